This design comes from an exercise in tuning for a short achievable clock period and few clock cycles on the open sky130 flow, not from production work. Where RTL was checked, it was by simulation tests only, not by an equivalence proof against the original. Runs are listed by start time; runs that overlapped did not see each other's results, and the first one shown may already differ from the original design. Not every run is shown, and edits may drop behaviour that the tests do not exercise. Function not checked in run 2: the RTL went through the layout flow alone. Power is estimated from default activity; no workload was simulated.

File: design/flow/config.mk
export PLATFORM = sky130hd
export DESIGN_NAME = CPU
export DESIGN_NICKNAME = CPU
export VERILOG_FILES = /design/flow/design.v
export SDC_FILE = /design/flow/constraint.sdc
export NUM_CORES = 4
export LEC_CHECK = 0
export CAP_MARGIN = 20
export CORE_MARGIN = 2
export CORE_UTILIZATION = 40
export PLACE_DENSITY = 0.6
export SLEW_MARGIN = 20
File: design/flow/constraint.sdc
create_clock -name core_clock -period 5.0 [get_ports {i_clk}]
set_input_delay 1.0000 -clock core_clock [delete_from_list [all_inputs] [get_ports {i_clk}]]
set_output_delay 1.0000 -clock core_clock [all_outputs]
set_load 0.01 [all_outputs]
File: design/flow/design.v
module ALU(
    /*verilator lint_off UNUSED*/
    input i_clk,
    input i_reset_n,
    /*verilator lint_on UNUSED*/
    input [3:0] i_op,
    input [31:0] i_d1,
    input [31:0] i_d2,
    output [31:0] o_result
);
reg [31:0] r_result;
localparam [3:0] OP_PASSTHROUGH = 0;
localparam [3:0] OP_ADD = 1;
localparam [3:0] OP_SUB = 2;
always @(*)
begin
    case (i_op)
        OP_PASSTHROUGH: r_result = i_d1;
        OP_ADD: r_result = i_d1 + i_d2;
        OP_SUB: r_result = i_d1 - i_d2;
        default: r_result = 0;
    endcase
end
assign o_result = r_result;
endmodule
module Decoder(
    /*verilator lint_off UNUSED*/
    input i_clk,
    input i_reset_n,
    /*verilator lint_on UNUSED*/
    input [31:0] i_ir,                   
    output [7:0] o_opcode,               
    output o_re1,                        
    output [3:0] o_rs1,                  
    output o_re2,                        
    output [3:0] o_rs2,                  
    output [3:0] o_ws,                   
    output o_we,                         
    output o_ie,                         
    output [15:0] o_id                   
);
localparam [7:0]  
                 LW = 1,
                 SW = 2,
                 ADD = 3,
                 SUB = 4;
reg [7:0] r_opcode;
reg r_re1;
reg [3:0] r_rs1;
reg r_re2;
reg [3:0] r_rs2;
reg [3:0] r_ws;
reg r_we;
reg r_ie;
reg [15:0] r_id;
always @(*)
begin
    r_re1 = 0;
    r_rs1 = 0;
    r_re2 = 0;
    r_rs2 = 0;
    r_ws = 0;
    r_we = 0;
    r_id = 0;
    r_ie = 0;
    r_opcode = i_ir[31:24];
    case (r_opcode)
        LW: begin
            r_ws = i_ir[23:20];
            r_ie = 1;
            r_id = i_ir[19:4];
            r_re1 = 1;
            r_rs1 = i_ir[3:0];
        end
        SW: begin
            r_ie = 1;
            r_id = i_ir[23:8];
            r_re1 = 1;
            r_rs1 = i_ir[7:4];
            r_re2 = 1;
            r_rs2 = i_ir[3:0];
        end
        ADD, SUB: begin
            r_re1 = 1;
            r_rs1 = i_ir[7:4];
            r_re2 = 1;
            r_rs2 = i_ir[3:0];
            r_ws = i_ir[23:20];
        end
        default: begin
        end
    endcase
    case (r_opcode)
        ADD, SUB, LW: r_we = 1;
        default: begin
        end
    endcase
end
assign o_opcode = r_opcode;
assign o_re1 = r_re1;
assign o_rs1 = r_rs1;
assign o_re2 = r_re2;
assign o_rs2 = r_rs2;
assign o_ws = r_ws;
assign o_we = r_we;
assign o_ie = r_ie;
assign o_id = r_id;
endmodule
module RegisterFile(
    input i_clk,
    input i_reset_n,
    input i_we,                      
    input [3:0] i_ws,                
    input [31:0] i_wd,               
    input [3:0] i_rs1,               
    input [3:0] i_rs2,               
    output [31:0] o_rd1,             
    output [31:0] o_rd2              
);
reg [31:0] r_registers [15:0];
reg [31:0] r_rd1;
reg [31:0] r_rd2;
always @(*)
begin
    r_rd1 = r_registers[i_rs1];
    r_rd2 = r_registers[i_rs2]; 
    if (i_we)
    begin
        if (i_ws == i_rs1)
            r_rd1 = i_wd;
        if (i_ws == i_rs2)
            r_rd2 = i_wd;
    end
end
integer i;
always @(posedge i_clk or negedge i_reset_n)
begin
    if (!i_reset_n)
    begin
        begin
            for (i=0; i<16; i=i+1)
                r_registers[i] <= 0;
        end
    end
    else if (i_we)
    begin
        r_registers[i_ws] <= i_wd;
    end
end
assign o_rd1 = r_rd1;
assign o_rd2 = r_rd2;
endmodule
module StallControl(
    /*verilator lint_off UNUSED*/
    input i_clk,
    input i_reset_n,
    /*verilator lint_on UNUSED*/
    input i_decoder_re1,             
    input [3:0] i_decoder_rs1,       
    input i_decoder_re2,             
    input [3:0] i_decoder_rs2,       
    input [3:0] i_execute_ws,        
    input [7:0] i_execute_opcode,
    output o_stall
);
localparam [7:0]  
                 LW = 1;
reg r_stall;
always @(*)
begin
    r_stall = (
                (i_decoder_rs1 == i_execute_ws)
                && (i_execute_opcode == LW)
                && i_decoder_re1
              ) || 
              (
                (i_decoder_rs2 == i_execute_ws)
                && (i_execute_opcode == LW)
                && i_decoder_re2
              );
end
assign o_stall = r_stall;
endmodule
module DecoderReadRegisterMux(
    input [3:0] i_rs,
    input [31:0] i_rd,
    input [7:0] i_memory_opcode,
    input [3:0] i_memory_ws,
    input [31:0] i_memory_data,
    input [31:0] i_memory_alu_data,
    input [7:0] i_execute_opcode,
    input [3:0] i_execute_ws,
    input [31:0] i_execute_data,
    output [31:0] o_rd
);
localparam [7:0]  
                 LW = 1,
                ADD = 3,
                SUB = 4;
reg [31:0] r_rd;
always @(*)
begin
    r_rd = i_rd;
    if (((i_execute_opcode == ADD) || (i_execute_opcode == SUB)) && (i_rs == i_execute_ws))
        r_rd = i_execute_data;
    else if ((i_memory_opcode == LW) && (i_rs == i_memory_ws))
        r_rd = i_memory_data;
    else if (((i_memory_opcode == ADD) || (i_memory_opcode == SUB)) && (i_rs == i_memory_ws))
        r_rd = i_memory_alu_data;
end
assign o_rd = r_rd;
endmodule
module CPU(
    input i_clk,
    input i_reset_n,
    output [15:0] o_pc,
    input [31:0] i_instruction,
    output [15:0] o_address,
    output o_rw,
    output [31:0] o_data,
    input [31:0] i_data
);
localparam RW_READ = 0;
localparam RW_WRITE = 1;
localparam [7:0]  
                 LW = 1,
                 SW = 2,
                 ADD = 3,
                 SUB = 4;
wire w_stall;
reg [7:0] r_execute_opcode;
reg [3:0] r_execute_ws;
reg r_execute_we;
reg [31:0] r_execute_rd1;
reg [31:0] r_execute_rd2;
reg [31:0] r_execute_write_data;
reg [7:0] r_memory_opcode;
reg [3:0] r_memory_ws;
reg r_memory_we;
reg [31:0] r_memory_alu_y;
reg [31:0] r_memory_write_data;
reg [7:0] r_writeback_opcode;
reg [3:0] r_writeback_ws;
reg r_writeback_we;
reg [31:0] r_writeback_alu_y;
reg [31:0] r_writeback_data;
reg [15:0] r_pc;             
reg [31:0] r_ir;             
always @(posedge i_clk or negedge i_reset_n)
begin
    if (!i_reset_n) begin
        r_pc <= 0;
        r_ir <= 0;
    end
    else if (!w_stall) begin
        r_pc <= r_pc + 4;
        r_ir <= i_instruction;
    end
end
assign o_pc = r_pc;
wire [7:0] w_decoder_opcode;
wire w_decoder_re1;
wire [3:0] w_decoder_rs1;
wire w_decoder_re2;
wire [3:0] w_decoder_rs2;
wire [3:0] w_decoder_ws;
wire w_decoder_we;
wire w_decoder_ie;
wire [15:0] w_decoder_id;
reg w_registerfile_we;              
reg [3:0] w_registerfile_ws;        
reg [31:0] w_registerfile_wd;       
wire [31:0] w_registerfile_rd1;
wire [31:0] w_registerfile_rd2;
Decoder decoder(
    .i_clk(i_clk),
    .i_reset_n(i_reset_n),
    .i_ir(r_ir),
    .o_opcode(w_decoder_opcode),
    .o_re1(w_decoder_re1),
    .o_rs1(w_decoder_rs1),
    .o_re2(w_decoder_re2),
    .o_rs2(w_decoder_rs2),
    .o_ws(w_decoder_ws),
    .o_we(w_decoder_we),
    .o_ie(w_decoder_ie),
    .o_id(w_decoder_id)
);
RegisterFile registerFile(
    .i_clk(i_clk),
    .i_reset_n(i_reset_n),
    .i_we(w_registerfile_we),
    .i_ws(w_registerfile_ws),
    .i_wd(w_registerfile_wd),
    .i_rs1(w_decoder_rs1),
    .i_rs2(w_decoder_rs2),
    .o_rd1(w_registerfile_rd1),
    .o_rd2(w_registerfile_rd2)
);
StallControl stallControl(
    .i_clk(i_clk),
    .i_reset_n(i_reset_n),
    .i_decoder_re1(w_decoder_re1),
    .i_decoder_rs1(w_decoder_rs1),
    .i_decoder_re2(w_decoder_re2),
    .i_decoder_rs2(w_decoder_rs2),
    .i_execute_ws(r_execute_ws),
    .i_execute_opcode(r_execute_opcode),
    .o_stall(w_stall)
);
reg [31:0] r_muxed_decoder_rd1;
reg [31:0] r_muxed_decoder_rd2;
DecoderReadRegisterMux decoderReadRegisterMuxRD1(
    .i_rs(w_decoder_rs1),
    .i_rd(w_registerfile_rd1),
    .i_memory_opcode(r_memory_opcode),
    .i_memory_ws(r_memory_ws),
    .i_memory_data(i_data),
    .i_memory_alu_data(r_memory_alu_y),
    .i_execute_opcode(r_execute_opcode),
    .i_execute_ws(r_execute_ws),
    .i_execute_data(w_alu_y),
    .o_rd(r_muxed_decoder_rd1)
);
DecoderReadRegisterMux decoderReadRegisterMuxRD2(
    .i_rs(w_decoder_rs2),
    .i_rd(w_registerfile_rd2),
    .i_memory_opcode(r_memory_opcode),
    .i_memory_ws(r_memory_ws),
    .i_memory_data(i_data),
    .i_memory_alu_data(r_memory_alu_y),
    .i_execute_opcode(r_execute_opcode),
    .i_execute_ws(r_execute_ws),
    .i_execute_data(w_alu_y),
    .o_rd(r_muxed_decoder_rd2)
);
always @(posedge i_clk or negedge i_reset_n)
begin
    if (!i_reset_n)
    begin
        r_execute_opcode <= 0;
        r_execute_ws <= 0;
        r_execute_we <= 0;
    end
    else if (!w_stall) 
    begin
        r_execute_opcode <= w_decoder_opcode;
        r_execute_ws <= w_decoder_ws;
        r_execute_we <= w_decoder_we;
    end
    else
    begin
        r_execute_opcode <= 0;
        r_execute_ws <= 0;
        r_execute_we <= 0;
    end
end
always @(posedge i_clk)
begin
    if (!w_stall) 
    begin
        r_execute_rd1 <= r_muxed_decoder_rd1;
        if (w_decoder_ie)
            r_execute_rd2 <= { 16'b0, w_decoder_id };
        else
            r_execute_rd2 <= r_muxed_decoder_rd2;
        r_execute_write_data <= r_muxed_decoder_rd2;
    end
    else
    begin
        r_execute_rd1 <= 0;
        r_execute_rd2 <= 0;
        r_execute_write_data <= 0;
    end
end
reg [3:0] r_alu_op;
reg [31:0] r_alu_a;
reg [31:0] r_alu_b;
wire [31:0] w_alu_y;
ALU alu(
    .i_clk(i_clk),
    .i_reset_n(i_reset_n),
    .i_op(r_alu_op),
    .i_d1(r_alu_a),
    .i_d2(r_alu_b),
    .o_result(w_alu_y)
);
localparam [3:0] OP_PASSTHROUGH = 0;
localparam [3:0] OP_ADD = 1;
localparam [3:0] OP_SUB = 2;
always @(*)
begin
    case (r_execute_opcode)
        ADD, LW, SW: r_alu_op = OP_ADD;
        SUB: r_alu_op = OP_SUB;
        default: r_alu_op = OP_PASSTHROUGH;
    endcase
    r_alu_a = r_execute_rd1;
    r_alu_b = r_execute_rd2;
end
always @(posedge i_clk or negedge i_reset_n)
begin
    if (!i_reset_n)
    begin
        r_memory_opcode <= 0;
        r_memory_ws <= 0;
        r_memory_we <= 0;
    end
    else
    begin
        r_memory_opcode <= r_execute_opcode;
        r_memory_ws <= r_execute_ws;
        r_memory_we <= r_execute_we;
    end
end
always @(posedge i_clk)
begin
    r_memory_write_data <= r_execute_write_data;
    r_memory_alu_y <= w_alu_y;
end
reg r_rw;
reg [31:0] r_data;
reg [15:0] r_address;
always @(*)
begin
    case (r_memory_opcode)
        SW: begin
            r_rw = RW_WRITE;
            r_data = r_memory_write_data;
        end
        default: begin
            r_rw = RW_READ;
            r_data = 0;
        end
    endcase
    r_address = r_memory_alu_y[15:0];
end
always @(posedge i_clk or negedge i_reset_n)
begin
    if (!i_reset_n)
    begin
        r_writeback_opcode <= 0;
        r_writeback_ws <= 0;
        r_writeback_we <= 0;
    end
    else
    begin
        r_writeback_opcode <= r_memory_opcode;
        r_writeback_ws <= r_memory_ws;
        r_writeback_we <= r_memory_we;
    end
end
always @(posedge i_clk)
begin
    r_writeback_alu_y <= r_memory_alu_y;
    r_writeback_data <= i_data;
end
always @(*)
begin
    w_registerfile_we = r_writeback_we;
    w_registerfile_ws = r_writeback_ws;
    case (r_writeback_opcode)
        ADD, SUB: w_registerfile_wd = r_writeback_alu_y;
        LW: w_registerfile_wd = r_writeback_data;
        default: w_registerfile_wd = 0;
    endcase
end
assign o_address = r_address;
assign o_data = r_data;
assign o_rw = r_rw;
endmodule
File: design/flow/run.sh
#!/bin/bash
# synth_recipe.tcl (not shown) runs the flow's synth.tcl, then flattens the netlist and writes it again
# the make line also repeats each setting of config.mk as NAME=value (left out here)
make -C /OpenROAD-flow-scripts/flow DESIGN_CONFIG=/design/flow/config.mk WORK_HOME=/design/flow/orfs CLKGATE_MAP_FILE= SYNTH_SCRIPT=/design/flow/synth_recipe.tcl finish
==> impl_metrics.py, run 1 <==
metrics = {
    "synth": {
        "async_flop_share_pct": 72.7,
        "synth_common_cells": "597 x dfrtp_1, 526 x nand2_1, 436 x nor2_1",
        "post_synth_num_cell_types": 110,
        "synth-warning-count": 7,
        "synth_edf_count": 0,
        "ys_seq_elements": 821,
        "syn_area_per_cell_um2": 9.04,
        "syn_area_um2": 40700,
        "synthTopCellsByArea": "dfrtp_1 37%, dfxtp_1 11%, a21oi_1 5.1%",
        "synthCells": 4506,
        "yosys.cell_count.top_type": "dfrtp_1",
        "yosysSeqAreaShare_pct": 47.7,
        "yosysTopAreaCell": "dfrtp_1",
        "ys.flop_type": "dfrtp_1",
        "synth_top_area_share_pct": 36.7,
    },
    "power": {
        "ir_drop_v": 0.000210,
        "powerDensity_nw_per_um2": 323,
        "power.leakage_uw": 0.0197,
        "power_uw": 15600,
    },
    "setup_path": {
        "required_ns": 5.62,
        "cp-endpoint": "r_execute_rd1[25]",
        "cp.arrival_ns": 5.31,
        "slowest_delay_ns": 1.22,
        "critPathCaptureType": "flop",
        "r2r_cells": 10,
        "path_cells": "and4bb_1, or3_2, o41ai_4, buf_4, a31oi_1, and3_1, nand3_1, o21ai_0, o22ai_1, a21o_1",
        "path_max_fanout": 25,
        "ff2ff_setup_slack_ns": 0.31,
        "worstReg2RegEnd": "r_execute_rd1[25]",
        "criticalPathCategory": "reg2reg",
        "rr_startpoint": "r_ir[26]",
        "cp-startpoint": "r_ir[26]",
        "cp-start-kind": "flop",
        "crit_path_top_delay_cell": "o41ai_4",
    },
    "clocking": {
        "htree_levels": 3,
        "cts_resized": 0,
        "cts-root-buf": "clkbuf_16",
        "cts.path.max_buffers": 3,
        "cts_hold_buffers": 0,
        "insertion_delay_ns": 0.70,
        "clk_pin_slew_ns": 0.06,
        "cts_num_sinks": 821,
        "postCtsSetupBuffers": 0,
        "cts_tree": "done",
        "numCtsBuffers": 92,
    },
    "floorplan": {
        "die_h_um": 323,
        "die_w_um": 323,
        "pin_count": 131,
        "die_area_um2": 104000,
        "core_area_um2": 101000,
        "std_cell_rows": 117,
        "start_util_pct": 40.2,
    },
    "timing": {
        "drv_slew": 0,
        "period_share_pct": 93.7,
        "fmaxAchievable_mhz": 213,
        "setup_viol": 0,
        "hold_viol_final": 0,
        "worst_pin_slew_ns": 1.35,
        "fin_crit_ns": 4.69,
        "rsz0062_at_grt": "false",
        "fin_tns_setup_ns": 0,
        "skew_ns": 0.0354,
        "slew_headroom_pct": 10.1,
        "holdWs_ns": 0.326,
    },
    "placement": {
        "io_buffers": 128,
        "post_dp_cell_area_um2": 45000,
        "dp_hpwl_mm": 140,
        "gp_congestion": 1.01,
    },
    "final_layout": {
        "regMostFlops": "registerFile.r_registers",
        "multiInputGateArea_um2": 19900,
        "area_growth_syn_to_layout_pct": 18.5,
        "drive_above_1_share_pct": 13.5,
        "regArea_um2": 19400,
        "nets": 4757,
        "fillCellCount": 9669,
        "final_cell_area_um2": 48300,
        "fin_util_pct": 47.6,
        "largest_reg_flops": 512,
    },
    "route": {
        "drc": 0,
        "post_drt_via_cell_ratio": 6.58,
        "drt_iter0_drc": 6895,
        "routed_wl_mm": 201,
        "antenna_left": 0,
        "dr.pass1.iters": 10,
        "num_vias": 40300,
        "wl_per_cell_um": 32.8,
    },
    "status": {
        "status": "no timing/DRC/antenna violations",
    },
    "global_route": {
        "grt_pass1_wl_mm": 283,
        "grt_pass1_vias": 37900,
        "grt_usage_pct": 37.8,
        "grt_max_degree": 112,
        "grt_overflow": 0,
        "antenna_found_initial": 15,
    },
    "flow_run": {
        "cap_violations": 0,
    },
    "worst_hold_path": {
        "hp-class": "reg2reg",
    },
}
==> through the flow <==
| stage | setup WS (ns) | std cells |
|---|---|---|
| finish | 0.315 | 6117 |
| global route | 0.00927 | 6102 |
| floorplan | 0.461 | 4507 |
| global placement | 0.143 | 5925 |
| detailed placement | 0.0924 | 5926 |
| CTS | 0.0936 | 6099 |
==> critical path, delay by kind of cell (launching register included) <==
kind | cells | cell delay [ns]
compound gates | 5 | 1.86
buf+inv | 1 | 0.31
flops | 1 | 0.78
simple gates | 4 | 1.65
==> cell type report <==
type / count / area share, %
Clock inverter: 54 / 1.17
Multi-Input combinational cell: 3260 / 41.1
Clock buffer: 119 / 5.48
Timing Repair Buffer: 443 / 8.09
Tap cell: 1368 / 3.54
Inverter: 36 / 0.280
Antenna cell: 16 / 0.0829
Sequential cell: 821 / 40.2
==> cell families (layout without fill, tap and decap cells) <==
group / Yosys count / count (layout) / synth area share [%]
buf+inv: 426 / 652 / 4.49
flops: 821 / 821 / 47.7
mux: 85 / 85 / 2.35
fa+ha+maj: 37 / 37 / 1.15
compound gates: 1592 / 1592 / 25.9
simple gates: 1467 / 1467 / 16.8
xor+xnor: 77 / 77 / 1.66
other cells: 1 / 18 / 0.00920
==> routing by layer <==
metal / up-vias / global-route usage (%) / wire length [µm]
met4: 4 / 22.9 / 14600
met3: 828 / 13.8 / 27200
li1: 16900 / - / -
met1: 19400 / 48.3 / 75700
met5: - / 0 / 34
met2: 3149 / 54.6 / 83100
==> power breakdown <==
| part | total (µW) | internal (µW) | leakage [µW] | switching, µW |
|---|---|---|---|---|
| Sequential | 6820 | 6710 | 0.0100 | 107 |
| Clock | 7260 | 4190 | 0.00159 | 3070 |
| Combinational | 1520 | 522 | 0.00811 | 999 |
==> placed cells by master, fill, tap and decap left out, types with 19 or more instances in the layout <==
master / n
a2111oi_0: 22
a211oi_1: 34
a21oi_1: 412
a221oi_1: 59
a222oi_1: 42
a22o_1: 45
a22oi_1: 208
a31oi_1: 30
a32oi_1: 28
and2_1: 58
and3_1: 46
buf_4: 295
clkbuf_16: 96
clkdlybuf4s50_1: 127
clkinv_2: 20
dfrtp_1: 593
dfxtp_1: 224
ha_1: 35
inv_1: 36
mux2_2: 34
mux2i_1: 46
nand2_1: 523
nand2b_1: 20
nand3_1: 97
nand4_1: 56
nor2_1: 413
nor3_1: 53
nor4_1: 25
o211ai_1: 43
o21a_1: 19
o21ai_0: 387
o221ai_1: 21
o22ai_1: 32
o31ai_1: 28
xnor2_1: 62
==> worst min-delay path by stage <==
| stage | startpoint | to | slack, ns | cells after the start |
|---|---|---|---|---|
| 2_1_floorplan | r_execute_write_data[0] | r_memory_write_data[0] | 0.31 | 0 |
| 3_3_place_gp | r_execute_write_data[22] | r_memory_write_data[22] | 0.31 | 0 |
| 3_5_place_dp | r_execute_write_data[1] | r_memory_write_data[1] | 0.31 | 0 |
| 4_1_cts | r_execute_write_data[24] | r_memory_write_data[24] | 0.33 | 0 |
| 5_1_grt | r_execute_write_data[1] | r_memory_write_data[1] | 0.33 | 0 |
| 6_report | r_execute_write_data[24] | r_memory_write_data[24] | 0.33 | 0 |
Testbench counts, summed over its fixed seeds: cycles 34,558.
==> run 2: changes to the inputs <==
==> design/flow/design.v (replaced) <==
module ALU(
    input i_sub,
    input [31:0] i_d1,
    input [31:0] i_d2,
    output [31:0] o_result
);
wire [31:0] w_sum  = i_d1 + i_d2;
wire [31:0] w_diff = i_d1 - i_d2;
assign o_result = i_sub ? w_diff : w_sum;
endmodule
module Decoder(
    input [31:0] i_ir,
    output o_lw,             
    output o_sw,             
    output o_alu,            
    output o_sub,            
    output o_we,             
    output o_e1,             
    output o_e2,             
    output [3:0] o_rd,
    output [3:0] o_rs1,
    output [3:0] o_rs2,
    output [15:0] o_imm
);
wire [7:0] w_op = i_ir[31:24];
assign o_lw  = (w_op == 8'd1);
assign o_sw  = (w_op == 8'd2);
assign o_alu = (w_op == 8'd3) || (w_op == 8'd4);
assign o_sub = (w_op == 8'd4);
assign o_we  = o_lw || o_alu;
assign o_e1  = o_lw || o_sw || o_alu;
assign o_e2  = o_alu;
assign o_rd  = i_ir[23:20];
assign o_rs1 = o_lw ? i_ir[3:0] : i_ir[7:4];
assign o_rs2 = i_ir[3:0];
assign o_imm = o_lw ? i_ir[19:4] : i_ir[23:8];
endmodule
module RegisterFile(
    input i_clk,
    input i_reset_n,
    input i_we,                      
    input [3:0] i_ws,                
    input [31:0] i_wd,               
    input [3:0] i_rs1,               
    input [3:0] i_rs2,               
    output [31:0] o_rd1,             
    output [31:0] o_rd2              
);
reg [31:0] r_registers [15:0];
assign o_rd1 = (i_we && i_ws == i_rs1) ? i_wd : r_registers[i_rs1];
assign o_rd2 = (i_we && i_ws == i_rs2) ? i_wd : r_registers[i_rs2];
integer i;
always @(posedge i_clk or negedge i_reset_n)
begin
    if (!i_reset_n) begin
        for (i = 0; i < 16; i = i + 1)
            r_registers[i] <= 0;
    end
    else if (i_we) begin
        r_registers[i_ws] <= i_wd;
    end
end
endmodule
module StallControl(
    input i_stall,
    input i_d_lw,
    input [3:0] i_d_rd,
    input i_f_e1,
    input [3:0] i_f_rs1,
    input i_f_e2,
    input [3:0] i_f_rs2,
    output o_stall_next
);
assign o_stall_next = !i_stall && i_d_lw &&
                      ((i_f_e1 && (i_f_rs1 == i_d_rd)) ||
                       (i_f_e2 && (i_f_rs2 == i_d_rd)));
endmodule
module DecoderReadRegisterMux(
    input [31:0] i_rd,
    input i_sel1,
    input [31:0] i_d1,
    input i_sel2,
    input [31:0] i_d2,
    output [31:0] o_rd
);
wire w_sel0 = !(i_sel1 || i_sel2);
assign o_rd = ({32{i_sel1}} & i_d1) | ({32{i_sel2}} & i_d2) | ({32{w_sel0}} & i_rd);
endmodule
module CPU(
    input i_clk,
    input i_reset_n,
    output [15:0] o_pc,
    input [31:0] i_instruction,
    output [15:0] o_address,
    output o_rw,
    output [31:0] o_data,
    input [31:0] i_data
);
wire        f_lw, f_sw, f_alu, f_sub, f_we, f_e1, f_e2;
wire [3:0]  f_rd, f_rs1, f_rs2;
wire [15:0] f_imm;
Decoder decoder(
    .i_ir(i_instruction),
    .o_lw(f_lw), .o_sw(f_sw), .o_alu(f_alu), .o_sub(f_sub), .o_we(f_we),
    .o_e1(f_e1), .o_e2(f_e2),
    .o_rd(f_rd), .o_rs1(f_rs1), .o_rs2(f_rs2), .o_imm(f_imm)
);
reg         r_stall;
reg [13:0]  r_pc;
reg         d_lw, d_sw, d_alu, d_sub, d_we;
reg [3:0]   d_rd, d_rs1, d_rs2;
reg [15:0]  d_imm;
reg         e_lw, e_sw, e_sub, e_we;
reg [3:0]   e_rd;
reg [31:0]  e_a, e_b, e_s;
reg         e_a1, e_a2, e_b1, e_b2, e_s1, e_s2, e_sl;
reg         m_lw, m_we;
reg [3:0]   m_rd;
reg [31:0]  m_res;
reg [15:0]  m_addr;
reg         m_rw;
reg [31:0]  m_data;
reg         w_we;
reg [3:0]   w_rd;
reg [31:0]  w_val;
wire w_stall_next;
StallControl stallControl(
    .i_stall(r_stall),
    .i_d_lw(d_lw),
    .i_d_rd(d_rd),
    .i_f_e1(f_e1),
    .i_f_rs1(f_rs1),
    .i_f_e2(f_e2),
    .i_f_rs2(f_rs2),
    .o_stall_next(w_stall_next)
);
always @(posedge i_clk or negedge i_reset_n)
begin
    if (!i_reset_n) begin
        r_stall <= 0;
        r_pc <= 0;
        d_lw <= 0;
        d_sw <= 0;
        d_alu <= 0;
        d_sub <= 0;
        d_we <= 0;
    end
    else begin
        r_stall <= w_stall_next;
        if (!r_stall) begin
            r_pc <= r_pc + 14'd1;
            d_lw <= f_lw;
            d_sw <= f_sw;
            d_alu <= f_alu;
            d_sub <= f_sub;
            d_we <= f_we;
        end
    end
end
always @(posedge i_clk)
begin
    if (!r_stall) begin
        d_rd <= f_rd;
        d_rs1 <= f_rs1;
        d_rs2 <= f_rs2;
        d_imm <= f_imm;
    end
end
assign o_pc = {r_pc, 2'b00};
wire [31:0] w_rf1, w_rf2;
RegisterFile registerFile(
    .i_clk(i_clk),
    .i_reset_n(i_reset_n),
    .i_we(w_we),
    .i_ws(w_rd),
    .i_wd(w_val),
    .i_rs1(d_rs1),
    .i_rs2(d_rs2),
    .o_rd1(w_rf1),
    .o_rd2(w_rf2)
);
wire d_m1 = e_we && (e_rd == d_rs1);
wire d_m2 = e_we && (e_rd == d_rs2);
wire d_n1 = m_we && (m_rd == d_rs1);
wire d_n2 = m_we && (m_rd == d_rs2);
always @(posedge i_clk or negedge i_reset_n)
begin
    if (!i_reset_n) begin
        e_lw <= 0;
        e_sw <= 0;
        e_sub <= 0;
        e_we <= 0;
    end
    else if (r_stall) begin
        e_lw <= 0;
        e_sw <= 0;
        e_sub <= 0;
        e_we <= 0;
    end
    else begin
        e_lw <= d_lw;
        e_sw <= d_sw;
        e_sub <= d_sub;
        e_we <= d_we;
    end
end
always @(posedge i_clk)
begin
    e_rd <= d_rd;
    e_a <= w_rf1;
    e_b <= d_alu ? w_rf2 : {16'b0, d_imm};
    e_s <= w_rf2;
    e_a1 <= d_m1;
    e_a2 <= d_n1 && !d_m1;
    e_b1 <= d_alu && d_m2;
    e_b2 <= d_alu && d_n2 && !d_m2;
    e_s1 <= d_m2 && !e_lw;
    e_sl <= d_m2 && e_lw;
    e_s2 <= d_n2 && !d_m2;
end
wire [31:0] w_a, w_b, w_s, w_y;
DecoderReadRegisterMux muxA(
    .i_rd(e_a), .i_sel1(e_a1), .i_d1(m_res), .i_sel2(e_a2), .i_d2(w_val),
    .o_rd(w_a)
);
DecoderReadRegisterMux muxB(
    .i_rd(e_b), .i_sel1(e_b1), .i_d1(m_res), .i_sel2(e_b2), .i_d2(w_val),
    .o_rd(w_b)
);
DecoderReadRegisterMux muxS(
    .i_rd(e_s), .i_sel1(e_s1), .i_d1(m_res), .i_sel2(e_s2), .i_d2(w_val),
    .o_rd(w_s)
);
ALU alu(
    .i_sub(e_sub),
    .i_d1(w_a),
    .i_d2(w_b),
    .o_result(w_y)
);
always @(posedge i_clk or negedge i_reset_n)
begin
    if (!i_reset_n) begin
        m_lw <= 0;
        m_we <= 0;
        m_rw <= 0;
    end
    else begin
        m_lw <= e_lw;
        m_we <= e_we;
        m_rw <= e_sw;
    end
end
always @(posedge i_clk)
begin
    m_rd <= e_rd;
    m_res <= w_y;
    m_addr <= w_y[15:0];
    m_data <= e_sl ? i_data : w_s;
end
assign o_address = m_addr;
assign o_rw = m_rw;
assign o_data = m_data;
always @(posedge i_clk or negedge i_reset_n)
begin
    if (!i_reset_n)
        w_we <= 0;
    else
        w_we <= m_we;
end
always @(posedge i_clk)
begin
    w_rd <= m_rd;
    w_val <= m_lw ? i_data : m_res;
end
endmodule
--- a/design/flow/config.mk
+++ b/design/flow/config.mk
@@ -5,8 +5,10 @@
 export SDC_FILE = /design/flow/constraint.sdc
 export NUM_CORES = 4
 export LEC_CHECK = 0
+export ABC_CLOCK_PERIOD_IN_PS = 1500
 export CAP_MARGIN = 20
 export CORE_MARGIN = 2
 export CORE_UTILIZATION = 40
 export PLACE_DENSITY = 0.6
+export SETUP_SLACK_MARGIN = 3.2
 export SLEW_MARGIN = 20
==> run 2 against run 1 <==
Net effect:
- wire length decreased by 11%
- via count decreased by 13%
- critical endpoint is now m_res[29]
- highest routed layer unchanged
- clock-buffer cell count decreased by 8
- fmax rose by 6.4%
- utilization increased by 10 points
- hold slack improved by 0.0030 ns
- critical path depth is 13 higher
- sequential power down 2%
- final area up 10%
- combinational power about the same
- clock skew rose by 0.010 ns
- sequential share of layout area fell by 5.0 points
- largest cell class unchanged
==> impl_metrics.py, run 2 <==
metrics = {
    "route": {
        "topRoutingLayerUsed": "met5",
        "drt_iter0_drc": 5408,
        "wl_per_cell_um": 34.5,
        "drc": 0,
        "post_drt_via_cell_ratio": 6.78,
        "wl_met2_mm": 73.0,
        "antenna_left": 0,
        "dr_wl_met3_mm": 27.4,
        "dr.pass1.iters": 8,
        "num_vias": 35200,
        "routed_wl_mm": 179,
        "wl_met1_mm": 62.1,
    },
    "floorplan": {
        "start_util_pct": 40.5,
        "die_h_um": 309,
        "core_area_um2": 91900,
        "die_w_um": 309,
        "pin_count": 131,
        "std_cell_rows": 111,
        "die_area_um2": 95600,
    },
    "flow_run": {
        "cap_violations": 0,
    },
    "timing": {
        "slew_headroom_pct": 22.6,
        "fin_tns_setup_ns": 0,
        "hold_viol_final": 0,
        "rsz0062_at_grt": "true",
        "fmaxAchievable_mhz": 227,
        "worst_pin_slew_ns": 1.16,
        "drv_slew": 0,
        "skew_ns": 0.0453,
        "setup_viol": 0,
        "period_share_pct": 88.1,
        "fin_crit_ns": 4.40,
    },
    "worst_hold_path": {
        "hp-class": "in2async",
    },
    "global_route": {
        "grt_pass1_wl_mm": 240,
        "antenna_found_initial": 7,
        "grt_usage_pct": 34.7,
        "grt_max_degree": 107,
        "grt_overflow": 0,
        "grt_pass1_vias": 33400,
    },
    "final_layout": {
        "drive_above_1_share_pct": 48.9,
        "final_common_cell": "dfrtp_1",
        "mostFrequentLayoutCells": "538 x dfrtp_1, 488 x mux2_2, 322 x a22oi_1, 293 x buf_4, 180 x buf_6",
        "fin_cells": 5198,
        "largest_reg_flops": 512,
        "area_growth_syn_to_layout_pct": 42.5,
        "regMostFlops": "registerFile.r_registers",
        "nets": 3989,
        "fillCellCount": 7058,
    },
    "setup_path": {
        "slowest_delay_ns": 0.40,
        "required_ns": 5.54,
        "worstReg2RegEnd": "m_res[29]",
        "cp-start-kind": "flop",
        "criticalPathCategory": "reg2reg",
        "path_max_fanout": 6,
        "rr_startpoint": "e_b2",
        "crit_path_top_delay_cell": "nor4_4",
        "critPathCaptureType": "flop",
        "cp.arrival_ns": 4.95,
        "critPathMostFrequentCell": "buf_6",
        "critPathTopFamily": "compound AO/OA/AOI/OAI gates",
        "r2r_cells": 23,
        "cp-startpoint": "e_b2",
        "critical_path_buf_inv_count": 7,
        "path_cells": "buf_8, buf_6, buf_6, a22o_4, a21oi_4, ha_4, nand4_1, buf_6, buf_6, nor4_4, a31oi_1, xnor2_1, ha_1, nand2_2, nor3_4, buf_6, nand2_4, a211oi_4, o31ai_2, buf_4, o21ai_4, nand4_1, o311ai_1",
        "ff2ff_setup_slack_ns": 0.60,
    },
    "status": {
        "status": "no timing/DRC/antenna violations",
    },
    "clocking": {
        "cts_num_sinks": 779,
        "clk_pin_slew_ns": 0.06,
        "cts_tree": "done",
        "cts-root-buf": "clkbuf_16",
        "cts.path.max_buffers": 3,
        "insertion_delay_ns": 0.68,
        "htree_levels": 3,
        "numCtsBuffers": 82,
    },
    "synth": {
        "post_synth_num_cell_types": 65,
        "synthCells": 3345,
        "yosysTopAreaCell": "dfrtp_1",
        "synth_common_cells": "583 x mux2_2, 540 x dfrtp_1, 386 x a22oi_1",
        "syn_area_per_cell_um2": 11.1,
        "syn_area_um2": 37300,
        "synth-warning-count": 3,
        "synthTopCellsByArea": "dfrtp_1 36%, mux2_2 18%, dfxtp_1 11%",
        "ys_seq_elements": 779,
        "synth_edf_count": 28,
        "yosysSeqAreaShare_pct": 49.9,
        "async_flop_share_pct": 69.3,
        "synth_top_area_share_pct": 36.3,
        "ys.flop_type": "dfrtp_1",
        "yosys.cell_count.top_type": "mux2_2",
    },
    "power": {
        "powerDensity_nw_per_um2": 281,
        "power.leakage_uw": 0.0239,
        "ir_drop_v": 0.000253,
    },
    "placement": {
        "io_buffers": 128,
        "place_inst": 4514,
        "dp_hpwl_mm": 85.4,
        "gp_congestion": 0.949,
    },
}
-- run 2: cell types whose count changed after synthesis, sizes merged, moves of 57 or more --
cell,delta
mux2,+549
a22oi,+178
dfrtp,-57
a22o,+65
buf,-68
o21ai,-320
a21oi,-253
nand2,-350
nor2,-361
-- run 2: area by class of cell --
cell class / count / area, µm² / share of cell area (%)
Multi-Input combinational cell: 2209 / 20700 / 39.0
Sequential cell: 779 / 18700 / 35.2
Timing Repair Buffer: 762 / 9060 / 17.1
Clock buffer: 111 / 2330 / 4.39
Tap cell: 1243 / 1560 / 2.93
Clock inverter: 40 / 567 / 1.07
Inverter: 47 / 180 / 0.339
Antenna cell: 6 / 15.0 / 0.0283
Timing Repair inverter: 1 / 7.51 / 0.0141
-- run 2: logic make-up after synthesis --
kind of cell | Yosys count | synth area share (%)
buffers and inverters | 365 | 3.90
and+or+nand+nor | 527 | 6.98
DFF | 779 | 49.9
xor gates and xnor gates | 98 | 2.30
adders and majority gates | 41 | 1.40
other | 1 | 0.0101
AOI/OAI and AO/OA | 951 | 17.9
muxes | 583 | 17.6
-- run 2: repair_timing --
action | in CTS | in global routing
pin swaps | 293 | 293
resized for setup | 971 | 357
setup buffers | 367 | 109
setup endpoints to repair | 797 | 643
hold buffers | 0 | 0
cloned | 37 | 14
hold endpoints to repair | 0 | 0
-- run 2: power breakdown --
part	internal (µW)	leakage (µW)	switching [µW]
Clock	3920	0.00141	2790
Combinational	640	0.0129	893
Sequential	6480	0.00956	213
Total	11000	0.0239	3900
-- run 2: metrics by stage --
step	instance area [µm²]	util [%]	hold WS, ns	total power, µW	setup slack (ns)
after global routing	53100	57.7	0.361	15300	0.482
after detailed placement	40600	44.2	0.336	7770	0.386
after global placement	40600	44.2	0.336	7770	0.473
final	53100	57.8	0.329	14900	0.597
after floorplan	38000	-	0.331	7220	1.16
after CTS	50200	54.7	0.349	14700	0.703
-- run 2: worst max-delay path by stage --
stage | cells past startpoint | endpoint
floorplan | 16 | m_res[20]
global placement | 15 | m_res[29]
detailed placement | 14 | m_res[29]
CTS | 17 | m_res[31]
global route | 22 | m_res[31]
finish | 23 | m_res[29]
-- run 2: metal layers --
metal  track usage, %  up-vias
li1                 -    13700
met3             14.6     1079
met2             50.1     3019
met5           0.0506        -
met4             22.8       16
met1             42.4    17400
==> run 3: changes to the inputs <==
==> design/flow/design.v (replaced) <==
module ALU(
    input i_c,
    input [15:0] i_d1,
    input [15:0] i_d2,
    output [15:0] o_result,
    output o_c
);
wire [15:0] w_p = i_d1 | i_d2;
wire [15:0] w_g = i_d1 & i_d2;
wire [15:0] g1, p1, g2, p2, g3, p3, g4, p4;
genvar i;
generate
    for (i = 0; i < 16; i = i + 1) begin : lv
        if (i >= 1) begin : l1
            assign g1[i] = w_g[i] | (w_p[i] & w_g[i-1]);
            assign p1[i] = w_p[i] & w_p[i-1];
        end else begin : l1n
            assign g1[i] = w_g[i];
            assign p1[i] = w_p[i];
        end
        if (i >= 2) begin : l2
            assign g2[i] = g1[i] | (p1[i] & g1[i-2]);
            assign p2[i] = p1[i] & p1[i-2];
        end else begin : l2n
            assign g2[i] = g1[i];
            assign p2[i] = p1[i];
        end
        if (i >= 4) begin : l3
            assign g3[i] = g2[i] | (p2[i] & g2[i-4]);
            assign p3[i] = p2[i] & p2[i-4];
        end else begin : l3n
            assign g3[i] = g2[i];
            assign p3[i] = p2[i];
        end
        if (i >= 8) begin : l4
            assign g4[i] = g3[i] | (p3[i] & g3[i-8]);
            assign p4[i] = p3[i] & p3[i-8];
        end else begin : l4n
            assign g4[i] = g3[i];
            assign p4[i] = p3[i];
        end
    end
endgenerate
wire [15:0] w_c = g4 | (p4 & {16{i_c}});
assign o_result = (i_d1 ^ {w_c[14:0], i_c}) ^ i_d2;
assign o_c = w_c[15];
endmodule
module Decoder(
    input [31:0] i_ir,
    output o_lw,             
    output o_sw,             
    output o_alu,            
    output o_sub,            
    output o_we,             
    output [3:0] o_rd,
    output [3:0] o_rs1,      
    output [3:0] o_rs2,      
    output [15:0] o_rs1_oh,  
    output [15:0] o_rs2_oh,  
    output [15:0] o_imm_lw,  
    output [15:0] o_imm_sw   
);
wire [7:0] w_op = i_ir[31:24];
assign o_lw  = (w_op == 8'd1);
assign o_sw  = (w_op == 8'd2);
assign o_alu = (w_op == 8'd3) || (w_op == 8'd4);
assign o_sub = (w_op == 8'd4);
assign o_we  = o_lw || o_alu;
assign o_rd  = i_ir[23:20];
assign o_rs1 = (w_op[2:0] == 3'b001) ? i_ir[3:0] : i_ir[7:4];
assign o_rs2 = i_ir[3:0];
genvar i;
generate
    for (i = 0; i < 16; i = i + 1) begin : oh
        assign o_rs1_oh[i] = (o_rs1 == i);
        assign o_rs2_oh[i] = (o_rs2 == i);
    end
endgenerate
assign o_imm_lw = i_ir[19:4];
assign o_imm_sw = i_ir[23:8];
endmodule
module RegisterFile(
    input i_clk,
    input i_reset_n,
    input i_we,                      
    input [3:0] i_ws,                
    input [31:0] i_wd,               
    input [15:0] i_rs1,              
    input [15:0] i_rs2,              
    output [31:0] o_rd1,
    output [31:0] o_rd2
);
reg [31:0] r_registers [15:0];
reg [31:0] w_part1 [3:0];
reg [31:0] w_part2 [3:0];
reg [31:0] r_part1 [3:0];
reg [31:0] r_part2 [3:0];
integer g, j;
always @(*)
begin
    for (g = 0; g < 4; g = g + 1) begin
        w_part1[g] = 0;
        w_part2[g] = 0;
        for (j = 0; j < 4; j = j + 1) begin
            w_part1[g] = w_part1[g] | ({32{i_rs1[4*g+j]}} & r_registers[4*g+j]);
            w_part2[g] = w_part2[g] | ({32{i_rs2[4*g+j]}} & r_registers[4*g+j]);
        end
    end
end
always @(posedge i_clk)
begin
    for (g = 0; g < 4; g = g + 1) begin
        r_part1[g] <= w_part1[g];
        r_part2[g] <= w_part2[g];
    end
end
assign o_rd1 = r_part1[0] | r_part1[1] | r_part1[2] | r_part1[3];
assign o_rd2 = r_part2[0] | r_part2[1] | r_part2[2] | r_part2[3];
integer i;
always @(posedge i_clk or negedge i_reset_n)
begin
    if (!i_reset_n) begin
        for (i = 0; i < 16; i = i + 1)
            r_registers[i] <= 0;
    end
    else if (i_we) begin
        r_registers[i_ws] <= i_wd;
    end
end
endmodule
module StallControl(
    input [3:0] i_rs,
    input i_e_we,            
    input i_e_lw,
    input [3:0] i_e_rd,
    input i_x_we,            
    input [3:0] i_x_rd,
    output o_f1,             
    output o_fl,             
    output o_f2              
);
wire w_m1 = i_e_we && (i_e_rd == i_rs);
wire w_m2 = i_x_we && (i_x_rd == i_rs);
assign o_f1 = w_m1 && !i_e_lw;
assign o_fl = w_m1 && i_e_lw;
assign o_f2 = w_m2 && !w_m1;
endmodule
module DecoderReadRegisterMux(
    input i_s0,
    input [15:0] i_d0,
    input i_s1,
    input [15:0] i_d1,
    input i_s2,
    input [15:0] i_d2,
    input i_s3,
    input [15:0] i_d3,
    output [15:0] o_d
);
assign o_d = ({16{i_s0}} & i_d0) | ({16{i_s1}} & i_d1)
           | ({16{i_s2}} & i_d2) | ({16{i_s3}} & i_d3);
endmodule
module CPU(
    input i_clk,
    input i_reset_n,
    output [15:0] o_pc,
    input [31:0] i_instruction,
    output [15:0] o_address,
    output o_rw,
    output [31:0] o_data,
    input [31:0] i_data
);
wire        f_lw, f_sw, f_alu, f_sub, f_we;
wire [3:0]  f_rd, f_rs1, f_rs2;
wire [15:0] f_rs1_oh, f_rs2_oh;
wire [15:0] f_imm_lw, f_imm_sw;
Decoder decoder(
    .i_ir(i_instruction),
    .o_lw(f_lw), .o_sw(f_sw), .o_alu(f_alu), .o_sub(f_sub), .o_we(f_we),
    .o_rd(f_rd), .o_rs1(f_rs1), .o_rs2(f_rs2),
    .o_rs1_oh(f_rs1_oh), .o_rs2_oh(f_rs2_oh), .o_imm_lw(f_imm_lw), .o_imm_sw(f_imm_sw)
);
reg [13:0]  r_pc;
reg         d_lw, d_sw, d_alu, d_sub, d_we;
reg [3:0]   d_rd, d_rs1, d_rs2;
reg         d_w1, d_w2;              
reg         d_v1, d_v2;              
reg [15:0]  d_imm_lw, d_imm_sw;
always @(posedge i_clk or negedge i_reset_n)
begin
    if (!i_reset_n) begin
        r_pc <= 0;
        d_lw <= 0;
        d_sw <= 0;
        d_alu <= 0;
        d_sub <= 0;
        d_we <= 0;
    end
    else begin
        r_pc <= r_pc + 14'd1;
        d_lw <= f_lw;
        d_sw <= f_sw;
        d_alu <= f_alu;
        d_sub <= f_sub;
        d_we <= f_we;
    end
end
always @(posedge i_clk)
begin
    d_rd <= f_rd;
    d_rs1 <= f_rs1;
    d_rs2 <= f_rs2;
    d_imm_lw <= f_imm_lw;
    d_imm_sw <= f_imm_sw;
end
assign o_pc = {r_pc, 2'b00};
reg         e_lw, e_sw, e_sub, e_we;
reg [3:0]   e_rd;
reg [31:0]  e_a, e_b, e_s;           
reg         e_a0, e_a1, e_al, e_a2;
reg         e_s0, e_s1, e_sl, e_s2;
reg         e_b0, e_b1, e_bl, e_b2, e_b1n, e_bln, e_b2n;
reg         x_lw, x_we;
reg [3:0]   x_rd;
reg [15:0]  x_lo;                    
reg [15:0]  x_lo_n;                  
reg         x_c;                     
reg [15:0]  x_a, x_b;                
reg         x_a0, x_a1, x_b0, x_b1, x_b1n;   
reg [15:0]  r_address;
reg         r_rw;
reg [31:0]  r_data;
reg         w_we;
reg [3:0]   w_rd;
reg [31:0]  w_val;
reg [31:0]  w2_val;
reg [31:0]  w_val_n;                 
wire [31:0] w_rfr1, w_rfr2;
wire [31:0] w_rf1 = d_w1 ? w_val : d_v1 ? w2_val : w_rfr1;
wire [31:0] w_rf2 = d_w2 ? w_val : d_v2 ? w2_val : w_rfr2;
wire [31:0] w_result;            
RegisterFile registerFile(
    .i_clk(i_clk),
    .i_reset_n(i_reset_n),
    .i_we(w_we),
    .i_ws(w_rd),
    .i_wd(w_val),
    .i_rs1(f_rs1_oh),
    .i_rs2(f_rs2_oh),
    .o_rd1(w_rfr1),
    .o_rd2(w_rfr2)
);
wire w_a1, w_al, w_a2, w_b1, w_bl, w_b2;
StallControl hazard1(
    .i_rs(d_rs1),
    .i_e_we(e_we), .i_e_lw(e_lw), .i_e_rd(e_rd),
    .i_x_we(x_we), .i_x_rd(x_rd),
    .o_f1(w_a1), .o_fl(w_al), .o_f2(w_a2)
);
StallControl hazard2(
    .i_rs(d_rs2),
    .i_e_we(e_we), .i_e_lw(e_lw), .i_e_rd(e_rd),
    .i_x_we(x_we), .i_x_rd(x_rd),
    .o_f1(w_b1), .o_fl(w_bl), .o_f2(w_b2)
);
wire d_add = d_alu && !d_sub;
always @(posedge i_clk)
begin
    d_w1 <= x_we && (x_rd == f_rs1);
    d_w2 <= x_we && (x_rd == f_rs2);
    d_v1 <= w_we && (w_rd == f_rs1);
    d_v2 <= w_we && (w_rd == f_rs2);
end
always @(posedge i_clk or negedge i_reset_n)
begin
    if (!i_reset_n) begin
        e_lw <= 0;
        e_sw <= 0;
        e_sub <= 0;
        e_we <= 0;
    end
    else begin
        e_lw <= d_lw;
        e_sw <= d_sw;
        e_sub <= d_sub;
        e_we <= d_we;
    end
end
always @(posedge i_clk)
begin
    e_rd <= d_rd;
    e_a <= w_rf1;
    e_b <= d_alu ? (w_rf2 ^ {32{d_sub}}) : {16'b0, d_lw ? d_imm_lw : d_imm_sw};
    e_s <= w_rf2;
    e_a0 <= !(w_a1 || w_al || w_a2);
    e_a1 <= w_a1;
    e_al <= w_al;
    e_a2 <= w_a2;
    e_b0 <= !(d_alu && (w_b1 || w_bl || w_b2));
    e_b1 <= d_add && w_b1;
    e_bl <= d_add && w_bl;
    e_b2 <= d_add && w_b2;
    e_b1n <= d_sub && w_b1;
    e_bln <= d_sub && w_bl;
    e_b2n <= d_sub && w_b2;
    e_s0 <= !(w_b1 || w_bl || w_b2);
    e_s1 <= w_b1;
    e_sl <= w_bl;
    e_s2 <= w_b2;
end
wire [15:0] w_a_lo, w_b_lo, w_bn_lo, w_s_lo;
DecoderReadRegisterMux muxA(
    .i_s0(e_a0), .i_d0(e_a[15:0]),
    .i_s1(e_a1), .i_d1(x_lo),
    .i_s2(e_al), .i_d2(i_data[15:0]),
    .i_s3(e_a2), .i_d3(w_val[15:0]),
    .o_d(w_a_lo)
);
DecoderReadRegisterMux muxB(
    .i_s0(e_b0), .i_d0(e_b[15:0]),
    .i_s1(e_b1), .i_d1(x_lo),
    .i_s2(e_bl), .i_d2(i_data[15:0]),
    .i_s3(e_b2), .i_d3(w_val[15:0]),
    .o_d(w_b_lo)
);
DecoderReadRegisterMux muxBn(
    .i_s0(1'b0), .i_d0(16'b0),
    .i_s1(e_b1n), .i_d1(x_lo_n),
    .i_s2(e_bln), .i_d2(~i_data[15:0]),
    .i_s3(e_b2n), .i_d3(w_val_n[15:0]),
    .o_d(w_bn_lo)
);
DecoderReadRegisterMux muxS(
    .i_s0(e_s0), .i_d0(e_s[15:0]),
    .i_s1(e_s1), .i_d1(x_lo),
    .i_s2(e_sl), .i_d2(i_data[15:0]),
    .i_s3(e_s2), .i_d3(w_val[15:0]),
    .o_d(w_s_lo)
);
wire [15:0] w_y_lo;
wire        w_c_lo;
ALU alu_lo(
    .i_c(e_sub),
    .i_d1(w_a_lo),
    .i_d2(w_b_lo | w_bn_lo),
    .o_result(w_y_lo),
    .o_c(w_c_lo)
);
wire [15:0] w_a_hi = ({16{x_a0}} & x_a) | ({16{x_a1}} & w_val[31:16]);
wire [15:0] w_b_hi = ({16{x_b0}} & x_b) | ({16{x_b1}} & w_val[31:16])
                   | ({16{x_b1n}} & w_val_n[31:16]);
wire [15:0] w_y_hi;
/*verilator lint_off UNUSED*/
wire        w_c_hi;
/*verilator lint_on UNUSED*/
ALU alu_hi(
    .i_c(x_c),
    .i_d1(w_a_hi),
    .i_d2(w_b_hi),
    .o_result(w_y_hi),
    .o_c(w_c_hi)
);
wire [15:0] w_s_hi;
DecoderReadRegisterMux muxShi(
    .i_s0(e_s0), .i_d0(e_s[31:16]),
    .i_s1(e_s1), .i_d1(w_y_hi),
    .i_s2(e_sl), .i_d2(i_data[31:16]),
    .i_s3(e_s2), .i_d3(w_val[31:16]),
    .o_d(w_s_hi)
);
always @(posedge i_clk or negedge i_reset_n)
begin
    if (!i_reset_n) begin
        x_lw <= 0;
        x_we <= 0;
        r_rw <= 0;
    end
    else begin
        x_lw <= e_lw;
        x_we <= e_we;
        r_rw <= e_sw;
    end
end
always @(posedge i_clk)
begin
    x_rd <= e_rd;
    x_lo <= w_y_lo;
    x_lo_n <= ~w_y_lo;
    x_c <= w_c_lo;
    r_address <= w_y_lo;
    x_a <= e_a2 ? w_val[31:16] : e_a[31:16];
    x_b <= (e_b2 ? w_val[31:16] : 16'b0) | (e_b2n ? w_val_n[31:16] : 16'b0)
         | (e_b2 || e_b2n ? 16'b0 : e_b[31:16]);
    x_a0 <= !(e_a1 || e_al);
    x_a1 <= e_a1 || e_al;
    x_b0 <= !(e_b1 || e_bl || e_b1n || e_bln);
    x_b1 <= e_b1 || e_bl;
    x_b1n <= e_b1n || e_bln;
    r_data <= {w_s_hi, w_s_lo};
end
assign o_address = r_address;
assign o_rw = r_rw;
assign o_data = r_data;
assign w_result = x_lw ? i_data : {w_y_hi, x_lo};
always @(posedge i_clk or negedge i_reset_n)
begin
    if (!i_reset_n)
        w_we <= 0;
    else
        w_we <= x_we;
end
always @(posedge i_clk)
begin
    w_rd <= x_rd;
    w2_val <= w_val;
    w_val <= w_result;
    w_val_n <= ~w_result;
end
endmodule
==> design/flow/config.mk (replaced) <==
export PLATFORM = sky130hd
export DESIGN_NAME = CPU
export DESIGN_NICKNAME = CPU
export VERILOG_FILES = /design/flow/design.v
export SDC_FILE = /design/flow/constraint.sdc
export NUM_CORES = 4
export LEC_CHECK = 0
export ABC_AREA = 1
export CAP_MARGIN = 20
export CORE_MARGIN = 2
export CORE_UTILIZATION = 60
export PLACE_DENSITY = 0.75
export SETUP_SLACK_MARGIN = 3.2
export SLEW_MARGIN = 20
==> run 3 against run 2 <==
Net effect:
- sequential cell count increased by 369
- largest power group is now registers
- setup slack improved by 2.0 ns
- wire length increased by 5.7%
- hold slack got worse by 0.0090 ns
==> impl_metrics.py, run 3 <==
metrics = {
    "clocking": {
        "clk_pin_slew_ns": 0.06,
        "insertion_delay_ns": 0.69,
        "cts_tree": "done",
        "htree_levels": 3,
        "cts_num_sinks": 1148,
        "cts-root-buf": "clkbuf_16",
        "numCtsBuffers": 113,
        "cts.path.max_buffers": 3,
    },
    "floorplan": {
        "die_w_um": 281,
        "std_cell_rows": 101,
        "pin_count": 131,
        "die_h_um": 281,
        "core_area_um2": 76100,
        "start_util_pct": 60.6,
        "die_area_um2": 79100,
    },
    "timing": {
        "fmaxAchievable_mhz": 418,
        "fin_crit_ns": 2.39,
        "slew_headroom_pct": 31.6,
        "worst_pin_slew_ns": 1.03,
        "drv_slew": 0,
        "fin_tns_setup_ns": 0,
        "rsz0062_at_grt": "true",
        "setup_viol": 0,
        "skew_ns": 0.0225,
        "period_share_pct": 47.8,
        "hold_viol_final": 0,
    },
    "placement": {
        "dp_hpwl_mm": 96.1,
        "gp_congestion": 0.948,
        "io_buffers": 128,
    },
    "synth": {
        "syn_area_um2": 46100,
        "syn_area_per_cell_um2": 8.11,
        "ys.flop_type": "dfxtp_1",
        "synth-warning-count": 7,
        "synth_edf_count": 0,
        "synth_top_area_share_pct": 29.3,
        "yosysTopAreaCell": "dfrtp_1",
        "post_synth_num_cell_types": 52,
        "async_flop_share_pct": 47.0,
        "yosys.cell_count.top_type": "nand2_1",
        "synth_common_cells": "1940 x nand2_1, 734 x o21ai_0, 609 x dfxtp_1",
        "synthTopCellsByArea": "dfrtp_1 29%, dfxtp_1 26%, nand2_1 16%",
        "synthCells": 5686,
        "yosysSeqAreaShare_pct": 55.7,
        "ys_seq_elements": 1148,
    },
    "route": {
        "routed_wl_mm": 190,
        "drc": 0,
        "dr.pass1.iters": 8,
        "wl_per_cell_um": 26.7,
        "antenna_left": 0,
        "post_drt_via_cell_ratio": 6.57,
        "num_vias": 46600,
        "drt_iter0_drc": 6691,
    },
    "power": {
        "power_uw": 19700,
        "powerDensity_nw_per_um2": 324,
        "power.leakage_uw": 0.0275,
        "ir_drop_v": 0.000370,
    },
    "status": {
        "status": "no timing/DRC/antenna violations",
    },
    "global_route": {
        "grt_overflow": 0,
        "grt_pass1_vias": 42200,
        "grt_usage_pct": 42.9,
        "grt_max_degree": 115,
        "grt_pass1_wl_mm": 253,
        "antenna_found_initial": 8,
    },
    "setup_path": {
        "path_max_fanout": 6,
        "required_ns": 5.55,
        "cp.arrival_ns": 2.94,
        "criticalPathCategory": "in2reg",
        "cp-start-kind": "primary input",
        "cp-startpoint": "i_instruction[25]",
        "critPathCaptureType": "flop",
        "rr_startpoint": "registerFile.r_part2[1][0]",
    },
    "final_layout": {
        "mostFrequentLayoutCells": "1566 x nand2_1, 650 x o21ai_0, 542 x dfxtp_1, 536 x dfrtp_1, 315 x inv_1",
        "nets": 6037,
        "largest_reg_flops": 512,
        "regMostFlops": "registerFile.r_registers",
        "multiInputGateArea_um2": 22500,
        "fillCellCount": 4495,
        "regArea_um2": 25900,
        "reg_top3": "registerFile.r_registers (512), registerFile.r_part1 (128), registerFile.r_part2 (128)",
        "area_growth_syn_to_layout_pct": 32.1,
        "drive_above_1_share_pct": 26.9,
        "final_common_cell": "nand2_1",
    },
    "worst_hold_path": {
        "hp-class": "in2async",
    },
    "flow_run": {
        "cap_violations": 0,
    },
}
run 3: changes by cell type after synthesis, moves of 157 or more:
| cell | delta |
|---|---|
| o21ai_0 | +654 |
| inv_1 | +345 |
| nand2_1 | +1763 |
| nor2_1 | +157 |
| mux2_2 | -583 |
| a22oi_1 | -381 |
| dfxtp_1 | +398 |
run 3: what timing repair did:
action	CTS	global route
pin swaps	223	287
setup endpoints to repair	911	847
buffers inserted	163	95
hold buffers	0	0
gates resized for setup	1148	758
cloned	46	8
run 3: final timing paths:
kind / endpoint / slack [ns] / depth (start not counted)
min reg2reg: r_rw / 0.35 / 0
min: registerFile.r_registers[5][23] / 0.32 / 1
min in group core_clock: r_rw / 0.35 / 0
max: registerFile.r_part1[0][30] / 2.61 / 14
max reg2reg: e_b[0] / 2.88 / 7
max in group asynchronous: d_sub / 3.50 / 2
run 3: logic make-up after synthesis:
logic type      Yosys count  share of synthesized area, %
compound gates         1242                          15.2
xor+xnor                 38                         0.722
fa+ha+maj                 3                         0.114
buf+inv                 741                          6.29
flops                  1148                          55.7
other cells               1                       0.00813
simple gates           2513                          22.0
run 3: where the power goes:
part	total, µW	switching [µW]	internal (µW)
registers	9490	142	9350
clock network	9000	3740	5260
logic	1250	856	390
total	19700	4740	15000
run 3: area by class of cell:
cell class	instances	area share [%]
diodes	3	0.0123
clock buffers	172	5.61
repair inverters	38	0.861
inverters	417	3.32
well taps	1030	2.12
clock inverters	41	0.820
flip-flops and latches	1148	42.5
repair buffers	448	7.88
multi-input cells	3802	36.9
run 3: worst max-delay path, stage by stage:
cell        delay, ns
buf_12           0.11
inv_12           0.05
nand2_8          0.05
nor2_4           0.20
clkinv_4         0.15
o21ai_4          0.31
buf_12           0.16
nor2_4           0.05
buf_12           0.14
nand2_8          0.09
clkinvlp_4       0.21
buf_12           0.23
nand2_4          0.07
o2111ai_4        0.10
run 3: routing by layer:
layer | vias up | routed length, µm | global-route usage (%)
met5 | - | 53 | 0
met3 | 1321 | 26000 | 10.4
li1 | 19200 | - | -
met2 | 4024 | 81100 | 64.8
met1 | 22000 | 63100 | 53.4
met4 | 8 | 19200 | 32.1
run 3: metrics by stage:
step | std cells | hold slack (ns) | instance area, µm² | setup WS [ns] | util, %
after global routing | 7096 | 0.362 | 60900 | 2.61 | 80.0
after detailed placement | 6571 | 0.345 | 48500 | 1.26 | 63.8
after CTS | 6993 | 0.356 | 56900 | 2.74 | 74.8
after floorplan | 5687 | 0.326 | 47200 | 2.64 | -
after global placement | 6570 | 0.334 | 48500 | 1.30 | 63.8
final | 7099 | 0.320 | 60900 | 2.61 | 80.0
Testbench counts for the RTL of run 3, summed over its fixed seeds: cycles 32,608.
==> run 4: changes to the inputs <==
--- a/design/flow/config.mk
+++ b/design/flow/config.mk
@@ -8,7 +8,7 @@
 export ABC_AREA = 1
 export CAP_MARGIN = 20
 export CORE_MARGIN = 2
-export CORE_UTILIZATION = 60
-export PLACE_DENSITY = 0.75
+export CORE_UTILIZATION = 40
+export PLACE_DENSITY = 0.6
 export SETUP_SLACK_MARGIN = 3.2
 export SLEW_MARGIN = 20
==> run 4 against run 3 <==
Net effect:
- critical path type unchanged
- synthesized cell count is the same
- area after synthesis is the same
- critical endpoint is now registerFile.r_part1[3][2]
- non-clock buffer count grew 51
- setup slack gained 0.085 ns
- first-iteration DRC count shrank 33%
- clock-buffer cell count grew 13
- global-route usage shrank 14 points
==> impl_metrics.py, run 4 <==
metrics = {
    "timing": {
        "fin_crit_ns": 2.31,
        "setup_slack_ns": 2.69,
        "skew_ns": 0.0236,
        "drv_slew": 0,
        "hold_viol_final": 0,
        "fin_tns_setup_ns": 0,
        "rsz0062_at_grt": "true",
        "period_share_pct": 46.1,
        "fmaxAchievable_mhz": 434,
        "worst_pin_slew_ns": 1.01,
        "holdWs_ns": 0.273,
        "slew_headroom_pct": 32.9,
        "setup_viol": 0,
    },
    "synth": {
        "ys.flop_type": "dfxtp_1",
        "synthTopCellsByArea": "dfrtp_1 29%, dfxtp_1 26%, nand2_1 16%",
        "syn_area_per_cell_um2": 8.11,
        "async_flop_share_pct": 47.0,
        "yosys.cell_count.top_type": "nand2_1",
        "yosysTopAreaCell": "dfrtp_1",
        "synth-warning-count": 7,
        "synth_common_cells": "1940 x nand2_1, 734 x o21ai_0, 609 x dfxtp_1",
        "syn_area_um2": 46100,
        "synth_top_area_share_pct": 29.3,
        "ys_seq_elements": 1148,
        "synthCells": 5686,
        "synth_edf_count": 0,
        "post_synth_num_cell_types": 52,
        "yosysSeqAreaShare_pct": 55.7,
    },
    "final_layout": {
        "fillCellCount": 9915,
        "mostFrequentLayoutCells": "1589 x nand2_1, 650 x o21ai_0, 543 x dfxtp_1, 537 x dfrtp_1, 316 x inv_1",
        "area_growth_syn_to_layout_pct": 34.0,
        "fin_util_pct": 54.0,
        "largest_reg_flops": 512,
        "drive_above_1_share_pct": 26.6,
        "final_cell_area_um2": 61800,
        "final_common_cell": "nand2_1",
        "reg_top3": "registerFile.r_registers (512), registerFile.r_part1 (128), registerFile.r_part2 (128)",
        "regMostFlops": "registerFile.r_registers",
        "nets": 6099,
    },
    "global_route": {
        "grt_usage_pct": 29.1,
        "grt_pass1_wl_mm": 258,
        "antenna_found_initial": 7,
        "grt_overflow": 0,
        "grt_max_degree": 95,
        "grt_pass1_vias": 40900,
    },
    "floorplan": {
        "start_util_pct": 40.3,
        "pin_count": 131,
        "std_cell_rows": 124,
        "die_w_um": 344,
        "die_h_um": 344,
        "core_area_um2": 114000,
        "die_area_um2": 118000,
    },
    "worst_hold_path": {
        "hp-class": "in2async",
    },
    "route": {
        "drc": 0,
        "antenna_left": 0,
        "routed_wl_mm": 183,
        "drt_iter0_drc": 4513,
        "wl_per_cell_um": 23.9,
        "dr.pass1.iters": 7,
        "num_vias": 43300,
        "post_drt_via_cell_ratio": 5.67,
    },
    "power": {
        "p_seq_share_pct": 47.8,
        "power.net_switching_uw": 4780,
        "internal-power_uw": 15100,
        "combinationalPowerShare_pct": 6.4,
        "p_clk_share_pct": 45.9,
        "ir_drop_v": 0.000293,
        "swShare_pct": 24.1,
        "power.leakage_uw": 0.0273,
        "powerDensity_nw_per_um2": 321,
    },
    "setup_path": {
        "required_ns": 5.61,
        "path_max_fanout": 5,
        "cp-start-kind": "primary input",
        "criticalPathCategory": "in2reg",
        "critPathCaptureType": "flop",
        "cp.arrival_ns": 2.91,
    },
    "clocking": {
        "htree_levels": 3,
        "cts.path.max_buffers": 3,
        "numCtsBuffers": 118,
        "clk_pin_slew_ns": 0.07,
        "insertion_delay_ns": 0.72,
        "cts_tree": "done",
        "cts-root-buf": "clkbuf_16",
        "cts_num_sinks": 1148,
    },
    "flow_run": {
        "cap_violations": 0,
    },
    "placement": {
        "io_buffers": 128,
        "place_worst_setup_slack_ns": 1.17,
        "gp_congestion": 0.925,
        "post_dp_cell_area_um2": 49200,
        "dp_hpwl_mm": 103,
    },
    "status": {
        "status": "no timing/DRC/antenna violations",
    },
}
## run 4: cell counts after synthesis
Identical to the previous run, type by type.
## run 4: through the flow
stage / power [µW] / instances
6_report: 19800 / 7647
5_1_grt: 20300 / 7644
4_1_cts: 19700 / 7530
3_5_place_dp: 10400 / 7065
3_3_place_gp: 10400 / 7065
2_1_floorplan: 10000 / 5687
## run 4: kinds of logic (layout without fill, tap and decap cells)
logic type,Yosys count,count (layout),share of synthesized area [%]
flops,1148,1148,55.7
xor+xnor,38,38,0.722
compound gates,1242,1242,15.2
fa+ha+maj,3,3,0.114
other cells,1,5,0.00813
simple gates,2513,2521,22.0
buf+inv,741,1178,6.29
## run 4: area by class of cell
| cell class | count | area (µm²) | share of cell area, % |
|---|---|---|---|
| tap | 1512 | 1890 | 3.06 |
| timing repair inverter | 40 | 493 | 0.798 |
| timing repair buffer | 499 | 5430 | 8.80 |
| clock buffer | 185 | 3590 | 5.81 |
| clock inverter | 37 | 405 | 0.656 |
| sequential | 1148 | 25900 | 41.9 |
| multi-input combinational | 3806 | 22100 | 35.8 |
| antenna | 3 | 7.51 | 0.0122 |
| inverter | 417 | 1990 | 3.22 |
## run 4: power by group through the flow
stage	combinational [µW]	sequential [µW]	clock (µW)
after floorplan	400	9630	0
after global placement	762	9670	0
after detailed placement	770	9670	0
after CTS	1090	9470	9150
after global routing	1330	9490	9530
final	1270	9480	9100
## run 4: worst max-delay path: stages
cell	delay, ns
buf_12	0.11
inv_12	0.04
nand2_4	0.04
nor2_4	0.16
inv_4	0.08
buf_12	0.13
o21ai_4	0.21
buf_6	0.14
nor2_4	0.05
buf_12	0.12
nand2_8	0.08
clkinvlp_4	0.26
buf_16	0.26
a21oi_2	0.14
o21ai_1	0.07
## run 4: repair_timing
| item | in CTS | in global routing |
|---|---|---|
| buffers inserted | 188 | 108 |
| cloned | 55 | 6 |
| endpoints found under the setup margin | 984 | 802 |
| pin swaps | 204 | 226 |
| resized for setup | 1218 | 569 |
| endpoints found under the hold margin | 0 | 0 |
| hold buffers | 0 | 0 |
## run 4: worst paths after layout
kind,start,endpoint,slack [ns],cells past startpoint
setup / recovery,i_instruction[25],registerFile.r_part1[3][2],2.69,15
hold / removal,i_reset_n,registerFile.r_registers[11][29],0.27,1
setup reg to reg,e_bln,x_lo_n[15],2.85,18
hold reg to reg,e_rd[1],x_rd[1],0.35,0
max in group asynchronous,i_reset_n,registerFile.r_registers[12][5],3.55,2
min in group core_clock,e_rd[1],x_rd[1],0.35,0
## run 4: routing by layer
metal	track usage [%]	wire (µm)	vias to the layer above
met1	39.0	71400	21200
met2	44.4	80600	2213
met3	6.00	19100	585
met4	15.2	11500	8
met5	0	92	-
li1	-	-	19400
==> run 5: changes to the inputs <==
--- a/design/flow/design.v
+++ b/design/flow/design.v
@@ -55,8 +55,6 @@
     output [3:0] o_rd,
     output [3:0] o_rs1,      
     output [3:0] o_rs2,      
-    output [15:0] o_rs1_oh,  
-    output [15:0] o_rs2_oh,  
     output [15:0] o_imm_lw,  
     output [15:0] o_imm_sw   
 );
@@ -69,13 +67,6 @@
 assign o_rd  = i_ir[23:20];
 assign o_rs1 = (w_op[2:0] == 3'b001) ? i_ir[3:0] : i_ir[7:4];
 assign o_rs2 = i_ir[3:0];
-genvar i;
-generate
-    for (i = 0; i < 16; i = i + 1) begin : oh
-        assign o_rs1_oh[i] = (o_rs1 == i);
-        assign o_rs2_oh[i] = (o_rs2 == i);
-    end
-endgenerate
 assign o_imm_lw = i_ir[19:4];
 assign o_imm_sw = i_ir[23:8];
 endmodule
@@ -85,37 +76,27 @@
     input i_we,                      
     input [3:0] i_ws,                
     input [31:0] i_wd,               
-    input [15:0] i_rs1,              
-    input [15:0] i_rs2,              
+    input [3:0] i_rs1,               
+    input [3:0] i_rs2,               
     output [31:0] o_rd1,
     output [31:0] o_rd2
 );
 reg [31:0] r_registers [15:0];
-reg [31:0] w_part1 [3:0];
-reg [31:0] w_part2 [3:0];
 reg [31:0] r_part1 [3:0];
 reg [31:0] r_part2 [3:0];
-integer g, j;
-always @(*)
-begin
-    for (g = 0; g < 4; g = g + 1) begin
-        w_part1[g] = 0;
-        w_part2[g] = 0;
-        for (j = 0; j < 4; j = j + 1) begin
-            w_part1[g] = w_part1[g] | ({32{i_rs1[4*g+j]}} & r_registers[4*g+j]);
-            w_part2[g] = w_part2[g] | ({32{i_rs2[4*g+j]}} & r_registers[4*g+j]);
-        end
-    end
-end
+reg [1:0]  r_grp1, r_grp2;
+integer g;
 always @(posedge i_clk)
 begin
     for (g = 0; g < 4; g = g + 1) begin
-        r_part1[g] <= w_part1[g];
-        r_part2[g] <= w_part2[g];
+        r_part1[g] <= r_registers[{g[1:0], i_rs1[1:0]}];
+        r_part2[g] <= r_registers[{g[1:0], i_rs2[1:0]}];
     end
+    r_grp1 <= i_rs1[3:2];
+    r_grp2 <= i_rs2[3:2];
 end
-assign o_rd1 = r_part1[0] | r_part1[1] | r_part1[2] | r_part1[3];
-assign o_rd2 = r_part2[0] | r_part2[1] | r_part2[2] | r_part2[3];
+assign o_rd1 = r_part1[r_grp1];
+assign o_rd2 = r_part2[r_grp2];
 integer i;
 always @(posedge i_clk or negedge i_reset_n)
 begin
@@ -171,19 +152,17 @@
 );
 wire        f_lw, f_sw, f_alu, f_sub, f_we;
 wire [3:0]  f_rd, f_rs1, f_rs2;
-wire [15:0] f_rs1_oh, f_rs2_oh;
 wire [15:0] f_imm_lw, f_imm_sw;
 Decoder decoder(
     .i_ir(i_instruction),
     .o_lw(f_lw), .o_sw(f_sw), .o_alu(f_alu), .o_sub(f_sub), .o_we(f_we),
-    .o_rd(f_rd), .o_rs1(f_rs1), .o_rs2(f_rs2),
-    .o_rs1_oh(f_rs1_oh), .o_rs2_oh(f_rs2_oh), .o_imm_lw(f_imm_lw), .o_imm_sw(f_imm_sw)
+    .o_rd(f_rd), .o_rs1(f_rs1), .o_rs2(f_rs2), .o_imm_lw(f_imm_lw), .o_imm_sw(f_imm_sw)
 );
 reg [13:0]  r_pc;
 reg         d_lw, d_sw, d_alu, d_sub, d_we;
 reg [3:0]   d_rd, d_rs1, d_rs2;
-reg         d_w1, d_w2;              
-reg         d_v1, d_v2;              
+reg         d_w1, d_w2;
+reg         d_v1, d_v2;
 reg [15:0]  d_imm_lw, d_imm_sw;
 always @(posedge i_clk or negedge i_reset_n)
 begin
@@ -235,8 +214,9 @@
 reg [31:0]  w2_val;
 reg [31:0]  w_val_n;                 
 wire [31:0] w_rfr1, w_rfr2;
-wire [31:0] w_rf1 = d_w1 ? w_val : d_v1 ? w2_val : w_rfr1;
-wire [31:0] w_rf2 = d_w2 ? w_val : d_v2 ? w2_val : w_rfr2;
+wire [31:0] w_rfa = d_w1 ? w_val : d_v1 ? w2_val : w_rfr1;    
+wire [31:0] w_rf2 = d_w2 ? w_val : d_v2 ? w2_val : w_rfr2;    
+wire [31:0] w_rf1 = d_lw ? w_rf2 : w_rfa;                     
 wire [31:0] w_result;            
 RegisterFile registerFile(
     .i_clk(i_clk),
@@ -244,8 +224,8 @@
     .i_we(w_we),
     .i_ws(w_rd),
     .i_wd(w_val),
-    .i_rs1(f_rs1_oh),
-    .i_rs2(f_rs2_oh),
+    .i_rs1(i_instruction[7:4]),
+    .i_rs2(i_instruction[3:0]),
     .o_rd1(w_rfr1),
     .o_rd2(w_rfr2)
 );
@@ -265,10 +245,10 @@
 wire d_add = d_alu && !d_sub;
 always @(posedge i_clk)
 begin
-    d_w1 <= x_we && (x_rd == f_rs1);
-    d_w2 <= x_we && (x_rd == f_rs2);
-    d_v1 <= w_we && (w_rd == f_rs1);
-    d_v2 <= w_we && (w_rd == f_rs2);
+    d_w1 <= x_we && (x_rd == i_instruction[7:4]);
+    d_w2 <= x_we && (x_rd == i_instruction[3:0]);
+    d_v1 <= w_we && (w_rd == i_instruction[7:4]);
+    d_v2 <= w_we && (w_rd == i_instruction[3:0]);
 end
 always @(posedge i_clk or negedge i_reset_n)
 begin
==> run 5 against run 4 <==
Net effect:
- clock skew is 0.0070 ns higher
- non-clock buffer count is 8 higher
- highest routed layer unchanged
- final area is 0.38% lower
- sequential share of layout area is 0.25 points higher
- via count is 4.0% higher
- area after synthesis is 3.2% higher
- wire length is 6.7% higher
==> impl_metrics.py, run 5 <==
metrics = {
    "clocking": {
        "cts_tree": "done",
        "cts_hold_buffers": 0,
        "numCtsBuffers": 119,
        "cts.path.max_buffers": 3,
        "cts-root-buf": "clkbuf_16",
        "clk_pin_slew_ns": 0.06,
        "htree_levels": 3,
        "cts_num_sinks": 1148,
        "insertion_delay_ns": 0.74,
    },
    "synth": {
        "syn_area_um2": 47600,
        "syn_area_per_cell_um2": 7.96,
        "synth_edf_count": 0,
        "yosys.cell_count.top_type": "nand2_1",
        "synthTopCellsByArea": "dfrtp_1 28%, dfxtp_1 26%, nand2_1 18%",
        "post_synth_num_cell_types": 52,
        "ys_seq_elements": 1148,
        "yosysTopAreaCell": "dfrtp_1",
        "ys.flop_type": "dfxtp_1",
        "yosysSeqAreaShare_pct": 54.0,
        "synthCells": 5978,
        "async_flop_share_pct": 47.0,
        "synth-warning-count": 5,
        "synth_top_area_share_pct": 28.3,
        "synth_common_cells": "2273 x nand2_1, 786 x o21ai_0, 609 x dfxtp_1",
    },
    "power": {
        "p_clk_share_pct": 43.4,
        "ir_drop_v": 0.000293,
        "combinationalPowerShare_pct": 8.8,
        "power.leakage_uw": 0.0269,
        "power.net_switching_uw": 5320,
        "swShare_pct": 26.0,
        "internal-power_uw": 15200,
        "powerDensity_nw_per_um2": 333,
        "p_seq_share_pct": 47.8,
    },
    "final_layout": {
        "area_growth_syn_to_layout_pct": 29.3,
        "regMostFlops": "registerFile.r_registers",
        "largest_reg_flops": 512,
        "multiInputGateArea_um2": 22900,
        "nets": 6306,
        "fin_cells": 7883,
        "final_cell_area_um2": 61500,
        "reg_top3": "registerFile.r_registers (512), registerFile.r_part1 (128), registerFile.r_part2 (128)",
        "drive_above_1_share_pct": 23.9,
        "mostFrequentLayoutCells": "1968 x nand2_1, 645 x o21ai_0, 535 x dfrtp_1, 523 x dfxtp_1, 256 x inv_1",
        "final_common_cell": "nand2_1",
        "regArea_um2": 25900,
        "fillCellCount": 10600,
    },
    "setup_path": {
        "path_max_fanout": 4,
        "crit_path_top_delay_cell": "dfxtp_4",
        "path_cells": "buf_6",
        "critical_path_buf_inv_count": 1,
        "slowest_delay_ns": 0.42,
        "rr_startpoint": "registerFile.r_grp2[1]",
        "cp-start-kind": "flop",
        "ff2ff_setup_slack_ns": 2.78,
        "worstReg2RegEnd": "e_b[4]",
        "required_ns": 4.00,
        "cp.arrival_ns": 1.27,
        "criticalPathCategory": "reg2out",
        "critPathTopFamily": "flip-flops",
        "r2r_cells": 14,
        "critPathCaptureType": "output pin",
    },
    "placement": {
        "post_dp_cell_area_um2": 50400,
        "place_inst": 7357,
        "gp_congestion": 0.964,
        "place_worst_setup_slack_ns": 1.63,
        "dp_hpwl_mm": 110,
        "io_buffers": 128,
    },
    "timing": {
        "drv_slew": 0,
        "fin_tns_setup_ns": 0,
        "fin_crit_ns": 2.27,
        "period_share_pct": 45.4,
        "rsz0062_at_grt": "true",
        "skew_ns": 0.0306,
        "setup_viol": 0,
        "hold_viol_final": 0,
        "fmaxAchievable_mhz": 440,
        "slew_headroom_pct": 33.1,
        "setup_slack_ns": 2.73,
        "worst_pin_slew_ns": 1.00,
    },
    "route": {
        "drt_iter0_drc": 5272,
        "num_vias": 45100,
        "routed_wl_mm": 195,
        "drc": 0,
        "post_drt_via_cell_ratio": 5.72,
        "dr.pass1.iters": 8,
        "antenna_left": 0,
        "wl_per_cell_um": 24.7,
    },
    "flow_run": {
        "cap_violations": 0,
    },
    "floorplan": {
        "pin_count": 131,
        "start_util_pct": 40.3,
        "die_area_um2": 122000,
        "core_area_um2": 118000,
        "die_h_um": 349,
        "std_cell_rows": 126,
        "die_w_um": 349,
    },
    "status": {
        "status": "no timing/DRC/antenna violations",
    },
    "global_route": {
        "grt_usage_pct": 30.9,
        "grt_overflow": 0,
        "grt_pass1_wl_mm": 280,
        "grt_max_degree": 94,
        "grt_pass1_vias": 42000,
        "antenna_found_initial": 9,
    },
    "worst_hold_path": {
        "hp-class": "in2async",
    },
}
[run 5: cell count changes after synthesis, moves of 25 or more]
| cell | previous run | this run |
|---|---|---|
| a21oi_1 | 177 | 109 |
| buf_2 | 59 | 19 |
| buf_6 | 1 | 26 |
| clkbuf_1 | 243 | 307 |
| inv_1 | 392 | 311 |
| nand2_1 | 1940 | 2273 |
| nand3_1 | 92 | 176 |
| nor2_1 | 236 | 201 |
| nor3_1 | 43 | 8 |
| nor4_1 | 36 | 4 |
| o2111ai_1 | 68 | 159 |
| o211ai_1 | 77 | 46 |
| o21ai_0 | 734 | 786 |
| o22ai_1 | 76 | 29 |
[run 5: worst max path at each step]
stage,start,endpoint,slack (ns),cells after the start
5_1_grt,r_pc[9],o_pc[11],2.70,1
6_report,r_address[5],o_address[5],2.73,1
2_1_floorplan,i_data[3],r_address[11],2.85,13
3_5_place_dp,i_instruction[5],registerFile.r_part1[1][27],1.63,6
3_3_place_gp,i_instruction[5],registerFile.r_part1[0][6],1.65,6
4_1_cts,r_pc[9],o_pc[11],2.70,1
[run 5: cell type report]
type,instances,area share [%]
Sequential cell,1148,42.1
Inverter,335,2.32
Timing Repair inverter,1,0.0122
Tap cell,1536,3.12
Antenna cell,7,0.0285
Clock inverter,34,0.523
Multi-Input combinational cell,4125,37.1
Clock buffer,190,5.83
Timing Repair Buffer,507,8.91
[run 5: stage by stage]
stage          total power, µW  utilization, %  hold slack, ns
3_3_place_gp             11300            42.7           0.337
2_1_floorplan            10500               -           0.331
5_1_grt                  21000            52.1           0.357
3_5_place_dp             11300            42.7           0.339
4_1_cts                  20300            50.0           0.351
6_report                 20500            52.1           0.344
[run 5: worst reg2reg max path, stage by stage (launching register included)]
cell        delay, ns
dfxtp_4          0.38
nand2_4          0.08
clkinvlp_4       0.17
buf_12           0.21
buf_6            0.12
buf_8            0.13
nand2_4          0.05
nand3_2          0.08
o21ai_1          0.09
nand2_1          0.08
o211ai_1         0.28
o21ai_2          0.20
nand2_1          0.10
nand2_1          0.08
o21ai_2          0.13
[run 5: timing repair]
item | in CTS | in global routing
pin swaps | 206 | 273
cloned | 13 | 3
setup buffers | 217 | 62
resized for setup | 1232 | 511
hold endpoints to repair | 0 | 0
setup endpoints to repair | 1068 | 829
[run 5: power by group through the flow]
stage          Combinational (µW)  Sequential (µW)  Clock (µW)
2_1_floorplan                 644             9850           0
3_3_place_gp                 1300             9950           0
3_5_place_dp                 1310             9950           0
4_1_cts                      1620             9760        8940
5_1_grt                      1890             9800        9340
6_report                     1810             9790        8880
[run 5: cell families after synthesis]
group	share of synthesized area, %
flops	54.0
xor+xnor	0.620
fa+ha+maj	0.110
compound gates	15.1
simple gates	24.1
buf+inv	6.14
other cells	0.00788
[run 5: per-layer routing]
metal	vias up	routed length (µm)	global-route usage [%]
li1	20200	-	-
met1	21700	77200	40.8
met5	-	46	0
met2	2562	85400	47.7
met4	6	11300	15.8
met3	572	21000	6.70
Testbench counts for the RTL of run 5, summed over its fixed seeds: cycles 32,608.
==> run 6: changes to the inputs <==
--- a/design/flow/design.v
+++ b/design/flow/design.v
@@ -76,27 +76,41 @@
     input i_we,                      
     input [3:0] i_ws,                
     input [31:0] i_wd,               
-    input [3:0] i_rs1,               
-    input [3:0] i_rs2,               
+    input [3:0] i_ra,                
+    input [3:0] i_rb,                
+    input [7:0] i_sel1,              
+    input [3:0] i_sel2,              
     output [31:0] o_rd1,
     output [31:0] o_rd2
 );
 reg [31:0] r_registers [15:0];
-reg [31:0] r_part1 [3:0];
-reg [31:0] r_part2 [3:0];
-reg [1:0]  r_grp1, r_grp2;
+reg [31:0] r_parta [3:0];
+reg [31:0] r_partb [3:0];
+reg [7:0]  r_sel1;
+reg [3:0]  r_sel2;
 integer g;
 always @(posedge i_clk)
 begin
     for (g = 0; g < 4; g = g + 1) begin
-        r_part1[g] <= r_registers[{g[1:0], i_rs1[1:0]}];
-        r_part2[g] <= r_registers[{g[1:0], i_rs2[1:0]}];
+        r_parta[g] <= r_registers[{g[1:0], i_ra[1:0]}];
+        r_partb[g] <= r_registers[{g[1:0], i_rb[1:0]}];
     end
-    r_grp1 <= i_rs1[3:2];
-    r_grp2 <= i_rs2[3:2];
+    r_sel1 <= i_sel1;
+    r_sel2 <= i_sel2;
 end
-assign o_rd1 = r_part1[r_grp1];
-assign o_rd2 = r_part2[r_grp2];
+reg [31:0] r_rd1;
+reg [31:0] r_rd2;
+always @(*)
+begin
+    r_rd1 = 0;
+    r_rd2 = 0;
+    for (g = 0; g < 4; g = g + 1) begin
+        r_rd1 = r_rd1 | ({32{r_sel1[g]}} & r_parta[g]) | ({32{r_sel1[4+g]}} & r_partb[g]);
+        r_rd2 = r_rd2 | ({32{r_sel2[g]}} & r_partb[g]);
+    end
+end
+assign o_rd1 = r_rd1;
+assign o_rd2 = r_rd2;
 integer i;
 always @(posedge i_clk or negedge i_reset_n)
 begin
@@ -158,7 +172,8 @@
     .o_lw(f_lw), .o_sw(f_sw), .o_alu(f_alu), .o_sub(f_sub), .o_we(f_we),
     .o_rd(f_rd), .o_rs1(f_rs1), .o_rs2(f_rs2), .o_imm_lw(f_imm_lw), .o_imm_sw(f_imm_sw)
 );
-reg [13:0]  r_pc;
+reg [13:0]  r_pc;                    
+reg [13:0]  r_pc_next;               
 reg         d_lw, d_sw, d_alu, d_sub, d_we;
 reg [3:0]   d_rd, d_rs1, d_rs2;
 reg         d_w1, d_w2;
@@ -168,6 +183,7 @@
 begin
     if (!i_reset_n) begin
         r_pc <= 0;
+        r_pc_next <= 1;
         d_lw <= 0;
         d_sw <= 0;
         d_alu <= 0;
@@ -175,7 +191,8 @@
         d_we <= 0;
     end
     else begin
-        r_pc <= r_pc + 14'd1;
+        r_pc <= r_pc_next;
+        r_pc_next <= r_pc_next + 14'd1;
         d_lw <= f_lw;
         d_sw <= f_sw;
         d_alu <= f_alu;
@@ -214,9 +231,17 @@
 reg [31:0]  w2_val;
 reg [31:0]  w_val_n;                 
 wire [31:0] w_rfr1, w_rfr2;
-wire [31:0] w_rfa = d_w1 ? w_val : d_v1 ? w2_val : w_rfr1;    
-wire [31:0] w_rf2 = d_w2 ? w_val : d_v2 ? w2_val : w_rfr2;    
-wire [31:0] w_rf1 = d_lw ? w_rf2 : w_rfa;                     
+wire [31:0] w_rf1 = w_rfr1 | ({32{d_w1}} & w_val) | ({32{d_v1}} & w2_val);
+wire [31:0] w_rf2 = w_rfr2 | ({32{d_w2}} & w_val) | ({32{d_v2}} & w2_val);
+wire        f_rs1_b = (i_instruction[26:24] == 3'b001);    
+wire        f_w1 = x_we && (x_rd == f_rs1);
+wire        f_w2 = x_we && (x_rd == f_rs2);
+wire        f_v1 = w_we && (w_rd == f_rs1) && !f_w1;
+wire        f_v2 = w_we && (w_rd == f_rs2) && !f_w2;
+wire [3:0]  f_grp_a = 4'b0001 << i_instruction[7:6];
+wire [3:0]  f_grp_b = 4'b0001 << i_instruction[3:2];
+wire [7:0]  f_sel1 = {8{!(f_w1 || f_v1)}} & (f_rs1_b ? {f_grp_b, 4'b0} : {4'b0, f_grp_a});
+wire [3:0]  f_sel2 = {4{!(f_w2 || f_v2)}} & f_grp_b;
 wire [31:0] w_result;            
 RegisterFile registerFile(
     .i_clk(i_clk),
@@ -224,8 +249,10 @@
     .i_we(w_we),
     .i_ws(w_rd),
     .i_wd(w_val),
-    .i_rs1(i_instruction[7:4]),
-    .i_rs2(i_instruction[3:0]),
+    .i_ra(i_instruction[7:4]),
+    .i_rb(i_instruction[3:0]),
+    .i_sel1(f_sel1),
+    .i_sel2(f_sel2),
     .o_rd1(w_rfr1),
     .o_rd2(w_rfr2)
 );
@@ -245,10 +272,10 @@
 wire d_add = d_alu && !d_sub;
 always @(posedge i_clk)
 begin
-    d_w1 <= x_we && (x_rd == i_instruction[7:4]);
-    d_w2 <= x_we && (x_rd == i_instruction[3:0]);
-    d_v1 <= w_we && (w_rd == i_instruction[7:4]);
-    d_v2 <= w_we && (w_rd == i_instruction[3:0]);
+    d_w1 <= f_w1;
+    d_w2 <= f_w2;
+    d_v1 <= f_v1;
+    d_v2 <= f_v2;
 end
 always @(posedge i_clk or negedge i_reset_n)
 begin
@@ -366,7 +393,8 @@
     x_lo <= w_y_lo;
     x_lo_n <= ~w_y_lo;
     x_c <= w_c_lo;
-    r_address <= w_y_lo;
+    if (e_lw || e_sw)
+        r_address <= w_y_lo;
     x_a <= e_a2 ? w_val[31:16] : e_a[31:16];
     x_b <= (e_b2 ? w_val[31:16] : 16'b0) | (e_b2n ? w_val_n[31:16] : 16'b0)
          | (e_b2 || e_b2n ? 16'b0 : e_b[31:16]);
==> run 6 against run 5 <==
Net effect:
- power up 5.2%
- synthesized cell count down 0.37%
- clock skew down 0.0030 ns
- clock-buffer cell count up 15
- sequential share of layout area up 1.1 points
- largest power group is now clock
- wire length down 1.3%
- via count down 0.38%
- area after synthesis up 2.2%
- setup slack worse by 0.080 ns
- non-clock buffer count down 53
- final cell count up 0.51%
- still clean
- combinational power down 34%
==> impl_metrics.py, run 6 <==
metrics = {
    "status": {
        "status": "no timing/DRC/antenna violations",
    },
    "floorplan": {
        "start_util_pct": 40.4,
        "die_w_um": 353,
        "core_area_um2": 120000,
        "die_area_um2": 124000,
        "pin_count": 131,
        "die_h_um": 353,
        "std_cell_rows": 127,
    },
    "route": {
        "antenna_left": 0,
        "drc": 0,
        "topRoutingLayerUsed": "met5",
        "wl_per_cell_um": 24.3,
        "wl_met2_mm": 87.5,
        "dr.pass1.iters": 6,
        "num_vias": 44900,
        "routed_wl_mm": 192,
        "post_drt_via_cell_ratio": 5.67,
        "dr_wl_met3_mm": 19.4,
        "drt_iter0_drc": 5528,
        "wl_met1_mm": 74.2,
    },
    "timing": {
        "slew_headroom_pct": 38.2,
        "hold_viol_final": 0,
        "setup_viol": 0,
        "drv_slew": 0,
        "rsz0062_at_grt": "true",
        "period_share_pct": 47.0,
        "worst_pin_slew_ns": 0.928,
        "fmaxAchievable_mhz": 425,
        "fin_crit_ns": 2.35,
        "fin_tns_setup_ns": 0,
        "skew_ns": 0.0276,
    },
    "clocking": {
        "cts.path.max_buffers": 3,
        "cts_tree": "done",
        "numCtsBuffers": 133,
        "clk_pin_slew_ns": 0.06,
        "cts-root-buf": "clkbuf_16",
        "insertion_delay_ns": 0.79,
        "htree_levels": 4,
        "cts_num_sinks": 1190,
    },
    "final_layout": {
        "regMostFlops": "registerFile.r_registers",
        "drive_above_1_share_pct": 21.2,
        "largest_reg_flops": 512,
        "area_growth_syn_to_layout_pct": 28.1,
        "fin_cells": 7923,
        "nets": 6264,
        "reg_top3": "registerFile.r_registers (512), registerFile.r_parta (128), registerFile.r_partb (128)",
        "final_common_cell": "nand2_1",
        "fillCellCount": 10800,
        "mostFrequentLayoutCells": "2149 x nand2_1, 548 x o21ai_0, 548 x dfrtp_1, 545 x dfxtp_1, 289 x inv_1",
    },
    "synth": {
        "yosysSeqAreaShare_pct": 55.0,
        "synthTopCellsByArea": "dfrtp_1 28%, dfxtp_1 26%, nand2_1 18%",
        "yosys.cell_count.top_type": "nand2_1",
        "synth_common_cells": "2390 x nand2_1, 621 x dfxtp_1, 560 x o21ai_0",
        "syn_area_um2": 48700,
        "synth-warning-count": 5,
        "synth_edf_count": 16,
        "synthCells": 5956,
        "post_synth_num_cell_types": 57,
        "syn_area_per_cell_um2": 8.17,
        "async_flop_share_pct": 46.5,
        "yosysTopAreaCell": "dfrtp_1",
        "synth_top_area_share_pct": 28.4,
        "ys.flop_type": "dfxtp_1",
        "ys_seq_elements": 1190,
    },
    "setup_path": {
        "critPathCaptureType": "output pin",
        "path_max_fanout": 1,
        "worstReg2RegEnd": "r_address[14]",
        "cp.arrival_ns": 1.35,
        "critPathTopFamily": "flip-flops",
        "cp-start-kind": "flop",
        "required_ns": 4.00,
        "crit_path_top_delay_cell": "edfxtp_1",
        "slowest_delay_ns": 0.42,
        "r2r_cells": 13,
        "rr_startpoint": "e_b2n",
        "critical_path_buf_inv_count": 1,
        "path_cells": "buf_6",
        "ff2ff_setup_slack_ns": 2.91,
        "criticalPathCategory": "reg2out",
    },
    "placement": {
        "place_inst": 7410,
        "io_buffers": 128,
        "gp_congestion": 0.911,
        "dp_hpwl_mm": 101,
    },
    "global_route": {
        "grt_pass1_vias": 41500,
        "grt_max_degree": 129,
        "grt_usage_pct": 28.5,
        "grt_overflow": 0,
        "antenna_found_initial": 9,
        "grt_pass1_wl_mm": 268,
    },
    "power": {
        "powerDensity_nw_per_um2": 345,
        "ir_drop_v": 0.000391,
        "power.leakage_uw": 0.0276,
    },
    "worst_hold_path": {
        "hp-class": "in2async",
    },
    "flow_run": {
        "cap_violations": 0,
    },
}
run 6: changes by cell type after synthesis, sizes merged, moves of 13 or more:
cell    before   now
dfrtp      539   552
o21ai      844   608
nor2       213   182
inv        329   361
edfxtp       0    16
a221oi       4    66
buf         70    56
nand2     2279  2399
a22o         3    51
nor4         7    22
a21oi      115   154
o211ai      46     9
nand4      123   170
nand3      187    86
run 6: final cells by class:
cell class	count	area, µm²	area share, %
flip-flops and latches	1190	26900	43.2
multi-input cells	4050	22100	35.5
repair buffers	454	4960	7.96
clock buffers	205	4000	6.41
well taps	1612	2020	3.24
inverters	363	1550	2.48
clock inverters	42	709	1.14
repair inverters	3	20.0	0.0321
diodes	4	10.0	0.0161
run 6: worst max-delay path by stage:
stage / startpoint / endpoint / slack [ns] / cells past startpoint
4_1_cts: r_address[1] / o_address[1] / 2.59 / 1
3_3_place_gp: i_instruction[24] / registerFile.r_sel1[4] / 1.32 / 11
3_5_place_dp: i_instruction[24] / registerFile.r_sel1[6] / 1.34 / 11
5_1_grt: r_address[1] / o_address[1] / 2.61 / 1
2_1_floorplan: i_data[0] / r_address[1] / 2.75 / 8
6_report: r_address[1] / o_address[1] / 2.65 / 1
run 6: routing by layer:
metal  up-vias  GRT usage, %
met5         -             0
met4         4          14.2
met3       655          6.23
met2      2637          45.4
met1     21500          36.7
li1      20100             -
run 6: power breakdown:
group          total [µW]  internal, µW  switching (µW)
combinational        1190           344             843
clock               10400          6250            4190
sequential           9910          9740             165
total               21500         16300            5200
run 6: repair_timing:
item / 4_1_cts / 5_1_grt
hold buffers: 0 / 0
gates cloned: 17 / 13
pin swaps: 156 / 219
setup buffers: 146 / 86
endpoints found under the setup margin: 1054 / 543
gates resized for setup: 829 / 490
run 6: cell families after synthesis:
kind of cell,count (synthesis),share of synthesized area (%)
XOR/XNOR,38,0.700
flip-flops,1190,55.0
adder cells (fa/ha/maj),3,0.108
AO/OA/AOI/OAI,1095,13.9
AND/OR/NAND/NOR,2902,24.3
buffers and inverters,727,6.04
other,1,0.00771
run 6: through the flow:
stage	instance area, µm²	setup slack [ns]	util [%]	hold WS [ns]	total power, µW
floorplan	49000	2.75	-	0.326	10500
global placement	51500	1.32	42.8	0.337	11000
detailed placement	51500	1.34	42.8	0.340	11000
CTS	59400	2.59	49.4	0.298	21500
global route	62300	2.61	51.8	0.332	22100
finish	62300	2.65	51.8	0.273	21500
Testbench counts for the RTL of run 6, summed over its fixed seeds: cycles 32,608.
==> run 7: changes to the inputs <==
--- a/design/flow/design.v
+++ b/design/flow/design.v
@@ -352,6 +352,17 @@
     .o_result(w_y_lo),
     .o_c(w_c_lo)
 );
+wire [15:0] w_addr;
+/*verilator lint_off UNUSED*/
+wire        w_c_addr;
+/*verilator lint_on UNUSED*/
+ALU agu(
+    .i_c(e_sub),
+    .i_d1(w_a_lo),
+    .i_d2(e_b[15:0]),
+    .o_result(w_addr),
+    .o_c(w_c_addr)
+);
 wire [15:0] w_a_hi = ({16{x_a0}} & x_a) | ({16{x_a1}} & w_val[31:16]);
 wire [15:0] w_b_hi = ({16{x_b0}} & x_b) | ({16{x_b1}} & w_val[31:16])
                    | ({16{x_b1n}} & w_val_n[31:16]);
@@ -393,8 +404,7 @@
     x_lo <= w_y_lo;
     x_lo_n <= ~w_y_lo;
     x_c <= w_c_lo;
-    if (e_lw || e_sw)
-        r_address <= w_y_lo;
+    r_address <= w_addr;
     x_a <= e_a2 ? w_val[31:16] : e_a[31:16];
     x_b <= (e_b2 ? w_val[31:16] : 16'b0) | (e_b2n ? w_val_n[31:16] : 16'b0)
          | (e_b2 || e_b2n ? 16'b0 : e_b[31:16]);
==> run 7 against run 6 <==
Net effect:
- critical path depth unchanged
- power is 1.5% lower
- clock skew rose by 0.0040 ns
==> impl_metrics.py, run 7 <==
metrics = {
    "final_layout": {
        "regMostFlops": "registerFile.r_registers",
        "nets": 6550,
        "final_common_cell": "nand2_1",
        "fin_util_pct": 50.9,
        "mostFrequentLayoutCells": "2263 x nand2_1, 603 x o21ai_0, 560 x dfxtp_1, 549 x dfrtp_1, 342 x inv_1",
        "largest_reg_flops": 512,
        "fillCellCount": 11300,
        "fin_cells": 8228,
        "drive_above_1_share_pct": 21.5,
        "area_growth_syn_to_layout_pct": 26.2,
        "reg_top3": "registerFile.r_registers (512), registerFile.r_parta (128), registerFile.r_partb (128)",
        "final_cell_area_um2": 63100,
    },
    "setup_path": {
        "crit_path_top_delay_cell": "dfrtp_1",
        "criticalPathCategory": "reg2out",
        "critPathTopFamily": "flip-flops",
        "worstReg2RegEnd": "x_lo[1]",
        "required_ns": 4.00,
        "slowest_delay_ns": 0.38,
        "cp-start-kind": "flop",
        "cp-endpoint": "o_pc[6]",
        "r2r_cells": 12,
        "ff2ff_setup_slack_ns": 2.99,
        "cp.depth": 1,
        "critPathCaptureType": "output pin",
        "cp.arrival_ns": 1.28,
        "rr_startpoint": "e_al",
        "cp-startpoint": "r_pc[4]",
        "critical_path_buf_inv_count": 1,
        "path_max_fanout": 1,
        "path_cells": "buf_2",
    },
    "clocking": {
        "cts_num_sinks": 1190,
        "insertion_delay_ns": 0.79,
        "clk_pin_slew_ns": 0.06,
        "cts-root-buf": "clkbuf_16",
        "cts_hold_buffers": 0,
        "htree_levels": 4,
        "numCtsBuffers": 131,
        "cts_tree": "done",
        "cts.path.max_buffers": 3,
    },
    "synth": {
        "yosysTopAreaCell": "dfrtp_1",
        "synthTopCellsByArea": "dfrtp_1 28%, dfxtp_1 25%, nand2_1 19%",
        "async_flop_share_pct": 46.5,
        "synth_top_area_share_pct": 27.6,
        "synthCells": 6274,
        "syn_area_per_cell_um2": 7.97,
        "yosysSeqAreaShare_pct": 53.2,
        "post_synth_num_cell_types": 53,
        "synth_common_cells": "2533 x nand2_1, 637 x dfxtp_1, 622 x o21ai_0",
        "synth-warning-count": 5,
        "yosys.cell_count.top_type": "nand2_1",
        "ys.flop_type": "dfxtp_1",
        "synth_edf_count": 0,
        "ys_seq_elements": 1190,
        "syn_area_um2": 50000,
    },
    "route": {
        "dr.pass1.iters": 8,
        "num_vias": 46100,
        "routed_wl_mm": 190,
        "antenna_left": 0,
        "wl_per_cell_um": 23.1,
        "post_drt_via_cell_ratio": 5.60,
        "drc": 0,
        "drt_iter0_drc": 5484,
    },
    "global_route": {
        "grt_pass1_vias": 43400,
        "grt_pass1_wl_mm": 273,
        "antenna_found_initial": 6,
        "grt_max_degree": 129,
        "grt_overflow": 0,
        "grt_usage_pct": 28.2,
    },
    "power": {
        "power.leakage_uw": 0.0283,
        "internal-power_uw": 16100,
        "p_clk_share_pct": 47.9,
        "power_uw": 21200,
        "p_seq_share_pct": 46.6,
        "ir_drop_v": 0.000390,
        "powerDensity_nw_per_um2": 336,
        "combinationalPowerShare_pct": 5.5,
        "swShare_pct": 24.1,
        "power.net_switching_uw": 5120,
    },
    "placement": {
        "gp_congestion": 0.928,
        "post_dp_cell_area_um2": 53000,
        "io_buffers": 128,
        "dp_hpwl_mm": 108,
        "place_inst": 7756,
    },
    "timing": {
        "fin_crit_ns": 2.28,
        "rsz0062_at_grt": "true",
        "hold_viol_final": 0,
        "drv_slew": 0,
        "skew_ns": 0.0316,
        "worst_pin_slew_ns": 0.977,
        "slew_headroom_pct": 34.9,
        "setup_viol": 0,
        "fin_tns_setup_ns": 0,
        "fmaxAchievable_mhz": 438,
        "period_share_pct": 45.7,
    },
    "worst_hold_path": {
        "hp-class": "in2async",
    },
    "floorplan": {
        "pin_count": 131,
        "die_area_um2": 128000,
        "die_w_um": 358,
        "core_area_um2": 124000,
        "std_cell_rows": 129,
        "start_util_pct": 40.3,
        "die_h_um": 358,
    },
    "status": {
        "status": "no timing/DRC/antenna violations",
    },
    "flow_run": {
        "cap_violations": 0,
    },
}
==> run 7: cell types whose count changed in the layout (fill, tap and decap cells not counted), moves of 22 or more <==
cell     before   now
nand2_1    2149  2263
o21ai_0     548   603
inv_1       289   342
nand2_2     166   214
a21oi_1     132   110
==> run 7: layer usage <==
layer  part of all wire, %  up-vias  wire length (µm)  GRT usage, %
li1                      -    21000                 -             -
met1                    41    22300             77400          37.6
met2                    45     2269             86000          44.4
met3                   9.2      537             17500          5.67
met4                   4.8        6              9180          12.7
met5                 0.020        -                38         0.111
==> run 7: final cells by class <==
class	count	area, µm²	area share (%)
diodes	2	5.00	0.00793
clock buffers	196	3970	6.29
clock inverters	46	581	0.920
inverters	415	1760	2.79
multi-input cells	4309	23500	37.2
flip-flops and latches	1190	26800	42.4
well taps	1637	2050	3.24
repair buffers	430	4510	7.14
repair inverters	3	21.3	0.0337
==> run 7: per-stage QoR <==
stage	hold slack, ns	setup slack, ns
5_1_grt	0.341	2.68
6_report	0.289	2.72
4_1_cts	0.297	2.67
3_3_place_gp	0.340	1.41
2_1_floorplan	0.326	2.89
3_5_place_dp	0.339	1.38
==> run 7: logic make-up (layout without fill, tap and decap cells) <==
group | count (synthesis) | in the layout | share of synthesized area [%]
xor+xnor | 47 | 47 | 0.838
buf+inv | 788 | 1090 | 6.40
fa+ha+maj | 4 | 4 | 0.145
simple gates | 3135 | 3147 | 25.9
other cells | 1 | 4 | 0.00750
compound gates | 1109 | 1109 | 13.5
flops | 1190 | 1190 | 53.2
==> run 7: power by group through the flow <==
stage               Clock, µW  Sequential (µW)  Combinational, µW
floorplan                   0            10000                478
global placement            0            10100                951
detailed placement          0            10100                959
CTS                     10200             9870               1070
global route            10600             9890               1240
finish                  10200             9890               1170
==> run 7: worst min-delay path by stage <==
stage	from	end	slack, ns
after global placement	d_sw	e_sw	0.34
after global routing	i_reset_n	registerFile.r_registers[9][27]	0.34
after CTS	i_reset_n	registerFile.r_registers[1][24]	0.30
after detailed placement	d_we	e_we	0.34
after floorplan	w_val[18]	w2_val[18]	0.33
final	i_reset_n	registerFile.r_registers[9][27]	0.29
==> run 7: repair_timing <==
action                     4_1_cts  5_1_grt
resized for setup              939      384
pin swaps                      196      215
setup endpoints to repair      978      646
cloned                          14       11
buffers inserted               134       69
Testbench counts for the RTL of run 7, summed over its fixed seeds: cycles 32,608.
==> run 8: changes to the inputs <==
--- a/design/flow/config.mk
+++ b/design/flow/config.mk
@@ -9,6 +9,8 @@
 export CAP_MARGIN = 20
 export CORE_MARGIN = 2
 export CORE_UTILIZATION = 40
+export CTS_CLUSTER_DIAMETER = 60
+export CTS_CLUSTER_SIZE = 20
 export PLACE_DENSITY = 0.6
 export SETUP_SLACK_MARGIN = 3.2
 export SLEW_MARGIN = 20
==> run 8 against run 7 <==
Net effect:
- still clean
- first-iteration DRC count shrank 2.1%
- sequential share of layout area is 0.42 points higher
- setup slack improved by 0.012 ns
- non-clock buffer count is 10 lower
- area after synthesis unchanged
- clock power decreased by 15%
- critical path type unchanged
- largest cell class unchanged
- highest routed layer unchanged
==> impl_metrics.py, run 8 <==
metrics = {
    "route": {
        "num_vias": 45800,
        "drt_iter0_drc": 5370,
        "wl_per_cell_um": 23.2,
        "drc": 0,
        "post_drt_via_cell_ratio": 5.61,
        "dr.pass1.iters": 8,
        "antenna_left": 0,
        "routed_wl_mm": 190,
    },
    "synth": {
        "ys.flop_type": "dfxtp_1",
        "synthCells": 6274,
        "ys_seq_elements": 1190,
        "synth_common_cells": "2533 x nand2_1, 637 x dfxtp_1, 622 x o21ai_0",
        "yosysSeqAreaShare_pct": 53.2,
        "async_flop_share_pct": 46.5,
        "syn_area_um2": 50000,
        "syn_area_per_cell_um2": 7.97,
        "post_synth_num_cell_types": 53,
        "synth_top_area_share_pct": 27.6,
        "yosys.cell_count.top_type": "nand2_1",
        "yosysTopAreaCell": "dfrtp_1",
        "synthTopCellsByArea": "dfrtp_1 28%, dfxtp_1 25%, nand2_1 19%",
        "synth_edf_count": 0,
        "synth-warning-count": 5,
    },
    "final_layout": {
        "reg_top3": "registerFile.r_registers (512), registerFile.r_parta (128), registerFile.r_partb (128)",
        "final_common_cell": "nand2_1",
        "largest_reg_flops": 512,
        "nets": 6513,
        "fin_util_pct": 50.4,
        "area_growth_syn_to_layout_pct": 25.0,
        "drive_above_1_share_pct": 21.3,
        "mostFrequentLayoutCells": "2249 x nand2_1, 608 x o21ai_0, 559 x dfxtp_1, 549 x dfrtp_1, 339 x inv_1",
        "regMostFlops": "registerFile.r_registers",
        "n_antenna_cell": 0,
    },
    "setup_path": {
        "required_ns": 4.00,
        "ff2ff_setup_slack_ns": 2.89,
        "cp-startpoint": "r_data[12]",
        "path_max_fanout": 1,
        "crit_path_top_delay_cell": "dfxtp_4",
        "rr_startpoint": "e_al",
        "criticalPathCategory": "reg2out",
        "path_cells": "buf_6",
        "critPathCaptureType": "output pin",
        "slowest_delay_ns": 0.39,
        "cp.arrival_ns": 1.27,
        "cp-start-kind": "flop",
        "worstReg2RegEnd": "r_address[10]",
        "cp.depth": 1,
        "cp-endpoint": "o_data[12]",
        "r2r_cells": 15,
        "critPathTopFamily": "flip-flops",
        "critical_path_buf_inv_count": 1,
    },
    "power": {
        "power.net_switching_uw": 5180,
        "p_clk_share_pct": 44.0,
        "combinationalPowerShare_pct": 6.0,
        "ir_drop_v": 0.000343,
        "power_uw": 19800,
        "powerDensity_nw_per_um2": 316,
        "p_seq_share_pct": 50.0,
        "swShare_pct": 26.2,
        "internal-power_uw": 14600,
        "power.leakage_uw": 0.0279,
    },
    "global_route": {
        "grt_overflow": 0,
        "grt_max_degree": 129,
        "grt_pass1_vias": 43200,
        "antenna_found_initial": 6,
        "grt_pass1_wl_mm": 272,
        "grt_usage_pct": 28.1,
    },
    "timing": {
        "setup_viol": 0,
        "drv_slew": 0,
        "hold_viol_final": 0,
        "holdWs_ns": 0.297,
        "period_share_pct": 45.4,
        "rsz0062_at_grt": "true",
        "fin_crit_ns": 2.27,
        "worst_pin_slew_ns": 0.950,
        "fmaxAchievable_mhz": 440,
        "fin_tns_setup_ns": 0,
        "slew_headroom_pct": 36.7,
        "skew_ns": 0.0786,
    },
    "placement": {
        "gp_congestion": 0.928,
        "io_buffers": 128,
        "dp_hpwl_mm": 108,
    },
    "floorplan": {
        "pin_count": 131,
        "die_w_um": 358,
        "std_cell_rows": 129,
        "start_util_pct": 40.3,
        "core_area_um2": 124000,
        "die_h_um": 358,
        "die_area_um2": 128000,
    },
    "clocking": {
        "clk_pin_slew_ns": 0.08,
        "cts-root-buf": "clkbuf_16",
        "cts_num_sinks": 1190,
        "insertion_delay_ns": 0.77,
        "cts_tree": "done",
        "htree_levels": 3,
        "cts.path.max_buffers": 3,
        "numCtsBuffers": 102,
    },
    "flow_run": {
        "cap_violations": 0,
    },
    "worst_hold_path": {
        "hp-class": "in2async",
    },
    "status": {
        "status": "no timing/DRC/antenna violations",
    },
}
[run 8: cell counts after synthesis]
No cell type changed its count.
[run 8: layout make-up]
cell class,instances,area (µm²)
Sequential cell,1190,26800
Multi-Input combinational cell,4312,23800
Clock buffer,119,2740
Timing Repair Buffer,420,4440
Fill cell,11400,61400
Inverter,415,1780
Clock inverter,75,937
Timing Repair inverter,2,12.5
Tap cell,1637,2050
[run 8: worst min path at each step]
| stage | startpoint | to | cells after the start |
|---|---|---|---|
| 6_report | i_reset_n | registerFile.r_registers[13][31] | 1 |
| 5_1_grt | i_reset_n | registerFile.r_registers[13][31] | 1 |
| 4_1_cts | i_reset_n | registerFile.r_registers[13][31] | 1 |
| 3_5_place_dp | d_we | e_we | 0 |
| 3_3_place_gp | d_sw | e_sw | 0 |
| 2_1_floorplan | w_val[18] | w2_val[18] | 0 |
[run 8: timing repair]
item / CTS / global route
cloned: 16 / 12
setup endpoints to repair: 987 / 552
buffers inserted: 124 / 68
endpoints found under the hold margin: 0 / 0
hold buffers: 0 / 0
pin swaps: 199 / 231
resized for setup: 969 / 432
[run 8: per-layer routing]
layer	vias up	track usage [%]	share of wire, %
li1	20900	-	-
met1	22000	37.3	40
met2	2369	44.3	45
met3	549	5.84	9.6
met4	6	12.3	5.2
met5	-	0	0.034
[run 8: cells by family (layout without fill, tap and decap cells)]
logic type	count (synthesis)	in the layout	synth area share (%)
AO/OA/AOI/OAI	1109	1109	13.5
buffers and inverters	788	1031	6.40
XOR/XNOR	47	47	0.838
other	1	2	0.00750
AND/OR/NAND/NOR	3135	3150	25.9
flip-flops	1190	1190	53.2
adder cells (fa/ha/maj)	4	4	0.145
[run 8: stage by stage]
| stage | worst slack, ns | instances | area [µm²] |
|---|---|---|---|
| after floorplan | 2.89 | 6275 | 50500 |
| after global placement | 1.41 | 7756 | 53000 |
| after detailed placement | 1.38 | 7756 | 53000 |
| after CTS | 2.71 | 8090 | 60100 |
| after global routing | 2.72 | 8170 | 62500 |
| final | 2.73 | 8170 | 62500 |
[run 8: power groups by stage]
stage                     clock network [µW]  logic (µW)  registers (µW)
after CTS                               8780        1080            9860
after global routing                    9160        1250            9880
after detailed placement                   0         959           10100
final                                   8700        1180            9870
after global placement                     0         951           10100
after floorplan                            0         478           10000
==> run 9: changes to the inputs <==
--- a/design/flow/config.mk
+++ b/design/flow/config.mk
@@ -9,8 +9,8 @@
 export CAP_MARGIN = 20
 export CORE_MARGIN = 2
 export CORE_UTILIZATION = 40
-export CTS_CLUSTER_DIAMETER = 60
-export CTS_CLUSTER_SIZE = 20
+export CTS_CLUSTER_DIAMETER = 80
+export CTS_CLUSTER_SIZE = 30
 export PLACE_DENSITY = 0.6
 export SETUP_SLACK_MARGIN = 3.2
 export SLEW_MARGIN = 20
==> run 9 against run 8 <==
Net effect:
- area after synthesis is the same
- fmax grew 0.12%
- largest power group unchanged
- still clean on timing, DRC and antenna
- register-to-register slack better by 0.09 ns
- hold slack improved by 0.0051 ns
- clock power down 29%
- sequential power about the same
- sequential cell count stayed put
- global-route usage is 0.42 points lower
- via count fell by 0.64%
- die area did not move
- first-iteration DRC count rose by 8.1%
==> impl_metrics.py, run 9 <==
metrics = {
    "setup_path": {
        "required_ns": 4.00,
        "critPathTopFamily": "flip-flops",
        "rr_startpoint": "e_al",
        "cp.depth": 1,
        "worstReg2RegEnd": "x_lo_n[10]",
        "cp.arrival_ns": 1.27,
        "path_cells": "buf_6",
        "path_max_fanout": 1,
        "slowest_delay_ns": 0.39,
        "criticalPathCategory": "reg2out",
        "ff2ff_setup_slack_ns": 2.98,
        "cp-startpoint": "r_data[12]",
        "cp-endpoint": "o_data[12]",
        "crit_path_top_delay_cell": "dfxtp_4",
        "cp-start-kind": "flop",
        "r2r_cells": 14,
        "critical_path_buf_inv_count": 1,
        "critPathCaptureType": "output pin",
    },
    "timing": {
        "fin_crit_ns": 2.27,
        "fmaxAchievable_mhz": 441,
        "drv_slew": 0,
        "slew_headroom_pct": 36.6,
        "setup_viol": 0,
        "skew_ns": 0.0691,
        "holdWs_ns": 0.302,
        "fin_tns_setup_ns": 0,
        "hold_viol_final": 0,
        "period_share_pct": 45.4,
        "worst_pin_slew_ns": 0.951,
        "rsz0062_at_grt": "true",
    },
    "floorplan": {
        "die_w_um": 358,
        "core_area_um2": 124000,
        "die_area_um2": 128000,
        "std_cell_rows": 129,
        "start_util_pct": 40.3,
        "die_h_um": 358,
        "pin_count": 131,
    },
    "final_layout": {
        "n_antenna_cell": 0,
        "nets": 6491,
        "area_growth_syn_to_layout_pct": 22.4,
        "regMostFlops": "registerFile.r_registers",
        "fin_util_pct": 49.4,
        "final_cell_area_um2": 61200,
        "mostFrequentLayoutCells": "2250 x nand2_1, 601 x o21ai_0, 558 x dfxtp_1, 548 x dfrtp_1, 338 x inv_1",
        "largest_reg_flops": 512,
        "drive_above_1_share_pct": 20.7,
        "final_common_cell": "nand2_1",
        "reg_top3": "registerFile.r_registers (512), registerFile.r_parta (128), registerFile.r_partb (128)",
        "fin_cells": 8108,
        "fillCellCount": 11600,
    },
    "synth": {
        "synth_edf_count": 0,
        "yosysTopAreaCell": "dfrtp_1",
        "synth-warning-count": 5,
        "ys_seq_elements": 1190,
        "syn_area_per_cell_um2": 7.97,
        "yosys.cell_count.top_type": "nand2_1",
        "ys.flop_type": "dfxtp_1",
        "synth_common_cells": "2533 x nand2_1, 637 x dfxtp_1, 622 x o21ai_0",
        "async_flop_share_pct": 46.5,
        "synthTopCellsByArea": "dfrtp_1 28%, dfxtp_1 25%, nand2_1 19%",
        "synth_top_area_share_pct": 27.6,
        "syn_area_um2": 50000,
        "synthCells": 6274,
        "post_synth_num_cell_types": 53,
        "yosysSeqAreaShare_pct": 53.2,
    },
    "global_route": {
        "grt_max_degree": 129,
        "grt_pass1_wl_mm": 269,
        "grt_usage_pct": 27.7,
        "grt_overflow": 0,
        "grt_pass1_vias": 42500,
        "antenna_found_initial": 5,
    },
    "route": {
        "num_vias": 45600,
        "drt_iter0_drc": 5805,
        "post_drt_via_cell_ratio": 5.62,
        "drc": 0,
        "wl_per_cell_um": 23.1,
        "antenna_left": 0,
        "dr.pass1.iters": 6,
        "routed_wl_mm": 187,
    },
    "placement": {
        "post_dp_cell_area_um2": 53000,
        "gp_congestion": 0.928,
        "place_inst": 7756,
        "io_buffers": 128,
        "dp_hpwl_mm": 108,
    },
    "clocking": {
        "htree_levels": 2,
        "clk_pin_slew_ns": 0.12,
        "insertion_delay_ns": 0.76,
        "cts_tree": "done",
        "cts_num_sinks": 1190,
        "cts_hold_buffers": 0,
        "cts.path.max_buffers": 3,
        "numCtsBuffers": 60,
        "cts-root-buf": "clkbuf_16",
    },
    "power": {
        "power.leakage_uw": 0.0272,
        "ir_drop_v": 0.000310,
        "powerDensity_nw_per_um2": 282,
    },
    "status": {
        "status": "no timing/DRC/antenna violations",
    },
    "worst_hold_path": {
        "hp-class": "in2async",
    },
    "flow_run": {
        "cap_violations": 0,
    },
}
## run 9: metal layers
layer,track usage (%),routed length [µm],up-vias
li1,-,-,20800
met1,37.5,76400,22100
met2,44.1,85000,2234
met3,4.89,17200,463
met4,10.9,8800,4
met5,0,23,-
## run 9: logic make-up after synthesis
family	synth area share [%]
xor gates and xnor gates	0.838
DFF	53.2
AOI/OAI and AO/OA	13.5
and+or+nand+nor	25.9
other	0.00750
buffers and inverters	6.40
adders and majority gates	0.145
## run 9: worst min path at each step
| stage | start | end | slack [ns] | cells after the start |
|---|---|---|---|---|
| finish | i_reset_n | registerFile.r_registers[15][31] | 0.30 | 1 |
| global placement | d_sw | e_sw | 0.34 | 0 |
| detailed placement | d_we | e_we | 0.34 | 0 |
| floorplan | w_val[18] | w2_val[18] | 0.33 | 0 |
| CTS | i_reset_n | registerFile.r_registers[15][31] | 0.32 | 1 |
| global route | i_reset_n | registerFile.r_registers[15][31] | 0.36 | 1 |
## run 9: through the flow
| stage | total power (µW) | setup WS, ns |
|---|---|---|
| 2_1_floorplan | 10500 | 2.89 |
| 3_3_place_gp | 11000 | 1.41 |
| 3_5_place_dp | 11000 | 1.38 |
| 4_1_cts | 17200 | 2.70 |
| 5_1_grt | 17700 | 2.71 |
| 6_report | 17300 | 2.73 |
## run 9: worst reg2reg max path: cells and delay by family, from the launching register on
kind / cells / cell delay [ns]
DFF: 1 / 0.41
and+or+nand+nor: 11 / 1.15
buffers and inverters: 3 / 0.36
## run 9: layout make-up
cell class                 instances  area, µm²  area share (%)
multi-input combinational       4312      23800            38.9
tap                             1637       2050            3.35
timing repair buffer             440       4670            7.62
clock buffer                      75       1580            2.58
clock inverter                    37        568           0.928
inverter                         415       1770            2.89
timing repair inverter             2       10.0          0.0164
sequential                      1190      26800            43.8
## run 9: power breakdown
part	internal (µW)	switching, µW	leakage, µW
Combinational	358	848	0.0133
Clock	2480	3690	0.00101
Sequential	9700	169	0.0129
Total	12500	4710	0.0272
## run 9: what timing repair did
action                     in CTS  in global routing
setup endpoints to repair    1010                604
gates resized for setup       913                497
hold endpoints to repair        0                  0
setup buffers                 121                 91
pin swaps                     184                230
gates cloned                   17                 11
==> run 10: changes to the inputs <==
--- a/design/flow/config.mk
+++ b/design/flow/config.mk
@@ -8,9 +8,7 @@
 export ABC_AREA = 1
 export CAP_MARGIN = 20
 export CORE_MARGIN = 2
-export CORE_UTILIZATION = 40
-export CTS_CLUSTER_DIAMETER = 80
-export CTS_CLUSTER_SIZE = 30
-export PLACE_DENSITY = 0.6
+export CORE_UTILIZATION = 65
+export PLACE_DENSITY = 0.75
 export SETUP_SLACK_MARGIN = 3.2
 export SLEW_MARGIN = 20
==> run 10 against run 9 <==
Net effect:
- area after synthesis unchanged
- utilization grew 32 points
- sequential share of layout area shrank 0.68 points
- clock power up 54%
- highest routed layer unchanged
==> impl_metrics.py, run 10 <==
metrics = {
    "floorplan": {
        "die_w_um": 281,
        "start_util_pct": 65.7,
        "die_area_um2": 79200,
        "std_cell_rows": 101,
        "pin_count": 131,
        "die_h_um": 281,
        "core_area_um2": 76100,
    },
    "final_layout": {
        "regMostFlops": "registerFile.r_registers",
        "fin_cells": 7590,
        "drive_above_1_share_pct": 21.9,
        "reg_top3": "registerFile.r_registers (512), registerFile.r_parta (128), registerFile.r_partb (128)",
        "mostFrequentLayoutCells": "2270 x nand2_1, 591 x o21ai_0, 555 x dfxtp_1, 550 x dfrtp_1, 336 x inv_1",
        "area_growth_syn_to_layout_pct": 24.4,
        "fin_util_pct": 81.8,
        "final_common_cell": "nand2_1",
        "largest_reg_flops": 512,
        "nets": 6520,
    },
    "synth": {
        "syn_area_per_cell_um2": 7.97,
        "syn_area_um2": 50000,
        "synth_top_area_share_pct": 27.6,
        "synth_common_cells": "2533 x nand2_1, 637 x dfxtp_1, 622 x o21ai_0",
        "synth-warning-count": 5,
        "post_synth_num_cell_types": 53,
        "synthTopCellsByArea": "dfrtp_1 28%, dfxtp_1 25%, nand2_1 19%",
        "ys.flop_type": "dfxtp_1",
        "synth_edf_count": 0,
        "yosysSeqAreaShare_pct": 53.2,
        "yosys.cell_count.top_type": "nand2_1",
        "ys_seq_elements": 1190,
        "synthCells": 6274,
        "yosysTopAreaCell": "dfrtp_1",
        "async_flop_share_pct": 46.5,
    },
    "placement": {
        "place_inst": 7136,
        "gp_congestion": 0.945,
        "io_buffers": 128,
        "dp_hpwl_mm": 99.8,
        "place_worst_setup_slack_ns": 1.42,
    },
    "power": {
        "powerDensity_nw_per_um2": 332,
        "power.leakage_uw": 0.0278,
        "swShare_pct": 23.9,
        "p_clk_share_pct": 46.1,
        "internal-power_uw": 15700,
        "p_seq_share_pct": 47.9,
        "ir_drop_v": 0.000461,
        "combinationalPowerShare_pct": 5.9,
        "power.net_switching_uw": 4930,
    },
    "clocking": {
        "cts_hold_buffers": 0,
        "cts.path.max_buffers": 3,
        "htree_levels": 3,
        "insertion_delay_ns": 0.72,
        "cts_num_sinks": 1190,
        "cts_tree": "done",
        "clk_pin_slew_ns": 0.06,
        "numCtsBuffers": 117,
        "cts-root-buf": "clkbuf_16",
    },
    "global_route": {
        "grt_pass1_vias": 44900,
        "antenna_found_initial": 12,
        "grt_pass1_wl_mm": 264,
        "grt_overflow": 0,
        "grt_usage_pct": 44.2,
        "grt_max_degree": 114,
    },
    "route": {
        "dr.pass1.iters": 8,
        "antenna_left": 0,
        "post_drt_via_cell_ratio": 6.40,
        "num_vias": 48600,
        "drt_iter0_drc": 6982,
        "wl_per_cell_um": 25.0,
        "drc": 0,
        "routed_wl_mm": 190,
    },
    "timing": {
        "hold_viol_final": 0,
        "fmaxAchievable_mhz": 432,
        "drv_slew": 0,
        "skew_ns": 0.0267,
        "fin_crit_ns": 2.32,
        "slew_headroom_pct": 39.7,
        "setup_viol": 0,
        "fin_tns_setup_ns": 0,
        "period_share_pct": 46.3,
        "worst_pin_slew_ns": 0.904,
        "rsz0062_at_grt": "true",
        "setup_slack_ns": 2.68,
    },
    "setup_path": {
        "criticalPathCategory": "reg2reg",
        "cp-start-kind": "flop",
        "critPathCaptureType": "flop",
        "required_ns": 5.60,
        "path_max_fanout": 8,
        "cp.arrival_ns": 2.91,
    },
    "status": {
        "status": "no timing/DRC/antenna violations",
    },
    "worst_hold_path": {
        "hp-class": "reg2reg",
    },
    "flow_run": {
        "cap_violations": 0,
    },
}
-- run 10: cell count changes in the layout (fill, tap and decap cells not counted), moves of 15 or more --
cell	change
clkbuf_16	+56
a221oi_1	-16
clkbuf_8	+41
a221oi_2	+15
buf_4	-24
nand2_1	+20
-- run 10: area by class of cell --
cell class / instances / area (µm²)
Sequential cell: 1190 / 26800
Multi-Input combinational cell: 4309 / 23800
Fill cell: 4640 / 13900
Timing Repair Buffer: 413 / 4350
Clock buffer: 188 / 3630
Inverter: 415 / 1750
Tap cell: 1030 / 1290
Clock inverter: 35 / 581
Timing Repair inverter: 4 / 30.0
Antenna cell: 6 / 15.0
-- run 10: stage by stage --
step	cell area [µm²]	hold WS (ns)	power (µW)
2_1_floorplan	50500	0.326	10500
3_3_place_gp	52100	0.336	11000
3_5_place_dp	52200	0.337	11000
4_1_cts	59100	0.350	20400
5_1_grt	62200	0.357	21000
6_report	62200	0.348	20600
-- run 10: cell families after synthesis --
family / count (synthesis) / synth area share [%]
compound gates: 1109 / 13.5
xor+xnor: 47 / 0.838
fa+ha+maj: 4 / 0.145
buf+inv: 788 / 6.40
flops: 1190 / 53.2
other cells: 1 / 0.00750
simple gates: 3135 / 25.9
-- run 10: worst paths after layout --
kind / slack, ns / from / cells after the start / end
worst max-delay path: 2.68 / e_b1 / 13 / x_lo_n[14]
worst min register to register: 0.35 / e_sw / 0 / r_rw
max in group asynchronous: 3.48 / i_reset_n / 2 / registerFile.r_registers[14][10]
worst max register to register: 2.68 / e_b1 / 13 / x_lo_n[14]
worst min-delay path: 0.35 / e_sw / 0 / r_rw
min in group asynchronous: 0.36 / i_reset_n / 1 / r_pc[5]
-- run 10: repair_timing --
item | in CTS | in global routing
endpoints found under the setup margin | 1019 | 781
cloned | 17 | 10
setup buffers | 107 | 91
pin swaps | 168 | 272
resized for setup | 897 | 555
-- run 10: worst max-delay path: stages (launching register included) --
cell     delay [ns]
dfxtp_4        0.44
buf_6          0.20
nand2_1        0.07
inv_1          0.07
nor2_2         0.05
nand3_4        0.16
nand2_4        0.10
buf_4          0.16
nor3_4         0.46
nand3_2        0.19
nand3_2        0.13
nand2_2        0.05
nand2_2        0.08
inv_2          0.03
-- run 10: power groups by stage --
| stage | Clock (µW) | Combinational (µW) | Sequential (µW) |
|---|---|---|---|
| 2_1_floorplan | 0 | 478 | 10000 |
| 3_3_place_gp | 0 | 919 | 10100 |
| 3_5_place_dp | 0 | 931 | 10100 |
| 4_1_cts | 9470 | 1050 | 9870 |
| 5_1_grt | 9880 | 1270 | 9900 |
| 6_report | 9520 | 1220 | 9890 |
-- run 10: routing by layer --
| metal | part of all wire, % | up-vias | GRT usage, % |
|---|---|---|---|
| met5 | 0.036 | - | 0 |
| li1 | - | 20900 | - |
| met4 | 7.3 | 12 | 25.7 |
| met3 | 14 | 1010 | 11.8 |
| met2 | 43 | 3761 | 66.7 |
| met1 | 35 | 22900 | 57.7 |
==> run 11: changes to the inputs <==
--- a/design/flow/config.mk
+++ b/design/flow/config.mk
@@ -8,7 +8,7 @@
 export ABC_AREA = 1
 export CAP_MARGIN = 20
 export CORE_MARGIN = 2
-export CORE_UTILIZATION = 65
-export PLACE_DENSITY = 0.75
-export SETUP_SLACK_MARGIN = 3.2
+export CORE_UTILIZATION = 55
+export PLACE_DENSITY = 0.7
+export SETUP_SLACK_MARGIN = 2.9
 export SLEW_MARGIN = 20
==> run 11 against run 10 <==
Net effect:
- non-clock buffer count down 157
- largest cell class unchanged
- power grew 0.53%
- register-to-register slack better by 0.20 ns
- clock power increased by 3.8%
- highest routed layer unchanged
- still clean on timing, DRC and antenna
- setup slack better by 0.11 ns
- critical path type is now reg2out
- critical path depth shrank 12
==> impl_metrics.py, run 11 <==
metrics = {
    "setup_path": {
        "ff2ff_setup_slack_ns": 2.88,
        "cp.arrival_ns": 1.21,
        "critPathTopFamily": "flip-flops",
        "path_cells": "buf_2",
        "critical_path_buf_inv_count": 1,
        "cp-start-kind": "flop",
        "rr_startpoint": "w_we",
        "required_ns": 4.00,
        "worstReg2RegEnd": "registerFile.r_registers[7][25]",
        "crit_path_top_delay_cell": "dfrtp_1",
        "path_max_fanout": 1,
        "slowest_delay_ns": 0.38,
        "criticalPathCategory": "reg2out",
        "critPathCaptureType": "output pin",
        "cp-startpoint": "r_pc[4]",
        "r2r_cells": 6,
    },
    "worst_hold_path": {
        "hp-class": "reg2reg",
        "min_to": "r_rw",
        "min_from": "e_sw",
        "min_path_cells": 0,
    },
    "synth": {
        "synth_common_cells": "2533 x nand2_1, 637 x dfxtp_1, 622 x o21ai_0",
        "ys_seq_elements": 1190,
        "yosysSeqAreaShare_pct": 53.2,
        "syn_area_per_cell_um2": 7.97,
        "yosysTopAreaCell": "dfrtp_1",
        "synth-warning-count": 5,
        "post_synth_num_cell_types": 53,
        "synthCells": 6274,
        "synth_top_area_share_pct": 27.6,
        "async_flop_share_pct": 46.5,
        "synthTopCellsByArea": "dfrtp_1 28%, dfxtp_1 25%, nand2_1 19%",
        "synth_edf_count": 0,
        "syn_area_um2": 50000,
        "ys.flop_type": "dfxtp_1",
        "yosys.cell_count.top_type": "nand2_1",
    },
    "clocking": {
        "numCtsBuffers": 118,
        "clk_pin_slew_ns": 0.06,
        "cts_num_sinks": 1190,
        "cts_hold_buffers": 0,
        "htree_levels": 3,
        "cts_tree": "done",
        "insertion_delay_ns": 0.72,
        "cts-root-buf": "clkbuf_16",
        "cts.path.max_buffers": 3,
    },
    "final_layout": {
        "regMostFlops": "registerFile.r_registers",
        "final_cell_area_um2": 57600,
        "fillCellCount": 7590,
        "drive_above_1_share_pct": 12.5,
        "mostFrequentLayoutCells": "2487 x nand2_1, 617 x o21ai_0, 578 x dfxtp_1, 551 x dfrtp_1, 374 x inv_1",
        "reg_top3": "registerFile.r_registers (512), registerFile.r_parta (128), registerFile.r_partb (128)",
        "largest_reg_flops": 512,
        "area_growth_syn_to_layout_pct": 15.2,
        "final_common_cell": "nand2_1",
        "nets": 6356,
        "fin_cells": 7570,
    },
    "placement": {
        "post_dp_cell_area_um2": 52100,
        "io_buffers": 128,
        "place_inst": 7288,
        "dp_hpwl_mm": 102,
        "gp_congestion": 0.965,
    },
    "route": {
        "routed_wl_mm": 165,
        "num_vias": 44700,
        "drc": 0,
        "dr.pass1.iters": 6,
        "antenna_left": 0,
        "wl_per_cell_um": 21.8,
        "post_drt_via_cell_ratio": 5.91,
        "drt_iter0_drc": 5744,
    },
    "timing": {
        "period_share_pct": 44.2,
        "hold_viol_final": 0,
        "fmaxAchievable_mhz": 453,
        "slew_headroom_pct": 31.4,
        "fin_crit_ns": 2.21,
        "worst_pin_slew_ns": 1.03,
        "rsz0062_at_grt": "true",
        "holdWs_ns": 0.351,
        "drv_slew": 0,
        "setup_viol": 0,
        "skew_ns": 0.0333,
        "fin_tns_setup_ns": 0,
    },
    "power": {
        "power_uw": 20700,
        "ir_drop_v": 0.000255,
        "powerDensity_nw_per_um2": 360,
        "power.leakage_uw": 0.0259,
    },
    "floorplan": {
        "die_area_um2": 93400,
        "core_area_um2": 90000,
        "pin_count": 131,
        "die_w_um": 306,
        "die_h_um": 306,
        "start_util_pct": 55.6,
        "std_cell_rows": 110,
    },
    "global_route": {
        "antenna_found_initial": 5,
        "grt_max_degree": 129,
        "grt_pass1_wl_mm": 245,
        "grt_overflow": 0,
        "grt_pass1_vias": 42100,
        "grt_usage_pct": 33.9,
    },
    "status": {
        "status": "no timing/DRC/antenna violations",
    },
    "flow_run": {
        "cap_violations": 0,
    },
}
-- run 11: cell counts after synthesis --
No cell type changed its count.
-- run 11: what timing repair did --
| action | 4_1_cts | 5_1_grt |
|---|---|---|
| pin swaps | 10 | 33 |
| gates cloned | 3 | 6 |
| buffers inserted | 15 | 30 |
| gates resized for setup | 368 | 201 |
| endpoints found under the setup margin | 605 | 515 |
-- run 11: cells by family after synthesis --
group / share of synthesized area (%)
AO/OA/AOI/OAI: 13.5
flip-flops: 53.2
XOR/XNOR: 0.838
adder cells (fa/ha/maj): 0.145
other: 0.00750
AND/OR/NAND/NOR: 25.9
buffers and inverters: 6.40
-- run 11: how the worst max path moves through the flow --
stage | endpoint | slack (ns) | cells past startpoint
CTS | registerFile.r_registers[14][16] | 2.50 | 6
global placement | registerFile.r_partb[1][31] | 1.53 | 6
global route | o_pc[6] | 2.75 | 1
finish | o_pc[6] | 2.79 | 1
detailed placement | registerFile.r_partb[3][25] | 1.48 | 6
floorplan | x_lo[1] | 2.87 | 8
-- run 11: routing by layer --
metal	wire [µm]	part of all wire [%]	vias to the layer above	GRT usage [%]
met5	28	0.017	-	0
met4	7390	4.5	4	14.1
met3	17400	11	483	6.96
met2	74400	45	2480	53.8
met1	66100	40	21200	45.5
li1	-	-	20500	-
-- run 11: report_power, final --
group | internal [µW] | switching, µW | leakage (µW) | total [µW]
Sequential | 9720 | 165 | 0.0129 | 9880
Combinational | 262 | 727 | 0.0108 | 989
Clock | 5960 | 3920 | 0.00216 | 9880
-- run 11: cell type report --
cell class | count | area (µm²) | share of cell area (%)
tap | 1176 | 1470 | 2.55
timing repair buffer | 256 | 2370 | 4.12
multi-input combinational | 4303 | 21000 | 36.5
inverter | 415 | 1630 | 2.83
timing repair inverter | 2 | 10.0 | 0.0174
clock buffer | 160 | 3480 | 6.04
antenna | 2 | 5.00 | 0.00869
clock inverter | 66 | 910 | 1.58
sequential | 1190 | 26700 | 46.4
-- run 11: stage by stage --
step / worst slack [ns] / util [%]
after floorplan: 2.87 / -
after global placement: 1.53 / 57.9
after detailed placement: 1.48 / 57.9
after CTS: 2.50 / 62.9
after global routing: 2.75 / 64.0
final: 2.79 / 64.0
==> run 12: changes to the inputs <==
--- a/design/flow/config.mk
+++ b/design/flow/config.mk
@@ -8,7 +8,7 @@
 export ABC_AREA = 1
 export CAP_MARGIN = 20
 export CORE_MARGIN = 2
-export CORE_UTILIZATION = 55
-export PLACE_DENSITY = 0.7
-export SETUP_SLACK_MARGIN = 2.9
+export CORE_UTILIZATION = 50
+export PLACE_DENSITY = 0.65
+export SETUP_SLACK_MARGIN = 2.8
 export SLEW_MARGIN = 20
==> run 12 against run 11 <==
Net effect:
- critical path depth is 7 higher
- global-route usage fell by 0.16 points
- clock-buffer cell count increased by 20
- sequential share of layout area increased by 0.49 points
- largest power group unchanged
- combinational power barely moved
- wire length grew 6.6%
- hold slack better by 0.0054 ns
- synthesized cell count stayed put
- clock power decreased by 3.1%
- via count is 0.42% lower
- final area is 1.1% lower
- setup slack worse by 0.012 ns
==> impl_metrics.py, run 12 <==
metrics = {
    "synth": {
        "yosys.cell_count.top_type": "nand2_1",
        "synth_edf_count": 0,
        "yosysSeqAreaShare_pct": 53.2,
        "yosysTopAreaCell": "dfrtp_1",
        "synth_common_cells": "2533 x nand2_1, 637 x dfxtp_1, 622 x o21ai_0",
        "syn_area_per_cell_um2": 7.97,
        "synthCells": 6274,
        "syn_area_um2": 50000,
        "synthTopCellsByArea": "dfrtp_1 28%, dfxtp_1 25%, nand2_1 19%",
        "async_flop_share_pct": 46.5,
        "ys.flop_type": "dfxtp_1",
        "synth-warning-count": 5,
        "ys_seq_elements": 1190,
        "post_synth_num_cell_types": 53,
        "synth_top_area_share_pct": 27.6,
    },
    "setup_path": {
        "critPathCaptureType": "flop",
        "worstReg2RegEnd": "registerFile.r_registers[14][30]",
        "criticalPathCategory": "in2reg",
        "r2r_cells": 6,
        "cp.arrival_ns": 2.82,
        "ff2ff_setup_slack_ns": 2.82,
        "cp-start-kind": "primary input",
        "path_max_fanout": 9,
        "rr_startpoint": "w_rd[1]",
        "required_ns": 5.60,
    },
    "final_layout": {
        "regArea_um2": 26700,
        "fillCellCount": 8954,
        "regMostFlops": "registerFile.r_registers",
        "drive_above_1_share_pct": 10.6,
        "final_common_cell": "nand2_1",
        "nets": 6322,
        "fin_util_pct": 57.2,
        "mostFrequentLayoutCells": "2513 x nand2_1, 619 x o21ai_0, 586 x dfxtp_1, 549 x dfrtp_1, 381 x inv_1",
        "reg_top3": "registerFile.r_registers (512), registerFile.r_parta (128), registerFile.r_partb (128)",
        "area_growth_syn_to_layout_pct": 13.9,
        "largest_reg_flops": 512,
        "multiInputGateArea_um2": 20700,
    },
    "timing": {
        "hold_viol_final": 0,
        "fin_crit_ns": 2.22,
        "period_share_pct": 44.4,
        "skew_ns": 0.0436,
        "fmaxAchievable_mhz": 450,
        "slew_headroom_pct": 29.4,
        "worst_pin_slew_ns": 1.06,
        "drv_slew": 0,
        "fin_tns_setup_ns": 0,
        "setup_viol": 0,
        "rsz0062_at_grt": "true",
    },
    "power": {
        "power.leakage_uw": 0.0256,
        "ir_drop_v": 0.000316,
        "powerDensity_nw_per_um2": 359,
    },
    "floorplan": {
        "die_w_um": 320,
        "die_area_um2": 103000,
        "die_h_um": 320,
        "pin_count": 131,
        "std_cell_rows": 116,
        "start_util_pct": 50.2,
        "core_area_um2": 99600,
    },
    "placement": {
        "io_buffers": 128,
        "gp_congestion": 0.940,
        "dp_hpwl_mm": 101,
    },
    "route": {
        "routed_wl_mm": 176,
        "dr.pass1.iters": 8,
        "drc": 0,
        "drt_iter0_drc": 5498,
        "post_drt_via_cell_ratio": 5.82,
        "wl_per_cell_um": 23.0,
        "antenna_left": 0,
        "num_vias": 44600,
    },
    "status": {
        "status": "no timing/DRC/antenna violations",
    },
    "global_route": {
        "grt_max_degree": 129,
        "grt_pass1_vias": 41300,
        "grt_overflow": 0,
        "grt_pass1_wl_mm": 261,
        "antenna_found_initial": 2,
        "grt_usage_pct": 33.8,
    },
    "clocking": {
        "cts-root-buf": "clkbuf_16",
        "numCtsBuffers": 119,
        "cts_hold_buffers": 0,
        "cts.path.max_buffers": 3,
        "cts_num_sinks": 1190,
        "cts_tree": "done",
        "clk_pin_slew_ns": 0.06,
        "htree_levels": 3,
        "insertion_delay_ns": 0.73,
    },
    "worst_hold_path": {
        "hp-class": "in2async",
    },
    "flow_run": {
        "cap_violations": 0,
    },
}
## run 12: cell counts after synthesis
Identical to the previous run, type by type.
## run 12: layout make-up
type                       count  area share [%]
multi-input combinational   4301            36.3
timing repair inverter         2          0.0176
clock inverter                46            1.09
antenna                        3          0.0132
inverter                     415            2.80
tap                         1298            2.85
clock buffer                 180            6.36
sequential                  1190            46.8
timing repair buffer         223            3.77
## run 12: cell families after synthesis
kind of cell / after synthesis / share of synthesized area (%)
buf+inv: 788 / 6.40
compound gates: 1109 / 13.5
simple gates: 3135 / 25.9
other cells: 1 / 0.00750
flops: 1190 / 53.2
xor+xnor: 47 / 0.838
fa+ha+maj: 4 / 0.145
## run 12: repair_timing
action / CTS / global route
setup buffers: 7 / 13
resized for setup: 345 / 96
hold endpoints to repair: 0 / 0
pin swaps: 7 / 10
endpoints found under the setup margin: 604 / 342
cloned: 9 / 2
## run 12: how the worst max path moves through the flow
stage | end | cells after the start | startpoint
after floorplan | registerFile.r_sel1[0] | 10 | i_instruction[24]
after global placement | registerFile.r_partb[0][9] | 7 | i_instruction[1]
after detailed placement | registerFile.r_partb[0][2] | 7 | i_instruction[1]
after CTS | registerFile.r_registers[14][16] | 5 | w_rd[1]
after global routing | registerFile.r_sel1[0] | 8 | i_instruction[2]
final | registerFile.r_sel1[2] | 8 | i_instruction[2]
## run 12: through the flow
step | area, µm² | setup slack [ns] | cells | total power [µW] | hold slack (ns)
2_1_floorplan | 50000 | 2.80 | 6275 | 10500 | 0.326
3_3_place_gp | 52100 | 1.54 | 7397 | 11000 | 0.335
3_5_place_dp | 52100 | 1.50 | 7397 | 11000 | 0.340
4_1_cts | 56500 | 2.44 | 7639 | 20500 | 0.360
5_1_grt | 57000 | 2.73 | 7655 | 21000 | 0.365
6_report | 57000 | 2.78 | 7658 | 20500 | 0.356
## run 12: metal layers
metal / up-vias / GRT usage [%] / share of wire [%]
li1: 20500 / - / -
met1: 21200 / 46.1 / 41
met2: 2375 / 51.6 / 44
met3: 497 / 7.90 / 11
met4: 2 / 14.3 / 4.5
met5: - / 0 / 0.0080
## run 12: critical path, cell delays in order
cell and delay (ns):
dlygate4sd2_1 0.55, inv_1 0.27, o21ai_2 0.31, o21ai_0 0.16
a21oi_1 0.16, nand3_1 0.15, nand2_4 0.14, nor3_1 0.06
## run 12: power breakdown
group | internal, µW | switching, µW
registers | 9720 | 166
logic | 249 | 757
clock network | 5710 | 3860
total | 15700 | 4780
==> run 13: changes to the inputs <==
--- a/design/flow/config.mk
+++ b/design/flow/config.mk
@@ -8,7 +8,7 @@
 export ABC_AREA = 1
 export CAP_MARGIN = 20
 export CORE_MARGIN = 2
-export CORE_UTILIZATION = 50
-export PLACE_DENSITY = 0.65
-export SETUP_SLACK_MARGIN = 2.8
+export CORE_UTILIZATION = 60
+export PLACE_DENSITY = 0.7
+export SETUP_SLACK_MARGIN = 2.9
 export SLEW_MARGIN = 20
==> run 13 against run 12 <==
Net effect:
- non-clock buffer count is 19 higher
- critical path type is now reg2out
- global-route usage rose by 4.7 points
- clock skew shrank 0.0076 ns
- hold slack worse by 0.0081 ns
- still clean
- largest cell class unchanged
- sequential cell count stayed put
- combinational power about the same
- register-to-register slack improved by 0.02 ns
- setup slack worse by 0.015 ns
==> impl_metrics.py, run 13 <==
metrics = {
    "setup_path": {
        "path_cells": "buf_2",
        "critical_path_buf_inv_count": 1,
        "cp-start-kind": "flop",
        "path_max_fanout": 1,
        "criticalPathCategory": "reg2out",
        "required_ns": 4.00,
        "crit_path_top_delay_cell": "dfrtp_1",
        "cp.arrival_ns": 1.24,
        "slowest_delay_ns": 0.39,
        "critPathTopFamily": "flip-flops",
        "critPathCaptureType": "output pin",
        "r2r_cells": 6,
        "cp.depth": 1,
    },
    "timing": {
        "worst_pin_slew_ns": 1.25,
        "skew_ns": 0.0360,
        "fmaxAchievable_mhz": 447,
        "period_share_pct": 44.7,
        "setup_viol": 0,
        "drv_slew": 0,
        "slew_headroom_pct": 16.3,
        "rsz0062_at_grt": "true",
        "setup_slack_ns": 2.76,
        "fin_crit_ns": 2.24,
        "hold_viol_final": 0,
        "fin_tns_setup_ns": 0,
    },
    "route": {
        "num_vias": 44600,
        "post_drt_via_cell_ratio": 5.98,
        "antenna_left": 0,
        "drt_iter0_drc": 5310,
        "drc": 0,
        "wl_per_cell_um": 22.5,
        "dr.pass1.iters": 8,
        "routed_wl_mm": 167,
    },
    "floorplan": {
        "die_w_um": 293,
        "std_cell_rows": 105,
        "start_util_pct": 60.7,
        "die_area_um2": 85700,
        "pin_count": 131,
        "die_h_um": 293,
        "core_area_um2": 82400,
    },
    "clocking": {
        "insertion_delay_ns": 0.71,
        "cts-root-buf": "clkbuf_16",
        "cts.path.max_buffers": 3,
        "clk_pin_slew_ns": 0.06,
        "cts_tree": "done",
        "htree_levels": 3,
        "cts_num_sinks": 1190,
        "cts_hold_buffers": 0,
        "numCtsBuffers": 120,
    },
    "global_route": {
        "grt_pass1_wl_mm": 251,
        "antenna_found_initial": 1,
        "grt_max_degree": 107,
        "grt_pass1_vias": 42000,
        "grt_usage_pct": 38.4,
        "grt_overflow": 0,
    },
    "synth": {
        "post_synth_num_cell_types": 53,
        "synth_edf_count": 0,
        "syn_area_um2": 50000,
        "syn_area_per_cell_um2": 7.97,
        "yosysSeqAreaShare_pct": 53.2,
        "synth_common_cells": "2533 x nand2_1, 637 x dfxtp_1, 622 x o21ai_0",
        "ys.flop_type": "dfxtp_1",
        "yosys.cell_count.top_type": "nand2_1",
        "synth-warning-count": 5,
        "yosysTopAreaCell": "dfrtp_1",
        "ys_seq_elements": 1190,
        "synthCells": 6274,
        "synthTopCellsByArea": "dfrtp_1 28%, dfxtp_1 25%, nand2_1 19%",
        "async_flop_share_pct": 46.5,
        "synth_top_area_share_pct": 27.6,
    },
    "placement": {
        "gp_congestion": 0.960,
        "dp_hpwl_mm": 101,
        "io_buffers": 128,
        "place_worst_setup_slack_ns": 1.40,
    },
    "final_layout": {
        "reg_top3": "registerFile.r_registers (512), registerFile.r_parta (128), registerFile.r_partb (128)",
        "largest_reg_flops": 512,
        "nets": 6341,
        "mostFrequentLayoutCells": "2492 x nand2_1, 617 x o21ai_0, 575 x dfxtp_1, 550 x dfrtp_1, 375 x inv_1",
        "regMostFlops": "registerFile.r_registers",
        "final_common_cell": "nand2_1",
        "area_growth_syn_to_layout_pct": 14.1,
        "drive_above_1_share_pct": 11.8,
    },
    "power": {
        "powerDensity_nw_per_um2": 358,
        "power.net_switching_uw": 4750,
        "p_seq_share_pct": 48.4,
        "ir_drop_v": 0.000309,
        "power.leakage_uw": 0.0257,
        "combinationalPowerShare_pct": 4.9,
        "p_clk_share_pct": 46.7,
        "internal-power_uw": 15700,
        "swShare_pct": 23.3,
    },
    "status": {
        "status": "no timing/DRC/antenna violations",
    },
    "worst_hold_path": {
        "hp-class": "reg2reg",
        "min_path_cells": 0,
    },
    "flow_run": {
        "cap_violations": 0,
    },
}
-- run 13: changes by cell type in the layout (fill, tap and decap cells not counted), sizes merged, moves of 5 or more --
cell | previous run | this run
clkinvlp | 9 | 14
clkinv | 30 | 35
inv | 410 | 404
dlymetal6s2s | 9 | 2
buf | 156 | 176
clkbuf | 180 | 187
-- run 13: stage by stage --
stage,cell area [µm²],total power (µW),utilization (%),hold slack (ns),cells
2_1_floorplan,50100,10500,-,0.326,6275
3_3_place_gp,52000,11000,63.1,0.335,7182
3_5_place_dp,52000,11000,63.1,0.335,7183
4_1_cts,56500,20400,68.6,0.349,7428
5_1_grt,57100,20900,69.3,0.355,7447
6_report,57100,20400,69.3,0.348,7451
-- run 13: metal layers --
| layer | global-route usage (%) | up-vias | share of wire [%] | routed length [µm] |
|---|---|---|---|---|
| met4 | 15.0 | 0 | 4.2 | 6970 |
| met2 | 60.1 | 2414 | 45 | 74900 |
| met3 | 9.22 | 510 | 11 | 18500 |
| li1 | - | 20500 | - | - |
| met1 | 51.8 | 21200 | 40 | 67100 |
| met5 | 0 | - | 0 | 0 |
-- run 13: timing repair --
action,4_1_cts,5_1_grt
resized for setup,380,162
hold endpoints to repair,0,0
setup endpoints to repair,601,592
pin swaps,10,17
cloned,5,3
setup buffers,12,16
-- run 13: cells by family (layout without fill, tap and decap cells) --
family	count (synthesis)	count (layout)	share of synthesized area (%)
flops	1190	1190	53.2
xor+xnor	47	47	0.838
compound gates	1109	1109	13.5
other cells	1	6	0.00750
simple gates	3135	3138	25.9
buf+inv	788	887	6.40
fa+ha+maj	4	4	0.145
-- run 13: final timing paths --
kind / endpoint / slack [ns] / startpoint
max: o_pc[13] / 2.76 / r_pc[11]
min: r_rw / 0.35 / e_sw
max reg2reg: e_b[26] / 2.84 / d_v2
min reg2reg: r_rw / 0.35 / e_sw
max in group asynchronous: e_sub / 3.63 / i_reset_n
min in group asynchronous: r_pc[0] / 0.36 / i_reset_n
-- run 13: area by class of cell --
class                           count  area (µm²)
Sequential cell                  1190       26700
Fill cell                        6676       25300
Multi-Input combinational cell   4300       20800
Clock buffer                      176        3580
Timing Repair Buffer              242        2270
Inverter                          415        1680
Tap cell                         1070        1340
Clock inverter                     52         671
Timing Repair inverter              2        10.0
Antenna cell                        4        10.0
-- run 13: worst reg2reg max path: stages (launching register included) --
cell and delay, ns:
dfxtp_1 0.30, buf_4 0.32, nand2_1 0.15, inv_1 0.04, nor4_1 0.97, o21ai_0 0.18, a21oi_1 0.14
-- run 13: power groups by stage --
stage          Combinational, µW  Sequential [µW]  Clock, µW
2_1_floorplan                461            10000          0
3_3_place_gp                 926            10100          0
3_5_place_dp                 934            10100          0
4_1_cts                      965             9870       9580
5_1_grt                     1070             9890       9970
6_report                    1010             9880       9530
==> run 14: changes to the inputs <==
--- a/design/flow/config.mk
+++ b/design/flow/config.mk
@@ -8,7 +8,7 @@
 export ABC_AREA = 1
 export CAP_MARGIN = 20
 export CORE_MARGIN = 2
-export CORE_UTILIZATION = 60
+export CORE_UTILIZATION = 55
 export PLACE_DENSITY = 0.7
-export SETUP_SLACK_MARGIN = 2.9
+export SETUP_SLACK_MARGIN = 3.0
 export SLEW_MARGIN = 20
==> run 14 against run 13 <==
Net effect:
- first-iteration DRC count increased by 2.7%
- non-clock buffer count increased by 69
- clock power decreased by 4.9%
- largest power group unchanged
- final cell count increased by 2.4%
- die area increased by 9.0%
- largest cell class unchanged
- fmax increased by 0.59%
==> impl_metrics.py, run 14 <==
metrics = {
    "timing": {
        "drv_slew": 0,
        "fmaxAchievable_mhz": 450,
        "worst_pin_slew_ns": 0.959,
        "holdWs_ns": 0.306,
        "fin_crit_ns": 2.22,
        "setup_viol": 0,
        "hold_viol_final": 0,
        "slew_headroom_pct": 36.1,
        "rsz0062_at_grt": "true",
        "skew_ns": 0.0258,
        "period_share_pct": 44.5,
        "fin_tns_setup_ns": 0,
    },
    "synth": {
        "async_flop_share_pct": 46.5,
        "synthCells": 6274,
        "synth.mux.area_fraction_pct": 0,
        "synth-warning-count": 5,
        "yosys.cell_count.top_type": "nand2_1",
        "synth_compound_gate_area_share_pct": 13.5,
        "yosys.area_share.simple_pct": 25.9,
        "syn_area_um2": 50000,
        "synth_top_area_share_pct": 27.6,
        "synth_edf_count": 0,
        "synth_common_cells": "2533 x nand2_1, 637 x dfxtp_1, 622 x o21ai_0",
        "post_synth_num_cell_types": 53,
        "yosysTopAreaCell": "dfrtp_1",
        "synth_xor_area_share_pct": 0.838,
        "ys.flop_type": "dfxtp_1",
        "synthTopCellsByArea": "dfrtp_1 28%, dfxtp_1 25%, nand2_1 19%",
        "synth_top_family_by_area": "simple AND/OR/NAND/NOR gates",
        "synthAdderAreaFrac_pct": 0.145,
        "syn_area_per_cell_um2": 7.97,
        "yosysSeqAreaShare_pct": 53.2,
        "ys_seq_elements": 1190,
    },
    "global_route": {
        "grt_usage_pct": 35.5,
        "grt_busiest_layer": "met2",
        "use_met1_pct": 47.1,
        "grt_overflow": 0,
        "grt_max_degree": 129,
        "grt_pass1_wl_mm": 254,
        "grt_util_met2_pct": 55.7,
        "grt_pass1_vias": 42300,
        "antenna_found_initial": 5,
        "use_met3_pct": 8.15,
    },
    "power": {
        "ir_drop_v": 0.000309,
        "power.leakage_uw": 0.0263,
        "powerDensity_nw_per_um2": 341,
    },
    "final_layout": {
        "regArea_um2": 26800,
        "mostFrequentLayoutCells": "2439 x nand2_1, 609 x o21ai_0, 560 x dfxtp_1, 550 x dfrtp_1, 369 x inv_1",
        "final_common_cell": "nand2_1",
        "area_growth_syn_to_layout_pct": 17.3,
        "regMostFlops": "registerFile.r_registers",
        "multiInputGateArea_um2": 21700,
        "reg_top3": "registerFile.r_registers (512), registerFile.r_parta (128), registerFile.r_partb (128)",
        "drive_above_1_share_pct": 14.9,
        "fin_util_pct": 65.2,
        "nets": 6417,
        "final_cell_area_um2": 58600,
        "fillCellCount": 7463,
        "largest_reg_flops": 512,
        "fin_cells": 7633,
    },
    "floorplan": {
        "std_cell_rows": 110,
        "start_util_pct": 55.6,
        "pin_count": 131,
        "core_area_um2": 90000,
        "die_h_um": 306,
        "die_area_um2": 93400,
        "die_w_um": 306,
    },
    "clocking": {
        "clk_pin_slew_ns": 0.06,
        "cts_hold_buffers": 0,
        "cts_num_sinks": 1190,
        "numCtsBuffers": 120,
        "cts-root-buf": "clkbuf_16",
        "insertion_delay_ns": 0.72,
        "cts_tree": "done",
        "cts.path.max_buffers": 3,
        "htree_levels": 3,
    },
    "route": {
        "drc": 0,
        "num_vias": 45200,
        "post_drt_via_cell_ratio": 5.92,
        "drt_iter0_drc": 5452,
        "wl_per_cell_um": 22.4,
        "routed_wl_mm": 171,
        "antenna_left": 0,
        "dr.pass1.iters": 7,
    },
    "flow_run": {
        "cap_violations": 0,
    },
    "worst_hold_path": {
        "hp-class": "in2async",
    },
    "status": {
        "status": "no timing/DRC/antenna violations",
    },
    "setup_path": {
        "critical_path_buf_inv_count": 1,
        "path_max_fanout": 1,
        "path_cells": "buf_2",
        "crit_path_top_delay_cell": "dfrtp_1",
        "critPathTopFamily": "flip-flops",
        "required_ns": 4.00,
        "cp.arrival_ns": 1.22,
        "slowest_delay_ns": 0.38,
        "criticalPathCategory": "reg2out",
        "cp-start-kind": "flop",
        "critPathCaptureType": "output pin",
    },
    "placement": {
        "place_inst": 7289,
        "io_buffers": 128,
        "gp_congestion": 0.946,
        "post_dp_cell_area_um2": 52300,
        "dp_hpwl_mm": 102,
    },
}
==> run 14: routing by layer <==
layer / vias up / wire length (µm)
met5: - / 91
met1: 21300 / 67800
met2: 2673 / 76100
met4: 2 / 8500
met3: 561 / 18800
li1: 20700 / -
==> run 14: layout make-up <==
class | count | share of cell area, %
Antenna cell | 2 | 0.00853
Clock buffer | 184 | 6.01
Clock inverter | 46 | 0.792
Inverter | 415 | 2.93
Multi-Input combinational cell | 4304 | 36.9
Sequential cell | 1190 | 45.6
Tap cell | 1176 | 2.51
Timing Repair Buffer | 311 | 5.11
Timing Repair inverter | 5 | 0.0640
==> run 14: cell families after synthesis <==
| logic type | Yosys count |
|---|---|
| AND/OR/NAND/NOR | 3135 |
| flip-flops | 1190 |
| AO/OA/AOI/OAI | 1109 |
| buffers and inverters | 788 |
| XOR/XNOR | 47 |
| adder cells (fa/ha/maj) | 4 |
| other | 1 |
==> run 14: path summary, 6_finish.rpt <==
path                                         from                               end  slack [ns]  cells after the start
max reg2reg                registerFile.r_sel1[3]                           e_a[21]        2.98                      5
max in group asynchronous               i_reset_n   registerFile.r_registers[1][15]        3.55                      2
max                                       r_pc[0]                           o_pc[2]        2.78                      1
min                                     i_reset_n  registerFile.r_registers[10][25]        0.31                      1
min in group core_clock                      d_sw                              e_sw        0.35                      0
min reg2reg                                  d_sw                              e_sw        0.35                      0
==> run 14: timing repair <==
action,4_1_cts,5_1_grt
setup endpoints to repair,800,821
pin swaps,21,62
setup buffers,32,65
resized for setup,470,312
gates cloned,11,4
==> run 14: power breakdown <==
group	leakage (µW)	internal (µW)	switching, µW
registers	0.0129	9710	178
logic	0.0114	294	757
clock network	0.00195	5180	3880
==> run 14: through the flow <==
stage | setup WS, ns | power, µW
after floorplan | 2.89 | 10500
after global placement | 1.37 | 11000
after detailed placement | 1.32 | 11000
after CTS | 2.71 | 19900
after global routing | 2.72 | 20500
final | 2.78 | 20000

==> afterwards: timing with drivers on the ports <==
In the flow no input, the clock included, has a driving cell. The finished layouts below were timed again as built, in two steps. Step 1 sets driving cells, clkbuf_16 on the clock port and buf_2 on the other inputs (assumed; they add their load-dependent delay and slew). Step 2 moves the port delays by t, midway between the first and last clock arrival at a register: inputs arrive t later, outputs are due t later. That takes back most of the time a late clock gives input paths. Slacks: ideal ports / drivers / drivers and shift; pairs: ideal ports / drivers.
| run | t (ns) | setup slack, ns | clock arrival spread, ns | worst register clock-pin slew, ns |
|---|---|---|---|---|
| run 1 | 0.750 | 0.315 / 0.315 / 0.315 | 0.036 / 0.036 | 0.07 / 0.07 |
| run 2 | 0.740 | 0.597 / 0.597 / 0.597 | 0.051 / 0.051 | 0.08 / 0.08 |
| run 3 | 0.758 | 2.609 / 2.637 / 1.878 | 0.029 / 0.029 | 0.08 / 0.08 |
| run 4 | 0.792 | 2.694 / 2.660 / 1.937 | 0.029 / 0.028 | 0.07 / 0.07 |
| run 5 | 0.804 | 2.728 / 2.650 / 2.323 | 0.036 / 0.036 | 0.07 / 0.07 |
| run 6 | 0.850 | 2.648 / 2.573 / 2.115 | 0.032 / 0.032 | 0.06 / 0.06 |
| run 7 | 0.847 | 2.717 / 2.641 / 2.292 | 0.039 / 0.039 | 0.07 / 0.07 |
| run 8 | 0.803 | 2.730 / 2.658 / 2.245 | 0.087 / 0.086 | 0.09 / 0.09 |
| run 9 | 0.796 | 2.732 / 2.660 / 2.227 | 0.071 / 0.070 | 0.12 / 0.12 |
| run 10 | 0.780 | 2.683 / 2.683 / 2.056 | 0.030 / 0.030 | 0.07 / 0.07 |
| run 11 | 0.772 | 2.790 / 2.727 / 2.187 | 0.037 / 0.037 | 0.07 / 0.07 |
| run 12 | 0.776 | 2.778 / 2.713 / 2.045 | 0.044 / 0.045 | 0.07 / 0.07 |
| run 13 | 0.771 | 2.763 / 2.689 / 2.169 | 0.040 / 0.040 | 0.07 / 0.07 |
| run 14 | 0.781 | 2.777 / 2.704 / 2.223 | 0.035 / 0.034 | 0.07 / 0.07 |
After both steps setup and hold are still met in every run listed. For run 4, which loses most, drivers alone change the setup slack by -0.034 ns; drivers and shift together by -0.757 ns.
